This is an optimization exercise on Yosys and OpenROAD, whose aim is small area, not a production implementation.
At most, simulation tests tie the RTL to the original design; equivalence was not proved.
Order is by start time. A run may have started before the one above it ended, and the first run may already hold edits.
The series may have gaps, and a smaller design here may also do less where the tests do not look.
No functional check of the RTL was part of runs 4 to 10 and 23.
No activity file was given, so power comes from the tool's default toggle rates.

### flow/design.v
module baud_tick_gen(
    input clock,
    input reset,
    output baud_tick
);
localparam BAUD_RATE=9600;
localparam MASTER_CLK=50000000;
localparam BIT_DIVISOR=325;
reg [8:0] baud_counter;
assign baud_tick = (baud_counter==BIT_DIVISOR);
always @(posedge clock)
begin
    if (reset)
        baud_counter<=9'b0;
    else
        if (baud_counter==BIT_DIVISOR)
            baud_counter<=9'b0;
        else
            baud_counter<=baud_counter+9'b1;
end
endmodule
module uart_rx(
    input b_tick,
    input clock,
    input reset,
    input rx,  
    input fifo_full,
    input clear_flags,
    output wire [7:0] data_out,
    output wire [7:0] LSR
);
reg rx_done,buffer_overrun,parity_error,framing_error;
reg rx_done_next,buffer_overrun_next,parity_error_next,framing_error_next;
assign LSR[0] = rx_done;
assign LSR[1] = buffer_overrun;
assign LSR[2] = parity_error;
assign LSR[3] = framing_error;
assign LSR[7:4] = {4{1'b0}};
always @(posedge clock) begin
 if (reset || clear_flags) begin
    rx_done <= 1'b0;
    buffer_overrun <= 1'b0;
    parity_error <= 1'b0;
    framing_error <=1'b0;
 end
 else begin
    rx_done <= rx_done_next;
    buffer_overrun <= buffer_overrun_next;
    parity_error <= parity_error_next;
    framing_error <= framing_error_next;
 end
end
localparam [2:0] idle = 3'b000;
localparam [2:0] start =3'b001;
localparam [2:0] data = 3'b010;
localparam [2:0] parity = 3'b011;
localparam [2:0] stop = 3'b100;
parameter SB = 2;  
parameter PB = 0;  
parameter DB = 8;  
reg [2:0] state,next_state;
reg [3:0] cnt,next_cnt;
reg       s_reg,s_next;
reg [2:0] n_reg,n_next;
reg [7:0] d_reg,d_next;
assign data_out = d_reg;
reg sync_rx;
reg i_rx;
always @(posedge clock) begin
    sync_rx<=rx;
    i_rx<=sync_rx;
end
always @(posedge clock) begin
    if (reset) begin
        state<= idle;
        s_reg<=0;
        n_reg<=0;
        cnt<=0;
        d_reg <=0;
    end
    else begin
        state<=next_state;
        s_reg<=s_next;
        n_reg<=n_next;
        cnt<=next_cnt;
        d_reg <= d_next;
    end
end   
always @(*) begin
    next_state = state;
    d_next = d_reg;
    s_next = s_reg;
    n_next = n_reg;
    next_cnt = cnt;
    rx_done_next = rx_done;
    buffer_overrun_next =buffer_overrun;
    parity_error_next =parity_error;
    framing_error_next =framing_error;
    case (state)
        idle:
            if (~i_rx) begin
                next_state = start;
                next_cnt = 0;
                d_next = 8'd0;
            end
        start: begin
            if (b_tick) begin
                next_cnt = cnt + 4'd1;
                if (cnt == 2 || cnt == 4 || cnt == 6) begin
                    if (i_rx) begin
                        next_state = idle;
                    end
                end
                else if (cnt==8) begin
                    if (i_rx) begin
                        next_state = idle;
                    end
                    else begin
                        next_state = data;
                        next_cnt = 4'd0;
                        n_next = 3'd0;
                    end
                end  
            end
        end
        data : begin
            if (b_tick) begin
                if (cnt == 15) begin
                    next_cnt = 4'd0;
                    d_next = {i_rx , d_reg[7:1]};   
                    if (n_reg == 7) begin
                        next_state = parity;
                    end
                    else begin
                        n_next = n_reg +3'd1;
                    end
                end
                else begin 
                    next_cnt = cnt + 4'd1;
                end
            end
        end
        parity : begin
            if (b_tick) begin
                if (cnt == 15) begin
                        s_next = 2'd0;
                        next_cnt = 4'd0;
                        next_state =stop;
                    if (~PB) begin  
                        if (i_rx != ^{d_reg}) begin
                            parity_error_next = 1'b1;
                        end
                    end
                    else begin  
                        if (i_rx != ~^{d_reg}) begin
                            parity_error_next = 1'b1;
                        end
                    end
                end
                else begin
                    next_cnt = cnt +4'd1;
                end
            end
        end
        stop: begin
            if (b_tick) begin
                if (cnt == 15) begin
                    if (~i_rx) begin
                        framing_error_next = 1'b1;
                    end
                    if (s_reg == SB-1) begin
                        if (fifo_full) begin
                            buffer_overrun_next = 1'b1;
                        end
                        rx_done_next = 1'b1;
                        next_state = idle;
                    end
                    else begin
                        s_next = s_reg + 2'd1;
                        next_cnt = 4'd0;
                    end
                end
                else begin
                    next_cnt = cnt +4'd1;
                end
            end
        end
        default: begin
            next_state = idle;
        end 
    endcase
end
endmodule
module fifo(
    input reset,
          clock,
          wr_en,
          rd_en,
    input [15:0] data_in,  
    output reg [15:0] data_out, 
    output empty,full
);
reg [2:0] wptr,rptr;
reg [15:0] fifo [0:7];
always @(posedge clock) begin
    if (reset) begin
        wptr <= 3'd0;
    end
    else begin
        if (wr_en && !full) begin
            fifo[wptr] <= data_in;
            wptr <= wptr+3'd1;
        end
    end
end
always @(posedge clock) begin
    if (reset) begin
        rptr<=3'd0;
        data_out <= 16'b0;
    end
    else begin
        if (rd_en && !empty) begin
            data_out <= fifo[rptr];
            rptr <= rptr+3'd1;
        end
    end
end
assign empty = (wptr==rptr);
assign full = ((wptr+3'd1)==rptr);
endmodule
module fifo8(
    input reset,
          clock,
          wr_en,
          rd_en,
    input [7:0] data_in,  
    output reg [7:0] data_out, 
    output empty,full
);
reg [2:0] wptr,rptr;
reg [7:0] fifo [0:7];
always @(posedge clock) begin
    if (reset) begin
        wptr <= 3'd0;
    end
    else begin
        if (wr_en && !full) begin
            fifo[wptr] <= data_in;
            wptr <= wptr+3'd1;
        end
    end
end
always @(posedge clock) begin
    if (reset) begin
        rptr<=3'd0;
        data_out <= 8'b0;
    end
    else begin
        if (rd_en && !empty) begin
            data_out <= fifo[rptr];
            rptr <= rptr+3'd1;
        end
    end
end
assign empty = (wptr==rptr);
assign full = ((wptr+3'd1)==rptr);
endmodule
module uart_tx(
    input b_tick,
          clock,
          reset,
          tx_start,
    input [7:0] data_in,
    output wire tx_done_tick,
    output wire tx
);
localparam [2:0] idle = 3'b000;
localparam [2:0] start =3'b001;
localparam [2:0] data = 3'b010;
localparam [2:0] parity = 3'b011;
localparam [2:0] stop = 3'b100;
parameter SB = 2;  
parameter PB = 0;  
parameter DB = 8;  
reg [2:0] state,next_state;
reg [3:0] cnt,next_cnt;
reg       s_reg,s_next;
reg [2:0] n_reg,n_next;
reg       d_reg,d_next;
reg       tx_done,tx_done_next;  
reg [7:0] data_stored,data_stored_next;
assign tx = d_reg;
assign tx_done_tick = tx_done;
always @(posedge clock) begin
    if (reset) begin
        state <= idle;
        cnt <= 4'b0;
        s_reg <= 1'b0;
        n_reg <= 3'b0;
        d_reg <=1'b1;   
        tx_done <=1'b0;
        data_stored <= 8'd0;
    end else begin
        state <= next_state;
        cnt <= next_cnt;
        s_reg <= s_next;
        n_reg <= n_next;
        d_reg <= d_next;
        tx_done <= tx_done_next;
        data_stored <= data_stored_next;
    end
end
always @(*) begin
    next_state = state;
    next_cnt = cnt;
    s_next = s_reg;
    n_next = n_reg;
    d_next = d_reg;
    tx_done_next = 1'b0;
    data_stored_next = data_stored;
    case (state)
        idle: begin
            if (tx_start) begin
                next_cnt = 4'b0;
                next_state = start;
                n_next = 3'b0;
                d_next = 1'b0;
                data_stored_next = data_in;
            end
        end
        start: begin
            if (b_tick) begin
                if (cnt == 15) begin
                    next_cnt = 4'd0;
                    next_state = data;
                    n_next=3'd0;
                    d_next = data_stored[0];
                end else begin
                    next_cnt = cnt + 4'd1;
                end
            end
        end
        data: begin
            if (b_tick) begin
                if (cnt==15) begin
                    if (n_reg==DB-1) begin
                        next_state = parity;
                        next_cnt = 4'd0;
                        d_next = (PB) ? ~^data_stored : ^data_stored;
                    end else begin
                        n_next = n_reg +3'd1;
                        d_next = data_stored[n_reg+3'd1];
                        next_cnt =4'd0;
                    end
                end else begin
                    next_cnt = cnt+4'd1;
                end
            end
        end
        parity: begin 
            if (b_tick) begin
                if(cnt==15) begin
                    next_state = stop;
                    next_cnt = 4'd0;
                    s_next = 1'd0;
                    d_next = 1'b1;
                end else begin
                    next_cnt = cnt +4'd1;
                end
            end
        end
        stop: begin
            if (b_tick) begin
                if(cnt==15) begin
                    if(s_reg == SB-1) begin
                        tx_done_next = 1'b1;
                        next_state = idle;
                        d_next = 1'b1;
                    end else begin
                        s_next = s_reg + 1'b1;
                        next_cnt =4'd0;
                    end
                end else begin
                    next_cnt = cnt +4'd1;
                end
            end
        end
    endcase
end
endmodule
module uart(
input clock,reset,
output tx,
input  rx,
output rx_empty,
input rd_uart,
output [7:0] data_out,
output [7:0] data_LSR,
output tx_full,
input wr_uart,
input [7:0] data_in
);
wire b_tick;
wire fifo_full;
wire [7:0] data_r;
wire [7:0] LSR;
reg clear_flags;
reg rx_wr_en;
reg rx_wr_flag;
wire [7:0] tx_data;
reg tx_start;
reg tx_fifo_read;
wire tx_done_tick;
wire tx_empty;
reg tx_started_flag;
reg tx_fifo_flag;
baud_tick_gen U0(.clock(clock),.reset(reset),.baud_tick(b_tick));
uart_rx U1(.clock(clock),.reset(reset),.b_tick(b_tick),.rx(rx),.fifo_full(fifo_full),.data_out(data_r),.LSR(LSR),.clear_flags(clear_flags));
fifo U2(.clock(clock),.reset(reset),.empty(rx_empty),.full(fifo_full),.wr_en(rx_wr_en),.rd_en(rd_uart),.data_in({data_r,LSR}),.data_out({data_out,data_LSR}));
uart_tx U3(.clock(clock),.reset(reset),.b_tick(b_tick),.tx(tx),.data_in(tx_data),.tx_start(tx_start),.tx_done_tick(tx_done_tick));
fifo8 U4(.clock(clock),.reset(reset),.empty(tx_empty),.full(tx_full),.wr_en(wr_uart),.rd_en(tx_fifo_read),.data_in(data_in),.data_out(tx_data));
always @(posedge clock) begin
    if (reset) begin
        rx_wr_en <= 1'b0;
        clear_flags <=1'b0;
        rx_wr_flag <= 1'b0;
    end else begin 
    if(LSR[0]) begin
        if (!fifo_full && !rx_wr_flag) begin
            rx_wr_en <= 1'b1;
            rx_wr_flag <= 1'b1;
        end else begin
            rx_wr_en <=1'b0;
            clear_flags <=1'b1;
        end
    end else begin
        clear_flags <= 1'b0;
        rx_wr_flag <=1'b0;
        rx_wr_en <=1'b0;
    end
    end
end
always @(posedge clock) begin
    if(reset) begin
        tx_start <= 1'b0;
        tx_started_flag <=1'b0;
        tx_fifo_read <= 1'b0;
        tx_fifo_flag <= 1'b0;
    end else begin 
        if(tx_done_tick) begin
            tx_start <= 1'b0;
            tx_started_flag <=1'b0;
            tx_fifo_flag <= 1'b0;
        end
        else if (!tx_empty && !tx_fifo_flag && !tx_started_flag) begin
            tx_fifo_read <= 1'b1;
            tx_fifo_flag <= 1'b1;
        end 
        else if (tx_fifo_flag && !tx_started_flag) begin
            tx_start <= 1'b1;
            tx_started_flag <= 1'b1;
            tx_fifo_read <= 1'b0;
        end 
        else if (tx_started_flag) begin
            tx_start <= 1'b0;
        end
    end
end
endmodule
### flow/run.sh
#!/bin/bash
# synth_recipe.tcl (not shown) runs the flow's synth.tcl, then flattens the netlist and writes it again
# the make line also repeats each setting of config.mk as NAME=value (left out here)
make -C /OpenROAD-flow-scripts/flow DESIGN_CONFIG=/design/flow/config.mk WORK_HOME=/design/flow/orfs CLKGATE_MAP_FILE= SYNTH_SCRIPT=/design/flow/synth_recipe.tcl finish
### flow/config.mk
export PLATFORM = sky130hd
export DESIGN_NAME = uart
export DESIGN_NICKNAME = uart
export VERILOG_FILES = /design/flow/design.v
export SDC_FILE = /design/flow/constraint.sdc
export NUM_CORES = 4
export LEC_CHECK = 0
export CAP_MARGIN = 20
export CORE_MARGIN = 2
export CORE_UTILIZATION = 40
export SLEW_MARGIN = 20
### flow/constraint.sdc
create_clock -name core_clock -period 10.0 [get_ports {clock}]
set_input_delay 2.0000 -clock core_clock [delete_from_list [all_inputs] [get_ports {clock}]]
set_output_delay 2.0000 -clock core_clock [all_outputs]
set_load 0.01 [all_outputs]
==> impl_metrics.env, run 1 <==
export IMPL_crit_path_end_kind="output port"
export IMPL_status="no timing/DRC/antenna violations"
export IMPL_cts_root_buffer="clkbuf_16"
export IMPL_synth_edff_count=160
export IMPL_post_cts_setup_buffers=0
export IMPL_synth_ff_latch_count=254
export IMPL_p_int_w=0.00174
export IMPL_rsz0062_at_grt="false"
export IMPL_num_vias=6133
export IMPL_first_pass_iters=4
export IMPL_drv_slew=0
export IMPL_syn_cell_area_sq_mm=0.0106
export IMPL_synth_cell_types=66
export IMPL_row_count=59
export IMPL_clockBufferDepth=3
export IMPL_ys_warn_count=6
export IMPL_power_density_mw_per_mm2=186
export IMPL_drc=0
export IMPL_antenna_cells=0
export IMPL_final_area_sq_mm=0.0121
export IMPL_place_ws_ps=5360
export IMPL_ys_seq_area_share_pct=63.3
export IMPL_clk_pin_slew_worst_paths_ps=60
export IMPL_via_per_inst=5.31
export IMPL_arrival_ps=2510
export IMPL_synth_async_reset_ratio_pct=0
export IMPL_io_pins=32
export IMPL_place_hpwl_um=12700
export IMPL_power_share_switching_pct=22.5
export IMPL_setup_ws_ps=5490
export IMPL_comb_power_share_pct=6.6
export IMPL_drtIter0Drc=389
export IMPL_clock_skew_ps=14.5
export IMPL_reg_largest_list="U2.fifo x96, U4.fifo x64, U2.data_out x12"
export IMPL_cts_tree="built"
export IMPL_critPathMaxFanout=20
export IMPL_place_gp_congestion=0.762
export IMPL_initial_utilization_pct=40.7
export IMPL_final_cell_mix="edfxtp_1, dfxtp_1, nor2_1"
export IMPL_core_area_sq_mm=0.0260
export IMPL_top_register="U2.fifo"
export IMPL_routedWlPerCell_um=17.3
export IMPL_power_switching_w=0.000503
export IMPL_nets=825
export IMPL_synth_area_leaders="edfxtp_1, dfxtp_1, mux4_2"
export IMPL_die_height_um=167
export IMPL_dieArea_sq_mm=0.0277
export IMPL_post_route_period_util_pct=45.1
export IMPL_p_clk_share_pct=42.1
export IMPL_grt_pass1_vias=5963
export IMPL_grt_pass1_wl_um=32500
export IMPL_finalHoldViolations=0
export IMPL_synth_cells=774
export IMPL_regArea_sq_mm=0.00669
export IMPL_total_power_w=0.00224
export IMPL_die_x_um=167
export IMPL_hold_path_class="reg -> reg"
export IMPL_crit_path_cell_trace="xnor2_1 > nand3_1 > inv_1 > clkdlybuf4s50_1"
export IMPL_multi_input_area_sq_mm=0.00373
export IMPL_largest_reg_flops=96
export IMPL_cts_buffers=27
export IMPL_maxCapViolCount=0
export IMPL_min_period_ps=4510
export IMPL_p_leak_nw=3.83
export IMPL_slew_headroom_pct=30.4
export IMPL_ant_nets=0
export IMPL_slowest_stage="dfxtp_1"
export IMPL_ys_flop_type="edfxtp_1"
export IMPL_cts_resized=0
export IMPL_overflow=0
export IMPL_pwr_share_seq_pct=51.3
export IMPL_crit_path_max_incr_delay_ps=990
export IMPL_fin_tns_setup_ps=0
export IMPL_worst_slew_pin_slew_ps=1040
export IMPL_syn_area_per_cell_sq_um=13.7
export IMPL_layout_commonest_cell="edfxtp_1"
export IMPL_area_growth_pct=14.3
export IMPL_grt_start_max_net_pins=59
export IMPL_finalSetupViolCount=0
export IMPL_clk_latency_ps=520
export IMPL_io_buffers=27
export IMPL_drive_above_1_share_pct=15.0
export IMPL_cp_required_ps=8000
export IMPL_fillerInstances=2317
export IMPL_wl_um=19900
export IMPL_antenna_found_initial=0
export IMPL_placed_cell_area_sq_mm=0.0112
export IMPL_peakVddDrop_mv=0.112
export IMPL_start_kind="flop"
export IMPL_htree_num_levels=1
export IMPL_grt_usage_pct=14.4
export IMPL_hold_ws_ps=329
export IMPL_synth_top_area_share_pct=45.5
export IMPL_fmax_mhz=222
export IMPL_cts_sinks=254
export IMPL_criticalPathCategory="reg -> out"
export IMPL_cts_hold_repair_buffers=0
export IMPL_synth_top_cell_by_area="edfxtp_1"
[synthesized netlist by cell type, types with 3 or more instances]
cell type	number
mux4_2	42
o31ai_1	3
o21ai_0	9
nand4_1	4
and3_1	6
buf_2	12
nand3_1	27
ha_1	14
nand2b_1	4
buf_4	4
edfxtp_1	160
inv_1	13
a211oi_1	22
or2_2	6
nand2_1	56
xnor2_1	31
mux2i_1	27
nor4_1	7
nor2b_1	4
nor2_1	71
clkbuf_1	28
a31oi_1	6
nor4b_1	5
xor2_1	10
nor3_1	19
and2_1	3
nor3b_1	3
dfxtp_1	94
a21oi_1	40
[power by group through the flow]
stage          Clock (W)  Combinational [W]  Sequential, W
5_1_grt          0.00101           0.000165        0.00115
3_5_place_dp           0           0.000148        0.00117
3_3_place_gp           0           0.000147        0.00117
4_1_cts         0.000964           0.000149        0.00115
6_report        0.000943           0.000148        0.00115
2_1_floorplan          0           0.000115        0.00116
[cell type report]
type | instances | area share, %
Tap cell | 335 | 3.47
Multi-Input combinational cell | 465 | 30.9
Inverter | 13 | 0.404
Clock inverter | 15 | 0.912
Clock buffer | 35 | 6.09
Sequential cell | 254 | 55.4
Timing Repair Buffer | 37 | 2.82
[layer usage]
| metal | vias to the layer above | GRT usage [%] | routed length, um |
|---|---|---|---|
| met5 | - | 0 | 0 |
| met4 | 0 | 3.26 | 347 |
| met2 | 76 | 23.8 | 9480 |
| met3 | 26 | 2.07 | 515 |
| li1 | 2969 | - | - |
| met1 | 3062 | 20.3 | 9570 |
[kinds of logic after synthesis]
family / Yosys count / synth area share [%]
flops: 254 / 63.3
simple gates: 228 / 10.5
compound gates: 107 / 6.80
xor+xnor: 43 / 3.83
other cells: 1 / 0.0355
mux: 69 / 11.5
buf+inv: 58 / 2.36
fa+ha+maj: 14 / 1.66
[per-stage QoR]
step | utilization, % | cells
after CTS | 46.4 | 1154
after global routing | 46.5 | 1154
after floorplan | - | 777
after global placement | 43.1 | 1104
after detailed placement | 43.1 | 1104
final | 46.5 | 1154
[critical path, delay by kind of cell, from the launching register on]
kind                   cells  cell delay [ps]
XOR/XNOR                   1              200
buffers and inverters      2              630
flip-flops                 1              990
AND/OR/NAND/NOR            1              180
[path summary, 6_finish.rpt]
kind                      startpoint  cells past startpoint                      end  slack (ps)
max          U4.rptr[1]$_SDFFE_PP0P_                      4                  tx_full        5490
min               U1.sync_rx$_DFF_P_                      0          U1.i_rx$_DFF_P_         330
max reg2reg  U2.rptr[2]$_SDFFE_PP0P_                      5  U2.fifo[0][9]$_DFFE_PP_        6790
min reg2reg       U1.sync_rx$_DFF_P_                      0          U1.i_rx$_DFF_P_         330
==> run 2, diff against run 1 <==
==> flow/design.v (replaced) <==
module baud_tick_gen(
    input clock,
    input reset,
    output baud_tick
);
localparam BAUD_RATE=9600;
localparam MASTER_CLK=50000000;
localparam BIT_DIVISOR=325;
reg [8:0] baud_counter;
assign baud_tick = (baud_counter==BIT_DIVISOR);
always @(posedge clock)
begin
    if (reset)
        baud_counter<=9'b0;
    else
        if (baud_counter==BIT_DIVISOR)
            baud_counter<=9'b0;
        else
            baud_counter<=baud_counter+9'b1;
end
endmodule
module uart_rx(
    input b_tick,
    input clock,
    input reset,
    input rx,
    input fifo_full,
    input clear_flags,
    output reg [7:0] data_out,
    output [3:0] LSR
);
reg rx_done, buffer_overrun, parity_error, framing_error;
assign LSR = {framing_error, parity_error, buffer_overrun, rx_done};
reg sync_rx, i_rx;
always @(posedge clock) begin
    sync_rx <= rx;
    i_rx <= sync_rx;
end
reg [3:0] b, cnt;
wire idle  = (b == 4'd3);
wire start = (b == 4'd7);
wire last  = b_tick & (cnt == 4'd15);
always @(posedge clock) begin
    if (reset)
        b <= 4'd3;
    else if (idle) begin
        if (!i_rx) begin
            b <= 4'd7;
            cnt <= 4'd7;
        end
    end else if (b_tick) begin
        if (start & cnt[3] & cnt[0] & i_rx)
            b <= 4'd3;
        else
            {b, cnt} <= {b, cnt} + 8'd1;
    end
end
always @(posedge clock) begin
    if (reset)
        data_out <= 8'd0;
    else if (idle & !i_rx)
        data_out <= 8'd0;
    else if (last & b[3])
        data_out <= {i_rx, data_out[7:1]};
end
always @(posedge clock) begin
    if (reset | clear_flags) begin
        rx_done <= 1'b0;
        buffer_overrun <= 1'b0;
        parity_error <= 1'b0;
        framing_error <= 1'b0;
    end else if (last) begin
        if (b == 4'd0 && (i_rx != ^data_out))
            parity_error <= 1'b1;
        if ((b == 4'd1 || b == 4'd2) && !i_rx)
            framing_error <= 1'b1;
        if (b == 4'd2) begin
            rx_done <= 1'b1;
            if (fifo_full)
                buffer_overrun <= 1'b1;
        end
    end
end
endmodule
module fifo(
    input reset,
          clock,
          wr_en,
          rd_en,
    input [11:0] data_in,
    output [11:0] data_out,
    output empty, full
);
reg [2:0] wptr, last;
reg valid;
reg [11:0] mem [0:7];
assign full  = (wptr == last);
assign empty = (wptr == last + 3'd1);
always @(posedge clock) begin
    if (wr_en && !full)
        mem[wptr] <= data_in;
end
always @(posedge clock) begin
    if (reset) begin
        wptr <= 3'd0;
        last <= 3'd7;
        valid <= 1'b0;
    end else begin
        if (wr_en && !full)
            wptr <= wptr + 3'd1;
        if (rd_en && !empty) begin
            last <= last + 3'd1;
            valid <= 1'b1;
        end
    end
end
assign data_out = valid ? mem[last] : 12'd0;
endmodule
module fifo8(
    input reset,
          clock,
          wr_en,
          rd_en,
    input [7:0] data_in,
    output [7:0] data_out,
    output empty, full
);
reg [2:0] wptr, last;
reg [7:0] mem [0:7];
assign full  = (wptr == last);
assign empty = (wptr == last + 3'd1);
always @(posedge clock) begin
    if (wr_en && !full)
        mem[wptr] <= data_in;
end
always @(posedge clock) begin
    if (reset) begin
        wptr <= 3'd0;
        last <= 3'd7;
    end else begin
        if (wr_en && !full)
            wptr <= wptr + 3'd1;
        if (rd_en)
            last <= last + 3'd1;
    end
end
assign data_out = mem[last];
endmodule
module uart_tx(
    input b_tick,
          clock,
          reset,
          fifo_empty,
    input [7:0] data_in,
    output fifo_read,
    output tx
);
reg [3:0] b, cnt;
wire idle = (b == 4'd3);
assign fifo_read = idle & (cnt == 4'd2);
always @(posedge clock) begin
    if (reset) begin
        b <= 4'd3;
        cnt <= 4'd1;
    end else if (idle) begin
        if (cnt == 4'd3) begin
            b <= 4'd7;
            cnt <= 4'd0;
        end else if (cnt != 4'd1 || !fifo_empty)
            cnt <= cnt + 4'd1;
    end else if (b_tick)
        {b, cnt} <= {b, cnt} + 8'd1;
end
assign tx = (b == 4'd7) ? 1'b0 :
            b[3]        ? data_in[b[2:0]] :
            (b == 4'd0) ? ^data_in : 1'b1;
endmodule
module uart(
input clock,reset,
output tx,
input  rx,
output rx_empty,
input rd_uart,
output [7:0] data_out,
output [7:0] data_LSR,
output tx_full,
input wr_uart,
input [7:0] data_in
);
wire b_tick;
wire fifo_full;
wire [7:0] data_r;
wire [3:0] LSR;
reg clear_flags;
reg rx_wr_en;
reg rx_wr_flag;
wire [7:0] tx_data;
wire tx_fifo_read;
wire tx_empty;
baud_tick_gen U0(.clock(clock),.reset(reset),.baud_tick(b_tick));
uart_rx U1(.clock(clock),.reset(reset),.b_tick(b_tick),.rx(rx),.fifo_full(fifo_full),.data_out(data_r),.LSR(LSR),.clear_flags(clear_flags));
fifo U2(.clock(clock),.reset(reset),.empty(rx_empty),.full(fifo_full),.wr_en(rx_wr_en),.rd_en(rd_uart),.data_in({data_r,LSR}),.data_out({data_out,data_LSR[3:0]}));
uart_tx U3(.clock(clock),.reset(reset),.b_tick(b_tick),.tx(tx),.data_in(tx_data),.fifo_empty(tx_empty),.fifo_read(tx_fifo_read));
fifo8 U4(.clock(clock),.reset(reset),.empty(tx_empty),.full(tx_full),.wr_en(wr_uart),.rd_en(tx_fifo_read),.data_in(data_in),.data_out(tx_data));
assign data_LSR[7:4] = 4'b0000;
always @(posedge clock) begin
    if (reset) begin
        rx_wr_en <= 1'b0;
        clear_flags <= 1'b0;
        rx_wr_flag <= 1'b0;
    end else begin
        if (LSR[0]) begin
            if (!fifo_full && !rx_wr_flag) begin
                rx_wr_en <= 1'b1;
                rx_wr_flag <= 1'b1;
            end else begin
                rx_wr_en <= 1'b0;
                clear_flags <= 1'b1;
            end
        end else begin
            clear_flags <= 1'b0;
            rx_wr_flag <= 1'b0;
            rx_wr_en <= 1'b0;
        end
    end
end
endmodule
==> impl_metrics.env, run 2 <==
export IMPL_status="no timing/DRC/antenna violations"
export IMPL_antenna_cells=0
export IMPL_cp_required_ps=8000
export IMPL_reg_largest_list="U2.mem x96, U4.mem x64, U0.baud_counter x9"
export IMPL_grt_util_met3_pct=2.19
export IMPL_total_power_w=0.00249
export IMPL_finalHoldViolations=0
export IMPL_finalSetupViolCount=0
export IMPL_crit_path_end_kind="output port"
export IMPL_htree_num_levels=1
export IMPL_grt_usage_pct=14.2
export IMPL_fmax_mhz=179
export IMPL_routedWlPerCell_um=17.2
export IMPL_drive_above_1_share_pct=12.0
export IMPL_grt_use_met2_pct=26.2
export IMPL_synth_cells=622
export IMPL_multi_input_area_sq_mm=0.00278
export IMPL_peakVddDrop_mv=0.131
export IMPL_p_int_w=0.00187
export IMPL_post_cts_setup_buffers=0
export IMPL_synth_top_family_by_area="multiplexers"
export IMPL_row_count=55
export IMPL_clk_pin_slew_worst_paths_ps=60
export IMPL_core_area_sq_mm=0.0224
export IMPL_rsz0062_at_grt="false"
export IMPL_pwr_share_seq_pct=43.1
export IMPL_die_x_um=154
export IMPL_critPathMaxFanout=14
export IMPL_place_gp_congestion=0.827
export IMPL_wl_um=16500
export IMPL_ys_flop_type="edfxtp_1"
export IMPL_synth_simple_area_share_pct=9.53
export IMPL_finalNonFillerCells=961
export IMPL_drtIter0Drc=309
export IMPL_ant_nets=0
export IMPL_criticalPathCategory="reg -> out"
export IMPL_cts_sinks=221
export IMPL_ys_warn_count=6
export IMPL_cts_buffers=23
export IMPL_synthXorXnorAreaFrac_pct=4.55
export IMPL_cts_resized=0
export IMPL_first_pass_iters=4
export IMPL_busiest_layer="met2"
export IMPL_fillerInstances=1920
export IMPL_top_register="U2.mem"
export IMPL_synth_mux_area_share_pct=11.8
export IMPL_ys_seq_area_share_pct=67.0
export IMPL_grt_start_max_net_pins=25
export IMPL_power_switching_w=0.000612
export IMPL_final_cell_mix="edfxtp_1, dfxtp_1, nor2_1"
export IMPL_dp_cells=919
export IMPL_cts_hold_repair_buffers=0
export IMPL_yosysMostFrequentCell="edfxtp_1"
export IMPL_drc=0
export IMPL_cts_root_buffer="clkbuf_16"
export IMPL_hold_ws_ps=328
export IMPL_io_pins=32
export IMPL_syn_cell_area_sq_mm=0.00905
export IMPL_regArea_sq_mm=0.00607
export IMPL_initial_utilization_pct=40.3
export IMPL_antenna_found_initial=0
export IMPL_via_per_inst=5.13
export IMPL_power_share_switching_pct=24.6
export IMPL_synthAdderAreaFrac_pct=1.38
export IMPL_clock_skew_ps=6.66
export IMPL_drv_slew=0
export IMPL_p_clk_share_pct=38.7
export IMPL_die_height_um=154
export IMPL_use_met1_pct=17.4
export IMPL_synth_top_area_share_pct=54.4
export IMPL_nets=682
export IMPL_num_vias=4931
export IMPL_crit_top_cell="a21oi_1"
export IMPL_hold_path_class="reg -> reg"
export IMPL_start_kind="flop"
export IMPL_synth_area_leaders="edfxtp_1, dfxtp_1, mux4_2"
export IMPL_arrival_ps=3570
export IMPL_dieArea_sq_mm=0.0238
export IMPL_post_route_period_util_pct=55.7
export IMPL_grt_pass1_wl_um=26900
export IMPL_grt_pass1_vias=5086
export IMPL_crit_path_max_incr_delay_ps=790
export IMPL_io_buffers=27
export IMPL_clk_latency_ps=510
export IMPL_slew_headroom_pct=29.4
export IMPL_slowest_stage="dfxtp_1"
export IMPL_area_growth_pct=16.0
export IMPL_synth_edff_count=164
export IMPL_power_density_mw_per_mm2=237
export IMPL_fin_tns_setup_ps=0
export IMPL_layout_commonest_cell="edfxtp_1"
export IMPL_synth_async_reset_ratio_pct=0
export IMPL_largest_reg_flops=96
export IMPL_crit_path_cell_trace="nand2b_1 > o22ai_1 > a21oi_1 > mux4_2 > a211oi_2 > mux2i_1 > a21oi_1 > clkdlybuf4s50_1"
export IMPL_syn_area_per_cell_sq_um=14.5
export IMPL_comb_power_share_pct=18.2
export IMPL_synth_top_cell_by_area="edfxtp_1"
export IMPL_min_period_ps=5570
export IMPL_worst_slew_pin_slew_ps=1050
export IMPL_yosys_top_cells_count="edfxtp_1, dfxtp_1, nor2_1"
export IMPL_maxCapViolCount=0
export IMPL_cts_tree="built"
export IMPL_clockBufferDepth=3
export IMPL_synth_cell_types=45
export IMPL_synth_ff_latch_count=221
export IMPL_p_leak_nw=3.72
export IMPL_overflow=0
export IMPL_synth_compound_area_share_pct=3.26
export IMPL_place_hpwl_um=10800
[run 2: routing by layer]
metal | wire length (um) | vias up
met1 | 7050 | 2447
met2 | 8640 | 84
met4 | 302 | 0
met5 | 0 | -
met3 | 523 | 24
li1 | - | 2376
[run 2: path summary, 6_finish.rpt]
kind                                                    start                     endpoint  slack (ps)  cells after the start
worst min-delay path                       U1.sync_rx$_DFF_P_              U1.i_rx$_DFF_P_         330                      0
worst max register to register  U0.baud_counter[0]$_SDFF_PP0_  U1.data_out[5]$_SDFFE_PP0P_        7490                      7
worst min register to register             U1.sync_rx$_DFF_P_              U1.i_rx$_DFF_P_         330                      0
worst max-delay path                                     flop                           tx        4430                      8
[run 2: cell type report]
| class | count | area share [%] |
|---|---|---|
| multi-input combinational | 359 | 26.5 |
| timing repair buffer | 40 | 3.50 |
| sequential | 221 | 57.8 |
| clock inverter | 16 | 2.62 |
| inverter | 14 | 0.501 |
| clock buffer | 26 | 5.69 |
| tap | 285 | 3.40 |
[run 2: critical path, delay by kind of cell (launching register included)]
family / cells / cell delay, ps
compound gates: 4 / 720
buf+inv: 1 / 590
flops: 1 / 790
mux: 2 / 590
simple gates: 1 / 370
[run 2: through the flow]
| stage | instance area [sq um] | setup slack (ps) | util (%) |
|---|---|---|---|
| global placement | 9620 | 4860 | 42.9 |
| CTS | 10500 | 4210 | 46.8 |
| detailed placement | 9620 | 4760 | 42.9 |
| global route | 10500 | 4190 | 46.8 |
| floorplan | 9060 | 6080 | - |
| finish | 10500 | 4430 | 46.8 |
[run 2: power by group through the flow]
stage	combinational, W	sequential (W)	clock (W)
4_1_cts	0.000460	0.00107	0.000983
2_1_floorplan	0.000377	0.00105	0
3_3_place_gp	0.000450	0.00109	0
6_report	0.000453	0.00107	0.000961
5_1_grt	0.000496	0.00108	0.00102
3_5_place_dp	0.000458	0.00109	0
[run 2: logic make-up (layout without fill, tap and decap cells)]
logic type	after synthesis	count (layout)
AOI/OAI and AO/OA	49	49
xor gates and xnor gates	47	47
adders and majority gates	10	10
buffers and inverters	45	96
DFF	221	221
muxes	70	70
other	1	4
and+or+nand+nor	179	179
==> run 3, diff against run 2 <==
--- a/flow/config.mk
+++ b/flow/config.mk
@@ -8,4 +8,5 @@
 export CAP_MARGIN = 20
 export CORE_MARGIN = 2
-export CORE_UTILIZATION = 40
+export CORE_UTILIZATION = 60
+export CTS_BUF_LIST = sky130_fd_sc_hd__clkbuf_2 sky130_fd_sc_hd__clkbuf_4 sky130_fd_sc_hd__clkbuf_8
 export SLEW_MARGIN = 20
==> impl_metrics.env, run 3 <==
export IMPL_power_density_mw_per_mm2=225
export IMPL_io_buffers=27
export IMPL_setup_ws_ps=4400
export IMPL_syn_cell_area_sq_mm=0.00905
export IMPL_synth_cell_types=45
export IMPL_largest_reg_flops=96
export IMPL_criticalPathCategory="reg -> out"
export IMPL_arrival_ps=3600
export IMPL_synth_edff_count=164
export IMPL_final_util_pct=69.9
export IMPL_clk_pin_slew_worst_paths_ps=60
export IMPL_io_pins=32
export IMPL_synth_area_leaders="edfxtp_1, dfxtp_1, mux4_2"
export IMPL_clk_latency_ps=530
export IMPL_ys_warn_count=6
export IMPL_post_cts_setup_buffers=0
export IMPL_synth_ff_latch_count=221
export IMPL_crit_path_end_kind="output port"
export IMPL_cts_resized=0
export IMPL_p_leak_nw=3.71
export IMPL_status="no timing/DRC/antenna violations"
export IMPL_die_x_um=127
export IMPL_crit_path_max_incr_delay_ps=770
export IMPL_rsz0062_at_grt="false"
export IMPL_dieArea_sq_mm=0.0161
export IMPL_yosys_top_cells_count="edfxtp_1, dfxtp_1, nor2_1"
export IMPL_grt_usage_pct=22.0
export IMPL_cts_buffers=36
export IMPL_min_period_ps=5600
export IMPL_drc=0
export IMPL_grt_pass1_vias=5273
export IMPL_crit_top_cell="a21oi_1"
export IMPL_antenna_cells=0
export IMPL_antenna_found_initial=0
export IMPL_peakVddDrop_mv=0.150
export IMPL_cts_tree="built"
export IMPL_cts_hold_repair_buffers=0
export IMPL_drive_above_1_share_pct=15.0
export IMPL_clockBufferDepth=3
export IMPL_drv_slew=0
export IMPL_layout_commonest_cell="edfxtp_1"
export IMPL_fin_tns_setup_ps=0
export IMPL_via_per_inst=5.68
export IMPL_reg_largest_list="U2.mem x96, U4.mem x64, U0.baud_counter x9"
export IMPL_finalSetupViolCount=0
export IMPL_row_count=44
export IMPL_clock_skew_ps=17.0
export IMPL_place_ws_ps=4750
export IMPL_wl_um=16800
export IMPL_ys_flop_type="edfxtp_1"
export IMPL_initial_utilization_pct=61.8
export IMPL_cts_root_buffer="clkbuf_8"
export IMPL_hold_path_class="reg -> reg"
export IMPL_first_pass_iters=4
export IMPL_cp_required_ps=8000
export IMPL_yosysMostFrequentCell="edfxtp_1"
export IMPL_critPathMaxFanout=14
export IMPL_finalHoldViolations=0
export IMPL_ant_nets=0
export IMPL_slew_headroom_pct=34.5
export IMPL_crit_buf_inv=1
export IMPL_syn_area_per_cell_sq_um=14.5
export IMPL_die_height_um=127
export IMPL_fillerInstances=1013
export IMPL_start_kind="flop"
export IMPL_synth_top_cell_by_area="edfxtp_1"
export IMPL_slowest_stage="dfxtp_1"
export IMPL_synth_top_area_share_pct=54.4
export IMPL_grt_start_max_net_pins=25
export IMPL_cts_sinks=221
export IMPL_place_gp_congestion=0.767
export IMPL_num_vias=5015
export IMPL_area_growth_pct=13.2
export IMPL_maxCapViolCount=0
export IMPL_final_cell_mix="edfxtp_1, dfxtp_1, nor2_1"
export IMPL_drtIter0Drc=308
export IMPL_post_route_period_util_pct=56.0
export IMPL_ys_seq_area_share_pct=67.0
export IMPL_htree_num_levels=2
export IMPL_top_register="U2.mem"
export IMPL_nets=695
export IMPL_core_area_sq_mm=0.0146
export IMPL_overflow=0
export IMPL_fmax_mhz=179
export IMPL_grt_pass1_wl_um=27000
export IMPL_worst_slew_pin_slew_ps=979
export IMPL_cpLargestDelayFamily="flip-flops"
export IMPL_synth_cells=622
export IMPL_place_hpwl_um=11100
export IMPL_routedWlPerCell_um=19.1
export IMPL_crit_path_cell_trace="nand2b_1 > o22ai_1 > a21oi_1 > mux4_2 > a211oi_2 > mux2i_1 > a21oi_1 > clkdlybuf4s50_1"
export IMPL_synth_async_reset_ratio_pct=0
run 3: cell count changes in the layout (fill, tap and decap cells not counted), sizes merged:
| cell | before | now |
|---|---|---|
| bufinv | 7 | 1 |
| clkbuf | 26 | 51 |
| clkinvlp | 4 | 0 |
| clkinv | 4 | 10 |
| inv | 15 | 17 |
run 3: worst paths after layout:
check | start | endpoint | slack, ps | cells after the start
max | flop | tx | 4400 | 8
min | U1.sync_rx$_DFF_P_ | U1.i_rx$_DFF_P_ | 330 | 0
max reg2reg | U2.wptr[2]$_SDFFE_PP0P_ | U2.mem[6][7]$_DFFE_PP_ | 7200 | 6
min reg2reg | U1.sync_rx$_DFF_P_ | U1.i_rx$_DFF_P_ | 330 | 0
run 3: power by group:
part	switching, W	internal, W
logic	0.000198	0.000249
registers	0.0000680	0.00101
clock network	0.000341	0.000439
run 3: cells by family after synthesis:
group / Yosys count / share of synthesized area (%)
flops: 221 / 67.0
simple gates: 179 / 9.53
other cells: 1 / 0.0414
compound gates: 49 / 3.26
fa+ha+maj: 10 / 1.38
xor+xnor: 47 / 4.55
buf+inv: 45 / 2.36
mux: 70 / 11.8
run 3: worst register-to-register path: cells and delay by family, from the launching register on:
| kind | cells | cell delay (ps) |
|---|---|---|
| buffers and inverters | 1 | 300 |
| XOR/XNOR | 1 | 270 |
| AND/OR/NAND/NOR | 4 | 1440 |
| flip-flops | 1 | 480 |
run 3: cell type report:
cell class / count / area, sq um / area share, %
clock buffer: 51 / 633 / 6.18
tap: 184 / 230 / 2.25
clock inverter: 14 / 100 / 0.977
sequential: 221 / 6070 / 59.2
timing repair buffer: 40 / 368 / 3.59
multi-input combinational: 359 / 2790 / 27.2
inverter: 14 / 52.6 / 0.513
run 3: routing by layer:
layer | track usage (%) | up-vias | routed length [um]
met5 | 0 | - | 0
met4 | 7.30 | 0 | 182
met3 | 3.88 | 18 | 744
met2 | 41.0 | 110 | 9010
met1 | 25.8 | 2473 | 6910
li1 | - | 2414 | -
run 3: stage by stage:
| stage | total power (W) | cell area, sq um | hold slack (ps) | std cells |
|---|---|---|---|---|
| 2_1_floorplan | 0.00143 | 9060 | 310 | 625 |
| 3_3_place_gp | 0.00154 | 9510 | 313 | 818 |
| 3_5_place_dp | 0.00155 | 9510 | 327 | 818 |
| 4_1_cts | 0.00233 | 10200 | 340 | 883 |
| 5_1_grt | 0.00241 | 10200 | 350 | 883 |
| 6_report | 0.00231 | 10200 | 334 | 883 |
==> run 4, diff against run 3 <==
--- a/flow/design.v
+++ b/flow/design.v
@@ -4,18 +4,11 @@
     output baud_tick
 );
-localparam BAUD_RATE=9600;
-localparam MASTER_CLK=50000000;
-localparam BIT_DIVISOR=325;
-reg [8:0] baud_counter;
-assign baud_tick = (baud_counter==BIT_DIVISOR);
-always @(posedge clock)
-begin
-    if (reset)
-        baud_counter<=9'b0;
+reg [8:0] lfsr;
+assign baud_tick = (lfsr == 9'd28);
+always @(posedge clock) begin
+    if (reset || baud_tick)
+        lfsr <= 9'd0;
     else
-        if (baud_counter==BIT_DIVISOR)
-            baud_counter<=9'b0;
-        else
-            baud_counter<=baud_counter+9'b1;
+        lfsr <= {lfsr[7:0], ~(lfsr[8] ^ lfsr[4])};
 end
 endmodule
@@ -57,7 +50,5 @@
 end
 always @(posedge clock) begin
-    if (reset)
-        data_out <= 8'd0;
-    else if (idle & !i_rx)
+    if (idle & !i_rx)
         data_out <= 8'd0;
     else if (last & b[3])
@@ -71,6 +62,6 @@
         framing_error <= 1'b0;
     end else if (last) begin
-        if (b == 4'd0 && (i_rx != ^data_out))
-            parity_error <= 1'b1;
+        if (b[3] || b == 4'd0)
+            parity_error <= parity_error ^ i_rx;
         if ((b == 4'd1 || b == 4'd2) && !i_rx)
             framing_error <= 1'b1;
@@ -89,31 +80,46 @@
           rd_en,
     input [11:0] data_in,
-    output [11:0] data_out,
+    output reg [11:0] data_out,
     output empty, full
 );
-reg [2:0] wptr, last;
+reg [3:0] wptr, last;
 reg valid;
 reg [11:0] mem [0:7];
+wire [3:0] wnext = {wptr[2:0], ~wptr[3]};
+wire [3:0] lnext = {last[2:0], ~last[3]};
+function [7:0] slot;
+    input [3:0] q;
+    slot = {~q[2] & q[3], q[2] & ~q[1], q[1] & ~q[0], q[0] & q[3],
+            ~q[3] & q[2], ~q[2] & q[1], ~q[1] & q[0], ~q[0] & ~q[3]};
+endfunction
+wire [7:0] wsel = slot(wptr);
+wire [7:0] lsel = slot(last);
 assign full  = (wptr == last);
-assign empty = (wptr == last + 3'd1);
-always @(posedge clock) begin
-    if (wr_en && !full)
-        mem[wptr] <= data_in;
-end
-always @(posedge clock) begin
-    if (reset) begin
-        wptr <= 3'd0;
-        last <= 3'd7;
+assign empty = (wptr == lnext);
+integer i;
+always @(posedge clock) begin
+    for (i = 0; i < 8; i = i + 1)
+        if (wr_en && !full && wsel[i])
+            mem[i] <= data_in;
+end
+always @(posedge clock) begin
+    if (reset) begin
+        wptr <= 4'b0000;
+        last <= 4'b1000;
         valid <= 1'b0;
     end else begin
         if (wr_en && !full)
-            wptr <= wptr + 3'd1;
+            wptr <= wnext;
         if (rd_en && !empty) begin
-            last <= last + 3'd1;
+            last <= lnext;
             valid <= 1'b1;
         end
     end
 end
-assign data_out = valid ? mem[last] : 12'd0;
+always @(*) begin
+    data_out = 12'd0;
+    for (i = 0; i < 8; i = i + 1)
+        data_out = data_out | ({12{valid & lsel[i]}} & mem[i]);
+end
 endmodule
 module fifo8(
@@ -123,27 +129,42 @@
           rd_en,
     input [7:0] data_in,
-    output [7:0] data_out,
+    output reg [7:0] data_out,
     output empty, full
 );
-reg [2:0] wptr, last;
+reg [3:0] wptr, last;
 reg [7:0] mem [0:7];
+wire [3:0] wnext = {wptr[2:0], ~wptr[3]};
+wire [3:0] lnext = {last[2:0], ~last[3]};
+function [7:0] slot;
+    input [3:0] q;
+    slot = {~q[2] & q[3], q[2] & ~q[1], q[1] & ~q[0], q[0] & q[3],
+            ~q[3] & q[2], ~q[2] & q[1], ~q[1] & q[0], ~q[0] & ~q[3]};
+endfunction
+wire [7:0] wsel = slot(wptr);
+wire [7:0] lsel = slot(last);
 assign full  = (wptr == last);
-assign empty = (wptr == last + 3'd1);
-always @(posedge clock) begin
-    if (wr_en && !full)
-        mem[wptr] <= data_in;
-end
-always @(posedge clock) begin
-    if (reset) begin
-        wptr <= 3'd0;
-        last <= 3'd7;
+assign empty = (wptr == lnext);
+integer i;
+always @(posedge clock) begin
+    for (i = 0; i < 8; i = i + 1)
+        if (wr_en && !full && wsel[i])
+            mem[i] <= data_in;
+end
+always @(posedge clock) begin
+    if (reset) begin
+        wptr <= 4'b0000;
+        last <= 4'b1000;
     end else begin
         if (wr_en && !full)
-            wptr <= wptr + 3'd1;
+            wptr <= wnext;
         if (rd_en)
-            last <= last + 3'd1;
-    end
-end
-assign data_out = mem[last];
+            last <= lnext;
+    end
+end
+always @(*) begin
+    data_out = 8'd0;
+    for (i = 0; i < 8; i = i + 1)
+        data_out = data_out | ({8{lsel[i]}} & mem[i]);
+end
 endmodule
 module uart_tx(
--- a/flow/config.mk
+++ b/flow/config.mk
@@ -8,5 +8,5 @@
 export CAP_MARGIN = 20
 export CORE_MARGIN = 2
-export CORE_UTILIZATION = 60
-export CTS_BUF_LIST = sky130_fd_sc_hd__clkbuf_2 sky130_fd_sc_hd__clkbuf_4 sky130_fd_sc_hd__clkbuf_8
+export CORE_UTILIZATION = 70
+export CTS_BUF_LIST = sky130_fd_sc_hd__clkbuf_4 sky130_fd_sc_hd__clkbuf_8
 export SLEW_MARGIN = 20
==> impl_metrics.env, run 4 <==
export IMPL_status="no timing/DRC/antenna violations"
export IMPL_overflow=0
export IMPL_synth_cells=638
export IMPL_syn_cell_area_sq_mm=0.00856
export IMPL_dieArea_sq_mm=0.0131
export IMPL_min_period_ps=5850
export IMPL_synth_simple_area_share_pct=10.6
export IMPL_slew_headroom_pct=25.2
export IMPL_fin_tns_setup_ps=0
export IMPL_wl_um=17600
export IMPL_synth_compound_area_share_pct=11.2
export IMPL_ant_nets=0
export IMPL_largest_reg_flops=96
export IMPL_place_gp_congestion=0.870
export IMPL_yosys_top_cells_count="edfxtp_1, dfxtp_1, nor2_1"
export IMPL_htree_num_levels=1
export IMPL_p_leak_nw=3.16
export IMPL_cts_root_buffer="clkbuf_8"
export IMPL_ys_seq_area_share_pct=70.4
export IMPL_synth_mux_area_share_pct=1.13
export IMPL_setup_ws_ps=4150
export IMPL_core_area_sq_mm=0.0120
export IMPL_antenna_cells=0
export IMPL_peakVddDrop_mv=0.161
export IMPL_post_cts_setup_buffers=0
export IMPL_start_kind="flop"
export IMPL_io_buffers=27
export IMPL_arrival_ps=3850
export IMPL_synth_area_leaders="edfxtp_1, dfxtp_1, a22oi_1"
export IMPL_layout_commonest_cell="edfxtp_1"
export IMPL_grt_pass1_vias=5172
export IMPL_clock_skew_ps=11.7
export IMPL_critPathMaxFanout=19
export IMPL_synthXorXnorAreaFrac_pct=3.13
export IMPL_cts_hold_repair_buffers=0
export IMPL_syn_area_per_cell_sq_um=13.4
export IMPL_synth_async_reset_ratio_pct=0
export IMPL_row_count=40
export IMPL_reg_largest_list="U2.mem x96, U4.mem x64, U0.lfsr x9"
export IMPL_die_height_um=115
export IMPL_power_density_mw_per_mm2=205
export IMPL_synth_top_family_by_area="compound AO/OA/AOI/OAI gates"
export IMPL_maxCapViolCount=0
export IMPL_routedWlPerCell_um=21.0
export IMPL_crit_path_end_kind="output port"
export IMPL_worst_slew_pin_slew_ps=1120
export IMPL_cts_resized=0
export IMPL_place_hpwl_um=10700
export IMPL_cts_sinks=219
export IMPL_clk_latency_ps=560
export IMPL_yosysMostFrequentCell="edfxtp_1"
export IMPL_drtIter0Drc=589
export IMPL_drv_slew=0
export IMPL_placed_cell_area_sq_mm=0.00892
export IMPL_criticalPathCategory="reg -> out"
export IMPL_rsz0062_at_grt="false"
export IMPL_hold_path_class="reg -> reg"
export IMPL_place_ws_ps=4770
export IMPL_initial_utilization_pct=71.5
export IMPL_clockBufferDepth=3
export IMPL_grt_start_max_net_pins=40
export IMPL_synth_edff_count=164
export IMPL_cts_tree="built"
export IMPL_synthAdderAreaFrac_pct=0.585
export IMPL_grt_usage_pct=27.2
export IMPL_synth_cell_types=53
export IMPL_first_pass_iters=5
export IMPL_antenna_found_initial=0
export IMPL_synth_top_area_share_pct=57.5
export IMPL_num_vias=5400
export IMPL_area_growth_pct=12.8
export IMPL_final_cell_mix="edfxtp_1, dfxtp_1, nor2_1"
export IMPL_nets=683
export IMPL_cts_buffers=31
export IMPL_finalSetupViolCount=0
export IMPL_fmax_mhz=171
export IMPL_via_per_inst=6.44
export IMPL_finalHoldViolations=0
export IMPL_post_route_period_util_pct=58.5
export IMPL_cp_required_ps=8000
export IMPL_final_area_sq_mm=0.00966
export IMPL_io_pins=32
export IMPL_die_x_um=115
export IMPL_top_register="U2.mem"
export IMPL_multi_input_area_sq_mm=0.00232
export IMPL_ys_flop_type="edfxtp_1"
export IMPL_clk_pin_slew_worst_paths_ps=60
export IMPL_regArea_sq_mm=0.00603
export IMPL_synth_top_cell_by_area="edfxtp_1"
export IMPL_synth_ff_latch_count=219
export IMPL_drive_above_1_share_pct=10.7
export IMPL_drc=0
export IMPL_grt_pass1_wl_um=27100
export IMPL_ys_warn_count=8
export IMPL_fillerInstances=683
[run 4: cell count changes in the layout (fill, tap and decap cells not counted), moves of 8 or more]
cell and change:
a22oi_1 +46, nor2b_1 -10, nand4_1 +10, a21oi_1 +8, nand2b_1 -9, a221oi_1 +29, xor2_1 -14, mux4_2 -25
mux2i_1 -37
[run 4: per-stage QoR]
step                      utilization [%]  cells  hold slack (ps)  total power, W
final                                80.7    838              334         0.00198
after global routing                 80.7    838              338         0.00204
after CTS                            80.6    838              336         0.00198
after detailed placement             74.6    780              321         0.00121
after global placement               74.5    780              312         0.00120
after floorplan                         -    641              310         0.00116
[run 4: logic make-up after synthesis]
logic type,Yosys count
buffers and inverters,59
DFF,219
other,1
muxes,7
adders and majority gates,4
xor gates and xnor gates,29
AOI/OAI and AO/OA,136
and+or+nand+nor,183
[run 4: power by group]
group          internal [W]  switching, W  total (W)
clock              0.000454      0.000331   0.000785
sequential         0.000991     0.0000294    0.00102
combinational     0.0000783     0.0000936   0.000172
total               0.00152      0.000454    0.00198
[run 4: worst paths after layout]
path,slack [ps],start,to,cells after the start
max,4150,U4.last[2]$_SDFFE_PP0P_,tx,8
min,330,U1.sync_rx$_DFF_P_,U1.i_rx$_DFF_P_,0
max reg2reg,7150,U4.last[0]$_SDFFE_PP0P_,U4.mem[3][5]$_DFFE_PP_,6
min reg2reg,330,U1.sync_rx$_DFF_P_,U1.i_rx$_DFF_P_,0
[run 4: critical path: stages, from the launching register on]
cell	delay [ps]
dfxtp_1	830
inv_4	190
a32o_1	280
or4_4	540
mux4_2	460
mux2_2	270
mux2i_1	130
a21oi_1	80
clkdlybuf4s50_1	510
[run 4: area by class of cell]
cell class,count,share of cell area (%)
flip-flops and latches,219,62.4
well taps,147,1.90
multi-input cells,363,24.1
clock inverters,16,1.97
inverters,15,0.609
clock buffers,42,5.53
repair buffers,36,3.50
[run 4: per-layer routing]
metal	GRT usage, %	vias up	part of all wire [%]
met4	11.1	0	3.3
met3	4.34	47	6.7
met1	35.0	2629	39
met5	0	-	0
met2	46.7	236	51
li1	-	2488	-
==> run 5, diff against run 4 <==
--- a/flow/config.mk
+++ b/flow/config.mk
@@ -9,4 +9,6 @@
 export CORE_MARGIN = 2
 export CORE_UTILIZATION = 70
-export CTS_BUF_LIST = sky130_fd_sc_hd__clkbuf_4 sky130_fd_sc_hd__clkbuf_8
+export CTS_BUF_LIST = sky130_fd_sc_hd__clkbuf_8
+export CTS_CLUSTER_DIAMETER = 60
+export CTS_CLUSTER_SIZE = 20
 export SLEW_MARGIN = 20
==> impl_metrics.env, run 5 <==
export IMPL_status="no timing/DRC/antenna violations"
export IMPL_synth_compound_area_share_pct=11.2
export IMPL_top_register="U2.mem"
export IMPL_finalNonFillerCells=806
export IMPL_place_gp_congestion=0.870
export IMPL_power_switching_w=0.000392
export IMPL_die_height_um=115
export IMPL_final_area_sq_mm=0.00920
export IMPL_drc=0
export IMPL_synth_ff_latch_count=219
export IMPL_synth_async_reset_ratio_pct=0
export IMPL_grt_pass1_vias=4931
export IMPL_cts_sinks=219
export IMPL_clockBufferDepth=3
export IMPL_synth_edff_count=164
export IMPL_clk_latency_ps=490
export IMPL_clock_skew_ps=19.8
export IMPL_initial_utilization_pct=71.5
export IMPL_total_power_w=0.00161
export IMPL_p_int_w=0.00122
export IMPL_p_clk_share_pct=25.9
export IMPL_yosys_top_cells_count="edfxtp_1, dfxtp_1, nor2_1"
export IMPL_dieArea_sq_mm=0.0131
export IMPL_routedWlPerCell_um=21.2
export IMPL_r2r_slack_ps=7160
export IMPL_grt_pass1_wl_um=26400
export IMPL_ys_seq_area_share_pct=70.4
export IMPL_largest_reg_flops=96
export IMPL_syn_area_per_cell_sq_um=13.4
export IMPL_criticalPathCategory="reg -> out"
export IMPL_rsz0062_at_grt="false"
export IMPL_synthXorXnorAreaFrac_pct=3.13
export IMPL_min_period_ps=5860
export IMPL_whs_path_depth=0
export IMPL_io_pins=32
export IMPL_synth_area_leaders="edfxtp_1, dfxtp_1, a22oi_1"
export IMPL_critPathMaxFanout=17
export IMPL_cp_required_ps=8000
export IMPL_cts_root_buffer="clkbuf_8"
export IMPL_peakVddDrop_mv=0.172
export IMPL_yosysMostFrequentCell="edfxtp_1"
export IMPL_post_route_period_util_pct=58.6
export IMPL_htree_num_levels=1
export IMPL_synth_cell_types=53
export IMPL_ys_flop_type="edfxtp_1"
export IMPL_fin_tns_setup_ps=0
export IMPL_cts_resized=0
export IMPL_fillerInstances=747
export IMPL_via_per_inst=6.52
export IMPL_start_kind="flop"
export IMPL_synth_top_cell_by_area="edfxtp_1"
export IMPL_place_hpwl_um=10700
export IMPL_ys_warn_count=8
export IMPL_reg2reg_from="U4.last[2]$_SDFFE_PP0P_"
export IMPL_reg2reg_to="U4.mem[3][2]$_DFFE_PP_"
export IMPL_synth_simple_area_share_pct=10.6
export IMPL_antenna_cells=0
export IMPL_cts_tree="built"
export IMPL_hold_path_class="reg -> reg"
export IMPL_drive_above_1_share_pct=5.77
export IMPL_row_count=40
export IMPL_fmax_mhz=171
export IMPL_comb_power_share_pct=10.7
export IMPL_grt_start_max_net_pins=40
export IMPL_ant_nets=0
export IMPL_slew_headroom_pct=29.1
export IMPL_synth_top_area_share_pct=57.5
export IMPL_maxCapViolCount=0
export IMPL_min_to="U1.i_rx$_DFF_P_"
export IMPL_finalSetupViolCount=0
export IMPL_arrival_ps=3860
export IMPL_wl_um=17100
export IMPL_pwr_share_seq_pct=63.4
export IMPL_worst_slew_pin_slew_ps=1060
export IMPL_reg_largest_list="U2.mem x96, U4.mem x64, U0.lfsr x9"
export IMPL_p_leak_nw=2.95
export IMPL_crit_path_end_kind="output port"
export IMPL_clk_pin_slew_worst_paths_ps=110
export IMPL_overflow=0
export IMPL_layout_commonest_cell="edfxtp_1"
export IMPL_finalHoldViolations=0
export IMPL_post_cts_setup_buffers=0
export IMPL_rr_worst_depth=6
export IMPL_synthAdderAreaFrac_pct=0.585
export IMPL_num_vias=5256
export IMPL_grt_usage_pct=26.6
export IMPL_final_cell_mix="edfxtp_1, dfxtp_1, nor2_1"
export IMPL_antenna_found_initial=0
export IMPL_io_buffers=27
export IMPL_area_growth_pct=7.53
export IMPL_dp_cells=780
export IMPL_drv_slew=0
export IMPL_power_density_mw_per_mm2=175
export IMPL_synth_cells=638
export IMPL_die_x_um=115
export IMPL_synth_mux_area_share_pct=1.13
export IMPL_drtIter0Drc=705
export IMPL_first_pass_iters=6
export IMPL_syn_cell_area_sq_mm=0.00856
export IMPL_hp_start="U1.sync_rx$_DFF_P_"
export IMPL_placed_cell_area_sq_mm=0.00892
export IMPL_cts_buffers=15
export IMPL_power_share_switching_pct=24.4
export IMPL_nets=667
export IMPL_core_area_sq_mm=0.0120
export IMPL_cts_hold_repair_buffers=0
export IMPL_synth_top_family_by_area="compound AO/OA/AOI/OAI gates"
run 5: cell counts after synthesis:
Identical to the previous run, type by type.
run 5: layer usage:
| metal | vias to the layer above | GRT usage, % | part of all wire, % |
|---|---|---|---|
| li1 | 2441 | - | - |
| met1 | 2549 | 35.4 | 40 |
| met2 | 228 | 46.0 | 51 |
| met3 | 38 | 3.12 | 6.3 |
| met4 | 0 | 8.78 | 3.0 |
| met5 | - | 0 | 0 |
run 5: stage by stage:
stage          worst slack [ps]  util [%]  hold WS, ps
3_5_place_dp               4770      74.6          321
3_3_place_gp               4870      74.5          312
2_1_floorplan              5890         -          310
6_report                   4140      76.9          346
5_1_grt                    4000      76.9          360
4_1_cts                    4150      76.9          355
run 5: area by class of cell:
| cell class | instances | area [sq um] | share of cell area [%] |
|---|---|---|---|
| clock inverter | 11 | 65.1 | 0.707 |
| sequential | 219 | 6030 | 65.5 |
| tap | 147 | 184 | 2.00 |
| inverter | 15 | 58.8 | 0.639 |
| clock buffer | 15 | 206 | 2.24 |
| timing repair buffer | 36 | 338 | 3.67 |
| multi-input combinational | 363 | 2320 | 25.3 |
run 5: cell families after synthesis:
logic type,after synthesis
and+or+nand+nor,183
adders and majority gates,4
muxes,7
AOI/OAI and AO/OA,136
other,1
buffers and inverters,59
DFF,219
xor gates and xnor gates,29
run 5: worst max path at each step:
stage / from / end / slack, ps / depth (start not counted)
2_1_floorplan: U4.last[2]$_SDFFE_PP0P_ / tx / 5890 / 8
3_3_place_gp: U4.last[2]$_SDFFE_PP0P_ / tx / 4870 / 8
3_5_place_dp: U4.last[2]$_SDFFE_PP0P_ / tx / 4770 / 8
4_1_cts: U4.last[3]$_SDFFE_PP1P_ / tx / 4150 / 8
5_1_grt: U4.last[1]$_SDFFE_PP0P_ / tx / 4000 / 8
6_report: U4.last[3]$_SDFFE_PP1P_ / tx / 4140 / 8
run 5: power by group through the flow:
stage	clock (W)	combinational, W	sequential, W
finish	0.000417	0.000172	0.00102
global route	0.000450	0.000189	0.00102
CTS	0.000422	0.000170	0.00102
global placement	0	0.000163	0.00104
detailed placement	0	0.000169	0.00104
floorplan	0	0.000142	0.00102
run 5: critical path, stage by stage (launching register included):
cell and delay (ps):
dfxtp_1 780, clkinv_1 470, a221oi_1 450, o22ai_1 210, mux4_2 490, mux2_2 270
mux2i_1 130, a21oi_1 80, clkdlybuf4s50_1 500
==> run 6, diff against run 5 <==
--- a/flow/design.v
+++ b/flow/design.v
@@ -83,9 +83,5 @@
     output empty, full
 );
-reg [3:0] wptr, last;
-reg valid;
-reg [11:0] mem [0:7];
-wire [3:0] wnext = {wptr[2:0], ~wptr[3]};
-wire [3:0] lnext = {last[2:0], ~last[3]};
+reg [3:0] count;
 function [7:0] slot;
     input [3:0] q;
@@ -93,26 +89,30 @@
             ~q[3] & q[2], ~q[2] & q[1], ~q[1] & q[0], ~q[0] & ~q[3]};
 endfunction
-wire [7:0] wsel = slot(wptr);
-wire [7:0] lsel = slot(last);
-assign full  = (wptr == last);
-assign empty = (wptr == lnext);
+wire [7:0] sel = slot(count);
+reg valid;
+reg [11:0] mem [0:7];
+assign full  = sel[7];
+assign empty = sel[0];
+wire push = wr_en & !full;
+wire pop  = rd_en & !empty;
 integer i;
 always @(posedge clock) begin
-    for (i = 0; i < 8; i = i + 1)
-        if (wr_en && !full && wsel[i])
-            mem[i] <= data_in;
+    if (push) begin
+        mem[0] <= data_in;
+        for (i = 1; i < 8; i = i + 1)
+            mem[i] <= mem[i-1];
+    end
 end
 always @(posedge clock) begin
     if (reset) begin
-        wptr <= 4'b0000;
-        last <= 4'b1000;
+        count <= 4'b0000;
         valid <= 1'b0;
     end else begin
-        if (wr_en && !full)
-            wptr <= wnext;
-        if (rd_en && !empty) begin
-            last <= lnext;
+        if (push & !pop)
+            count <= {count[2:0], ~count[3]};
+        else if (pop & !push)
+            count <= {~count[0], count[3:1]};
+        if (pop)
             valid <= 1'b1;
-        end
     end
 end
@@ -120,5 +120,5 @@
     data_out = 12'd0;
     for (i = 0; i < 8; i = i + 1)
-        data_out = data_out | ({12{valid & lsel[i]}} & mem[i]);
+        data_out = data_out | ({12{valid & sel[i]}} & mem[i]);
 end
 endmodule
@@ -132,8 +132,5 @@
     output empty, full
 );
-reg [3:0] wptr, last;
-reg [7:0] mem [0:7];
-wire [3:0] wnext = {wptr[2:0], ~wptr[3]};
-wire [3:0] lnext = {last[2:0], ~last[3]};
+reg [3:0] count;
 function [7:0] slot;
     input [3:0] q;
@@ -141,29 +138,29 @@
             ~q[3] & q[2], ~q[2] & q[1], ~q[1] & q[0], ~q[0] & ~q[3]};
 endfunction
-wire [7:0] wsel = slot(wptr);
-wire [7:0] lsel = slot(last);
-assign full  = (wptr == last);
-assign empty = (wptr == lnext);
+wire [7:0] sel = slot(count);
+reg [7:0] mem [0:7];
+assign full  = sel[7];
+assign empty = sel[0];
+wire push = wr_en & !full;
 integer i;
 always @(posedge clock) begin
-    for (i = 0; i < 8; i = i + 1)
-        if (wr_en && !full && wsel[i])
-            mem[i] <= data_in;
-end
-always @(posedge clock) begin
-    if (reset) begin
-        wptr <= 4'b0000;
-        last <= 4'b1000;
-    end else begin
-        if (wr_en && !full)
-            wptr <= wnext;
-        if (rd_en)
-            last <= lnext;
-    end
+    if (push) begin
+        mem[0] <= data_in;
+        for (i = 1; i < 8; i = i + 1)
+            mem[i] <= mem[i-1];
+    end
+end
+always @(posedge clock) begin
+    if (reset)
+        count <= 4'b0000;
+    else if (push & !rd_en)
+        count <= {count[2:0], ~count[3]};
+    else if (rd_en & !push)
+        count <= {~count[0], count[3:1]};
 end
 always @(*) begin
     data_out = 8'd0;
     for (i = 0; i < 8; i = i + 1)
-        data_out = data_out | ({8{lsel[i]}} & mem[i]);
+        data_out = data_out | ({8{sel[i]}} & mem[i]);
 end
 endmodule
--- a/flow/config.mk
+++ b/flow/config.mk
@@ -8,7 +8,7 @@
 export CAP_MARGIN = 20
 export CORE_MARGIN = 2
-export CORE_UTILIZATION = 70
-export CTS_BUF_LIST = sky130_fd_sc_hd__clkbuf_8
-export CTS_CLUSTER_DIAMETER = 60
-export CTS_CLUSTER_SIZE = 20
+export CORE_UTILIZATION = 78
+export CTS_BUF_LIST = sky130_fd_sc_hd__clkbuf_4 sky130_fd_sc_hd__clkbuf_8
+export CTS_CLUSTER_DIAMETER = 40
+export CTS_CLUSTER_SIZE = 16
 export SLEW_MARGIN = 20
==> impl_metrics.env, run 6 <==
export IMPL_status="no timing/DRC/antenna violations"
export IMPL_clk_latency_ps=540
export IMPL_reg2reg_from="U4.count[2]$_SDFFE_PP0P_"
export IMPL_io_buffers=27
export IMPL_p_leak_nw=2.93
export IMPL_min_to="U1.i_rx$_DFF_P_"
export IMPL_cts_resized=0
export IMPL_grt_pass1_vias=5142
export IMPL_crit_start="U4.count[0]$_SDFFE_PP0P_"
export IMPL_drv_slew=0
export IMPL_die_height_um=106
export IMPL_grt_usage_pct=33.7
export IMPL_place_hpwl_um=10600
export IMPL_synth_area_leaders="edfxtp_1, dfxtp_1, a221oi_1"
export IMPL_synth_ff_latch_count=211
export IMPL_io_pins=32
export IMPL_yosysMostFrequentCell="edfxtp_1"
export IMPL_drtIter0Drc=954
export IMPL_finalSetupViolCount=0
export IMPL_setup_ws_ps=4440
export IMPL_via_per_inst=7.22
export IMPL_antenna_cells=0
export IMPL_initial_utilization_pct=79.7
export IMPL_dieArea_sq_mm=0.0113
export IMPL_placed_cell_area_sq_mm=0.00846
export IMPL_min_period_ps=5560
export IMPL_crit_path_max_incr_delay_ps=890
export IMPL_finalHoldViolations=0
export IMPL_start_kind="flop"
export IMPL_ys_flop_type="edfxtp_1"
export IMPL_critPathMaxFanout=19
export IMPL_layout_commonest_cell="edfxtp_1"
export IMPL_die_x_um=106
export IMPL_slowest_stage="dfxtp_1"
export IMPL_drc=0
export IMPL_peakVddDrop_mv=0.199
export IMPL_clock_skew_ps=42.0
export IMPL_grt_start_max_net_pins=97
export IMPL_fin_tns_setup_ps=0
export IMPL_synth_top_area_share_pct=60.1
export IMPL_synth_cells=573
export IMPL_crit_path_cell_trace="inv_4 > a221oi_1 > o22a_2 > xnor2_1 > xnor2_2 > xnor2_1 > a21oi_1 > clkdlybuf4s50_1"
export IMPL_place_ws_ps=5220
export IMPL_slew_headroom_pct=22.5
export IMPL_synth_async_reset_ratio_pct=0
export IMPL_synth_top_cell_by_area="edfxtp_1"
export IMPL_criticalPathCategory="reg -> out"
export IMPL_rr_worst_depth=7
export IMPL_cts_hold_repair_buffers=0
export IMPL_area_growth_pct=9.32
export IMPL_fillerInstances=442
export IMPL_cp_required_ps=8000
export IMPL_drive_above_1_share_pct=11.0
export IMPL_crit_top_cell="xnor2_1"
export IMPL_rsz0062_at_grt="false"
export IMPL_num_vias=5380
export IMPL_antenna_found_initial=0
export IMPL_wl_um=18700
export IMPL_power_density_mw_per_mm2=230
export IMPL_crit_path_end_kind="output port"
export IMPL_syn_area_per_cell_sq_um=14.3
export IMPL_top_register="U2.mem"
export IMPL_finalNonFillerCells=745
export IMPL_ant_nets=0
export IMPL_reg2reg_to="U4.count[1]$_SDFFE_PP0P_"
export IMPL_arrival_ps=3560
export IMPL_ys_seq_area_share_pct=71.6
export IMPL_dp_cells=704
export IMPL_yosys_top_cells_count="edfxtp_1, dfxtp_1, nor2_1"
export IMPL_cts_tree="built"
export IMPL_nets=612
export IMPL_ys_warn_count=8
export IMPL_maxCapViolCount=0
export IMPL_cts_root_buffer="clkbuf_8"
export IMPL_cts_sinks=211
export IMPL_worst_slew_pin_slew_ps=1160
export IMPL_whs_path_depth=0
export IMPL_first_pass_iters=5
export IMPL_htree_num_levels=1
export IMPL_routedWlPerCell_um=25.1
export IMPL_post_route_period_util_pct=55.6
export IMPL_clk_pin_slew_worst_paths_ps=110
export IMPL_clockBufferDepth=3
export IMPL_grt_pass1_wl_um=28600
export IMPL_total_power_w=0.00206
export IMPL_hp_start="U1.sync_rx$_DFF_P_"
export IMPL_r2r_slack_ps=6810
export IMPL_reg_largest_list="U2.mem x96, U4.mem x64, U0.lfsr x9"
export IMPL_place_gp_congestion=0.817
export IMPL_row_count=37
export IMPL_fmax_mhz=180
export IMPL_largest_reg_flops=96
export IMPL_final_area_sq_mm=0.00895
export IMPL_synth_cell_types=54
export IMPL_overflow=0
export IMPL_syn_cell_area_sq_mm=0.00819
export IMPL_hold_path_class="reg -> reg"
export IMPL_synth_edff_count=164
export IMPL_cts_buffers=23
export IMPL_post_cts_setup_buffers=0
export IMPL_final_cell_mix="edfxtp_1, dfxtp_1, nor2_1"
export IMPL_core_area_sq_mm=0.0103
[run 6: cell types whose count changed after synthesis, moves of 6 or more]
cell,before,now
xnor2_1,20,12
dfxtp_1,55,47
a22oi_1,46,30
nand2_1,40,29
o21ai_0,10,4
clkbuf_1,34,17
nand4_1,17,5
a22o_1,1,10
nor3b_1,6,0
nor2_1,54,44
a221oi_1,29,37
o22ai_1,7,1
[run 6: worst max path at each step]
| stage | endpoint | depth (start not counted) |
|---|---|---|
| 2_1_floorplan | U2.count[1]$_SDFFE_PP0P_ | 9 |
| 3_3_place_gp | tx | 8 |
| 3_5_place_dp | tx | 8 |
| 4_1_cts | tx | 8 |
| 5_1_grt | tx | 8 |
| 6_report | tx | 8 |
[run 6: logic make-up (layout without fill, tap and decap cells)]
logic type	after synthesis	count (layout)	share of synthesized area (%)
AOI/OAI and AO/OA	135	135	12.4
muxes	6	6	0.917
buffers and inverters	48	81	3.19
other	1	4	0.0458
adders and majority gates	6	6	0.917
xor gates and xnor gates	16	16	1.80
and+or+nand+nor	150	150	9.09
DFF	211	211	71.6
[run 6: power by group]
group          switching, W  total [W]  leakage, nW  internal [W]
clock network      0.000343   0.000600        0.249      0.000257
logic              0.000201   0.000356        0.798      0.000155
registers         0.0000819    0.00111         1.88       0.00102
total              0.000625    0.00206         2.93       0.00144
[run 6: layer usage]
metal	up-vias	share of wire (%)	global-route usage, %	wire length, um
met5	-	0	0	0
met4	0	4.5	13.8	844
met3	86	12	5.82	2170
met2	461	48	54.0	8900
met1	2570	36	46.9	6760
li1	2263	-	-	-
[run 6: per-stage QoR]
step	hold WS (ps)	utilization (%)
floorplan	310	-
global placement	312	82.3
detailed placement	315	82.3
CTS	350	87.0
global route	355	87.1
finish	347	87.1
[run 6: final cells by class]
class | instances | area, sq um | share of cell area, %
inverter | 11 | 46.3 | 0.517
tap | 136 | 170 | 1.90
clock inverter | 14 | 133 | 1.48
clock buffer | 27 | 353 | 3.94
sequential | 211 | 5870 | 65.5
multi-input combinational | 317 | 2100 | 23.5
timing repair buffer | 29 | 284 | 3.17
[run 6: critical path: cells and delay by family (launching register included)]
kind            cells  cell delay [ps]
buf+inv             2              770
flops               1              890
compound gates      3              880
xor+xnor            3              470
==> run 7, diff against run 6 <==
--- a/flow/config.mk
+++ b/flow/config.mk
@@ -8,7 +8,7 @@
 export CAP_MARGIN = 20
 export CORE_MARGIN = 2
-export CORE_UTILIZATION = 78
-export CTS_BUF_LIST = sky130_fd_sc_hd__clkbuf_4 sky130_fd_sc_hd__clkbuf_8
-export CTS_CLUSTER_DIAMETER = 40
+export CORE_UTILIZATION = 85
+export CTS_BUF_LIST = sky130_fd_sc_hd__clkbuf_8
+export CTS_CLUSTER_DIAMETER = 50
 export CTS_CLUSTER_SIZE = 16
 export SLEW_MARGIN = 20
==> impl_metrics.env, run 7 <==
export IMPL_clock_skew_ps=19.5
export IMPL_initial_utilization_pct=88.2
export IMPL_arrival_ps=3680
export IMPL_grt_pass1_vias=5664
export IMPL_drtIter0Drc=1124
export IMPL_synth_edff_count=164
export IMPL_largest_reg_flops=96
export IMPL_clockBufferDepth=3
export IMPL_pwr_share_seq_pct=54.9
export IMPL_place_hpwl_um=11700
export IMPL_reg2reg_from="U1.b[3]$_SDFFE_PP0P_"
export IMPL_cp_required_ps=8000
export IMPL_start_kind="flop"
export IMPL_dieArea_sq_mm=0.0104
export IMPL_first_pass_iters=6
export IMPL_ys_flop_type="edfxtp_1"
export IMPL_via_per_inst=8.23
export IMPL_hold_ws_ps=355
export IMPL_grt_start_max_net_pins=97
export IMPL_final_area_sq_mm=0.00881
export IMPL_peakVddDrop_mv=0.213
export IMPL_criticalPathCategory="reg -> out"
export IMPL_cts_hold_repair_buffers=0
export IMPL_overflow=0
export IMPL_core_area_sq_mm=0.00928
export IMPL_final_cell_mix="edfxtp_1, dfxtp_1, nor2_1"
export IMPL_worst_slew_pin_slew_ps=1240
export IMPL_fillerInstances=204
export IMPL_p_clk_share_pct=26.1
export IMPL_status="no timing/DRC/antenna violations"
export IMPL_cts_resized=0
export IMPL_ys_seq_area_share_pct=71.6
export IMPL_ant_nets=0
export IMPL_syn_area_per_cell_sq_um=14.3
export IMPL_synth_cell_types=54
export IMPL_place_gp_congestion=0.859
export IMPL_top_register="U2.mem"
export IMPL_fmax_mhz=176
export IMPL_min_to="U1.i_rx$_DFF_P_"
export IMPL_num_vias=6000
export IMPL_synth_top_area_share_pct=60.1
export IMPL_maxCapViolCount=0
export IMPL_whs_path_depth=0
export IMPL_hp_start="U1.sync_rx$_DFF_P_"
export IMPL_crit_path_end_kind="output port"
export IMPL_p_leak_nw=2.89
export IMPL_drc=0
export IMPL_cts_tree="built"
export IMPL_cts_sinks=211
export IMPL_grt_pass1_wl_um=35200
export IMPL_cts_root_buffer="clkbuf_8"
export IMPL_routedWlPerCell_um=32.9
export IMPL_r2r_slack_ps=7130
export IMPL_synth_area_leaders="edfxtp_1, dfxtp_1, a221oi_1"
export IMPL_die_x_um=102
export IMPL_rsz0062_at_grt="false"
export IMPL_drv_slew=0
export IMPL_grt_usage_pct=47.3
export IMPL_placed_cell_area_sq_mm=0.00846
export IMPL_syn_cell_area_sq_mm=0.00819
export IMPL_hold_path_class="reg -> reg"
export IMPL_p_int_w=0.00140
export IMPL_slew_headroom_pct=16.7
export IMPL_layout_commonest_cell="edfxtp_1"
export IMPL_row_count=35
export IMPL_cts_buffers=17
export IMPL_nets=607
export IMPL_power_share_switching_pct=31.0
export IMPL_place_ws_ps=5220
export IMPL_finalSetupViolCount=0
export IMPL_power_switching_w=0.000631
export IMPL_io_pins=32
export IMPL_htree_num_levels=1
export IMPL_fin_tns_setup_ps=0
export IMPL_post_cts_setup_buffers=0
export IMPL_power_density_mw_per_mm2=231
export IMPL_wl_um=24000
export IMPL_yosysMostFrequentCell="edfxtp_1"
export IMPL_min_period_ps=5680
export IMPL_drive_above_1_share_pct=8.01
export IMPL_crit_start="U4.count[3]$_SDFFE_PP0P_"
export IMPL_clk_pin_slew_worst_paths_ps=120
export IMPL_reg2reg_to="U1.cnt[1]$_SDFFCE_PN1P_"
export IMPL_area_growth_pct=7.63
export IMPL_ys_warn_count=8
export IMPL_finalHoldViolations=0
export IMPL_synth_ff_latch_count=211
export IMPL_comb_power_share_pct=19.0
export IMPL_io_buffers=27
export IMPL_synth_cells=573
export IMPL_critPathMaxFanout=15
export IMPL_rr_worst_depth=5
export IMPL_clk_latency_ps=540
export IMPL_die_height_um=102
export IMPL_synth_top_cell_by_area="edfxtp_1"
export IMPL_setup_ws_ps=4320
export IMPL_post_route_period_util_pct=56.8
export IMPL_antenna_found_initial=1
export IMPL_yosys_top_cells_count="edfxtp_1, dfxtp_1, nor2_1"
export IMPL_synth_async_reset_ratio_pct=0
export IMPL_reg_largest_list="U2.mem x96, U4.mem x64, U0.lfsr x9"
[run 7: cell types whose count changed in the layout (fill, tap and decap cells not counted), sizes merged]
cell | before | now
buf | 3 | 4
bufinv | 0 | 2
diode | 0 | 1
clkbuf | 27 | 18
clkinv | 5 | 1
[run 7: layout make-up]
cell class | count | area (sq um) | area share, %
Inverter | 11 | 46.3 | 0.525
Antenna cell | 1 | 2.50 | 0.0284
Tap cell | 129 | 161 | 1.83
Timing Repair Buffer | 30 | 292 | 3.31
Clock inverter | 12 | 103 | 1.16
Multi-Input combinational cell | 317 | 2090 | 23.8
Sequential cell | 211 | 5870 | 66.6
Clock buffer | 18 | 248 | 2.81
[run 7: metrics by stage]
step           power [W]  util [%]  instances
6_report         0.00203      94.9        729
5_1_grt          0.00205      94.9        729
4_1_cts          0.00198      94.9        728
3_5_place_dp     0.00145      91.1        698
3_3_place_gp     0.00142      91.1        698
2_1_floorplan    0.00138         -        576
[run 7: power by group through the flow]
| stage | Sequential [W] | Clock, W | Combinational [W] |
|---|---|---|---|
| after detailed placement | 0.00112 | 0 | 0.000333 |
| after CTS | 0.00111 | 0.000509 | 0.000364 |
| after global placement | 0.00111 | 0 | 0.000304 |
| after floorplan | 0.00107 | 0 | 0.000308 |
| final | 0.00112 | 0.000530 | 0.000386 |
| after global routing | 0.00112 | 0.000538 | 0.000390 |
[run 7: cells by family after synthesis]
group | count (synthesis) | synth area share, %
buf+inv | 48 | 3.19
flops | 211 | 71.6
mux | 6 | 0.917
compound gates | 135 | 12.4
simple gates | 150 | 9.09
other cells | 1 | 0.0458
fa+ha+maj | 6 | 0.917
xor+xnor | 16 | 1.80
[run 7: worst max-delay path, cell delays in order (launching register included)]
cell and delay [ps]:
dfxtp_1 740, nor2b_1 570, a22o_1 330, nor4_4 60
mux4_2 450, nor2_1 150, o32ai_1 120, a21oi_1 170
clkdlybuf4s50_1 560
[run 7: worst max path at each step]
stage,to,slack (ps),cells past startpoint
after floorplan,U2.count[1]$_SDFFE_PP0P_,3710,9
after global placement,tx,5440,8
after detailed placement,tx,5220,8
after CTS,tx,4470,8
after global routing,tx,4280,8
final,tx,4320,8
[run 7: per-layer routing]
layer	wire (um)	track usage, %
met5	0	0
met4	1670	22.5
met3	3860	12.8
met2	11200	76.8
met1	7260	60.3
==> run 8, diff against run 7 <==
==> flow/flow/run.sh (new file) <==
#!/bin/bash
# The standard layout, with three changes: clock tree synthesis inserts no
# dummy loads, the ports are buffered with buf_1, and timing repair after
# global routing downsizes gates off the critical paths.
set -euo pipefail
bash standard.sh \
  "CTS_ARGS=-sink_clustering_enable -repair_clock_nets -dont_use_dummy_load -buf_list sky130_fd_sc_hd__clkbuf_8 -sink_clustering_size 16 -sink_clustering_max_diameter 50" \
  "BUFFER_PORTS_ARGS=-buffer_cell sky130_fd_sc_hd__buf_1" \
  "RECOVER_POWER=100" \
  finish > standard.log 2>&1
==> flow/standard.sh (new file) <==
#!/bin/bash
# synth_recipe.tcl (not shown) runs the flow's synth.tcl, then flattens the netlist and writes it again
# the make line also repeats each setting of config.mk as NAME=value (left out here)
make -C /OpenROAD-flow-scripts/flow DESIGN_CONFIG=/design/flow/config.mk WORK_HOME=/design/flow/orfs CLKGATE_MAP_FILE= SYNTH_SCRIPT=/design/flow/synth_recipe.tcl "${@:-finish}"
--- a/flow/config.mk
+++ b/flow/config.mk
@@ -8,5 +8,5 @@
 export CAP_MARGIN = 20
 export CORE_MARGIN = 2
-export CORE_UTILIZATION = 85
+export CORE_UTILIZATION = 78
 export CTS_BUF_LIST = sky130_fd_sc_hd__clkbuf_8
 export CTS_CLUSTER_DIAMETER = 50
removed: flow/run.sh
==> impl_metrics.env, run 8 <==
export IMPL_top_register="U2.mem"
export IMPL_ys_flop_type="edfxtp_1"
export IMPL_total_power_w=0.00183
export IMPL_routedWlPerCell_um=21.4
export IMPL_yosys_top_cells_count="edfxtp_1, dfxtp_1, nor2_1"
export IMPL_critPathMaxFanout=49
export IMPL_synth_ff_latch_count=211
export IMPL_place_hpwl_um=10000
export IMPL_cts_buffers=17
export IMPL_syn_cell_area_sq_mm=0.00819
export IMPL_via_per_inst=6.86
export IMPL_clock_skew_ps=24.4
export IMPL_wl_um=15500
export IMPL_synth_cell_types=54
export IMPL_initial_utilization_pct=79.7
export IMPL_multi_input_area_sq_mm=0.00208
export IMPL_power_density_mw_per_mm2=215
export IMPL_arrival_ps=5220
export IMPL_min_period_ps=5180
export IMPL_ant_nets=0
export IMPL_area_growth_pct=3.90
export IMPL_status="failed layout checks"
export IMPL_grt_pass1_vias=4690
export IMPL_worst_slew_pin_slew_ps=4900
export IMPL_final_cell_mix="edfxtp_1, dfxtp_1, nor2_1"
export IMPL_drc=0
export IMPL_htree_num_levels=1
export IMPL_synth_cells=573
export IMPL_synth_top_cell_by_area="edfxtp_1"
export IMPL_place_gp_congestion=0.820
export IMPL_hold_ws_ps=349
export IMPL_final_util_pct=82.8
export IMPL_grt_pass1_wl_um=24400
export IMPL_antenna_found_initial=0
export IMPL_drv_slew=147
export IMPL_crit_path_end_kind="flop"
export IMPL_layout_commonest_cell="edfxtp_1"
export IMPL_nets=607
export IMPL_die_x_um=106
export IMPL_fmax_mhz=193
export IMPL_finalSetupViolCount=0
export IMPL_fillerInstances=528
export IMPL_synth_async_reset_ratio_pct=0
export IMPL_setup_ws_ps=4820
export IMPL_criticalPathCategory="in -> reg"
export IMPL_place_ws_ps=5700
export IMPL_maxCapViolCount=2
export IMPL_syn_area_per_cell_sq_um=14.3
export IMPL_peakVddDrop_mv=0.158
export IMPL_clk_latency_ps=490
export IMPL_post_cts_setup_buffers=0
export IMPL_so_violations="max-capacitance violations, max-slew violations"
export IMPL_cts_resized=0
export IMPL_antenna_cells=0
export IMPL_cts_sinks=211
export IMPL_start_kind="input port"
export IMPL_fin_tns_setup_ps=0
export IMPL_overflow=0
export IMPL_cts_root_buffer="clkbuf_8"
export IMPL_ys_warn_count=8
export IMPL_synth_edff_count=164
export IMPL_hold_path_class="reg -> reg"
export IMPL_clockBufferDepth=3
export IMPL_rsz0062_at_grt="false"
export IMPL_core_area_sq_mm=0.0103
export IMPL_drive_above_1_share_pct=6.14
export IMPL_cts_tree="built"
export IMPL_io_buffers=27
export IMPL_dieArea_sq_mm=0.0113
export IMPL_clk_pin_slew_worst_paths_ps=90
export IMPL_grt_usage_pct=27.9
export IMPL_ys_seq_area_share_pct=71.6
export IMPL_io_pins=32
export IMPL_cp_required_ps=10030
export IMPL_cts_hold_repair_buffers=0
export IMPL_reg_largest_list="U2.mem x96, U4.mem x64, U0.lfsr x9"
export IMPL_finalHoldViolations=0
export IMPL_slew_headroom_pct=-227
export IMPL_regArea_sq_mm=0.00587
export IMPL_synth_top_area_share_pct=60.1
export IMPL_synth_area_leaders="edfxtp_1, dfxtp_1, a221oi_1"
export IMPL_p_leak_nw=2.71
export IMPL_yosysMostFrequentCell="edfxtp_1"
export IMPL_first_pass_iters=5
export IMPL_largest_reg_flops=96
export IMPL_die_height_um=106
export IMPL_drtIter0Drc=563
export IMPL_row_count=37
export IMPL_grt_start_max_net_pins=97
export IMPL_post_route_period_util_pct=51.8
export IMPL_num_vias=4952
run 8: final timing paths:
path,startpoint,endpoint,slack (ps),cells past startpoint
worst min register to register,U1.sync_rx$_DFF_P_,U1.i_rx$_DFF_P_,350,0
worst max-delay path,wr_uart,U4.mem[4][0]$_DFFE_PP_,4820,3
worst min-delay path,U1.sync_rx$_DFF_P_,U1.i_rx$_DFF_P_,350,0
worst max register to register,U2.count[3]$_SDFFE_PP0P_,U2.mem[3][10]$_DFFE_PP_,5190,3
run 8: cells by family (layout without fill, tap and decap cells):
family,Yosys count,count (layout),synth area share (%)
flops,211,211,71.6
simple gates,150,150,9.09
compound gates,135,135,12.4
buf+inv,48,58,3.19
xor+xnor,16,16,1.80
fa+ha+maj,6,6,0.917
mux,6,6,0.917
other cells,1,4,0.0458
run 8: area by class of cell:
cell class / instances / area share, %
Tap cell: 136 / 2.00
Timing Repair Buffer: 30 / 1.32
Multi-Input combinational cell: 317 / 24.4
Sequential cell: 211 / 69.0
Inverter: 11 / 0.544
Clock buffer: 17 / 2.75
run 8: where the power goes:
group,internal (W),switching [W],total (W),leakage [nW]
logic,0.000148,0.000177,0.000324,0.706
clock network,0.000153,0.000247,0.000401,0.122
registers,0.00103,0.0000770,0.00110,1.88
total,0.00133,0.000501,0.00183,2.71
run 8: metal layers:
layer / vias up / share of wire, % / global-route usage, %
met4: 0 / 1.9 / 6.77
met2: 315 / 46 / 42.7
li1: 2232 / - / -
met1: 2372 / 42 / 42.0
met5: - / 0 / 0
met3: 33 / 11 / 6.07
run 8: per-stage QoR:
| stage | instance area [sq um] | cells |
|---|---|---|
| after detailed placement | 8300 | 705 |
| final | 8510 | 722 |
| after CTS | 8530 | 722 |
| after floorplan | 8200 | 576 |
| after global placement | 8300 | 705 |
| after global routing | 8510 | 722 |
run 8: critical path, stage by stage:
cell and delay (ps):
buf_1 130, nor2b_1 1140, clkbuf_1 1910
==> run 9, diff against run 8 <==
==> flow/flow/run.sh (replaced) <==
#!/bin/bash
# The standard layout, with two changes: clock tree synthesis inserts no
# dummy loads, and the ports are buffered with buf_1.
set -euo pipefail
bash standard.sh \
  "CTS_ARGS=-sink_clustering_enable -repair_clock_nets -dont_use_dummy_load -buf_list sky130_fd_sc_hd__clkbuf_4 -sink_clustering_size 10 -sink_clustering_max_diameter 40" \
  "BUFFER_PORTS_ARGS=-buffer_cell sky130_fd_sc_hd__buf_1" \
  finish > standard.log 2>&1
--- a/flow/config.mk
+++ b/flow/config.mk
@@ -9,6 +9,6 @@
 export CORE_MARGIN = 2
 export CORE_UTILIZATION = 78
-export CTS_BUF_LIST = sky130_fd_sc_hd__clkbuf_8
-export CTS_CLUSTER_DIAMETER = 50
-export CTS_CLUSTER_SIZE = 16
+export CTS_BUF_LIST = sky130_fd_sc_hd__clkbuf_4
+export CTS_CLUSTER_DIAMETER = 40
+export CTS_CLUSTER_SIZE = 10
 export SLEW_MARGIN = 20
==> impl_metrics.env, run 9 <==
export IMPL_worst_slew_pin_slew_ps=1160
export IMPL_grt_pass1_wl_um=25000
export IMPL_cts_root_buffer="clkbuf_4"
export IMPL_synth_async_reset_ratio_pct=0
export IMPL_cts_sinks=211
export IMPL_synth_top_cell_by_area="edfxtp_1"
export IMPL_largest_reg_flops=96
export IMPL_dp_cells=705
export IMPL_num_vias=5029
export IMPL_layout_commonest_cell="edfxtp_1"
export IMPL_grt_pass1_vias=4743
export IMPL_row_count=37
export IMPL_die_x_um=106
export IMPL_rsz0062_at_grt="false"
export IMPL_syn_area_per_cell_sq_um=14.3
export IMPL_ys_seq_area_share_pct=71.6
export IMPL_first_pass_iters=7
export IMPL_arrival_ps=3070
export IMPL_synth_cells=573
export IMPL_cts_resized=0
export IMPL_slew_headroom_pct=22.6
export IMPL_io_buffers=27
export IMPL_initial_utilization_pct=79.7
export IMPL_placed_cell_area_sq_mm=0.00830
export IMPL_die_height_um=106
export IMPL_reg_largest_list="U2.mem x96, U4.mem x64, U0.lfsr x9"
export IMPL_htree_num_levels=1
export IMPL_clk_latency_ps=630
export IMPL_synth_cell_types=54
export IMPL_cts_hold_repair_buffers=0
export IMPL_finalNonFillerCells=733
export IMPL_area_growth_pct=3.90
export IMPL_post_route_period_util_pct=50.7
export IMPL_antenna_found_initial=1
export IMPL_clock_skew_ps=33.3
export IMPL_maxCapViolCount=0
export IMPL_fmax_mhz=197
export IMPL_fillerInstances=529
export IMPL_cts_tree="built"
export IMPL_yosysMostFrequentCell="edfxtp_1"
export IMPL_ys_flop_type="edfxtp_1"
export IMPL_synth_area_leaders="edfxtp_1, dfxtp_1, a221oi_1"
export IMPL_ant_nets=0
export IMPL_drive_above_1_share_pct=8.56
export IMPL_finalSetupViolCount=0
export IMPL_clockBufferDepth=3
export IMPL_final_area_sq_mm=0.00851
export IMPL_nets=617
export IMPL_final_cell_mix="edfxtp_1, dfxtp_1, nor2_1"
export IMPL_synth_ff_latch_count=211
export IMPL_cts_buffers=27
export IMPL_clk_pin_slew_worst_paths_ps=110
export IMPL_drc=0
export IMPL_place_hpwl_um=10000
export IMPL_min_period_ps=5070
export IMPL_ys_warn_count=8
export IMPL_grt_start_max_net_pins=97
export IMPL_drtIter0Drc=556
export IMPL_hold_ws_ps=335
export IMPL_place_gp_congestion=0.820
export IMPL_post_cts_setup_buffers=0
export IMPL_cp_required_ps=8000
export IMPL_p_leak_nw=2.74
export IMPL_final_util_pct=82.8
export IMPL_syn_cell_area_sq_mm=0.00819
export IMPL_finalHoldViolations=0
export IMPL_overflow=0
export IMPL_status="no timing/DRC/antenna violations"
export IMPL_top_register="U2.mem"
export IMPL_yosys_top_cells_count="edfxtp_1, dfxtp_1, nor2_1"
export IMPL_critPathMaxFanout=15
export IMPL_io_pins=32
export IMPL_grt_usage_pct=28.8
export IMPL_crit_path_end_kind="output port"
export IMPL_dieArea_sq_mm=0.0113
export IMPL_synth_edff_count=164
export IMPL_routedWlPerCell_um=21.8
export IMPL_fin_tns_setup_ps=0
export IMPL_criticalPathCategory="reg -> out"
export IMPL_core_area_sq_mm=0.0103
export IMPL_hold_path_class="reg -> reg"
export IMPL_wl_um=15900
export IMPL_synth_top_area_share_pct=60.1
export IMPL_peakVddDrop_mv=0.186
export IMPL_start_kind="flop"
export IMPL_drv_slew=0
export IMPL_power_density_mw_per_mm2=214
export IMPL_via_per_inst=6.86
## run 9: cell counts after synthesis
Identical to the previous run, type by type.
## run 9: layout make-up
type | count | area [sq um] | share of cell area, %
antenna | 1 | 2.50 | 0.0294
clock buffer | 27 | 203 | 2.38
inverter | 11 | 46.3 | 0.544
multi-input combinational | 317 | 2090 | 24.6
sequential | 211 | 5870 | 69.0
tap | 136 | 170 | 2.00
timing repair buffer | 30 | 128 | 1.50
## run 9: where the power goes
group	switching, W	total [W]	internal [W]	leakage (nW)
Clock	0.000258	0.000382	0.000124	0.124
Combinational	0.000184	0.000333	0.000149	0.736
Sequential	0.0000777	0.00110	0.00102	1.88
## run 9: worst paths after layout
check | start | end | slack [ps] | depth (start not counted)
worst max-delay path | U4.count[3]$_SDFFE_PP0P_ | tx | 4930 | 8
worst min register to register | U1.sync_rx$_DFF_P_ | U1.i_rx$_DFF_P_ | 330 | 0
worst max register to register | U4.count[2]$_SDFFE_PP0P_ | U4.mem[4][0]$_DFFE_PP_ | 7480 | 3
worst min-delay path | U1.sync_rx$_DFF_P_ | U1.i_rx$_DFF_P_ | 330 | 0
## run 9: metal layers
metal	GRT usage [%]	up-vias	share of wire [%]
li1	-	2257	-
met1	43.5	2410	40
met2	43.4	329	47
met3	6.07	33	11
met4	8.63	0	2.0
met5	0	-	0
## run 9: kinds of logic (layout without fill, tap and decap cells)
logic type               Yosys count  count (layout)  synth area share (%)
AO/OA/AOI/OAI                    135             135                  12.4
XOR/XNOR                          16              16                  1.80
adder cells (fa/ha/maj)            6               6                 0.917
buffers and inverters             48              68                  3.19
flip-flops                       211             211                  71.6
multiplexers                       6               6                 0.917
other                              1               5                0.0458
AND/OR/NAND/NOR                  150             150                  9.09
## run 9: stage by stage
stage	power (W)	setup WS (ps)
global route	0.00187	4840
CTS	0.00181	5000
detailed placement	0.00144	5700
floorplan	0.00138	3710
finish	0.00182	4930
global placement	0.00142	5820
## run 9: worst max-delay path, cell delays in order (launching register included)
cell and delay, ps:
dfxtp_1 700, inv_1 350, a221oi_1 380, o22a_1 220
xnor2_1 190, xnor2_2 130, xnor2_1 140, a21oi_1 180
buf_1 170
==> run 10, diff against run 9 <==
==> flow/flow/run.sh (replaced) <==
#!/bin/bash
# The standard layout, with two changes: clock tree synthesis inserts no
# dummy loads, and the ports are buffered with buf_1.
set -euo pipefail
bash standard.sh \
  "CTS_ARGS=-sink_clustering_enable -repair_clock_nets -dont_use_dummy_load -buf_list sky130_fd_sc_hd__clkbuf_8 -sink_clustering_size 16 -sink_clustering_max_diameter 50" \
  "BUFFER_PORTS_ARGS=-buffer_cell sky130_fd_sc_hd__buf_1" \
  finish > standard.log 2>&1
--- a/flow/config.mk
+++ b/flow/config.mk
@@ -9,6 +9,6 @@
 export CORE_MARGIN = 2
 export CORE_UTILIZATION = 78
-export CTS_BUF_LIST = sky130_fd_sc_hd__clkbuf_4
-export CTS_CLUSTER_DIAMETER = 40
-export CTS_CLUSTER_SIZE = 10
+export CTS_BUF_LIST = sky130_fd_sc_hd__clkbuf_8
+export CTS_CLUSTER_DIAMETER = 50
+export CTS_CLUSTER_SIZE = 16
 export SLEW_MARGIN = 20
==> impl_metrics.env, run 10 <==
export IMPL_final_util_pct=83.1
export IMPL_finalSetupViolCount=0
export IMPL_synth_cell_types=54
export IMPL_peakVddDrop_mv=0.157
export IMPL_cts_sinks=211
export IMPL_largest_reg_flops=96
export IMPL_clockBufferDepth=3
export IMPL_place_ws_ps=5700
export IMPL_ys_seq_area_share_pct=71.6
export IMPL_finalNonFillerCells=722
export IMPL_maxCapViolCount=0
export IMPL_post_route_period_util_pct=48.9
export IMPL_synth_async_reset_ratio_pct=0
export IMPL_whs_path_depth=0
export IMPL_syn_cell_area_sq_mm=0.00819
export IMPL_dieArea_sq_mm=0.0113
export IMPL_synth_ff_latch_count=211
export IMPL_fin_tns_setup_ps=0
export IMPL_critPathMaxFanout=18
export IMPL_grt_util_met3_pct=6.07
export IMPL_drc=0
export IMPL_routedWlPerCell_um=21.4
export IMPL_use_met1_pct=42.0
export IMPL_busiest_layer="met2"
export IMPL_via_per_inst=6.82
export IMPL_ant_nets=0
export IMPL_arrival_ps=2890
export IMPL_overflow=0
export IMPL_drtIter0Drc=464
export IMPL_finalHoldViolations=0
export IMPL_crit_path_end_kind="output port"
export IMPL_die_height_um=106
export IMPL_antenna_cells=0
export IMPL_grt_pass1_wl_um=24400
export IMPL_wl_um=15400
export IMPL_clk_pin_slew_worst_paths_ps=100
export IMPL_layout_commonest_cell="edfxtp_1"
export IMPL_comb_power_share_pct=17.9
export IMPL_synth_top_area_share_pct=60.1
export IMPL_drive_above_1_share_pct=7.00
export IMPL_area_growth_pct=4.25
export IMPL_power_switching_w=0.000500
export IMPL_crit_path_cell_trace="inv_4 > a221oi_1 > o22a_1 > xnor2_1 > xnor2_2 > xnor2_1 > a21oi_1 > buf_1"
export IMPL_cp_required_ps=8000
export IMPL_hold_path_class="reg -> reg"
export IMPL_dp_cells=705
export IMPL_power_density_mw_per_mm2=214
export IMPL_reg_largest_list="U2.mem x96, U4.mem x64, U0.lfsr x9"
export IMPL_row_count=37
export IMPL_grt_start_max_net_pins=97
export IMPL_power_share_switching_pct=27.4
export IMPL_crit_path_max_incr_delay_ps=800
export IMPL_cts_root_buffer="clkbuf_8"
export IMPL_clock_skew_ps=21.4
export IMPL_setup_ws_ps=5110
export IMPL_start_kind="flop"
export IMPL_first_pass_iters=7
export IMPL_cpLargestDelayFamily="flip-flops"
export IMPL_place_gp_congestion=0.820
export IMPL_io_pins=32
export IMPL_yosysMostFrequentCell="edfxtp_1"
export IMPL_rr_worst_depth=3
export IMPL_post_cts_setup_buffers=0
export IMPL_crit_top_cell="xnor2_1"
export IMPL_grt_pass1_vias=4690
export IMPL_p_leak_nw=2.74
export IMPL_die_x_um=106
export IMPL_final_cell_mix="edfxtp_1, dfxtp_1, nor2_1"
export IMPL_cts_resized=0
export IMPL_worst_slew_pin_slew_ps=1130
export IMPL_min_period_ps=4890
export IMPL_pwr_share_seq_pct=60.2
export IMPL_synth_cells=573
export IMPL_p_int_w=0.00133
export IMPL_syn_area_per_cell_sq_um=14.3
export IMPL_fmax_mhz=205
export IMPL_grt_use_met2_pct=42.7
export IMPL_cts_hold_repair_buffers=0
export IMPL_slew_headroom_pct=24.5
export IMPL_ys_warn_count=8
export IMPL_core_area_sq_mm=0.0103
export IMPL_nets=607
export IMPL_clk_latency_ps=490
export IMPL_synth_top_cell_by_area="edfxtp_1"
export IMPL_synth_area_leaders="edfxtp_1, dfxtp_1, a221oi_1"
export IMPL_p_clk_share_pct=21.9
export IMPL_rsz0062_at_grt="false"
export IMPL_grt_usage_pct=27.9
export IMPL_top_register="U2.mem"
export IMPL_slowest_stage="dfxtp_1"
export IMPL_worst_path_stages=8
export IMPL_r2r_slack_ps=7500
export IMPL_place_hpwl_um=10000
export IMPL_initial_utilization_pct=79.7
export IMPL_drv_slew=0
export IMPL_htree_num_levels=1
export IMPL_synth_edff_count=164
export IMPL_crit_buf_inv=2
export IMPL_cts_tree="built"
export IMPL_cts_buffers=17
export IMPL_yosys_top_cells_count="edfxtp_1, dfxtp_1, nor2_1"
export IMPL_criticalPathCategory="reg -> out"
export IMPL_total_power_w=0.00183
export IMPL_num_vias=4926
export IMPL_io_buffers=27
export IMPL_ys_flop_type="edfxtp_1"
export IMPL_antenna_found_initial=0
export IMPL_status="no timing/DRC/antenna violations"
run 10: cell count changes in the layout (fill, tap and decap cells not counted), sizes merged:
| cell | before | now |
|---|---|---|
| clkbuf | 27 | 17 |
| diode | 1 | 0 |
run 10: worst paths after layout:
check,from,endpoint
hold reg to reg,U1.sync_rx$_DFF_P_,U1.i_rx$_DFF_P_
hold / removal,U1.sync_rx$_DFF_P_,U1.i_rx$_DFF_P_
setup reg to reg,U4.count[2]$_SDFFE_PP0P_,U4.mem[4][0]$_DFFE_PP_
setup / recovery,U4.count[2]$_SDFFE_PP0P_,tx
run 10: logic make-up after synthesis:
logic type / after synthesis / share of synthesized area, %
compound gates: 135 / 12.4
flops: 211 / 71.6
simple gates: 150 / 9.09
buf+inv: 48 / 3.19
xor+xnor: 16 / 1.80
other cells: 1 / 0.0458
fa+ha+maj: 6 / 0.917
mux: 6 / 0.917
run 10: area by class of cell:
type	count	area (sq um)
Clock buffer	17	234
Tap cell	136	170
Fill cell	522	1740
Multi-Input combinational cell	317	2090
Timing Repair Buffer	30	128
Sequential cell	211	5870
Inverter	11	46.3
run 10: metal layers:
metal | routed length (um) | up-vias | share of wire [%]
met5 | 0 | - | 0
met4 | 266 | 0 | 1.7
met3 | 1600 | 33 | 10
met2 | 7170 | 296 | 46
met1 | 6390 | 2361 | 41
li1 | - | 2236 | -
run 10: power by group through the flow:
stage | Combinational, W | Clock (W) | Sequential [W]
finish | 0.000326 | 0.000401 | 0.00110
CTS | 0.000321 | 0.000403 | 0.00110
global placement | 0.000301 | 0 | 0.00111
floorplan | 0.000308 | 0 | 0.00107
detailed placement | 0.000319 | 0 | 0.00112
global route | 0.000350 | 0.000429 | 0.00111
run 10: through the flow:
stage               instance area (sq um)  hold slack, ps
detailed placement                   8300             327
global placement                     8300             313
CTS                                  8530             353
global route                         8540             356
floorplan                            8200             310
finish                               8540             348
==> run 11, diff against run 10 <==
--- a/flow/design.v
+++ b/flow/design.v
@@ -21,4 +21,5 @@
     input clear_flags,
     output reg [7:0] data_out,
+    output clr_data,
     output [3:0] LSR
 );
@@ -49,26 +50,27 @@
     end
 end
-always @(posedge clock) begin
-    if (idle & !i_rx)
-        data_out <= 8'd0;
-    else if (last & b[3])
+assign clr_data = start;
+always @(posedge clock) begin
+    if (last & b[3])
         data_out <= {i_rx, data_out[7:1]};
 end
 always @(posedge clock) begin
-    if (reset | clear_flags) begin
+    if (reset | clear_flags)
         rx_done <= 1'b0;
-        buffer_overrun <= 1'b0;
-        parity_error <= 1'b0;
-        framing_error <= 1'b0;
-    end else if (last) begin
-        if (b[3] || b == 4'd0)
+    else if (last & (b == 4'd2))
+        rx_done <= 1'b1;
+end
+always @(posedge clock) begin
+    if (last) begin
+        if (b == 4'd8)
+            parity_error <= i_rx;
+        else if (b[3] || b == 4'd0)
             parity_error <= parity_error ^ i_rx;
-        if ((b == 4'd1 || b == 4'd2) && !i_rx)
+        if (b == 4'd1)
+            framing_error <= !i_rx;
+        else if (b == 4'd2 && !i_rx)
             framing_error <= 1'b1;
-        if (b == 4'd2) begin
-            rx_done <= 1'b1;
-            if (fifo_full)
-                buffer_overrun <= 1'b1;
-        end
+        if (b == 4'd2)
+            buffer_overrun <= fifo_full;
     end
 end
@@ -80,45 +82,56 @@
           rd_en,
     input [11:0] data_in,
+    input clr_data,
     output reg [11:0] data_out,
     output empty, full
 );
-reg [3:0] count;
-function [7:0] slot;
-    input [3:0] q;
-    slot = {~q[2] & q[3], q[2] & ~q[1], q[1] & ~q[0], q[0] & q[3],
-            ~q[3] & q[2], ~q[2] & q[1], ~q[1] & q[0], ~q[0] & ~q[3]};
-endfunction
-wire [7:0] sel = slot(count);
-reg valid;
-reg [11:0] mem [0:7];
-assign full  = sel[7];
-assign empty = sel[0];
+reg [2:0] wpos, lpos;
+reg valid, pending, hold_clr;
+reg hold_done;
+reg [11:0] ring [0:7];
+assign full  = (wpos == lpos);
+assign empty = (wpos == lpos + 3'd1);
 wire push = wr_en & !full;
 wire pop  = rd_en & !empty;
+wire [11:0] held = {data_in[11:4] & {8{!hold_clr}}, data_in[3:1] & {3{hold_done}}, hold_done};
+wire store = pending & (wpos == 3'd0);
 integer i;
 always @(posedge clock) begin
+    ring[0] <= store ? held : ring[7];
+    for (i = 1; i < 8; i = i + 1)
+        ring[i] <= ring[i-1];
+end
+always @(posedge clock) begin
     if (push) begin
-        mem[0] <= data_in;
-        for (i = 1; i < 8; i = i + 1)
-            mem[i] <= mem[i-1];
+        hold_done <= data_in[0];
+        hold_clr <= clr_data;
     end
 end
 always @(posedge clock) begin
     if (reset) begin
-        count <= 4'b0000;
+        wpos <= 3'd0;
+        lpos <= 3'd7;
         valid <= 1'b0;
+        pending <= 1'b0;
     end else begin
-        if (push & !pop)
-            count <= {count[2:0], ~count[3]};
-        else if (pop & !push)
-            count <= {~count[0], count[3:1]};
+        wpos <= wpos + {1'b0, push, !push};
+        lpos <= lpos + {1'b0, pop, !pop};
         if (pop)
             valid <= 1'b1;
+        if (push)
+            pending <= 1'b1;
+        else if (store)
+            pending <= 1'b0;
     end
 end
 always @(*) begin
     data_out = 12'd0;
-    for (i = 0; i < 8; i = i + 1)
-        data_out = data_out | ({12{valid & sel[i]}} & mem[i]);
+    if (valid) begin
+        if (pending & empty)
+            data_out = held;
+        else
+            for (i = 0; i < 8; i = i + 1)
+                data_out = data_out | ({12{lpos == i}} & ring[i]);
+    end
 end
 endmodule
@@ -210,4 +223,5 @@
 wire [7:0] data_r;
 wire [3:0] LSR;
+wire rx_clr;
 reg clear_flags;
 reg rx_wr_en;
@@ -217,6 +231,6 @@
 wire tx_empty;
 baud_tick_gen U0(.clock(clock),.reset(reset),.baud_tick(b_tick));
-uart_rx U1(.clock(clock),.reset(reset),.b_tick(b_tick),.rx(rx),.fifo_full(fifo_full),.data_out(data_r),.LSR(LSR),.clear_flags(clear_flags));
-fifo U2(.clock(clock),.reset(reset),.empty(rx_empty),.full(fifo_full),.wr_en(rx_wr_en),.rd_en(rd_uart),.data_in({data_r,LSR}),.data_out({data_out,data_LSR[3:0]}));
+uart_rx U1(.clock(clock),.reset(reset),.b_tick(b_tick),.rx(rx),.fifo_full(fifo_full),.data_out(data_r),.LSR(LSR),.clr_data(rx_clr),.clear_flags(clear_flags));
+fifo U2(.clock(clock),.reset(reset),.empty(rx_empty),.full(fifo_full),.wr_en(rx_wr_en),.rd_en(rd_uart),.data_in({data_r,LSR}),.clr_data(rx_clr),.data_out({data_out,data_LSR[3:0]}));
 uart_tx U3(.clock(clock),.reset(reset),.b_tick(b_tick),.tx(tx),.data_in(tx_data),.fifo_empty(tx_empty),.fifo_read(tx_fifo_read));
 fifo8 U4(.clock(clock),.reset(reset),.empty(tx_empty),.full(tx_full),.wr_en(wr_uart),.rd_en(tx_fifo_read),.data_in(data_in),.data_out(tx_data));
==> impl_metrics.env, run 11 <==
export IMPL_pwr_share_seq_pct=54.7
export IMPL_layout_commonest_cell="dfxtp_1"
export IMPL_nets=664
export IMPL_multi_input_area_sq_mm=0.00241
export IMPL_ant_nets=0
export IMPL_met3_length_um=1210
export IMPL_worst_slew_pin_slew_ps=1080
export IMPL_antenna_cells=0
export IMPL_row_count=36
export IMPL_slowest_stage="dfxtp_1"
export IMPL_reg_largest_list="U2.ring x96, U4.mem x64, U0.lfsr x9"
export IMPL_comb_power_share_pct=25.4
export IMPL_cp_required_ps=8000
export IMPL_start_kind="flop"
export IMPL_overflow=0
export IMPL_status="no timing/DRC/antenna violations"
export IMPL_power_switching_w=0.000661
export IMPL_first_pass_iters=9
export IMPL_area_growth_pct=4.18
export IMPL_criticalPathCategory="reg -> out"
export IMPL_final_cell_mix="dfxtp_1, edfxtp_1, nand2_1"
export IMPL_clk_latency_ps=510
export IMPL_cts_buffers=17
export IMPL_critPathMaxFanout=23
export IMPL_fin_tns_setup_ps=0
export IMPL_min_period_ps=6030
export IMPL_p_int_w=0.00137
export IMPL_total_power_w=0.00203
export IMPL_maxCapViolCount=0
export IMPL_syn_cell_area_sq_mm=0.00781
export IMPL_crit_path_max_incr_delay_ps=940
export IMPL_post_cts_setup_buffers=0
export IMPL_cts_sinks=216
export IMPL_clock_skew_ps=50.6
export IMPL_final_util_pct=83.6
export IMPL_finalHoldViolations=0
export IMPL_wl_met1_um=6540
export IMPL_drv_slew=0
export IMPL_power_density_mw_per_mm2=250
export IMPL_grt_pass1_vias=4953
export IMPL_via_per_inst=6.62
export IMPL_hold_ws_ps=302
export IMPL_wl_um=15800
export IMPL_cts_resized=0
export IMPL_fillerInstances=543
export IMPL_grt_start_max_net_pins=65
export IMPL_fmax_mhz=166
export IMPL_syn_area_per_cell_sq_um=12.5
export IMPL_p_clk_share_pct=20.0
export IMPL_synth_edff_count=81
export IMPL_synth_cell_types=58
export IMPL_routedWlPerCell_um=20.5
export IMPL_htree_num_levels=1
export IMPL_synth_area_leaders="dfxtp_1, edfxtp_1, a221oi_1"
export IMPL_top_register="U2.ring"
export IMPL_rsz0062_at_grt="false"
export IMPL_ys_seq_area_share_pct=65.7
export IMPL_yosys_top_cells_count="dfxtp_1, edfxtp_1, nand2_1"
export IMPL_hold_path_class="reg -> reg"
export IMPL_post_route_period_util_pct=60.3
export IMPL_num_vias=5079
export IMPL_synth_top_area_share_pct=34.6
export IMPL_regArea_sq_mm=0.00513
export IMPL_grt_pass1_wl_um=25600
export IMPL_synth_async_reset_ratio_pct=0
export IMPL_largest_reg_flops=96
export IMPL_die_height_um=104
export IMPL_antenna_found_initial=0
export IMPL_finalSetupViolCount=0
export IMPL_slew_headroom_pct=27.7
export IMPL_synth_cells=624
export IMPL_crit_path_end_kind="output port"
export IMPL_cts_root_buffer="clkbuf_8"
export IMPL_clockBufferDepth=3
export IMPL_die_x_um=104
export IMPL_place_hpwl_um=10100
export IMPL_synth_ff_latch_count=216
export IMPL_drc=0
export IMPL_arrival_ps=4030
export IMPL_io_buffers=27
export IMPL_clk_pin_slew_worst_paths_ps=90
export IMPL_power_share_switching_pct=32.5
export IMPL_top_layer="met4"
export IMPL_drive_above_1_share_pct=5.99
export IMPL_initial_utilization_pct=80.3
export IMPL_drtIter0Drc=503
export IMPL_yosysMostFrequentCell="dfxtp_1"
export IMPL_ys_warn_count=8
export IMPL_crit_path_cell_trace="inv_1 > ha_1 > xnor2_1 > nor3_1 > and2_1 > nor2_1 > a221oi_1 > buf_1"
export IMPL_peakVddDrop_mv=0.225
export IMPL_place_gp_congestion=0.860
export IMPL_dieArea_sq_mm=0.0108
export IMPL_p_leak_nw=2.87
export IMPL_synth_top_cell_by_area="dfxtp_1"
export IMPL_cts_hold_repair_buffers=0
export IMPL_cts_tree="built"
export IMPL_core_area_sq_mm=0.00973
export IMPL_io_pins=32
export IMPL_ys_flop_type="dfxtp_1"
export IMPL_route_met2_wl_um=7660
export IMPL_grt_usage_pct=29.3
==> run 11: cell count changes in the layout (fill, tap and decap cells not counted), moves of 7 or more <==
cell	change
inv_1	+10
o21ai_0	+11
a22oi_1	-30
nor2_1	-7
nand2b_1	+11
nand3_1	-16
edfxtp_1	-83
a22o_1	-9
dfxtp_1	+88
nand2_1	+30
a222oi_1	+30
ha_1	+7
==> run 11: logic make-up after synthesis <==
kind of cell | after synthesis | synth area share, %
buffers and inverters | 60 | 3.68
multiplexers | 4 | 0.721
flip-flops | 216 | 65.7
AO/OA/AOI/OAI | 138 | 14.0
AND/OR/NAND/NOR | 168 | 10.6
XOR/XNOR | 22 | 2.56
other | 1 | 0.0480
adder cells (fa/ha/maj) | 15 | 2.59
==> run 11: layout make-up <==
cell class                 instances  share of cell area (%)
inverter                          21                   0.969
multi-input combinational        351                    29.6
sequential                       216                    63.1
tap                              133                    2.04
clock buffer                      17                    2.88
timing repair buffer              29                    1.43
==> run 11: routing by layer <==
metal,global-route usage [%],vias to the layer above
met1,42.1,2481
li1,-,2326
met2,47.1,239
met5,0,-
met3,5.14,33
met4,7.34,0
==> run 11: worst paths after layout <==
kind,end,cells after the start,start,slack (ps)
worst min register to register,U2.ring[6][0]$_DFF_P_,0,U2.ring[5][0]$_DFF_P_,300
worst max-delay path,data_LSR[3],8,U2.lpos[2]$_SDFF_PP1_,3970
worst min-delay path,U2.ring[6][0]$_DFF_P_,0,U2.ring[5][0]$_DFF_P_,300
worst max register to register,U2.lpos[2]$_SDFF_PP1_,10,U2.lpos[2]$_SDFF_PP1_,6600
==> run 11: power by group through the flow <==
| stage | Combinational (W) | Sequential (W) | Clock, W |
|---|---|---|---|
| floorplan | 0.000435 | 0.00107 | 0 |
| global placement | 0.000477 | 0.00112 | 0 |
| detailed placement | 0.000500 | 0.00113 | 0 |
| CTS | 0.000503 | 0.00111 | 0.000405 |
| global route | 0.000556 | 0.00112 | 0.000436 |
| finish | 0.000515 | 0.00111 | 0.000406 |
==> run 11: worst max-delay path, delay by kind of cell (launching register included) <==
family          cells  cell delay (ps)
simple gates        3             1100
flops               1              940
buf+inv             2              560
compound gates      1              420
fa+ha+maj           1              400
xor+xnor            1              130
==> run 11: per-stage QoR <==
stage	setup slack (ps)	instances	area [sq um]
after floorplan	4020	627	7820
after global placement	4780	750	7900
after detailed placement	4510	750	7900
after CTS	4000	767	8140
after global routing	3720	767	8140
final	3970	767	8140
==> run 12, diff against run 11 <==
--- a/flow/config.mk
+++ b/flow/config.mk
@@ -8,5 +8,5 @@
 export CAP_MARGIN = 20
 export CORE_MARGIN = 2
-export CORE_UTILIZATION = 78
+export CORE_UTILIZATION = 85
 export CTS_BUF_LIST = sky130_fd_sc_hd__clkbuf_8
 export CTS_CLUSTER_DIAMETER = 50
==> impl_metrics.env, run 12 <==
export IMPL_status="no timing/DRC/antenna violations"
export IMPL_place_gp_congestion=0.861
export IMPL_place_ws_ps=4730
export IMPL_grt_start_max_net_pins=65
export IMPL_post_cts_setup_buffers=0
export IMPL_cts_resized=0
export IMPL_final_cell_mix="dfxtp_1, edfxtp_1, nand2_1"
export IMPL_post_route_period_util_pct=61.5
export IMPL_grt_pass1_vias=5431
export IMPL_ant_nets=0
export IMPL_worst_slew_pin_slew_ps=1060
export IMPL_wl_um=19000
export IMPL_critPathMaxFanout=23
export IMPL_yosys_top_cells_count="dfxtp_1, edfxtp_1, nand2_1"
export IMPL_p_leak_nw=2.87
export IMPL_final_area_sq_mm=0.00811
export IMPL_cts_sinks=216
export IMPL_synth_top_area_share_pct=34.6
export IMPL_setup_ws_ps=3850
export IMPL_htree_num_levels=1
export IMPL_place_hpwl_um=11400
export IMPL_power_density_mw_per_mm2=258
export IMPL_reg2reg_from="U2.lpos[2]$_SDFF_PP1_"
export IMPL_first_pass_iters=10
export IMPL_finalHoldViolations=0
export IMPL_clockBufferDepth=3
export IMPL_area_growth_pct=3.78
export IMPL_arrival_ps=4150
export IMPL_dieArea_sq_mm=0.00997
export IMPL_total_power_w=0.00209
export IMPL_ys_warn_count=8
export IMPL_min_period_ps=6150
export IMPL_synth_ff_latch_count=216
export IMPL_io_pins=32
export IMPL_whs_path_depth=0
export IMPL_synth_cell_types=58
export IMPL_core_area_sq_mm=0.00881
export IMPL_drv_slew=0
export IMPL_cts_tree="built"
export IMPL_top_register="U2.ring"
export IMPL_fillerInstances=305
export IMPL_drtIter0Drc=993
export IMPL_nets=664
export IMPL_min_to="U2.ring[2][3]$_DFF_P_"
export IMPL_antenna_found_initial=0
export IMPL_synth_cells=624
export IMPL_clk_pin_slew_worst_paths_ps=100
export IMPL_yosysMostFrequentCell="dfxtp_1"
export IMPL_ys_seq_area_share_pct=65.7
export IMPL_clock_skew_ps=60.3
export IMPL_via_per_inst=7.56
export IMPL_drc=0
export IMPL_cts_hold_repair_buffers=0
export IMPL_syn_area_per_cell_sq_um=12.5
export IMPL_synth_top_cell_by_area="dfxtp_1"
export IMPL_synth_async_reset_ratio_pct=0
export IMPL_synth_area_leaders="dfxtp_1, edfxtp_1, a221oi_1"
export IMPL_overflow=0
export IMPL_cts_root_buffer="clkbuf_8"
export IMPL_ys_flop_type="dfxtp_1"
export IMPL_start_kind="flop"
export IMPL_grt_pass1_wl_um=30000
export IMPL_hp_start="U2.ring[1][3]$_DFF_P_"
export IMPL_largest_reg_flops=96
export IMPL_maxCapViolCount=0
export IMPL_die_x_um=99.9
export IMPL_grt_usage_pct=39.0
export IMPL_initial_utilization_pct=88.7
export IMPL_final_util_pct=92.1
export IMPL_drive_above_1_share_pct=5.99
export IMPL_r2r_slack_ps=6290
export IMPL_syn_cell_area_sq_mm=0.00781
export IMPL_hold_path_class="reg -> reg"
export IMPL_fmax_mhz=163
export IMPL_routedWlPerCell_um=25.7
export IMPL_finalSetupViolCount=0
export IMPL_slew_headroom_pct=29.6
export IMPL_rsz0062_at_grt="false"
export IMPL_peakVddDrop_mv=0.207
export IMPL_reg2reg_to="U2.lpos[2]$_SDFF_PP1_"
export IMPL_crit_path_end_kind="output port"
export IMPL_cp_required_ps=8000
export IMPL_clk_latency_ps=510
export IMPL_layout_commonest_cell="dfxtp_1"
export IMPL_placed_cell_area_sq_mm=0.00787
export IMPL_reg_largest_list="U2.ring x96, U4.mem x64, U0.lfsr x9"
export IMPL_die_height_um=99.9
export IMPL_rr_worst_depth=10
export IMPL_cts_buffers=17
export IMPL_num_vias=5606
export IMPL_row_count=34
export IMPL_antenna_cells=0
export IMPL_synth_edff_count=81
export IMPL_fin_tns_setup_ps=0
export IMPL_io_buffers=27
export IMPL_criticalPathCategory="reg -> out"
-- run 12: logic make-up (layout without fill, tap and decap cells) --
logic type      count (synthesis)  count (layout)  synth area share (%)
compound gates                138             138                  14.0
xor+xnor                       22              22                  2.56
fa+ha+maj                      15              15                  2.59
buf+inv                        60              67                  3.68
flops                         216             216                  65.7
mux                             4               4                 0.721
other cells                     1               4                0.0480
simple gates                  168             168                  10.6
-- run 12: per-layer routing --
layer,track usage [%],vias to the layer above,wire [um]
met3,8.64,116,2390
met5,0,-,0
met2,63.6,554,8910
met1,51.1,2610,6650
li1,-,2326,-
met4,17.0,0,1090
-- run 12: report_power, final --
group          switching (W)  leakage, nW  total (W)  internal, W
sequential          0.000105         1.87    0.00112      0.00101
clock               0.000266        0.122   0.000420     0.000154
combinational       0.000344        0.879   0.000552     0.000207
total               0.000715         2.87    0.00209      0.00137
-- run 12: metrics by stage --
step,std cells,hold WS [ps]
4_1_cts,742,323
3_3_place_gp,725,314
6_report,742,319
3_5_place_dp,725,323
5_1_grt,742,331
2_1_floorplan,627,310
-- run 12: how the worst max path moves through the flow --
stage                                      from                       end  slack, ps
after floorplan                         wr_uart  U4.count[0]$_SDFFE_PP0P_       4020
after global placement    U2.lpos[2]$_SDFF_PP1_               data_out[1]       5010
after detailed placement  U2.lpos[2]$_SDFF_PP1_               data_out[0]       4730
after CTS                 U2.lpos[2]$_SDFF_PP1_               data_out[6]       4060
after global routing      U2.lpos[2]$_SDFF_PP1_               data_LSR[3]       3770
final                     U2.lpos[2]$_SDFF_PP1_               data_out[1]       3850
-- run 12: critical path, stage by stage, from the launching register on --
cell	delay [ps]
dfxtp_1	970
inv_1	400
ha_1	410
xnor2_1	130
nor3_1	380
and2_1	630
nor2_1	120
a221oi_1	360
buf_1	240
-- run 12: layout make-up --
| type | instances | area, sq um | area share, % |
|---|---|---|---|
| repair buffers | 29 | 116 | 1.44 |
| inverters | 21 | 78.8 | 0.972 |
| well taps | 108 | 135 | 1.67 |
| multi-input cells | 351 | 2410 | 29.7 |
| flip-flops and latches | 216 | 5130 | 63.3 |
| clock buffers | 17 | 234 | 2.89 |
==> run 13, diff against run 12 <==
==> flow/flow/run.sh (replaced) <==
#!/bin/bash
# The standard layout, with two changes: clock tree synthesis inserts no
# dummy loads, and the ports are buffered with buf_1.
set -euo pipefail
bash standard.sh \
  "CTS_ARGS=-sink_clustering_enable -repair_clock_nets -dont_use_dummy_load -buf_list sky130_fd_sc_hd__clkbuf_16 -sink_clustering_size 30 -sink_clustering_max_diameter 80" \
  "BUFFER_PORTS_ARGS=-buffer_cell sky130_fd_sc_hd__buf_1" \
  finish > standard.log 2>&1
--- a/flow/config.mk
+++ b/flow/config.mk
@@ -8,7 +8,7 @@
 export CAP_MARGIN = 20
 export CORE_MARGIN = 2
-export CORE_UTILIZATION = 85
-export CTS_BUF_LIST = sky130_fd_sc_hd__clkbuf_8
-export CTS_CLUSTER_DIAMETER = 50
-export CTS_CLUSTER_SIZE = 16
+export CORE_UTILIZATION = 80
+export CTS_BUF_LIST = sky130_fd_sc_hd__clkbuf_16
+export CTS_CLUSTER_DIAMETER = 80
+export CTS_CLUSTER_SIZE = 30
 export SLEW_MARGIN = 20
==> impl_metrics.env, run 13 <==
export IMPL_status="no timing/DRC/antenna violations"
export IMPL_start_kind="flop"
export IMPL_finalHoldViolations=0
export IMPL_cts_resized=0
export IMPL_io_buffers=27
export IMPL_fmax_mhz=167
export IMPL_critPathMaxFanout=23
export IMPL_routedWlPerCell_um=20.2
export IMPL_row_count=36
export IMPL_synth_cells=624
export IMPL_maxCapViolCount=0
export IMPL_place_gp_congestion=0.880
export IMPL_area_growth_pct=4.71
export IMPL_drv_slew=0
export IMPL_finalSetupViolCount=0
export IMPL_p_leak_nw=2.88
export IMPL_post_route_period_util_pct=59.7
export IMPL_clockBufferDepth=3
export IMPL_total_power_w=0.00206
export IMPL_core_area_sq_mm=0.00964
export IMPL_synth_edff_count=81
export IMPL_overflow=0
export IMPL_place_ws_ps=4710
export IMPL_antenna_found_initial=0
export IMPL_drtIter0Drc=557
export IMPL_syn_cell_area_sq_mm=0.00781
export IMPL_synth_async_reset_ratio_pct=0
export IMPL_arrival_ps=3970
export IMPL_hold_ws_ps=347
export IMPL_crit_path_end_kind="output port"
export IMPL_drc=0
export IMPL_synth_top_area_share_pct=34.6
export IMPL_power_density_mw_per_mm2=252
export IMPL_cts_hold_repair_buffers=0
export IMPL_grt_start_max_net_pins=65
export IMPL_wl_um=15400
export IMPL_synth_ff_latch_count=216
export IMPL_r2r_slack_ps=6560
export IMPL_final_util_pct=84.9
export IMPL_syn_area_per_cell_sq_um=12.5
export IMPL_antenna_cells=0
export IMPL_cts_tree="built"
export IMPL_fillerInstances=502
export IMPL_synth_top_cell_by_area="dfxtp_1"
export IMPL_fin_tns_setup_ps=0
export IMPL_hold_path_class="reg -> reg"
export IMPL_largest_reg_flops=96
export IMPL_yosys_top_cells_count="dfxtp_1, edfxtp_1, nand2_1"
export IMPL_ys_warn_count=8
export IMPL_cp_required_ps=8000
export IMPL_reg_largest_list="U2.ring x96, U4.mem x64, U0.lfsr x9"
export IMPL_via_per_inst=6.65
export IMPL_clk_latency_ps=460
export IMPL_worst_slew_pin_slew_ps=1100
export IMPL_place_hpwl_um=9680
export IMPL_num_vias=5057
export IMPL_ys_flop_type="dfxtp_1"
export IMPL_die_x_um=103
export IMPL_clock_skew_ps=31.2
export IMPL_die_height_um=103
export IMPL_clk_pin_slew_worst_paths_ps=100
export IMPL_io_pins=32
export IMPL_slew_headroom_pct=26.9
export IMPL_htree_num_levels=1
export IMPL_rsz0062_at_grt="false"
export IMPL_cts_sinks=216
export IMPL_setup_ws_ps=4030
export IMPL_cts_root_buffer="clkbuf_16"
export IMPL_dieArea_sq_mm=0.0106
export IMPL_min_period_ps=5970
export IMPL_synth_area_leaders="dfxtp_1, edfxtp_1, a221oi_1"
export IMPL_grt_pass1_vias=4834
export IMPL_post_cts_setup_buffers=0
export IMPL_ant_nets=0
export IMPL_criticalPathCategory="reg -> out"
export IMPL_grt_usage_pct=29.7
export IMPL_synth_cell_types=58
export IMPL_initial_utilization_pct=81.0
export IMPL_yosysMostFrequentCell="dfxtp_1"
export IMPL_final_cell_mix="dfxtp_1, edfxtp_1, nand2_1"
export IMPL_peakVddDrop_mv=0.181
export IMPL_nets=658
export IMPL_ys_seq_area_share_pct=65.7
export IMPL_cts_buffers=11
export IMPL_layout_commonest_cell="dfxtp_1"
export IMPL_grt_pass1_wl_um=24400
export IMPL_drive_above_1_share_pct=5.10
export IMPL_first_pass_iters=9
export IMPL_top_register="U2.ring"
## run 13: cell counts after synthesis
Identical to the previous run, type by type.
## run 13: metal layers
layer | vias up | wire [um] | global-route usage (%)
li1 | 2319 | - | -
met1 | 2449 | 6430 | 42.8
met3 | 34 | 1210 | 3.80
met4 | 0 | 371 | 9.72
met5 | - | 0 | 0
met2 | 255 | 7390 | 47.7
## run 13: power breakdown
group / internal [W] / switching (W)
sequential: 0.00101 / 0.000100
clock: 0.000199 / 0.000247
combinational: 0.000206 / 0.000301
total: 0.00142 / 0.000648
## run 13: kinds of logic after synthesis
group,Yosys count,synth area share (%)
other,1,0.0480
AO/OA/AOI/OAI,138,14.0
XOR/XNOR,22,2.56
multiplexers,4,0.721
buffers and inverters,60,3.68
flip-flops,216,65.7
adder cells (fa/ha/maj),15,2.59
AND/OR/NAND/NOR,168,10.6
## run 13: layout make-up
| class | count | area [sq um] | share of cell area [%] |
|---|---|---|---|
| Sequential cell | 216 | 5130 | 62.8 |
| Multi-Input combinational cell | 351 | 2410 | 29.4 |
| Clock buffer | 11 | 275 | 3.37 |
| Tap cell | 133 | 166 | 2.03 |
| Timing Repair Buffer | 29 | 116 | 1.42 |
| Inverter | 21 | 78.8 | 0.964 |
## run 13: worst max-delay path, stage by stage, from the launching register on
cell and delay (ps):
dfxtp_1 990, inv_1 380, ha_1 410, xnor2_1 130, nor3_1 320, and2_1 630
nor2_1 120, a221oi_1 340, buf_1 190
## run 13: stage by stage
stage	cells	area, sq um
3_5_place_dp	750	7900
6_report	761	8180
2_1_floorplan	627	7820
5_1_grt	761	8180
3_3_place_gp	750	7900
4_1_cts	761	8180
## run 13: path summary, 6_finish.rpt
| path | start | to | depth (start not counted) |
|---|---|---|---|
| setup / recovery | U2.lpos[2]$_SDFF_PP1_ | data_out[0] | 8 |
| hold / removal | U1.sync_rx$_DFF_P_ | U1.i_rx$_DFF_P_ | 0 |
| setup reg to reg | U2.lpos[2]$_SDFF_PP1_ | U2.lpos[2]$_SDFF_PP1_ | 10 |
| hold reg to reg | U1.sync_rx$_DFF_P_ | U1.i_rx$_DFF_P_ | 0 |
==> run 14, diff against run 13 <==
==> flow/flow/run.sh (replaced) <==
#!/bin/bash
# The standard layout, with two changes: clock tree synthesis inserts no
# dummy loads, and the ports are buffered with buf_1.
set -euo pipefail
bash standard.sh \
  "CTS_ARGS=-sink_clustering_enable -repair_clock_nets -dont_use_dummy_load -buf_list {sky130_fd_sc_hd__clkbuf_2 sky130_fd_sc_hd__clkbuf_4} -sink_clustering_size 8 -sink_clustering_max_diameter 30" \
  "BUFFER_PORTS_ARGS=-buffer_cell sky130_fd_sc_hd__buf_1" \
  finish > standard.log 2>&1
--- a/flow/config.mk
+++ b/flow/config.mk
@@ -8,7 +8,7 @@
 export CAP_MARGIN = 20
 export CORE_MARGIN = 2
-export CORE_UTILIZATION = 80
-export CTS_BUF_LIST = sky130_fd_sc_hd__clkbuf_16
-export CTS_CLUSTER_DIAMETER = 80
-export CTS_CLUSTER_SIZE = 30
+export CORE_UTILIZATION = 78
+export CTS_BUF_LIST = sky130_fd_sc_hd__clkbuf_2 sky130_fd_sc_hd__clkbuf_4
+export CTS_CLUSTER_DIAMETER = 30
+export CTS_CLUSTER_SIZE = 8
 export SLEW_MARGIN = 20
==> impl_metrics.env, run 14 <==
export IMPL_io_pins=32
export IMPL_cts_resized=0
export IMPL_nets=684
export IMPL_first_pass_iters=7
export IMPL_drive_above_1_share_pct=8.87
export IMPL_post_cts_setup_buffers=0
export IMPL_clk_pin_slew_worst_paths_ps=80
export IMPL_synth_async_reset_ratio_pct=0
export IMPL_regArea_sq_mm=0.00513
export IMPL_rr_worst_depth=10
export IMPL_ant_nets=0
export IMPL_grt_pass1_vias=5047
export IMPL_cts_sinks=216
export IMPL_io_buffers=27
export IMPL_reg2reg_from="U2.lpos[2]$_SDFF_PP1_"
export IMPL_num_vias=5192
export IMPL_finalHoldViolations=0
export IMPL_reg2reg_to="U2.lpos[2]$_SDFF_PP1_"
export IMPL_worst_slew_pin_slew_ps=1080
export IMPL_largest_reg_flops=96
export IMPL_crit_path_end="data_LSR[3]"
export IMPL_layout_commonest_cell="dfxtp_1"
export IMPL_placed_cell_area_sq_mm=0.00790
export IMPL_area_growth_pct=4.74
export IMPL_cts_buffers=37
export IMPL_synth_top_cell_by_area="dfxtp_1"
export IMPL_ys_flop_type="dfxtp_1"
export IMPL_power_density_mw_per_mm2=253
export IMPL_yosysMostFrequentCell="dfxtp_1"
export IMPL_crit_start="U2.lpos[2]$_SDFF_PP1_"
export IMPL_cts_root_buffer="clkbuf_4"
export IMPL_yosys_top_cells_count="dfxtp_1, edfxtp_1, nand2_1"
export IMPL_antenna_found_initial=0
export IMPL_clk_latency_ps=570
export IMPL_top_register="U2.ring"
export IMPL_drv_slew=0
export IMPL_min_period_ps=6110
export IMPL_place_hpwl_um=10100
export IMPL_reg_largest_list="U2.ring x96, U4.mem x64, U0.lfsr x9"
export IMPL_cts_tree="built"
export IMPL_htree_num_levels=2
export IMPL_clockBufferDepth=3
export IMPL_routedWlPerCell_um=20.3
export IMPL_arrival_ps=4110
export IMPL_wl_um=16000
export IMPL_synth_edff_count=81
export IMPL_final_cell_mix="dfxtp_1, edfxtp_1, nand2_1"
export IMPL_cp_required_ps=8000
export IMPL_ys_warn_count=8
export IMPL_peakVddDrop_mv=0.156
export IMPL_ys_seq_area_share_pct=65.7
export IMPL_multi_input_area_sq_mm=0.00241
export IMPL_p_leak_nw=2.92
export IMPL_synth_top_area_share_pct=34.6
export IMPL_critPathMaxFanout=23
export IMPL_via_per_inst=6.60
export IMPL_antenna_cells=0
export IMPL_synth_area_leaders="dfxtp_1, edfxtp_1, a221oi_1"
export IMPL_synth_cells=624
export IMPL_finalSetupViolCount=0
export IMPL_final_area_sq_mm=0.00818
export IMPL_fin_tns_setup_ps=0
export IMPL_maxCapViolCount=0
export IMPL_initial_utilization_pct=80.3
export IMPL_die_height_um=104
export IMPL_cts_hold_repair_buffers=0
export IMPL_post_route_period_util_pct=61.1
export IMPL_rsz0062_at_grt="false"
export IMPL_clock_skew_ps=47.1
export IMPL_die_x_um=104
export IMPL_grt_start_max_net_pins=65
export IMPL_fmax_mhz=164
export IMPL_overflow=0
export IMPL_syn_area_per_cell_sq_um=12.5
export IMPL_grt_usage_pct=29.7
export IMPL_hold_path_class="reg -> reg"
export IMPL_status="no timing/DRC/antenna violations"
export IMPL_drtIter0Drc=501
export IMPL_dieArea_sq_mm=0.0108
export IMPL_row_count=36
export IMPL_drc=0
export IMPL_grt_pass1_wl_um=25700
export IMPL_synth_ff_latch_count=216
export IMPL_r2r_slack_ps=6540
export IMPL_start_kind="flop"
export IMPL_slew_headroom_pct=27.9
export IMPL_criticalPathCategory="reg -> out"
export IMPL_place_gp_congestion=0.860
export IMPL_syn_cell_area_sq_mm=0.00781
export IMPL_synth_cell_types=58
export IMPL_crit_path_end_kind="output port"
export IMPL_core_area_sq_mm=0.00973
export IMPL_fillerInstances=550
==> run 14: cell count changes in the layout (fill, tap and decap cells not counted), sizes merged <==
cell and delta:
clkbuf +26
==> run 14: cells by family after synthesis <==
kind of cell | share of synthesized area [%]
DFF | 65.7
and+or+nand+nor | 10.6
AOI/OAI and AO/OA | 14.0
buffers and inverters | 3.68
xor gates and xnor gates | 2.56
adders and majority gates | 2.59
muxes | 0.721
other | 0.0480
==> run 14: final cells by class <==
class                      instances  share of cell area, %
tap                              133                   2.03
timing repair buffer              29                   1.42
multi-input combinational        351                   29.4
sequential                       216                   62.8
clock buffer                      37                   3.40
inverter                          21                  0.963
==> run 14: routing by layer <==
metal	part of all wire [%]	global-route usage, %	vias to the layer above
met4	2.0	8.88	0
met2	47	45.7	268
met1	42	42.6	2521
li1	-	-	2371
met5	0	0	-
met3	8.8	7.33	32
==> run 14: critical path, cell delays in order (launching register included) <==
cell,delay [ps]
dfxtp_1,970
inv_1,360
ha_1,400
xnor2_1,130
nor3_1,340
and2_1,630
nor2_1,110
a221oi_1,420
buf_1,210
==> run 14: how the worst min path moves through the flow <==
| stage | start | endpoint | slack, ps | depth (start not counted) |
|---|---|---|---|---|
| after global routing | U2.ring[2][11]$_DFF_P_ | U2.ring[3][11]$_DFF_P_ | 290 | 0 |
| after floorplan | U1.sync_rx$_DFF_P_ | U1.i_rx$_DFF_P_ | 310 | 0 |
| after detailed placement | U1.sync_rx$_DFF_P_ | U1.i_rx$_DFF_P_ | 320 | 0 |
| final | U2.ring[5][0]$_DFF_P_ | U2.ring[6][0]$_DFF_P_ | 300 | 0 |
| after global placement | U1.sync_rx$_DFF_P_ | U1.i_rx$_DFF_P_ | 320 | 0 |
| after CTS | U2.ring[2][11]$_DFF_P_ | U2.ring[3][11]$_DFF_P_ | 300 | 0 |
==> run 14: report_power, final <==
group          switching [W]  internal (W)
Combinational       0.000309      0.000207
Clock               0.000271      0.000171
Sequential          0.000100       0.00101
==> run 14: metrics by stage <==
step | util, % | hold WS, ps | worst slack, ps | std cells | total power [W]
final | 84.1 | 304 | 3890 | 787 | 0.00207
after global routing | 84.1 | 287 | 3650 | 787 | 0.00216
after CTS | 84.1 | 301 | 3940 | 787 | 0.00206
after detailed placement | 81.2 | 324 | 4510 | 750 | 0.00163
after global placement | 81.2 | 316 | 4780 | 750 | 0.00160
after floorplan | - | 310 | 4020 | 627 | 0.00150
==> run 15, diff against run 14 <==
==> flow/flow/run.sh (replaced) <==
#!/bin/bash
# The standard layout (standard.sh), with these changes:
# - synthesis maps the combinational logic with an area-oriented ABC script
#   (flow/synth.tcl, flow/abc_area.script); registers are mapped as in the
#   standard synthesis;
# - clock tree synthesis inserts no dummy loads;
# - the ports are buffered with buf_1.
# All tool output goes to standard.log here and to ORFS's logs under orfs/.
set -euo pipefail
export FLOW_WORK=$PWD
export FLOW_ABC_SCRIPT=$PWD/flow/abc_area.script
bash standard.sh \
  "SYNTH_SCRIPT=$PWD/flow/synth.tcl" \
  "CTS_ARGS=-sink_clustering_enable -repair_clock_nets -dont_use_dummy_load -buf_list {sky130_fd_sc_hd__clkbuf_8 sky130_fd_sc_hd__clkbuf_16} -sink_clustering_size 24 -sink_clustering_max_diameter 60" \
  "BUFFER_PORTS_ARGS=-buffer_cell sky130_fd_sc_hd__buf_1" \
  finish > standard.log 2>&1
==> flow/flow/abc_area.script (new file) <==
&get -n
&st
&dch
&nf -R 1000
&put
==> flow/flow/synth.tcl (new file) <==
# The standard flow's synthesis script, with one change: the technology mapping of the
# combinational logic runs ABC with flow/abc_area.script (area-oriented
# mapping with area recovery) instead of ORFS's speed script. The flip-flops
# are mapped before this step and are left as they are.
proc abc {args} {
  set i [lsearch $args -script]
  if {$i >= 0} { lset args [expr {$i + 1}] $::env(FLOW_ABC_SCRIPT) }
  yosys abc {*}$args
}
source $::env(FLOW_WORK)/synth_recipe.tcl
--- a/flow/config.mk
+++ b/flow/config.mk
@@ -9,6 +9,6 @@
 export CORE_MARGIN = 2
 export CORE_UTILIZATION = 78
-export CTS_BUF_LIST = sky130_fd_sc_hd__clkbuf_2 sky130_fd_sc_hd__clkbuf_4
-export CTS_CLUSTER_DIAMETER = 30
-export CTS_CLUSTER_SIZE = 8
+export CTS_BUF_LIST = sky130_fd_sc_hd__clkbuf_8 sky130_fd_sc_hd__clkbuf_16
+export CTS_CLUSTER_DIAMETER = 60
+export CTS_CLUSTER_SIZE = 24
 export SLEW_MARGIN = 20
==> impl_metrics.env, run 15 <==
export IMPL_synth_ff_latch_count=216
export IMPL_dp_cells=743
export IMPL_place_gp_congestion=0.887
export IMPL_post_route_period_util_pct=54.4
export IMPL_die_height_um=102
export IMPL_top_register="U2.ring"
export IMPL_htree_num_levels=1
export IMPL_crit_path_cell_trace="clkinv_1 > ha_1 > xnor2_1 > nor3_1 > and2_1 > o21ai_0 > a21oi_1 > buf_1"
export IMPL_grt_util_met3_pct=5.54
export IMPL_layout_commonest_cell="dfxtp_1"
export IMPL_num_vias=4913
export IMPL_status="no timing/DRC/antenna violations"
export IMPL_busiest_layer="met2"
export IMPL_final_util_pct=86.9
export IMPL_row_count=35
export IMPL_fillerInstances=457
export IMPL_synth_cells=582
export IMPL_p_leak_nw=2.93
export IMPL_yosys_top_cells_count="dfxtp_1, edfxtp_1, a21oi_1"
export IMPL_finalSetupViolCount=0
export IMPL_use_met1_pct=41.4
export IMPL_place_ws_ps=4980
export IMPL_drc=0
export IMPL_synth_cell_types=39
export IMPL_cts_resized=0
export IMPL_place_hpwl_um=9920
export IMPL_routedWlPerCell_um=20.3
export IMPL_yosysMostFrequentCell="dfxtp_1"
export IMPL_clock_skew_ps=66.7
export IMPL_cts_hold_repair_buffers=0
export IMPL_maxCapViolCount=0
export IMPL_synth_area_leaders="dfxtp_1, edfxtp_1, a222oi_1"
export IMPL_power_density_mw_per_mm2=241
export IMPL_final_cell_mix="dfxtp_1, edfxtp_1, a21oi_1"
export IMPL_initial_utilization_pct=80.5
export IMPL_slowest_stage="and2_1"
export IMPL_synth_edff_count=81
export IMPL_drive_above_1_share_pct=3.99
export IMPL_synth_async_reset_ratio_pct=0
export IMPL_rsz0062_at_grt="false"
export IMPL_synth_top_area_share_pct=36.2
export IMPL_cts_tree="built"
export IMPL_clockBufferDepth=3
export IMPL_io_buffers=27
export IMPL_slew_headroom_pct=23.3
export IMPL_hold_path_class="reg -> reg"
export IMPL_setup_ws_ps=4560
export IMPL_io_pins=32
export IMPL_largest_reg_flops=96
export IMPL_crit_path_end_kind="output port"
export IMPL_cts_buffers=13
export IMPL_syn_area_per_cell_sq_um=12.8
export IMPL_clk_latency_ps=510
export IMPL_die_x_um=102
export IMPL_finalHoldViolations=0
export IMPL_ys_seq_area_share_pct=68.7
export IMPL_crit_path_max_incr_delay_ps=760
export IMPL_regArea_sq_mm=0.00513
export IMPL_first_pass_iters=9
export IMPL_antenna_cells=0
export IMPL_min_period_ps=5440
export IMPL_dieArea_sq_mm=0.0104
export IMPL_grt_pass1_vias=4925
export IMPL_ys_warn_count=8
export IMPL_post_cts_setup_buffers=0
export IMPL_drv_slew=0
export IMPL_area_growth_pct=8.02
export IMPL_overflow=0
export IMPL_multi_input_area_sq_mm=0.00229
export IMPL_ant_nets=0
export IMPL_syn_cell_area_sq_mm=0.00747
export IMPL_nets=657
export IMPL_drtIter0Drc=521
export IMPL_via_per_inst=6.50
export IMPL_synth_top_cell_by_area="dfxtp_1"
export IMPL_core_area_sq_mm=0.00928
export IMPL_antenna_found_initial=0
export IMPL_clk_pin_slew_worst_paths_ps=90
export IMPL_fmax_mhz=184
export IMPL_arrival_ps=3440
export IMPL_peakVddDrop_mv=0.161
export IMPL_grt_use_met2_pct=50.7
export IMPL_worst_slew_pin_slew_ps=1150
export IMPL_grt_start_max_net_pins=66
export IMPL_ys_flop_type="dfxtp_1"
export IMPL_critPathMaxFanout=24
export IMPL_grt_pass1_wl_um=24400
export IMPL_cts_root_buffer="clkbuf_8"
export IMPL_grt_usage_pct=30.5
export IMPL_cts_sinks=216
export IMPL_start_kind="flop"
export IMPL_wl_um=15400
export IMPL_finalNonFillerCells=756
export IMPL_reg_largest_list="U2.ring x96, U4.mem x64, U0.lfsr x9"
export IMPL_cp_required_ps=8000
export IMPL_fin_tns_setup_ps=0
export IMPL_criticalPathCategory="reg -> out"
==> run 15: cell count changes after synthesis, moves of 13 or more <==
cell	before	now
clkinv_1	0	13
inv_1	18	0
nand2_1	59	33
nand3_1	6	28
a21oi_1	26	51
a221oi_1	35	1
clkbuf_1	20	0
==> run 15: stage by stage <==
| stage | instance area [sq um] | hold slack (ps) | power (W) |
|---|---|---|---|
| floorplan | 7480 | 310 | 0.00136 |
| global placement | 7770 | 331 | 0.00146 |
| detailed placement | 7770 | 332 | 0.00149 |
| CTS | 8070 | 331 | 0.00194 |
| global route | 8070 | 331 | 0.00202 |
| finish | 8070 | 324 | 0.00194 |
==> run 15: worst max-delay path: cells and delay by family, from the launching register on <==
kind | cells | cell delay [ps]
buffers and inverters | 2 | 320
DFF | 1 | 560
and+or+nand+nor | 2 | 1100
AOI/OAI and AO/OA | 2 | 500
xor gates and xnor gates | 1 | 130
adders and majority gates | 1 | 320
==> run 15: cells by family (layout without fill, tap and decap cells) <==
kind of cell | Yosys count | in the layout | share of synthesized area, %
XOR/XNOR | 21 | 21 | 2.46
buffers and inverters | 17 | 59 | 1.06
AND/OR/NAND/NOR | 174 | 174 | 11.6
flip-flops | 216 | 216 | 68.7
multiplexers | 5 | 5 | 1.00
adder cells (fa/ha/maj) | 15 | 15 | 2.71
AO/OA/AOI/OAI | 133 | 133 | 12.4
other | 1 | 4 | 0.0502
==> run 15: path summary, 6_finish.rpt <==
kind | startpoint | to | slack [ps] | cells after the start
setup / recovery | U2.lpos[2]$_SDFF_PP1_ | data_LSR[2] | 4560 | 8
hold / removal | U2.ring[2][3]$_DFF_P_ | U2.ring[3][3]$_DFF_P_ | 320 | 0
setup reg to reg | U2.lpos[2]$_SDFF_PP1_ | U2.lpos[2]$_SDFF_PP1_ | 7090 | 10
hold reg to reg | U2.ring[2][3]$_DFF_P_ | U2.ring[3][3]$_DFF_P_ | 320 | 0
==> run 15: power breakdown <==
part	switching [W]	total (W)	internal [W]	leakage (nW)
clock network	0.000251	0.000456	0.000205	0.145
registers	0.0000659	0.00108	0.00101	1.87
logic	0.000249	0.000407	0.000158	0.913
total	0.000566	0.00194	0.00138	2.93
==> run 15: layer usage <==
| layer | routed length (um) | vias up |
|---|---|---|
| met5 | 0 | - |
| met4 | 360 | 0 |
| met3 | 1270 | 36 |
| met2 | 7620 | 242 |
| met1 | 6110 | 2378 |
| li1 | - | 2257 |
==> run 15: area by class of cell <==
cell class / instances / share of cell area, %
flip-flops and latches: 216 / 63.6
inverters: 13 / 0.605
repair buffers: 33 / 1.81
multi-input cells: 352 / 28.3
well taps: 129 / 2.00
clock buffers: 13 / 3.61
==> run 16, diff against run 15 <==
--- a/flow/flow/run.sh
+++ b/flow/flow/run.sh
@@ -12,5 +12,5 @@
 bash standard.sh \
   "SYNTH_SCRIPT=$PWD/flow/synth.tcl" \
-  "CTS_ARGS=-sink_clustering_enable -repair_clock_nets -dont_use_dummy_load -buf_list {sky130_fd_sc_hd__clkbuf_8 sky130_fd_sc_hd__clkbuf_16} -sink_clustering_size 24 -sink_clustering_max_diameter 60" \
+  "CTS_ARGS=-sink_clustering_enable -repair_clock_nets -dont_use_dummy_load -buf_list sky130_fd_sc_hd__clkbuf_8 -sink_clustering_size 16 -sink_clustering_max_diameter 50" \
   "BUFFER_PORTS_ARGS=-buffer_cell sky130_fd_sc_hd__buf_1" \
   finish > standard.log 2>&1
--- a/flow/config.mk
+++ b/flow/config.mk
@@ -9,6 +9,6 @@
 export CORE_MARGIN = 2
 export CORE_UTILIZATION = 78
-export CTS_BUF_LIST = sky130_fd_sc_hd__clkbuf_8 sky130_fd_sc_hd__clkbuf_16
-export CTS_CLUSTER_DIAMETER = 60
-export CTS_CLUSTER_SIZE = 24
+export CTS_BUF_LIST = sky130_fd_sc_hd__clkbuf_8
+export CTS_CLUSTER_DIAMETER = 50
+export CTS_CLUSTER_SIZE = 16
 export SLEW_MARGIN = 20
==> impl_metrics.env, run 16 <==
export IMPL_critPathMaxFanout=24
export IMPL_busiest_layer="met2"
export IMPL_synth_edff_count=81
export IMPL_pwr_share_seq_pct=57.3
export IMPL_yosysMostFrequentCell="dfxtp_1"
export IMPL_die_height_um=102
export IMPL_post_cts_setup_buffers=0
export IMPL_place_hpwl_um=9920
export IMPL_htree_num_levels=1
export IMPL_crit_buf_inv=2
export IMPL_clock_skew_ps=21.7
export IMPL_cts_buffers=17
export IMPL_num_vias=4862
export IMPL_worst_slew_pin_slew_ps=1130
export IMPL_min_to="U1.i_rx$_DFF_P_"
export IMPL_syn_cell_area_sq_mm=0.00747
export IMPL_routedWlPerCell_um=19.6
export IMPL_whs_path_depth=0
export IMPL_cts_root_buffer="clkbuf_8"
export IMPL_nets=661
export IMPL_crit_path_max_incr_delay_ps=750
export IMPL_grt_util_met3_pct=3.90
export IMPL_yosys_top_cells_count="dfxtp_1, edfxtp_1, a21oi_1"
export IMPL_maxCapViolCount=0
export IMPL_synth_top_area_share_pct=36.2
export IMPL_drive_above_1_share_pct=4.60
export IMPL_via_per_inst=6.40
export IMPL_reg2reg_from="U2.lpos[2]$_SDFF_PP1_"
export IMPL_grt_start_max_net_pins=66
export IMPL_crit_path_end_kind="output port"
export IMPL_hp_start="U1.sync_rx$_DFF_P_"
export IMPL_power_density_mw_per_mm2=235
export IMPL_start_kind="flop"
export IMPL_synth_area_leaders="dfxtp_1, edfxtp_1, a222oi_1"
export IMPL_p_clk_share_pct=21.4
export IMPL_cts_resized=0
export IMPL_finalSetupViolCount=0
export IMPL_clockBufferDepth=3
export IMPL_drv_slew=0
export IMPL_row_count=35
export IMPL_post_route_period_util_pct=54.1
export IMPL_comb_power_share_pct=21.3
export IMPL_io_buffers=27
export IMPL_cts_hold_repair_buffers=0
export IMPL_cpLargestDelayFamily="simple AND/OR/NAND/NOR gates"
export IMPL_clk_pin_slew_worst_paths_ps=90
export IMPL_power_share_switching_pct=29.7
export IMPL_crit_path_cell_trace="clkinv_1 > ha_1 > xnor2_1 > nor3_1 > and2_1 > o21ai_0 > a21oi_1 > buf_1"
export IMPL_synth_ff_latch_count=216
export IMPL_min_period_ps=5410
export IMPL_cts_sinks=216
export IMPL_cp_required_ps=8000
export IMPL_area_growth_pct=7.25
export IMPL_setup_ws_ps=4590
export IMPL_io_pins=32
export IMPL_layout_commonest_cell="dfxtp_1"
export IMPL_antenna_found_initial=0
export IMPL_grt_usage_pct=29.0
export IMPL_fmax_mhz=185
export IMPL_syn_area_per_cell_sq_um=12.8
export IMPL_use_met1_pct=39.9
export IMPL_power_switching_w=0.000559
export IMPL_dieArea_sq_mm=0.0104
export IMPL_r2r_slack_ps=7100
export IMPL_rr_worst_depth=10
export IMPL_status="no timing/DRC/antenna violations"
export IMPL_synth_cell_types=39
export IMPL_first_pass_iters=8
export IMPL_ant_nets=0
export IMPL_arrival_ps=3410
export IMPL_fin_tns_setup_ps=0
export IMPL_drtIter0Drc=439
export IMPL_slew_headroom_pct=24.4
export IMPL_place_ws_ps=4980
export IMPL_largest_reg_flops=96
export IMPL_p_int_w=0.00132
export IMPL_finalHoldViolations=0
export IMPL_die_x_um=102
export IMPL_ys_warn_count=8
export IMPL_rsz0062_at_grt="false"
export IMPL_reg2reg_to="U2.lpos[2]$_SDFF_PP1_"
export IMPL_core_area_sq_mm=0.00928
export IMPL_grt_use_met2_pct=49.1
export IMPL_cts_tree="built"
export IMPL_initial_utilization_pct=80.5
export IMPL_synth_async_reset_ratio_pct=0
export IMPL_final_cell_mix="dfxtp_1, edfxtp_1, a21oi_1"
export IMPL_p_leak_nw=2.91
export IMPL_clk_latency_ps=480
export IMPL_hold_path_class="reg -> reg"
export IMPL_synth_top_cell_by_area="dfxtp_1"
export IMPL_reg_largest_list="U2.ring x96, U4.mem x64, U0.lfsr x9"
export IMPL_ys_flop_type="dfxtp_1"
export IMPL_peakVddDrop_mv=0.190
export IMPL_overflow=0
export IMPL_ys_seq_area_share_pct=68.7
export IMPL_wl_um=14900
export IMPL_grt_pass1_wl_um=23500
export IMPL_place_gp_congestion=0.887
export IMPL_antenna_cells=0
export IMPL_criticalPathCategory="reg -> out"
export IMPL_slowest_stage="and2_1"
export IMPL_synth_cells=582
export IMPL_drc=0
export IMPL_top_register="U2.ring"
export IMPL_grt_pass1_vias=4809
## run 16: cell type report
cell class / instances / area, sq um
well taps: 129 / 161
flip-flops and latches: 216 / 5130
multi-input cells: 352 / 2290
fillers: 463 / 1270
clock buffers: 17 / 234
inverters: 13 / 48.8
repair buffers: 33 / 146
## run 16: logic make-up (layout without fill, tap and decap cells)
family	after synthesis	in the layout	share of synthesized area (%)
XOR/XNOR	21	21	2.46
other	1	4	0.0502
flip-flops	216	216	68.7
adder cells (fa/ha/maj)	15	15	2.71
multiplexers	5	5	1.00
buffers and inverters	17	63	1.06
AO/OA/AOI/OAI	133	133	12.4
AND/OR/NAND/NOR	174	174	11.6
## run 16: routing by layer
layer / part of all wire, % / wire length, um
met5: 0 / 0
met2: 49 / 7360
met1: 41 / 6150
met4: 2.1 / 307
met3: 7.2 / 1070
## run 16: power by group through the flow
stage	clock network (W)	logic (W)	registers (W)
final	0.000403	0.000401	0.00108
after detailed placement	0	0.000388	0.00110
after CTS	0.000406	0.000394	0.00108
after global placement	0	0.000371	0.00109
after global routing	0.000431	0.000435	0.00109
after floorplan	0	0.000287	0.00108
## run 16: worst max path at each step
stage,start,end,slack [ps],cells after the start
after floorplan,wr_uart,U4.count[1]$_SDFFE_PP0P_,4010,6
after global placement,U2.lpos[2]$_SDFF_PP1_,data_LSR[1],5330,8
after detailed placement,U2.lpos[2]$_SDFF_PP1_,data_LSR[3],4980,8
after CTS,U2.lpos[2]$_SDFF_PP1_,data_LSR[3],4410,8
after global routing,U2.lpos[2]$_SDFF_PP1_,data_LSR[3],4470,8
final,U2.lpos[2]$_SDFF_PP1_,data_LSR[3],4590,8
## run 16: worst register-to-register path: stages, from the launching register on
cell and delay, ps:
dfxtp_1 550, clkinv_1 130, ha_1 320, xnor2_1 140, nor3_1 350, nand2b_1 250, ha_1 180, clkinv_1 80
fa_1 460, a21oi_1 190, o21ai_0 120
## run 16: metrics by stage
stage	total power, W	instance area [sq um]	utilization [%]	hold WS [ps]	instances
final	0.00188	8010	86.3	352	760
after detailed placement	0.00149	7770	83.7	332	743
after global routing	0.00196	8010	86.3	353	760
after global placement	0.00146	7770	83.7	331	743
after floorplan	0.00136	7480	-	310	585
after CTS	0.00188	8010	86.3	352	760
==> run 17, diff against run 16 <==
--- a/flow/flow/run.sh
+++ b/flow/flow/run.sh
@@ -12,5 +12,5 @@
 bash standard.sh \
   "SYNTH_SCRIPT=$PWD/flow/synth.tcl" \
-  "CTS_ARGS=-sink_clustering_enable -repair_clock_nets -dont_use_dummy_load -buf_list sky130_fd_sc_hd__clkbuf_8 -sink_clustering_size 16 -sink_clustering_max_diameter 50" \
+  "CTS_ARGS=-sink_clustering_enable -repair_clock_nets -dont_use_dummy_load -buf_list sky130_fd_sc_hd__clkbuf_4 -sink_clustering_size 12 -sink_clustering_max_diameter 36" \
   "BUFFER_PORTS_ARGS=-buffer_cell sky130_fd_sc_hd__buf_1" \
   finish > standard.log 2>&1
--- a/flow/config.mk
+++ b/flow/config.mk
@@ -9,6 +9,6 @@
 export CORE_MARGIN = 2
 export CORE_UTILIZATION = 78
-export CTS_BUF_LIST = sky130_fd_sc_hd__clkbuf_8
-export CTS_CLUSTER_DIAMETER = 50
-export CTS_CLUSTER_SIZE = 16
+export CTS_BUF_LIST = sky130_fd_sc_hd__clkbuf_4
+export CTS_CLUSTER_DIAMETER = 36
+export CTS_CLUSTER_SIZE = 12
 export SLEW_MARGIN = 20
==> impl_metrics.env, run 17 <==
export IMPL_top_layer="met4"
export IMPL_cp_required_ps=8000
export IMPL_post_route_period_util_pct=55.6
export IMPL_num_vias=4926
export IMPL_criticalPathCategory="reg -> out"
export IMPL_comb_power_share_pct=21.7
export IMPL_synth_ff_latch_count=216
export IMPL_grt_pass1_vias=4854
export IMPL_critPathMaxFanout=24
export IMPL_synth_cell_types=39
export IMPL_htree_num_levels=1
export IMPL_routedWlPerCell_um=19.4
export IMPL_antenna_found_initial=0
export IMPL_wl_um=14900
export IMPL_drc=0
export IMPL_grt_pass1_wl_um=23800
export IMPL_min_period_ps=5560
export IMPL_largest_reg_flops=96
export IMPL_synth_area_leaders="dfxtp_1, edfxtp_1, a222oi_1"
export IMPL_grt_usage_pct=29.4
export IMPL_status="no timing/DRC/antenna violations"
export IMPL_core_area_sq_mm=0.00928
export IMPL_initial_utilization_pct=80.5
export IMPL_nets=670
export IMPL_synth_async_reset_ratio_pct=0
export IMPL_area_growth_pct=6.73
export IMPL_hold_path_class="reg -> reg"
export IMPL_syn_cell_area_sq_mm=0.00747
export IMPL_final_util_pct=85.9
export IMPL_synth_edff_count=81
export IMPL_dieArea_sq_mm=0.0104
export IMPL_placed_cell_area_sq_mm=0.00777
export IMPL_pwr_share_seq_pct=58.3
export IMPL_yosysMostFrequentCell="dfxtp_1"
export IMPL_peakVddDrop_mv=0.195
export IMPL_start_kind="flop"
export IMPL_p_clk_share_pct=19.9
export IMPL_crit_path_end_kind="output port"
export IMPL_io_pins=32
export IMPL_ys_flop_type="dfxtp_1"
export IMPL_slew_headroom_pct=27.9
export IMPL_ant_nets=0
export IMPL_clk_pin_slew_worst_paths_ps=120
export IMPL_route_met2_wl_um=7390
export IMPL_synth_top_area_share_pct=36.2
export IMPL_drtIter0Drc=469
export IMPL_whs_path_depth=0
export IMPL_fmax_mhz=180
export IMPL_antenna_cells=0
export IMPL_power_switching_w=0.000559
export IMPL_rr_worst_depth=10
export IMPL_power_density_mw_per_mm2=232
export IMPL_drive_above_1_share_pct=5.94
export IMPL_p_leak_nw=2.90
export IMPL_synth_cells=582
export IMPL_post_cts_setup_buffers=0
export IMPL_layout_commonest_cell="dfxtp_1"
export IMPL_yosys_top_cells_count="dfxtp_1, edfxtp_1, a21oi_1"
export IMPL_cts_tree="built"
export IMPL_cts_resized=0
export IMPL_syn_area_per_cell_sq_um=12.8
export IMPL_finalSetupViolCount=0
export IMPL_place_gp_congestion=0.887
export IMPL_ys_warn_count=8
export IMPL_die_height_um=102
export IMPL_grt_start_max_net_pins=66
export IMPL_reg_largest_list="U2.ring x96, U4.mem x64, U0.lfsr x9"
export IMPL_die_x_um=102
export IMPL_final_area_sq_mm=0.00797
export IMPL_worst_slew_pin_slew_ps=1080
export IMPL_cts_root_buffer="clkbuf_4"
export IMPL_met3_length_um=1250
export IMPL_via_per_inst=6.41
export IMPL_arrival_ps=3560
export IMPL_fin_tns_setup_ps=0
export IMPL_clock_skew_ps=41.3
export IMPL_finalHoldViolations=0
export IMPL_clockBufferDepth=3
export IMPL_first_pass_iters=7
export IMPL_p_int_w=0.00129
export IMPL_drv_slew=0
export IMPL_ys_seq_area_share_pct=68.7
export IMPL_final_cell_mix="dfxtp_1, edfxtp_1, a21oi_1"
export IMPL_place_hpwl_um=9920
export IMPL_top_register="U2.ring"
export IMPL_rsz0062_at_grt="false"
export IMPL_cts_hold_repair_buffers=0
export IMPL_row_count=35
export IMPL_clk_latency_ps=590
export IMPL_synth_top_cell_by_area="dfxtp_1"
export IMPL_overflow=0
export IMPL_io_buffers=27
export IMPL_maxCapViolCount=0
export IMPL_cts_buffers=26
export IMPL_cts_sinks=216
export IMPL_power_share_switching_pct=30.2
export IMPL_wl_met1_um=6090
-- run 17: cell counts after synthesis --
No cell type changed its count.
-- run 17: cells by family (layout without fill, tap and decap cells) --
group	count (synthesis)	after routing	synth area share (%)
muxes	5	5	1.00
xor gates and xnor gates	21	21	2.46
DFF	216	216	68.7
AOI/OAI and AO/OA	133	133	12.4
and+or+nand+nor	174	174	11.6
other	1	4	0.0502
buffers and inverters	17	72	1.06
adders and majority gates	15	15	2.71
-- run 17: area by class of cell --
cell class / count / area (sq um)
Tap cell: 129 / 161
Inverter: 13 / 48.8
Timing Repair Buffer: 33 / 146
Multi-Input combinational cell: 352 / 2290
Fill cell: 482 / 1310
Sequential cell: 216 / 5130
Clock buffer: 26 / 195
-- run 17: layer usage --
layer	vias up	global-route usage (%)
met5	-	0
met4	0	8.31
met3	22	5.13
met2	234	49.1
met1	2382	40.5
li1	2288	-
-- run 17: path summary, 6_finish.rpt --
kind | from | endpoint | slack [ps]
max | U2.lpos[2]$_SDFF_PP1_ | data_LSR[3] | 4440
min | U2.ring[1][1]$_DFF_P_ | U2.ring[2][1]$_DFF_P_ | 310
max reg2reg | U2.lpos[2]$_SDFF_PP1_ | U2.lpos[2]$_SDFF_PP1_ | 7080
min reg2reg | U2.ring[1][1]$_DFF_P_ | U2.ring[2][1]$_DFF_P_ | 310
-- run 17: worst max-delay path, stage by stage (launching register included) --
cell	delay, ps
dfxtp_1	560
clkinv_1	130
ha_1	320
xnor2_1	130
nor3_1	390
and2_1	750
o21ai_0	260
a21oi_1	240
buf_1	180
-- run 17: power by group through the flow --
| stage | clock network, W | registers, W | logic [W] |
|---|---|---|---|
| 6_report | 0.000369 | 0.00108 | 0.000402 |
| 5_1_grt | 0.000406 | 0.00109 | 0.000437 |
| 4_1_cts | 0.000373 | 0.00108 | 0.000395 |
| 3_5_place_dp | 0 | 0.00110 | 0.000388 |
| 3_3_place_gp | 0 | 0.00109 | 0.000371 |
| 2_1_floorplan | 0 | 0.00108 | 0.000287 |
-- run 17: per-stage QoR --
stage	worst slack (ps)	cells	power (W)	hold WS, ps
2_1_floorplan	4010	585	0.00136	310
3_3_place_gp	5330	743	0.00146	331
3_5_place_dp	4980	743	0.00149	332
4_1_cts	4280	769	0.00185	303
5_1_grt	4260	769	0.00193	321
6_report	4440	769	0.00185	305
==> run 18, diff against run 17 <==
--- a/flow/flow/run.sh
+++ b/flow/flow/run.sh
@@ -12,5 +12,5 @@
 bash standard.sh \
   "SYNTH_SCRIPT=$PWD/flow/synth.tcl" \
-  "CTS_ARGS=-sink_clustering_enable -repair_clock_nets -dont_use_dummy_load -buf_list sky130_fd_sc_hd__clkbuf_4 -sink_clustering_size 12 -sink_clustering_max_diameter 36" \
+  "CTS_ARGS=-sink_clustering_enable -repair_clock_nets -dont_use_dummy_load -buf_list sky130_fd_sc_hd__clkbuf_4 -sink_clustering_size 10 -sink_clustering_max_diameter 40" \
   "BUFFER_PORTS_ARGS=-buffer_cell sky130_fd_sc_hd__buf_1" \
   finish > standard.log 2>&1
--- a/flow/config.mk
+++ b/flow/config.mk
@@ -10,5 +10,5 @@
 export CORE_UTILIZATION = 78
 export CTS_BUF_LIST = sky130_fd_sc_hd__clkbuf_4
-export CTS_CLUSTER_DIAMETER = 36
-export CTS_CLUSTER_SIZE = 12
+export CTS_CLUSTER_DIAMETER = 40
+export CTS_CLUSTER_SIZE = 10
 export SLEW_MARGIN = 20
==> impl_metrics.env, run 18 <==
export IMPL_status="no timing/DRC/antenna violations"
export IMPL_crit_path_max_incr_delay_ps=740
export IMPL_area_growth_pct=6.73
export IMPL_place_gp_congestion=0.887
export IMPL_synth_area_leaders="dfxtp_1, edfxtp_1, a222oi_1"
export IMPL_regArea_sq_mm=0.00513
export IMPL_final_cell_mix="dfxtp_1, edfxtp_1, a21oi_1"
export IMPL_setup_ws_ps=4560
export IMPL_min_period_ps=5440
export IMPL_core_area_sq_mm=0.00928
export IMPL_place_ws_ps=4980
export IMPL_p_leak_nw=2.90
export IMPL_first_pass_iters=6
export IMPL_start_kind="flop"
export IMPL_multi_input_area_sq_mm=0.00229
export IMPL_layout_commonest_cell="dfxtp_1"
export IMPL_slew_headroom_pct=27.4
export IMPL_row_count=35
export IMPL_clock_skew_ps=74.1
export IMPL_hold_ws_ps=333
export IMPL_ys_flop_type="dfxtp_1"
export IMPL_power_density_mw_per_mm2=231
export IMPL_worst_path_stages=8
export IMPL_antenna_found_initial=0
export IMPL_criticalPathCategory="reg -> out"
export IMPL_hold_path_class="reg -> reg"
export IMPL_comb_power_share_pct=21.6
export IMPL_yosys_top_cells_count="dfxtp_1, edfxtp_1, a21oi_1"
export IMPL_p_int_w=0.00129
export IMPL_cts_resized=0
export IMPL_worst_slew_pin_slew_ps=1090
export IMPL_cts_buffers=26
export IMPL_nets=670
export IMPL_clk_pin_slew_worst_paths_ps=110
export IMPL_fmax_mhz=184
export IMPL_final_util_pct=85.9
export IMPL_synth_cells=582
export IMPL_io_buffers=27
export IMPL_clockBufferDepth=3
export IMPL_wl_um=14900
export IMPL_die_height_um=102
export IMPL_reg2reg_from="U2.lpos[2]$_SDFF_PP1_"
export IMPL_grt_usage_pct=29.3
export IMPL_fin_tns_setup_ps=0
export IMPL_grt_start_max_net_pins=66
export IMPL_grt_pass1_wl_um=23700
export IMPL_overflow=0
export IMPL_antenna_cells=0
export IMPL_initial_utilization_pct=80.5
export IMPL_drc=0
export IMPL_synth_async_reset_ratio_pct=0
export IMPL_top_layer="met4"
export IMPL_crit_path_cell_trace="clkinv_1 > ha_1 > xnor2_1 > nor3_1 > and2_1 > o21ai_0 > a21oi_1 > buf_1"
export IMPL_drive_above_1_share_pct=5.94
export IMPL_cts_root_buffer="clkbuf_4"
export IMPL_cpLargestDelayFamily="simple AND/OR/NAND/NOR gates"
export IMPL_num_vias=4949
export IMPL_clk_latency_ps=590
export IMPL_largest_reg_flops=96
export IMPL_maxCapViolCount=0
export IMPL_routedWlPerCell_um=19.4
export IMPL_arrival_ps=3440
export IMPL_finalHoldViolations=0
export IMPL_io_pins=32
export IMPL_post_cts_setup_buffers=0
export IMPL_pwr_share_seq_pct=58.5
export IMPL_synth_top_cell_by_area="dfxtp_1"
export IMPL_ant_nets=0
export IMPL_drtIter0Drc=452
export IMPL_reg_largest_list="U2.ring x96, U4.mem x64, U0.lfsr x9"
export IMPL_cts_tree="built"
export IMPL_p_clk_share_pct=19.9
export IMPL_finalSetupViolCount=0
export IMPL_power_switching_w=0.000555
export IMPL_hp_start="U2.ring[3][11]$_DFF_P_"
export IMPL_synth_cell_types=39
export IMPL_htree_num_levels=1
export IMPL_rr_worst_depth=10
export IMPL_crit_path_end="data_LSR[3]"
export IMPL_crit_start="U2.lpos[2]$_SDFF_PP1_"
export IMPL_synth_top_area_share_pct=36.2
export IMPL_ys_seq_area_share_pct=68.7
export IMPL_crit_buf_inv=2
export IMPL_dieArea_sq_mm=0.0104
export IMPL_synth_edff_count=81
export IMPL_cts_hold_repair_buffers=0
export IMPL_syn_area_per_cell_sq_um=12.8
export IMPL_power_share_switching_pct=30.1
export IMPL_drv_slew=0
export IMPL_cp_required_ps=8000
export IMPL_fillerInstances=475
export IMPL_wl_met1_um=6070
export IMPL_top_register="U2.ring"
export IMPL_cts_sinks=216
export IMPL_rsz0062_at_grt="false"
export IMPL_critPathMaxFanout=24
export IMPL_syn_cell_area_sq_mm=0.00747
export IMPL_peakVddDrop_mv=0.173
export IMPL_yosysMostFrequentCell="dfxtp_1"
export IMPL_place_hpwl_um=9920
export IMPL_via_per_inst=6.44
export IMPL_ys_warn_count=8
export IMPL_met3_length_um=1130
export IMPL_die_x_um=102
export IMPL_reg2reg_to="U2.lpos[2]$_SDFF_PP1_"
export IMPL_post_route_period_util_pct=54.4
export IMPL_r2r_slack_ps=7220
export IMPL_slowest_stage="and2_1"
export IMPL_route_met2_wl_um=7450
export IMPL_grt_pass1_vias=4845
export IMPL_synth_ff_latch_count=216
export IMPL_crit_path_end_kind="output port"
run 18: cell counts in the layout (fill, tap and decap cells not counted):
No cell type changed its count.
run 18: routing by layer:
layer  up-vias  global-route usage (%)
li1       2291                       -
met1      2400                    40.6
met2       232                    48.7
met3        26                    5.06
met4         0                    8.31
met5         -                       0
run 18: final cells by class:
class / instances / area share (%)
Sequential cell: 216 / 64.4
Timing Repair Buffer: 33 / 1.84
Inverter: 13 / 0.612
Multi-Input combinational cell: 352 / 28.7
Clock buffer: 26 / 2.45
Tap cell: 129 / 2.02
run 18: power groups by stage:
stage | combinational [W] | clock, W | sequential, W
floorplan | 0.000287 | 0 | 0.00108
global placement | 0.000371 | 0 | 0.00109
detailed placement | 0.000388 | 0 | 0.00110
CTS | 0.000392 | 0.000370 | 0.00108
global route | 0.000436 | 0.000402 | 0.00109
finish | 0.000399 | 0.000368 | 0.00108
run 18: cell families (layout without fill, tap and decap cells):
group | count (synthesis) | in the layout | share of synthesized area [%]
simple gates | 174 | 174 | 11.6
flops | 216 | 216 | 68.7
compound gates | 133 | 133 | 12.4
other cells | 1 | 4 | 0.0502
fa+ha+maj | 15 | 15 | 2.71
buf+inv | 17 | 72 | 1.06
xor+xnor | 21 | 21 | 2.46
mux | 5 | 5 | 1.00
run 18: per-stage QoR:
step | instance area, sq um | cells | power (W)
2_1_floorplan | 7480 | 585 | 0.00136
3_3_place_gp | 7770 | 743 | 0.00146
3_5_place_dp | 7770 | 743 | 0.00149
4_1_cts | 7970 | 769 | 0.00184
5_1_grt | 7970 | 769 | 0.00193
6_report | 7970 | 769 | 0.00185
run 18: worst min-delay path by stage:
| stage | endpoint | slack, ps | cells past startpoint |
|---|---|---|---|
| CTS | U2.ring[3][2]$_DFF_P_ | 340 | 0 |
| detailed placement | U1.i_rx$_DFF_P_ | 330 | 0 |
| global placement | U2.ring[2][7]$_DFF_P_ | 330 | 0 |
| global route | U2.ring[4][11]$_DFF_P_ | 340 | 0 |
| finish | U2.ring[4][11]$_DFF_P_ | 330 | 0 |
| floorplan | U1.i_rx$_DFF_P_ | 310 | 0 |
==> run 19, diff against run 18 <==
--- a/flow/flow/run.sh
+++ b/flow/flow/run.sh
@@ -4,5 +4,5 @@
 #   (flow/synth.tcl, flow/abc_area.script); registers are mapped as in the
 #   standard synthesis;
-# - clock tree synthesis inserts no dummy loads;
+# - clock tree synthesis inserts no dummy loads and uses clkbuf_4;
 # - the ports are buffered with buf_1.
 # All tool output goes to standard.log here and to ORFS's logs under orfs/.
==> impl_metrics.env, run 19 <==
export IMPL_top_register="U2.ring"
export IMPL_syn_area_per_cell_sq_um=12.8
export IMPL_die_height_um=102
export IMPL_grt_usage_pct=29.3
export IMPL_core_area_sq_mm=0.00928
export IMPL_multi_input_area_sq_mm=0.00229
export IMPL_grt_start_max_net_pins=66
export IMPL_cts_buffers=26
export IMPL_synthXorXnorAreaFrac_pct=2.46
export IMPL_clk_latency_ps=590
export IMPL_ys_seq_area_share_pct=68.7
export IMPL_placed_cell_area_sq_mm=0.00777
export IMPL_dieArea_sq_mm=0.0104
export IMPL_yosysMostFrequentCell="dfxtp_1"
export IMPL_antenna_cells=0
export IMPL_final_area_sq_mm=0.00797
export IMPL_power_share_switching_pct=30.1
export IMPL_reg_largest_list="U2.ring x96, U4.mem x64, U0.lfsr x9"
export IMPL_synth_cell_types=39
export IMPL_ant_nets=0
export IMPL_finalNonFillerCells=769
export IMPL_rsz0062_at_grt="false"
export IMPL_critPathMaxFanout=24
export IMPL_drc=0
export IMPL_r2r_slack_ps=7220
export IMPL_io_buffers=27
export IMPL_synth_top_family_by_area="compound AO/OA/AOI/OAI gates"
export IMPL_place_hpwl_um=9920
export IMPL_peakVddDrop_mv=0.173
export IMPL_regArea_sq_mm=0.00513
export IMPL_num_vias=4949
export IMPL_layout_commonest_cell="dfxtp_1"
export IMPL_syn_cell_area_sq_mm=0.00747
export IMPL_p_int_w=0.00129
export IMPL_post_route_period_util_pct=54.4
export IMPL_synth_simple_area_share_pct=11.6
export IMPL_overflow=0
export IMPL_routedWlPerCell_um=19.4
export IMPL_nets=670
export IMPL_grt_pass1_vias=4845
export IMPL_fmax_mhz=184
export IMPL_criticalPathCategory="reg -> out"
export IMPL_clockBufferDepth=3
export IMPL_finalHoldViolations=0
export IMPL_synth_top_area_share_pct=36.2
export IMPL_synth_edff_count=81
export IMPL_cts_hold_repair_buffers=0
export IMPL_antenna_found_initial=0
export IMPL_ys_warn_count=8
export IMPL_synth_area_leaders="dfxtp_1, edfxtp_1, a222oi_1"
export IMPL_synthAdderAreaFrac_pct=2.71
export IMPL_synth_async_reset_ratio_pct=0
export IMPL_drv_slew=0
export IMPL_cts_sinks=216
export IMPL_p_leak_nw=2.90
export IMPL_finalSetupViolCount=0
export IMPL_power_switching_w=0.000555
export IMPL_grt_pass1_wl_um=23700
export IMPL_pwr_share_seq_pct=58.5
export IMPL_yosys_top_cells_count="dfxtp_1, edfxtp_1, a21oi_1"
export IMPL_p_clk_share_pct=19.9
export IMPL_power_density_mw_per_mm2=231
export IMPL_synth_compound_area_share_pct=12.4
export IMPL_initial_utilization_pct=80.5
export IMPL_fin_tns_setup_ps=0
export IMPL_slew_headroom_pct=27.4
export IMPL_via_per_inst=6.44
export IMPL_cp_required_ps=8000
export IMPL_synth_ff_latch_count=216
export IMPL_clock_skew_ps=74.1
export IMPL_worst_slew_pin_slew_ps=1090
export IMPL_final_cell_mix="dfxtp_1, edfxtp_1, a21oi_1"
export IMPL_status="no timing/DRC/antenna violations"
export IMPL_first_pass_iters=6
export IMPL_synth_cells=582
export IMPL_start_kind="flop"
export IMPL_die_x_um=102
export IMPL_largest_reg_flops=96
export IMPL_cts_root_buffer="clkbuf_4"
export IMPL_fillerInstances=475
export IMPL_ys_flop_type="dfxtp_1"
export IMPL_wl_um=14900
export IMPL_hold_path_class="reg -> reg"
export IMPL_crit_path_max_incr_delay_ps=740
export IMPL_cpLargestDelayFamily="simple AND/OR/NAND/NOR gates"
export IMPL_post_cts_setup_buffers=0
export IMPL_min_period_ps=5440
export IMPL_crit_buf_inv=2
export IMPL_cts_resized=0
export IMPL_row_count=35
export IMPL_dp_cells=743
export IMPL_comb_power_share_pct=21.6
export IMPL_clk_pin_slew_worst_paths_ps=110
export IMPL_cts_tree="built"
export IMPL_place_gp_congestion=0.887
export IMPL_arrival_ps=3440
export IMPL_io_pins=32
export IMPL_htree_num_levels=1
export IMPL_maxCapViolCount=0
export IMPL_final_util_pct=85.9
export IMPL_slowest_stage="and2_1"
export IMPL_drive_above_1_share_pct=5.94
export IMPL_crit_path_cell_trace="clkinv_1 > ha_1 > xnor2_1 > nor3_1 > and2_1 > o21ai_0 > a21oi_1 > buf_1"
export IMPL_synth_mux_area_share_pct=1.00
export IMPL_drtIter0Drc=452
export IMPL_crit_path_end_kind="output port"
export IMPL_area_growth_pct=6.73
export IMPL_synth_top_cell_by_area="dfxtp_1"
-- run 19: cell counts in the layout (fill, tap and decap cells not counted) --
Identical to the previous run, type by type.
-- run 19: cell families after synthesis --
| group | after synthesis |
|---|---|
| compound gates | 133 |
| xor+xnor | 21 |
| fa+ha+maj | 15 |
| buf+inv | 17 |
| flops | 216 |
| mux | 5 |
| other cells | 1 |
| simple gates | 174 |
-- run 19: routing by layer --
metal  wire length, um  up-vias  share of wire, %  global-route usage [%]
met5                 0        -                 0                       0
met2              7450      232                50                    48.7
met4               247        0               1.7                    8.31
met1              6070     2400                41                    40.6
li1                  -     2291                 -                       -
met3              1130       26               7.6                    5.06
-- run 19: per-stage QoR --
step,hold slack (ps),setup WS (ps),total power (W)
after global placement,331,5330,0.00146
after floorplan,310,4010,0.00136
after global routing,339,4320,0.00193
after CTS,337,4340,0.00184
after detailed placement,332,4980,0.00149
final,333,4560,0.00185
-- run 19: area by class of cell --
cell class / instances / area share, %
clock buffer: 26 / 2.45
inverter: 13 / 0.612
multi-input combinational: 352 / 28.7
timing repair buffer: 33 / 1.84
tap: 129 / 2.02
sequential: 216 / 64.4
-- run 19: worst register-to-register path, stage by stage, from the launching register on --
cell	delay (ps)
dfxtp_1	550
clkinv_1	120
ha_1	310
xnor2_1	130
nor3_1	350
nand2b_1	250
ha_1	180
clkinv_1	80
fa_1	460
a21oi_1	160
o21ai_0	90
-- run 19: path summary, 6_finish.rpt --
| path | to | depth (start not counted) | startpoint |
|---|---|---|---|
| hold reg to reg | U2.ring[4][11]$_DFF_P_ | 0 | U2.ring[3][11]$_DFF_P_ |
| setup / recovery | data_LSR[3] | 8 | U2.lpos[2]$_SDFF_PP1_ |
| setup reg to reg | U2.lpos[2]$_SDFF_PP1_ | 10 | U2.lpos[2]$_SDFF_PP1_ |
| hold / removal | U2.ring[4][11]$_DFF_P_ | 0 | U2.ring[3][11]$_DFF_P_ |
-- run 19: power groups by stage --
stage,clock [W],sequential (W),combinational (W)
after floorplan,0,0.00108,0.000287
after global placement,0,0.00109,0.000371
after detailed placement,0,0.00110,0.000388
after CTS,0.000370,0.00108,0.000392
after global routing,0.000402,0.00109,0.000436
final,0.000368,0.00108,0.000399
==> run 20, diff against run 19 <==
--- a/flow/design.v
+++ b/flow/design.v
@@ -142,39 +142,45 @@
           rd_en,
     input [7:0] data_in,
-    output reg [7:0] data_out,
+    output [7:0] data_out,
     output empty, full
 );
 reg [3:0] count;
-function [7:0] slot;
-    input [3:0] q;
-    slot = {~q[2] & q[3], q[2] & ~q[1], q[1] & ~q[0], q[0] & q[3],
-            ~q[3] & q[2], ~q[2] & q[1], ~q[1] & q[0], ~q[0] & ~q[3]};
-endfunction
-wire [7:0] sel = slot(count);
-reg [7:0] mem [0:7];
-assign full  = sel[7];
-assign empty = sel[0];
+reg [7:0] valid;
+reg [7:0] stage [0:7];
+assign full  = ~count[2] & count[3];
+assign empty = ~count[0] & ~count[3];
 wire push = wr_en & !full;
+wire [6:0] move;
+assign move[6] = valid[6] & (!valid[7] | rd_en);
+genvar g;
+generate
+    for (g = 0; g < 6; g = g + 1) begin : mv
+        assign move[g] = valid[g] & (!valid[g+1] | move[g+1]);
+    end
+endgenerate
 integer i;
 always @(posedge clock) begin
-    if (push) begin
-        mem[0] <= data_in;
-        for (i = 1; i < 8; i = i + 1)
-            mem[i] <= mem[i-1];
-    end
-end
-always @(posedge clock) begin
-    if (reset)
+    if (push)
+        stage[0] <= data_in;
+    for (i = 1; i < 8; i = i + 1)
+        if (move[i-1])
+            stage[i] <= stage[i-1];
+end
+always @(posedge clock) begin
+    if (reset) begin
         count <= 4'b0000;
-    else if (push & !rd_en)
-        count <= {count[2:0], ~count[3]};
-    else if (rd_en & !push)
-        count <= {~count[0], count[3:1]};
-end
-always @(*) begin
-    data_out = 8'd0;
-    for (i = 0; i < 8; i = i + 1)
-        data_out = data_out | ({8{sel[i]}} & mem[i]);
-end
+        valid <= 8'd0;
+    end else begin
+        valid[0] <= (valid[0] & !move[0]) | push;
+        for (i = 1; i < 7; i = i + 1)
+            valid[i] <= (valid[i] & !move[i]) | move[i-1];
+        valid[7] <= (valid[7] & !rd_en) | move[6];
+        if (push & !rd_en)
+            count <= {count[2:0], ~count[3]};
+        else if (rd_en & !push)
+            count <= {~count[0], count[3:1]};
+    end
+end
+assign data_out = stage[7];
 endmodule
 module uart_tx(
==> impl_metrics.env, run 20 <==
export IMPL_status="no timing/DRC/antenna violations"
export IMPL_arrival_ps=3250
export IMPL_worst_slew_pin_slew_ps=1140
export IMPL_ys_warn_count=8
export IMPL_initial_utilization_pct=80.5
export IMPL_regArea_sq_mm=0.00530
export IMPL_layout_commonest_cell="dfxtp_1"
export IMPL_ant_nets=0
export IMPL_post_route_period_util_pct=52.5
export IMPL_crit_path_end_kind="output port"
export IMPL_synth_cell_types=42
export IMPL_wl_met1_um=5640
export IMPL_wl_um=13200
export IMPL_nets=653
export IMPL_ys_flop_type="dfxtp_1"
export IMPL_place_gp_congestion=0.787
export IMPL_synth_async_reset_ratio_pct=0
export IMPL_drv_slew=0
export IMPL_power_density_mw_per_mm2=210
export IMPL_drive_above_1_share_pct=5.62
export IMPL_p_leak_nw=2.85
export IMPL_syn_cell_area_sq_mm=0.00744
export IMPL_finalHoldViolations=0
export IMPL_hold_path_class="reg -> reg"
export IMPL_yosysMostFrequentCell="dfxtp_1"
export IMPL_dieArea_sq_mm=0.0103
export IMPL_fillerInstances=463
export IMPL_multi_input_area_sq_mm=0.00207
export IMPL_cts_sinks=224
export IMPL_fin_tns_setup_ps=0
export IMPL_yosys_top_cells_count="dfxtp_1, edfxtp_1, nor2_1"
export IMPL_io_buffers=27
export IMPL_htree_num_levels=1
export IMPL_antenna_found_initial=0
export IMPL_via_per_inst=6.11
export IMPL_total_power_w=0.00167
export IMPL_clk_latency_ps=610
export IMPL_cts_root_buffer="clkbuf_4"
export IMPL_criticalPathCategory="reg -> out"
export IMPL_synth_edff_count=81
export IMPL_hold_ws_ps=331
export IMPL_antenna_cells=0
export IMPL_finalNonFillerCells=752
export IMPL_synth_cells=565
export IMPL_cts_buffers=27
export IMPL_maxCapViolCount=0
export IMPL_die_height_um=102
export IMPL_finalSetupViolCount=0
export IMPL_grt_usage_pct=26.9
export IMPL_cts_resized=0
export IMPL_largest_reg_flops=96
export IMPL_reg_largest_list="U2.ring x96, U4.stage x64, U0.lfsr x9"
export IMPL_cts_tree="built"
export IMPL_io_pins=32
export IMPL_route_met2_wl_um=6430
export IMPL_cts_hold_repair_buffers=0
export IMPL_ys_seq_area_share_pct=71.2
export IMPL_clk_pin_slew_worst_paths_ps=100
export IMPL_slew_headroom_pct=23.7
export IMPL_met3_length_um=857
export IMPL_core_area_sq_mm=0.00924
export IMPL_synth_ff_latch_count=224
export IMPL_synth_area_leaders="dfxtp_1, edfxtp_1, a222oi_1"
export IMPL_drtIter0Drc=304
export IMPL_dp_cells=725
export IMPL_place_hpwl_um=8990
export IMPL_min_period_ps=5250
export IMPL_start_kind="flop"
export IMPL_num_vias=4591
export IMPL_fmax_mhz=190
export IMPL_synth_top_area_share_pct=38.5
export IMPL_peakVddDrop_mv=0.177
export IMPL_row_count=35
export IMPL_overflow=0
export IMPL_post_cts_setup_buffers=0
export IMPL_routedWlPerCell_um=17.6
export IMPL_drc=0
export IMPL_synth_top_cell_by_area="dfxtp_1"
export IMPL_syn_area_per_cell_sq_um=13.2
export IMPL_final_cell_mix="dfxtp_1, edfxtp_1, nor2_1"
export IMPL_top_layer="met4"
export IMPL_grt_pass1_vias=4608
export IMPL_grt_pass1_wl_um=21800
export IMPL_top_register="U2.ring"
export IMPL_grt_start_max_net_pins=41
export IMPL_critPathMaxFanout=24
export IMPL_area_growth_pct=6.59
export IMPL_die_x_um=102
export IMPL_clock_skew_ps=36.6
export IMPL_first_pass_iters=8
export IMPL_cp_required_ps=8000
export IMPL_clockBufferDepth=3
export IMPL_rsz0062_at_grt="false"
[run 20: cell types whose count changed in the layout (fill, tap and decap cells not counted), sizes merged, moves of 4 or more]
cell    previous run  this run
nand2             33        21
dfxtp            135       143
a21oi             51        44
xor2               6        10
nand3             28        21
a221o              8         0
nor2              43        53
a222oi            31        24
[run 20: worst paths after layout]
path                         start                       end  slack (ps)  depth (start not counted)
max          U2.lpos[0]$_SDFF_PP1_               data_LSR[3]        4750                          8
min          U2.ring[0][6]$_DFF_P_     U2.ring[1][6]$_DFF_P_         330                          0
max reg2reg   U3.b[1]$_SDFFE_PP1P_  U4.stage[2][1]$_DFFE_PP_        6940                          7
min reg2reg  U2.ring[0][6]$_DFF_P_     U2.ring[1][6]$_DFF_P_         330                          0
[run 20: worst max-delay path, cell delays in order, from the launching register on]
cell and delay (ps):
dfxtp_1 370, ha_1 260, ha_1 320, xnor2_1 130, nor3_1 280, and2_1 720, o21ai_0 250, a21oi_1 180
buf_1 170
[run 20: where the power goes]
group | switching [W] | internal, W | total [W]
Combinational | 0.000160 | 0.0000905 | 0.000250
Sequential | 0.0000461 | 0.000995 | 0.00104
Clock | 0.000254 | 0.000124 | 0.000378
[run 20: cells by family after synthesis]
logic type | Yosys count | synth area share, %
AOI/OAI and AO/OA | 113 | 10.2
xor gates and xnor gates | 24 | 2.83
adders and majority gates | 15 | 2.72
buffers and inverters | 20 | 1.21
DFF | 224 | 71.2
muxes | 4 | 0.875
other | 1 | 0.0504
and+or+nand+nor | 164 | 11.0
[run 20: final cells by class]
class | instances | area share (%)
multi-input cells | 324 | 26.1
repair buffers | 32 | 1.75
clock buffers | 27 | 2.56
flip-flops and latches | 224 | 66.8
well taps | 129 | 2.04
inverters | 16 | 0.757
[run 20: per-layer routing]
layer  track usage (%)  vias to the layer above
li1                  -                     2177
met4              9.88                        0
met3              3.80                       31
met1              37.2                     2194
met5                 0                        -
met2              44.2                      189
[run 20: per-stage QoR]
step	area (sq um)	utilization (%)	setup slack (ps)
after floorplan	7450	-	5600
after global placement	7730	83.6	5340
after detailed placement	7730	83.6	5110
after CTS	7930	85.8	4470
after global routing	7930	85.8	4430
final	7930	85.8	4750
==> run 21, diff against run 20 <==
--- a/flow/design.v
+++ b/flow/design.v
@@ -19,11 +19,11 @@
     input rx,
     input fifo_full,
-    input clear_flags,
     output reg [7:0] data_out,
     output clr_data,
-    output [3:0] LSR
-);
-reg rx_done, buffer_overrun, parity_error, framing_error;
-assign LSR = {framing_error, parity_error, buffer_overrun, rx_done};
+    output [2:0] LSR,
+    output frame_end
+);
+reg buffer_overrun, parity_error, framing_error;
+assign LSR = {framing_error, parity_error, buffer_overrun};
 reg sync_rx, i_rx;
 always @(posedge clock) begin
@@ -55,10 +55,5 @@
         data_out <= {i_rx, data_out[7:1]};
 end
-always @(posedge clock) begin
-    if (reset | clear_flags)
-        rx_done <= 1'b0;
-    else if (last & (b == 4'd2))
-        rx_done <= 1'b1;
-end
+assign frame_end = last & (b == 4'd2);
 always @(posedge clock) begin
     if (last) begin
@@ -228,15 +223,15 @@
 wire fifo_full;
 wire [7:0] data_r;
-wire [3:0] LSR;
+wire [2:0] LSR;
 wire rx_clr;
-reg clear_flags;
-reg rx_wr_en;
-reg rx_wr_flag;
+wire frame_end;
 wire [7:0] tx_data;
 wire tx_fifo_read;
 wire tx_empty;
+reg rx_wr_en, decide, done;
+wire rx_idle = !rx_wr_en & !decide;
 baud_tick_gen U0(.clock(clock),.reset(reset),.baud_tick(b_tick));
-uart_rx U1(.clock(clock),.reset(reset),.b_tick(b_tick),.rx(rx),.fifo_full(fifo_full),.data_out(data_r),.LSR(LSR),.clr_data(rx_clr),.clear_flags(clear_flags));
-fifo U2(.clock(clock),.reset(reset),.empty(rx_empty),.full(fifo_full),.wr_en(rx_wr_en),.rd_en(rd_uart),.data_in({data_r,LSR}),.clr_data(rx_clr),.data_out({data_out,data_LSR[3:0]}));
+uart_rx U1(.clock(clock),.reset(reset),.b_tick(b_tick),.rx(rx),.fifo_full(fifo_full),.data_out(data_r),.LSR(LSR),.frame_end(frame_end),.clr_data(rx_clr));
+fifo U2(.clock(clock),.reset(reset),.empty(rx_empty),.full(fifo_full),.wr_en(rx_wr_en),.rd_en(rd_uart),.data_in({data_r,LSR,done}),.clr_data(rx_clr),.data_out({data_out,data_LSR[3:0]}));
 uart_tx U3(.clock(clock),.reset(reset),.b_tick(b_tick),.tx(tx),.data_in(tx_data),.fifo_empty(tx_empty),.fifo_read(tx_fifo_read));
 fifo8 U4(.clock(clock),.reset(reset),.empty(tx_empty),.full(tx_full),.wr_en(wr_uart),.rd_en(tx_fifo_read),.data_in(data_in),.data_out(tx_data));
@@ -245,21 +240,11 @@
     if (reset) begin
         rx_wr_en <= 1'b0;
-        clear_flags <= 1'b0;
-        rx_wr_flag <= 1'b0;
+        decide <= 1'b0;
+        done <= 1'b0;
     end else begin
-        if (LSR[0]) begin
-            if (!fifo_full && !rx_wr_flag) begin
-                rx_wr_en <= 1'b1;
-                rx_wr_flag <= 1'b1;
-            end else begin
-                rx_wr_en <= 1'b0;
-                clear_flags <= 1'b1;
-            end
-        end else begin
-            clear_flags <= 1'b0;
-            rx_wr_flag <= 1'b0;
-            rx_wr_en <= 1'b0;
-        end
-    end
-end
-endmodule
+        rx_wr_en <= decide & !fifo_full;
+        decide <= (rx_idle & frame_end) | (decide & done & fifo_full);
+        done <= (rx_idle & frame_end) | (decide & done & !fifo_full);
+    end
+end
+endmodule
==> impl_metrics.env, run 21 <==
export IMPL_cts_root_buffer="clkbuf_4"
export IMPL_hp_start="U1.sync_rx$_DFF_P_"
export IMPL_dieArea_sq_mm=0.0104
export IMPL_hold_path_class="reg -> reg"
export IMPL_clock_skew_ps=34.8
export IMPL_peakVddDrop_mv=0.138
export IMPL_ys_seq_area_share_pct=70.8
export IMPL_crit_path_end_kind="output port"
export IMPL_slew_headroom_pct=26.6
export IMPL_io_buffers=27
export IMPL_yosys_top_cells_count="dfxtp_1, edfxtp_1, a21oi_1, nor2_1, nand3_1"
export IMPL_critPathMaxFanout=24
export IMPL_final_cell_mix="dfxtp_1, edfxtp_1, nor2_1, a21oi_1, buf_1"
export IMPL_cts_tree="built"
export IMPL_synth_cell_types=44
export IMPL_die_height_um=102
export IMPL_ant_nets=0
export IMPL_syn_cell_area_sq_mm=0.00745
export IMPL_io_pins=32
export IMPL_synth_top_cell_by_area="dfxtp_1"
export IMPL_busiest_layer="met2"
export IMPL_ys_warn_count=8
export IMPL_cts_resized=0
export IMPL_finalHoldViolations=0
export IMPL_placed_cell_area_sq_mm=0.00772
export IMPL_synth_async_reset_ratio_pct=0
export IMPL_worst_slew_pin_slew_ps=1100
export IMPL_cts_sinks=223
export IMPL_post_cts_setup_buffers=0
export IMPL_clk_pin_slew_worst_paths_ps=100
export IMPL_initial_utilization_pct=80.6
export IMPL_grt_usage_pct=26.5
export IMPL_nets=648
export IMPL_num_vias=4590
export IMPL_largest_reg_flops=96
export IMPL_clk_latency_ps=590
export IMPL_r2r_slack_ps=7170
export IMPL_reg2reg_from="U2.lpos[2]$_SDFF_PP1_"
export IMPL_area_growth_pct=6.28
export IMPL_synth_top_area_share_pct=38.1
export IMPL_grt_pass1_vias=4492
export IMPL_synth_area_leaders="dfxtp_1, edfxtp_1, a21oi_1"
export IMPL_arrival_ps=3420
export IMPL_overflow=0
export IMPL_cts_hold_repair_buffers=0
export IMPL_ys_flop_type="dfxtp_1"
export IMPL_grt_start_max_net_pins=42
export IMPL_htree_num_levels=1
export IMPL_use_met1_pct=35.3
export IMPL_grt_pass1_wl_um=21300
export IMPL_min_period_ps=5420
export IMPL_cp_required_ps=8000
export IMPL_fin_tns_setup_ps=0
export IMPL_power_density_mw_per_mm2=214
export IMPL_rsz0062_at_grt="false"
export IMPL_drc=0
export IMPL_place_ws_ps=4950
export IMPL_drv_slew=0
export IMPL_post_route_period_util_pct=54.2
export IMPL_routedWlPerCell_um=17.9
export IMPL_rr_worst_depth=10
export IMPL_grt_use_met2_pct=44.1
export IMPL_core_area_sq_mm=0.00924
export IMPL_reg_largest_list="U2.ring x96, U4.stage x64, U0.lfsr x9"
export IMPL_top_register="U2.ring"
export IMPL_status="no timing/DRC/antenna violations"
export IMPL_via_per_inst=6.13
export IMPL_drive_above_1_share_pct=5.18
export IMPL_synth_ff_latch_count=223
export IMPL_place_gp_congestion=0.852
export IMPL_setup_ws_ps=4580
export IMPL_wl_um=13400
export IMPL_synth_cells=564
export IMPL_reg2reg_to="U2.lpos[2]$_SDFF_PP1_"
export IMPL_yosysMostFrequentCell="dfxtp_1"
export IMPL_cts_buffers=26
export IMPL_drtIter0Drc=352
export IMPL_die_x_um=102
export IMPL_antenna_found_initial=0
export IMPL_start_kind="flop"
export IMPL_fmax_mhz=184
export IMPL_whs_path_depth=0
export IMPL_final_area_sq_mm=0.00792
export IMPL_p_leak_nw=2.83
export IMPL_grt_util_met3_pct=5.24
export IMPL_min_to="U1.i_rx$_DFF_P_"
export IMPL_finalSetupViolCount=0
export IMPL_place_hpwl_um=9080
export IMPL_maxCapViolCount=0
export IMPL_row_count=35
export IMPL_clockBufferDepth=3
export IMPL_criticalPathCategory="reg -> out"
export IMPL_first_pass_iters=5
export IMPL_synth_edff_count=81
export IMPL_syn_area_per_cell_sq_um=13.2
export IMPL_layout_commonest_cell="dfxtp_1"
[run 21: cell families (layout without fill, tap and decap cells)]
family	count (synthesis)	count (layout)	share of synthesized area (%)
compound gates	123	123	11.1
xor+xnor	22	22	2.59
fa+ha+maj	15	15	2.72
buf+inv	18	69	1.11
flops	223	223	70.8
mux	4	4	0.873
other cells	1	6	0.0503
simple gates	158	158	10.8
[run 21: through the flow]
step	util [%]	hold slack, ps	std cells	total power, W
finish	85.7	336	749	0.00169
global route	85.7	342	747	0.00176
floorplan	-	310	567	0.00124
CTS	85.6	339	747	0.00169
detailed placement	83.5	316	721	0.00133
global placement	83.5	313	721	0.00131
[run 21: where the power goes]
group	internal, W	switching, W
clock network	0.000120	0.000253
logic	0.0000985	0.000181
registers	0.000992	0.0000490
[run 21: worst max-delay path, stage by stage, from the launching register on]
cell      delay [ps]
dfxtp_1          520
clkinv_1         190
ha_1             320
xnor2_1          120
nor3_1           320
and2_1           740
o21ai_0          270
a21oi_1          200
buf_1            170
[run 21: per-layer routing]
metal	wire [um]	part of all wire, %
met1	5650	42
met3	794	5.9
met2	6620	49
met5	0	0
met4	368	2.7
[run 21: layout make-up]
class / instances / area, sq um
timing repair buffer: 29 / 116
clock buffer: 26 / 195
multi-input combinational: 326 / 2110
tap: 129 / 161
antenna: 2 / 5.00
inverter: 14 / 52.6
sequential: 223 / 5280
fill: 461 / 1320
[run 21: worst max path at each step]
| stage | slack [ps] | to | from |
|---|---|---|---|
| global route | 4370 | data_LSR[1] | U2.lpos[2]$_SDFF_PP1_ |
| finish | 4580 | data_out[2] | U2.lpos[2]$_SDFF_PP1_ |
| detailed placement | 4950 | data_out[2] | U2.lpos[2]$_SDFF_PP1_ |
| global placement | 5360 | data_LSR[1] | U2.lpos[0]$_SDFF_PP1_ |
| floorplan | 5570 | data_LSR[0] | U2.lpos[0]$_SDFF_PP1_ |
| CTS | 4280 | data_out[2] | U2.lpos[2]$_SDFF_PP1_ |
==> run 22, diff against run 21 <==
--- a/flow/design.v
+++ b/flow/design.v
@@ -136,13 +136,25 @@
           wr_en,
           rd_en,
+          waiting,
     input [7:0] data_in,
     output [7:0] data_out,
     output empty, full
 );
-reg [3:0] count;
 reg [7:0] valid;
 reg [7:0] stage [0:7];
-assign full  = ~count[2] & count[3];
-assign empty = ~count[0] & ~count[3];
+wire in_flight = !valid[7] & !waiting;
+reg seen, two;
+integer k;
+always @(*) begin
+    seen = 1'b0;
+    two = 1'b0;
+    for (k = 0; k < 7; k = k + 1) begin
+        two = two | (seen & valid[k]);
+        seen = seen | valid[k];
+    end
+end
+wire one_at_most = !two;
+assign full  = &valid[6:0] & !in_flight;
+assign empty = in_flight ? one_at_most : !(|valid[6:0]);
 wire push = wr_en & !full;
 wire [6:0] move;
@@ -164,5 +176,4 @@
 always @(posedge clock) begin
     if (reset) begin
-        count <= 4'b0000;
         valid <= 8'd0;
     end else begin
@@ -171,8 +182,4 @@
             valid[i] <= (valid[i] & !move[i]) | move[i-1];
         valid[7] <= (valid[7] & !rd_en) | move[6];
-        if (push & !rd_en)
-            count <= {count[2:0], ~count[3]};
-        else if (rd_en & !push)
-            count <= {~count[0], count[3:1]};
     end
 end
@@ -186,4 +193,5 @@
     input [7:0] data_in,
     output fifo_read,
+    output waiting,
     output tx
 );
@@ -191,4 +199,5 @@
 wire idle = (b == 4'd3);
 assign fifo_read = idle & (cnt == 4'd2);
+assign waiting = idle & (cnt[1] ^ cnt[0]);
 always @(posedge clock) begin
     if (reset) begin
@@ -229,4 +238,5 @@
 wire tx_fifo_read;
 wire tx_empty;
+wire tx_waiting;
 reg rx_wr_en, decide, done;
 wire rx_idle = !rx_wr_en & !decide;
@@ -234,6 +244,6 @@
 uart_rx U1(.clock(clock),.reset(reset),.b_tick(b_tick),.rx(rx),.fifo_full(fifo_full),.data_out(data_r),.LSR(LSR),.frame_end(frame_end),.clr_data(rx_clr));
 fifo U2(.clock(clock),.reset(reset),.empty(rx_empty),.full(fifo_full),.wr_en(rx_wr_en),.rd_en(rd_uart),.data_in({data_r,LSR,done}),.clr_data(rx_clr),.data_out({data_out,data_LSR[3:0]}));
-uart_tx U3(.clock(clock),.reset(reset),.b_tick(b_tick),.tx(tx),.data_in(tx_data),.fifo_empty(tx_empty),.fifo_read(tx_fifo_read));
-fifo8 U4(.clock(clock),.reset(reset),.empty(tx_empty),.full(tx_full),.wr_en(wr_uart),.rd_en(tx_fifo_read),.data_in(data_in),.data_out(tx_data));
+uart_tx U3(.clock(clock),.reset(reset),.b_tick(b_tick),.tx(tx),.data_in(tx_data),.fifo_empty(tx_empty),.fifo_read(tx_fifo_read),.waiting(tx_waiting));
+fifo8 U4(.clock(clock),.reset(reset),.empty(tx_empty),.full(tx_full),.wr_en(wr_uart),.rd_en(tx_fifo_read),.waiting(tx_waiting),.data_in(data_in),.data_out(tx_data));
 assign data_LSR[7:4] = 4'b0000;
 always @(posedge clock) begin
==> impl_metrics.env, run 22 <==
export IMPL_crit_path_end_kind="output port"
export IMPL_io_buffers=27
export IMPL_synth_cells=560
export IMPL_hold_ws_ps=322
export IMPL_synth_ff_latch_count=219
export IMPL_min_period_ps=5460
export IMPL_initial_utilization_pct=79.7
export IMPL_placed_cell_area_sq_mm=0.00757
export IMPL_first_pass_iters=8
export IMPL_grt_start_max_net_pins=36
export IMPL_grt_pass1_wl_um=20700
export IMPL_routedWlPerCell_um=17.6
export IMPL_power_share_switching_pct=27.8
export IMPL_ys_seq_area_share_pct=70.9
export IMPL_synth_async_reset_ratio_pct=0
export IMPL_top_register="U2.ring"
export IMPL_arrival_ps=3460
export IMPL_drc=0
export IMPL_clk_pin_slew_worst_paths_ps=110
export IMPL_die_height_um=101
export IMPL_yosys_top_cells_count="dfxtp_1, edfxtp_1, a21oi_1, nor2_1"
export IMPL_synth_area_leaders="dfxtp_1, edfxtp_1, a21oi_1"
export IMPL_grt_pass1_vias=4421
export IMPL_yosysMostFrequentCell="dfxtp_1"
export IMPL_drive_above_1_share_pct=5.68
export IMPL_io_pins=32
export IMPL_final_util_pct=84.6
export IMPL_synth_top_area_share_pct=37.7
export IMPL_cts_tree="built"
export IMPL_die_x_um=101
export IMPL_synth_top_cell_by_area="dfxtp_1"
export IMPL_post_route_period_util_pct=54.6
export IMPL_crit_path_max_incr_delay_ps=820
export IMPL_clock_skew_ps=59.0
export IMPL_dp_cells=699
export IMPL_slowest_stage="and2_0"
export IMPL_core_area_sq_mm=0.00920
export IMPL_area_growth_pct=6.21
export IMPL_criticalPathCategory="reg -> out"
export IMPL_finalNonFillerCells=727
export IMPL_post_cts_setup_buffers=0
export IMPL_cp_required_ps=8000
export IMPL_antenna_cells=0
export IMPL_crit_path_cell_trace="clkinv_1 > ha_1 > xor2_1 > nor3_1 > and2_0 > o21ai_0 > a21oi_1 > buf_1"
export IMPL_critPathMaxFanout=19
export IMPL_clockBufferDepth=3
export IMPL_crit_buf_inv=2
export IMPL_wl_um=12800
export IMPL_overflow=0
export IMPL_ys_flop_type="dfxtp_1"
export IMPL_ant_nets=0
export IMPL_p_clk_share_pct=22.9
export IMPL_largest_reg_flops=96
export IMPL_power_density_mw_per_mm2=208
export IMPL_row_count=35
export IMPL_synth_edff_count=81
export IMPL_pwr_share_seq_pct=61.8
export IMPL_final_area_sq_mm=0.00778
export IMPL_place_gp_congestion=0.867
export IMPL_drv_slew=0
export IMPL_antenna_found_initial=0
export IMPL_comb_power_share_pct=15.4
export IMPL_rsz0062_at_grt="false"
export IMPL_finalSetupViolCount=0
export IMPL_layout_commonest_cell="dfxtp_1"
export IMPL_syn_cell_area_sq_mm=0.00733
export IMPL_slew_headroom_pct=19.3
export IMPL_finalHoldViolations=0
export IMPL_cpLargestDelayFamily="simple AND/OR/NAND/NOR gates"
export IMPL_p_leak_nw=2.77
export IMPL_drtIter0Drc=320
export IMPL_htree_num_levels=1
export IMPL_cts_resized=0
export IMPL_peakVddDrop_mv=0.135
export IMPL_dieArea_sq_mm=0.0102
export IMPL_via_per_inst=6.17
export IMPL_synth_cell_types=39
export IMPL_clk_latency_ps=590
export IMPL_reg_largest_list="U2.ring x96, U4.stage x64, U0.lfsr x9"
export IMPL_place_hpwl_um=8670
export IMPL_syn_area_per_cell_sq_um=13.1
export IMPL_nets=645
export IMPL_cts_root_buffer="clkbuf_4"
export IMPL_grt_usage_pct=25.8
export IMPL_num_vias=4482
export IMPL_power_switching_w=0.000450
export IMPL_cts_sinks=219
export IMPL_fin_tns_setup_ps=0
export IMPL_final_cell_mix="dfxtp_1, edfxtp_1, nor2_1, a21oi_1"
export IMPL_cts_buffers=27
export IMPL_cts_hold_repair_buffers=0
export IMPL_start_kind="flop"
export IMPL_status="no timing/DRC/antenna violations"
export IMPL_worst_slew_pin_slew_ps=1210
export IMPL_maxCapViolCount=0
export IMPL_p_int_w=0.00117
export IMPL_hold_path_class="reg -> reg"
export IMPL_ys_warn_count=8
export IMPL_fmax_mhz=183
==> run 22: worst register-to-register path, cell delays in order, from the launching register on <==
cell and delay (ps):
dfxtp_1 450, clkinv_1 140, ha_1 340, xor2_1 160, nor3_1 330, nand2b_1 240, ha_1 170, clkinv_1 80
fa_1 450, a21oi_1 160, o21ai_0 110
==> run 22: power by group through the flow <==
stage	sequential (W)	combinational (W)	clock, W
final	0.00100	0.000249	0.000370
after global routing	0.00101	0.000274	0.000408
after CTS	0.00100	0.000245	0.000376
after detailed placement	0.00102	0.000243	0
after global placement	0.00102	0.000230	0
after floorplan	0.00101	0.000170	0
==> run 22: worst paths after layout <==
path                      endpoint  slack (ps)                   from  cells after the start
max reg2reg  U2.lpos[2]$_SDFF_PP1_        7250  U2.lpos[0]$_SDFF_PP1_                     10
max                    data_LSR[3]        4540  U2.lpos[0]$_SDFF_PP1_                      8
min reg2reg  U2.ring[2][5]$_DFF_P_         320  U2.ring[1][5]$_DFF_P_                      0
min          U2.ring[2][5]$_DFF_P_         320  U2.ring[1][5]$_DFF_P_                      0
==> run 22: metrics by stage <==
step	total power [W]	setup slack, ps
final	0.00162	4540
after global routing	0.00169	4260
after CTS	0.00162	4530
after detailed placement	0.00126	5230
after global placement	0.00124	5450
after floorplan	0.00118	5690
==> run 22: cells by family after synthesis <==
kind of cell | after synthesis | synth area share (%)
AOI/OAI and AO/OA | 111 | 10.1
xor gates and xnor gates | 23 | 2.75
adders and majority gates | 14 | 2.60
buffers and inverters | 19 | 1.18
DFF | 219 | 70.9
muxes | 4 | 0.922
other | 1 | 0.0512
and+or+nand+nor | 169 | 11.6
==> run 22: layout make-up <==
| class | count | area, sq um |
|---|---|---|
| tap | 111 | 139 |
| inverter | 15 | 56.3 |
| timing repair buffer | 30 | 121 |
| multi-input combinational | 325 | 2070 |
| clock buffer | 27 | 203 |
| fill | 484 | 1410 |
| sequential | 219 | 5190 |
==> run 22: per-layer routing <==
metal	GRT usage [%]	wire, um	vias to the layer above
met2	43.1	6380	179
met5	0	0	-
met4	8.84	182	0
li1	-	-	2162
met3	4.44	837	16
met1	34.6	5420	2125
==> run 23, diff against run 22 <==
--- a/flow/design.v
+++ b/flow/design.v
@@ -83,5 +83,4 @@
 reg [2:0] wpos, lpos;
 reg valid, pending, hold_clr;
-reg hold_done;
 reg [11:0] ring [0:7];
 assign full  = (wpos == lpos);
@@ -89,4 +88,5 @@
 wire push = wr_en & !full;
 wire pop  = rd_en & !empty;
+wire hold_done = data_in[0];
 wire [11:0] held = {data_in[11:4] & {8{!hold_clr}}, data_in[3:1] & {3{hold_done}}, hold_done};
 wire store = pending & (wpos == 3'd0);
@@ -99,6 +99,5 @@
 always @(posedge clock) begin
     if (push) begin
-        hold_done <= data_in[0];
-        hold_clr <= clr_data;
+                hold_clr <= clr_data;
     end
 end
@@ -255,6 +254,9 @@
         rx_wr_en <= decide & !fifo_full;
         decide <= (rx_idle & frame_end) | (decide & done & fifo_full);
-        done <= (rx_idle & frame_end) | (decide & done & !fifo_full);
-    end
-end
-endmodule
+        if (rx_idle & frame_end)
+            done <= 1'b1;
+        else if (decide)
+            done <= done & !fifo_full;
+    end
+end
+endmodule
==> impl_metrics.env, run 23 <==
export IMPL_status="no timing/DRC/antenna violations"
export IMPL_crit_start="U2.lpos[2]$_SDFF_PP1_"
export IMPL_io_buffers=27
export IMPL_syn_area_per_cell_sq_um=13.0
export IMPL_ys_flop_type="dfxtp_1"
export IMPL_cts_hold_repair_buffers=0
export IMPL_drv_slew=0
export IMPL_worst_path_stages=8
export IMPL_synth_cells=562
export IMPL_htree_num_levels=1
export IMPL_crit_path_end="data_LSR[1]"
export IMPL_cts_root_buffer="clkbuf_4"
export IMPL_rr_worst_depth=10
export IMPL_min_period_ps=5330
export IMPL_clockBufferDepth=3
export IMPL_arrival_ps=3330
export IMPL_final_cell_mix="dfxtp_1, edfxtp_1, a21oi_1"
export IMPL_antenna_found_initial=0
export IMPL_dieArea_sq_mm=0.0102
export IMPL_cts_buffers=25
export IMPL_crit_buf_inv=2
export IMPL_initial_utilization_pct=79.9
export IMPL_synth_edff_count=80
export IMPL_cp_required_ps=8000
export IMPL_first_pass_iters=5
export IMPL_wl_um=13500
export IMPL_io_pins=32
export IMPL_criticalPathCategory="reg -> out"
export IMPL_worst_slew_pin_slew_ps=1180
export IMPL_synth_async_reset_ratio_pct=0
export IMPL_die_x_um=101
export IMPL_cts_tree="built"
export IMPL_slowest_stage="and2_1"
export IMPL_fmax_mhz=188
export IMPL_reg2reg_to="U2.lpos[2]$_SDFF_PP1_"
export IMPL_peakVddDrop_mv=0.172
export IMPL_yosysMostFrequentCell="dfxtp_1"
export IMPL_ys_seq_area_share_pct=70.6
export IMPL_place_ws_ps=5100
export IMPL_p_leak_nw=2.78
export IMPL_fillerInstances=491
export IMPL_fin_tns_setup_ps=0
export IMPL_hold_path_class="reg -> reg"
export IMPL_clk_pin_slew_worst_paths_ps=120
export IMPL_nets=646
export IMPL_power_density_mw_per_mm2=207
export IMPL_die_height_um=101
export IMPL_synth_top_cell_by_area="dfxtp_1"
export IMPL_overflow=0
export IMPL_rsz0062_at_grt="false"
export IMPL_total_power_w=0.00161
export IMPL_grt_pass1_wl_um=22000
export IMPL_via_per_inst=6.31
export IMPL_finalHoldViolations=0
export IMPL_top_register="U2.ring"
export IMPL_drtIter0Drc=348
export IMPL_ys_warn_count=8
export IMPL_grt_usage_pct=27.8
export IMPL_synth_area_leaders="dfxtp_1, edfxtp_1, a21oi_1"
export IMPL_synth_ff_latch_count=218
export IMPL_final_util_pct=84.7
export IMPL_start_kind="flop"
export IMPL_reg_largest_list="U2.ring x96, U4.stage x64, U0.lfsr x9"
export IMPL_crit_path_end_kind="output port"
export IMPL_grt_start_max_net_pins=37
export IMPL_drive_above_1_share_pct=5.35
export IMPL_row_count=35
export IMPL_area_growth_pct=6.09
export IMPL_synth_top_area_share_pct=37.8
export IMPL_core_area_sq_mm=0.00915
export IMPL_drc=0
export IMPL_post_cts_setup_buffers=0
export IMPL_finalSetupViolCount=0
export IMPL_clock_skew_ps=24.2
export IMPL_slew_headroom_pct=21.3
export IMPL_routedWlPerCell_um=18.5
export IMPL_post_route_period_util_pct=53.3
export IMPL_place_gp_congestion=0.807
export IMPL_layout_commonest_cell="dfxtp_1"
export IMPL_place_hpwl_um=9030
export IMPL_syn_cell_area_sq_mm=0.00731
export IMPL_setup_ws_ps=4670
export IMPL_crit_path_cell_trace="clkinv_1 > ha_1 > xnor2_1 > nor3_1 > and2_1 > o21ai_0 > a21oi_1 > buf_1"
export IMPL_cpLargestDelayFamily="simple AND/OR/NAND/NOR gates"
export IMPL_crit_path_max_incr_delay_ps=750
export IMPL_grt_pass1_vias=4716
export IMPL_r2r_slack_ps=7170
export IMPL_cts_resized=0
export IMPL_antenna_cells=0
export IMPL_maxCapViolCount=0
export IMPL_synth_cell_types=40
export IMPL_clk_latency_ps=590
export IMPL_cts_sinks=218
export IMPL_largest_reg_flops=96
export IMPL_yosys_top_cells_count="dfxtp_1, edfxtp_1, a21oi_1"
export IMPL_ant_nets=0
export IMPL_num_vias=4596
export IMPL_reg2reg_from="U2.lpos[2]$_SDFF_PP1_"
export IMPL_critPathMaxFanout=24
run 23: worst min-delay path by stage:
stage	start	endpoint	slack [ps]	cells after the start
after global routing	U1.sync_rx$_DFF_P_	U1.i_rx$_DFF_P_	340	0
after global placement	U1.sync_rx$_DFF_P_	U1.i_rx$_DFF_P_	310	0
final	U1.sync_rx$_DFF_P_	U1.i_rx$_DFF_P_	330	0
after CTS	U1.sync_rx$_DFF_P_	U1.i_rx$_DFF_P_	340	0
after detailed placement	U1.sync_rx$_DFF_P_	U1.i_rx$_DFF_P_	320	0
after floorplan	U1.sync_rx$_DFF_P_	U1.i_rx$_DFF_P_	310	0
run 23: final cells by class:
class,count,area [sq um],area share [%]
clock buffers,25,188,2.42
inverters,15,56.3,0.726
repair buffers,31,129,1.66
multi-input cells,328,2080,26.8
flip-flops and latches,218,5160,66.6
well taps,111,139,1.79
run 23: logic make-up (layout without fill, tap and decap cells):
kind of cell / count (synthesis) / count (layout) / share of synthesized area, %
XOR/XNOR: 23 / 23 / 2.76
AO/OA/AOI/OAI: 119 / 119 / 10.6
buffers and inverters: 19 / 71 / 1.18
adder cells (fa/ha/maj): 14 / 14 / 2.60
flip-flops: 218 / 218 / 70.6
multiplexers: 3 / 3 / 0.770
other: 1 / 4 / 0.0513
AND/OR/NAND/NOR: 165 / 165 / 11.4
run 23: per-layer routing:
layer | GRT usage, % | up-vias | wire (um)
met5 | 0 | - | 0
li1 | - | 2169 | -
met2 | 46.5 | 195 | 6750
met1 | 36.6 | 2201 | 5520
met4 | 10.2 | 0 | 336
met3 | 5.13 | 31 | 887
run 23: power by group:
part / internal [W] / leakage, nW / switching [W]
Combinational: 0.0000861 / 0.806 / 0.000163
Clock: 0.000115 / 0.115 / 0.000248
Sequential: 0.000953 / 1.86 / 0.0000432
run 23: stage by stage:
step	cells	hold WS [ps]	area [sq um]
2_1_floorplan	565	310	7320
6_report	728	331	7760
3_3_place_gp	702	314	7560
5_1_grt	728	337	7760
4_1_cts	727	342	7750
3_5_place_dp	702	317	7560
==> run 24, diff against run 23 <==
--- a/flow/design.v
+++ b/flow/design.v
@@ -19,6 +19,6 @@
     input rx,
     input fifo_full,
+    input fifo_pending,
     output reg [7:0] data_out,
-    output clr_data,
     output [2:0] LSR,
     output frame_end
@@ -50,7 +50,8 @@
     end
 end
-assign clr_data = start;
-always @(posedge clock) begin
-    if (last & b[3])
+always @(posedge clock) begin
+    if (reset | (idle & !i_rx & !fifo_pending))
+        data_out <= 8'd0;
+    else if (last & b[3])
         data_out <= {i_rx, data_out[7:1]};
 end
@@ -77,10 +78,9 @@
           rd_en,
     input [11:0] data_in,
-    input clr_data,
     output reg [11:0] data_out,
+    output reg pending,
     output empty, full
 );
 reg [2:0] wpos, lpos;
-reg valid, pending, hold_clr;
 reg [11:0] ring [0:7];
 assign full  = (wpos == lpos);
@@ -89,5 +89,5 @@
 wire pop  = rd_en & !empty;
 wire hold_done = data_in[0];
-wire [11:0] held = {data_in[11:4] & {8{!hold_clr}}, data_in[3:1] & {3{hold_done}}, hold_done};
+wire [11:0] held = {data_in[11:4], data_in[3:1] & {3{hold_done}}, hold_done};
 wire store = pending & (wpos == 3'd0);
 integer i;
@@ -98,19 +98,11 @@
 end
 always @(posedge clock) begin
-    if (push) begin
-                hold_clr <= clr_data;
-    end
-end
-always @(posedge clock) begin
     if (reset) begin
         wpos <= 3'd0;
         lpos <= 3'd7;
-        valid <= 1'b0;
-        pending <= 1'b0;
+        pending <= 1'b1;
     end else begin
         wpos <= wpos + {1'b0, push, !push};
         lpos <= lpos + {1'b0, pop, !pop};
-        if (pop)
-            valid <= 1'b1;
         if (push)
             pending <= 1'b1;
@@ -121,11 +113,9 @@
 always @(*) begin
     data_out = 12'd0;
-    if (valid) begin
-        if (pending & empty)
-            data_out = held;
-        else
-            for (i = 0; i < 8; i = i + 1)
-                data_out = data_out | ({12{lpos == i}} & ring[i]);
-    end
+    if (pending & empty)
+        data_out = held;
+    else
+        for (i = 0; i < 8; i = i + 1)
+            data_out = data_out | ({12{lpos == i}} & ring[i]);
 end
 endmodule
@@ -232,5 +222,5 @@
 wire [7:0] data_r;
 wire [2:0] LSR;
-wire rx_clr;
+wire rx_pending;
 wire frame_end;
 wire [7:0] tx_data;
@@ -241,6 +231,6 @@
 wire rx_idle = !rx_wr_en & !decide;
 baud_tick_gen U0(.clock(clock),.reset(reset),.baud_tick(b_tick));
-uart_rx U1(.clock(clock),.reset(reset),.b_tick(b_tick),.rx(rx),.fifo_full(fifo_full),.data_out(data_r),.LSR(LSR),.frame_end(frame_end),.clr_data(rx_clr));
-fifo U2(.clock(clock),.reset(reset),.empty(rx_empty),.full(fifo_full),.wr_en(rx_wr_en),.rd_en(rd_uart),.data_in({data_r,LSR,done}),.clr_data(rx_clr),.data_out({data_out,data_LSR[3:0]}));
+uart_rx U1(.clock(clock),.reset(reset),.b_tick(b_tick),.rx(rx),.fifo_full(fifo_full),.data_out(data_r),.LSR(LSR),.frame_end(frame_end),.fifo_pending(rx_pending));
+fifo U2(.clock(clock),.reset(reset),.empty(rx_empty),.full(fifo_full),.wr_en(rx_wr_en),.rd_en(rd_uart),.data_in({data_r,LSR,done}),.pending(rx_pending),.data_out({data_out,data_LSR[3:0]}));
 uart_tx U3(.clock(clock),.reset(reset),.b_tick(b_tick),.tx(tx),.data_in(tx_data),.fifo_empty(tx_empty),.fifo_read(tx_fifo_read),.waiting(tx_waiting));
 fifo8 U4(.clock(clock),.reset(reset),.empty(tx_empty),.full(tx_full),.wr_en(wr_uart),.rd_en(tx_fifo_read),.waiting(tx_waiting),.data_in(data_in),.data_out(tx_data));
==> impl_metrics.env, run 24 <==
export IMPL_r2r_slack_ps=7290
export IMPL_io_pins=32
export IMPL_worst_slew_pin_slew_ps=1130
export IMPL_p_leak_nw=2.78
export IMPL_fin_tns_setup_ps=0
export IMPL_grt_usage_pct=27.1
export IMPL_rsz0062_at_grt="false"
export IMPL_dp_cells=705
export IMPL_first_pass_iters=6
export IMPL_drv_slew=0
export IMPL_antenna_cells=0
export IMPL_syn_cell_area_sq_mm=0.00722
export IMPL_routedWlPerCell_um=18.1
export IMPL_synth_top_area_share_pct=40.2
export IMPL_synth_top_cell_by_area="dfxtp_1"
export IMPL_criticalPathCategory="reg -> out"
export IMPL_min_period_ps=5130
export IMPL_top_register="U2.ring"
export IMPL_reg_largest_list="U2.ring x96, U4.stage x64, U0.lfsr x9"
export IMPL_syn_area_per_cell_sq_um=12.8
export IMPL_cts_tree="built"
export IMPL_grt_pass1_vias=4531
export IMPL_cp_required_ps=8000
export IMPL_dieArea_sq_mm=0.0100
export IMPL_via_per_inst=6.26
export IMPL_post_route_period_util_pct=51.3
export IMPL_clockBufferDepth=3
export IMPL_finalNonFillerCells=731
export IMPL_drive_above_1_share_pct=5.16
export IMPL_io_buffers=27
export IMPL_cts_root_buffer="clkbuf_4"
export IMPL_peakVddDrop_mv=0.193
export IMPL_finalSetupViolCount=0
export IMPL_final_util_pct=84.2
export IMPL_final_cell_mix="dfxtp_1, edfxtp_1, nor2_1"
export IMPL_hold_path_class="reg -> reg"
export IMPL_ys_warn_count=8
export IMPL_place_gp_congestion=0.922
export IMPL_start_kind="flop"
export IMPL_yosys_top_cells_count="dfxtp_1, edfxtp_1, nor2_1"
export IMPL_cts_buffers=26
export IMPL_grt_start_max_net_pins=36
export IMPL_die_x_um=100
export IMPL_grt_pass1_wl_um=21500
export IMPL_wl_um=13200
export IMPL_finalHoldViolations=0
export IMPL_nets=649
export IMPL_synth_area_leaders="dfxtp_1, edfxtp_1, nor2_1"
export IMPL_clk_latency_ps=600
export IMPL_synth_ff_latch_count=216
export IMPL_place_hpwl_um=8960
export IMPL_cts_sinks=216
export IMPL_slew_headroom_pct=24.3
export IMPL_area_growth_pct=6.17
export IMPL_crit_path_end_kind="output port"
export IMPL_ant_nets=0
export IMPL_ys_seq_area_share_pct=69.7
export IMPL_critPathMaxFanout=24
export IMPL_overflow=0
export IMPL_die_height_um=100
export IMPL_antenna_found_initial=0
export IMPL_drc=0
export IMPL_clk_pin_slew_worst_paths_ps=100
export IMPL_synth_cell_types=45
export IMPL_fillerInstances=490
export IMPL_status="no timing/DRC/antenna violations"
export IMPL_post_cts_setup_buffers=0
export IMPL_num_vias=4579
export IMPL_clock_skew_ps=25.9
export IMPL_cts_hold_repair_buffers=0
export IMPL_layout_commonest_cell="dfxtp_1"
export IMPL_final_area_sq_mm=0.00767
export IMPL_fmax_mhz=195
export IMPL_cts_resized=0
export IMPL_ys_flop_type="dfxtp_1"
export IMPL_power_density_mw_per_mm2=226
export IMPL_yosysMostFrequentCell="dfxtp_1"
export IMPL_maxCapViolCount=0
export IMPL_drtIter0Drc=410
export IMPL_initial_utilization_pct=79.3
export IMPL_synth_async_reset_ratio_pct=0
export IMPL_largest_reg_flops=96
export IMPL_synth_cells=565
export IMPL_arrival_ps=3130
export IMPL_placed_cell_area_sq_mm=0.00747
export IMPL_synth_edff_count=71
export IMPL_row_count=35
export IMPL_htree_num_levels=1
export IMPL_core_area_sq_mm=0.00911
run 24: cell count changes in the layout (fill, tap and decap cells not counted), moves of 8 or more:
| cell | before | now |
|---|---|---|
| nor3_1 | 6 | 18 |
| nand3_1 | 24 | 13 |
| nor2_1 | 44 | 63 |
| mux2_1 | 1 | 9 |
| nand2b_1 | 15 | 1 |
| edfxtp_1 | 80 | 71 |
| a21oi_1 | 48 | 25 |
run 24: final timing paths:
kind | start | to | depth (start not counted)
hold / removal | U1.sync_rx$_DFF_P_ | U1.i_rx$_DFF_P_ | 0
setup / recovery | U2.lpos[2]$_SDFF_PP1_ | data_LSR[2] | 8
hold reg to reg | U1.sync_rx$_DFF_P_ | U1.i_rx$_DFF_P_ | 0
setup reg to reg | U3.b[0]$_SDFFE_PP1P_ | U4.stage[1][4]$_DFFE_PP_ | 6
run 24: cells by family after synthesis:
| logic type | after synthesis | share of synthesized area [%] |
|---|---|---|
| AO/OA/AOI/OAI | 95 | 9.41 |
| XOR/XNOR | 23 | 2.79 |
| adder cells (fa/ha/maj) | 14 | 2.63 |
| buffers and inverters | 24 | 1.46 |
| flip-flops | 216 | 69.7 |
| multiplexers | 11 | 2.03 |
| other | 1 | 0.0519 |
| AND/OR/NAND/NOR | 181 | 11.9 |
run 24: power by group:
| group | leakage [nW] | switching (W) | internal [W] | total [W] |
|---|---|---|---|---|
| combinational | 0.826 | 0.000233 | 0.000118 | 0.000352 |
| sequential | 1.83 | 0.0000493 | 0.000962 | 0.00101 |
| clock | 0.120 | 0.000248 | 0.000120 | 0.000368 |
run 24: worst max-delay path, stage by stage (launching register included):
cell and delay, ps:
dfxtp_1 510, clkinv_1 170, ha_1 320, xor2_1 150, nand3_1 120, clkinv_1 80, nand2_1 480, o21ai_0 500
buf_1 200
run 24: metal layers:
metal,GRT usage [%],part of all wire [%],wire (um)
met5,0,0,0
met4,9.27,2.6,341
met3,4.87,6.7,886
met2,46.5,49,6520
met1,35.1,41,5490
run 24: through the flow:
| stage | worst slack (ps) | total power [W] | hold WS [ps] |
|---|---|---|---|
| CTS | 4880 | 0.00173 | 339 |
| global route | 4590 | 0.00181 | 344 |
| detailed placement | 5580 | 0.00137 | 315 |
| finish | 4870 | 0.00173 | 337 |
| floorplan | 6030 | 0.00125 | 310 |
| global placement | 5630 | 0.00135 | 311 |
run 24: area by class of cell:
class	count	area, sq um	area share [%]
clock buffer	26	195	2.55
inverter	20	75.1	0.979
multi-input combinational	328	2100	27.4
sequential	216	5030	65.7
tap	111	139	1.81
timing repair buffer	30	124	1.62
==> run 25, diff against run 24 <==
--- a/flow/design.v
+++ b/flow/design.v
@@ -19,6 +19,6 @@
     input rx,
     input fifo_full,
-    input fifo_pending,
     output reg [7:0] data_out,
+    output clr_data,
     output [2:0] LSR,
     output frame_end
@@ -50,8 +50,7 @@
     end
 end
-always @(posedge clock) begin
-    if (reset | (idle & !i_rx & !fifo_pending))
-        data_out <= 8'd0;
-    else if (last & b[3])
+assign clr_data = start;
+always @(posedge clock) begin
+    if (last & b[3])
         data_out <= {i_rx, data_out[7:1]};
 end
@@ -78,9 +77,10 @@
           rd_en,
     input [11:0] data_in,
+    input clr_data,
     output reg [11:0] data_out,
-    output reg pending,
     output empty, full
 );
 reg [2:0] wpos, lpos;
+reg pending, hold_clr;
 reg [11:0] ring [0:7];
 assign full  = (wpos == lpos);
@@ -89,5 +89,5 @@
 wire pop  = rd_en & !empty;
 wire hold_done = data_in[0];
-wire [11:0] held = {data_in[11:4], data_in[3:1] & {3{hold_done}}, hold_done};
+wire [11:0] held = {data_in[11:4] & {8{!hold_clr}}, data_in[3:1] & {3{hold_done}}, hold_done};
 wire store = pending & (wpos == 3'd0);
 integer i;
@@ -96,4 +96,10 @@
     for (i = 1; i < 8; i = i + 1)
         ring[i] <= ring[i-1];
+end
+always @(posedge clock) begin
+    if (reset)
+        hold_clr <= 1'b1;
+    else if (push)
+        hold_clr <= clr_data;
 end
 always @(posedge clock) begin
@@ -222,5 +228,5 @@
 wire [7:0] data_r;
 wire [2:0] LSR;
-wire rx_pending;
+wire rx_clr;
 wire frame_end;
 wire [7:0] tx_data;
@@ -231,6 +237,6 @@
 wire rx_idle = !rx_wr_en & !decide;
 baud_tick_gen U0(.clock(clock),.reset(reset),.baud_tick(b_tick));
-uart_rx U1(.clock(clock),.reset(reset),.b_tick(b_tick),.rx(rx),.fifo_full(fifo_full),.data_out(data_r),.LSR(LSR),.frame_end(frame_end),.fifo_pending(rx_pending));
-fifo U2(.clock(clock),.reset(reset),.empty(rx_empty),.full(fifo_full),.wr_en(rx_wr_en),.rd_en(rd_uart),.data_in({data_r,LSR,done}),.pending(rx_pending),.data_out({data_out,data_LSR[3:0]}));
+uart_rx U1(.clock(clock),.reset(reset),.b_tick(b_tick),.rx(rx),.fifo_full(fifo_full),.data_out(data_r),.LSR(LSR),.frame_end(frame_end),.clr_data(rx_clr));
+fifo U2(.clock(clock),.reset(reset),.empty(rx_empty),.full(fifo_full),.wr_en(rx_wr_en),.rd_en(rd_uart),.data_in({data_r,LSR,done}),.clr_data(rx_clr),.data_out({data_out,data_LSR[3:0]}));
 uart_tx U3(.clock(clock),.reset(reset),.b_tick(b_tick),.tx(tx),.data_in(tx_data),.fifo_empty(tx_empty),.fifo_read(tx_fifo_read),.waiting(tx_waiting));
 fifo8 U4(.clock(clock),.reset(reset),.empty(tx_empty),.full(tx_full),.wr_en(wr_uart),.rd_en(tx_fifo_read),.waiting(tx_waiting),.data_in(data_in),.data_out(tx_data));
==> impl_metrics.env, run 25 <==
export IMPL_status="no timing/DRC/antenna violations"
export IMPL_place_hpwl_um=8720
export IMPL_crit_path_end_kind="output port"
export IMPL_num_vias=4427
export IMPL_drc=0
export IMPL_synth_edff_count=79
export IMPL_place_ws_ps=5660
export IMPL_ys_seq_area_share_pct=70.8
export IMPL_dp_cells=695
export IMPL_setup_ws_ps=4940
export IMPL_grt_pass1_vias=4435
export IMPL_place_gp_congestion=0.840
export IMPL_layout_commonest_cell="dfxtp_1"
export IMPL_hold_path_class="reg -> reg"
export IMPL_slew_headroom_pct=19.9
export IMPL_cts_tree="built"
export IMPL_cp_required_ps=8000
export IMPL_synth_cells=555
export IMPL_start_kind="flop"
export IMPL_die_x_um=100
export IMPL_ys_warn_count=8
export IMPL_reg2reg_from="U3.b[1]$_SDFFE_PP1P_"
export IMPL_arrival_ps=3060
export IMPL_routedWlPerCell_um=18.0
export IMPL_core_area_sq_mm=0.00911
export IMPL_area_growth_pct=6.14
export IMPL_final_cell_mix="dfxtp_1, edfxtp_1, nor2_1"
export IMPL_synth_cell_types=42
export IMPL_post_route_period_util_pct=50.6
export IMPL_cts_sinks=217
export IMPL_largest_reg_flops=96
export IMPL_clockBufferDepth=3
export IMPL_worst_slew_pin_slew_ps=1200
export IMPL_rr_worst_depth=5
export IMPL_yosys_top_cells_count="dfxtp_1, edfxtp_1, nor2_1"
export IMPL_syn_cell_area_sq_mm=0.00725
export IMPL_io_buffers=27
export IMPL_syn_area_per_cell_sq_um=13.1
export IMPL_reg2reg_to="U4.stage[5][1]$_DFFE_PP_"
export IMPL_reg_largest_list="U2.ring x96, U4.stage x64, U0.lfsr x9"
export IMPL_clk_pin_slew_worst_paths_ps=110
export IMPL_grt_pass1_wl_um=21200
export IMPL_power_density_mw_per_mm2=252
export IMPL_crit_path_cell_trace="clkinv_1 > ha_1 > xor2_1 > nand3_1 > clkinv_1 > nand2_1 > nor2_1 > a21oi_1 > buf_1"
export IMPL_finalSetupViolCount=0
export IMPL_drv_slew=0
export IMPL_multi_input_area_sq_mm=0.00205
export IMPL_slowest_stage="nand2_1"
export IMPL_htree_num_levels=1
export IMPL_p_leak_nw=2.79
export IMPL_drtIter0Drc=432
export IMPL_whs_path_depth=0
export IMPL_cts_resized=0
export IMPL_initial_utilization_pct=79.6
export IMPL_yosysMostFrequentCell="dfxtp_1"
export IMPL_total_power_w=0.00194
export IMPL_first_pass_iters=8
export IMPL_peakVddDrop_mv=0.202
export IMPL_via_per_inst=6.14
export IMPL_hp_start="U2.ring[5][0]$_DFF_P_"
export IMPL_dieArea_sq_mm=0.0101
export IMPL_grt_start_max_net_pins=26
export IMPL_wl_met1_um=5380
export IMPL_overflow=0
export IMPL_cts_buffers=26
export IMPL_synth_area_leaders="dfxtp_1, edfxtp_1, a222oi_1"
export IMPL_wl_um=13000
export IMPL_criticalPathCategory="reg -> out"
export IMPL_min_period_ps=5060
export IMPL_route_met2_wl_um=6320
export IMPL_antenna_cells=0
export IMPL_fillerInstances=479
export IMPL_maxCapViolCount=0
export IMPL_crit_top_cell="clkinv_1"
export IMPL_met3_length_um=990
export IMPL_grt_usage_pct=26.6
export IMPL_nets=639
export IMPL_synth_top_area_share_pct=38.1
export IMPL_cts_root_buffer="clkbuf_4"
export IMPL_die_height_um=100
export IMPL_final_util_pct=84.5
export IMPL_antenna_found_initial=0
export IMPL_post_cts_setup_buffers=0
export IMPL_top_layer="met4"
export IMPL_cts_hold_repair_buffers=0
export IMPL_ant_nets=0
export IMPL_io_pins=32
export IMPL_crit_path_max_incr_delay_ps=570
export IMPL_synth_ff_latch_count=217
export IMPL_top_register="U2.ring"
export IMPL_finalHoldViolations=0
export IMPL_finalNonFillerCells=721
export IMPL_regArea_sq_mm=0.00513
export IMPL_fmax_mhz=198
export IMPL_synth_top_cell_by_area="dfxtp_1"
export IMPL_clk_latency_ps=600
export IMPL_ys_flop_type="dfxtp_1"
export IMPL_rsz0062_at_grt="false"
export IMPL_critPathMaxFanout=24
export IMPL_r2r_slack_ps=7190
export IMPL_min_to="U2.ring[6][0]$_DFF_P_"
export IMPL_synth_async_reset_ratio_pct=0
export IMPL_clock_skew_ps=69.9
export IMPL_row_count=35
export IMPL_fin_tns_setup_ps=0
export IMPL_drive_above_1_share_pct=5.25
## run 25: final cells by class
cell class / instances / area share [%]
flip-flops and latches: 217 / 66.7
inverters: 15 / 0.732
well taps: 111 / 1.80
clock buffers: 26 / 2.54
multi-input cells: 322 / 26.6
repair buffers: 30 / 1.61
## run 25: cells by family (layout without fill, tap and decap cells)
logic type / count (synthesis) / in the layout / share of synthesized area [%]
flops: 217 / 217 / 70.8
simple gates: 173 / 173 / 11.5
compound gates: 101 / 101 / 9.72
xor+xnor: 26 / 26 / 3.14
buf+inv: 19 / 71 / 1.19
fa+ha+maj: 14 / 14 / 2.62
mux: 4 / 4 / 0.915
other cells: 1 / 4 / 0.0517
## run 25: where the power goes
part / internal (W) / leakage, nW / switching (W)
clock: 0.000120 / 0.120 / 0.000243
sequential: 0.00105 / 1.87 / 0.0000912
combinational: 0.000164 / 0.797 / 0.000272
## run 25: layer usage
metal	vias up	GRT usage, %
met5	-	0
met1	2088	36.0
li1	2128	-
met4	0	10.5
met2	180	43.7
met3	31	4.46
## run 25: critical path: cells and delay by family, from the launching register on
kind / cells / cell delay, ps
AO/OA/AOI/OAI: 1 / 210
buffers and inverters: 3 / 480
flip-flops: 1 / 500
AND/OR/NAND/NOR: 3 / 770
adder cells (fa/ha/maj): 1 / 330
XOR/XNOR: 1 / 150
## run 25: how the worst max path moves through the flow
| stage | start | endpoint | slack (ps) | depth (start not counted) |
|---|---|---|---|---|
| after floorplan | U2.lpos[0]$_SDFF_PP1_ | data_LSR[0] | 6100 | 8 |
| after global placement | U2.lpos[2]$_SDFF_PP1_ | data_LSR[0] | 5650 | 9 |
| after detailed placement | U2.lpos[2]$_SDFF_PP1_ | data_LSR[0] | 5660 | 9 |
| after CTS | U2.lpos[2]$_SDFF_PP1_ | data_LSR[0] | 4930 | 9 |
| after global routing | U2.lpos[2]$_SDFF_PP1_ | data_LSR[0] | 4700 | 9 |
| final | U2.lpos[2]$_SDFF_PP1_ | data_LSR[0] | 4940 | 9 |
## run 25: through the flow
step                      hold slack (ps)  cell area, sq um
final                                 333              7690
after global routing                  338              7690
after CTS                             331              7690
after detailed placement              314              7500
after global placement                313              7500
after floorplan                       310              7260
==> run 26, diff against run 25 <==
--- a/flow/design.v
+++ b/flow/design.v
@@ -19,6 +19,6 @@
     input rx,
     input fifo_full,
+    input fifo_pending,
     output reg [7:0] data_out,
-    output clr_data,
     output [2:0] LSR,
     output frame_end
@@ -50,7 +50,8 @@
     end
 end
-assign clr_data = start;
-always @(posedge clock) begin
-    if (last & b[3])
+always @(posedge clock) begin
+    if (reset | (idle & !i_rx & !fifo_pending))
+        data_out <= 8'd0;
+    else if (last & b[3])
         data_out <= {i_rx, data_out[7:1]};
 end
@@ -77,10 +78,9 @@
           rd_en,
     input [11:0] data_in,
-    input clr_data,
     output reg [11:0] data_out,
+    output reg pending,
     output empty, full
 );
 reg [2:0] wpos, lpos;
-reg pending, hold_clr;
 reg [11:0] ring [0:7];
 assign full  = (wpos == lpos);
@@ -89,5 +89,5 @@
 wire pop  = rd_en & !empty;
 wire hold_done = data_in[0];
-wire [11:0] held = {data_in[11:4] & {8{!hold_clr}}, data_in[3:1] & {3{hold_done}}, hold_done};
+wire [11:0] held = {data_in[11:4], data_in[3:1] & {3{hold_done}}, hold_done};
 wire store = pending & (wpos == 3'd0);
 integer i;
@@ -96,10 +96,4 @@
     for (i = 1; i < 8; i = i + 1)
         ring[i] <= ring[i-1];
-end
-always @(posedge clock) begin
-    if (reset)
-        hold_clr <= 1'b1;
-    else if (push)
-        hold_clr <= clr_data;
 end
 always @(posedge clock) begin
@@ -228,5 +222,5 @@
 wire [7:0] data_r;
 wire [2:0] LSR;
-wire rx_clr;
+wire rx_pending;
 wire frame_end;
 wire [7:0] tx_data;
@@ -237,6 +231,6 @@
 wire rx_idle = !rx_wr_en & !decide;
 baud_tick_gen U0(.clock(clock),.reset(reset),.baud_tick(b_tick));
-uart_rx U1(.clock(clock),.reset(reset),.b_tick(b_tick),.rx(rx),.fifo_full(fifo_full),.data_out(data_r),.LSR(LSR),.frame_end(frame_end),.clr_data(rx_clr));
-fifo U2(.clock(clock),.reset(reset),.empty(rx_empty),.full(fifo_full),.wr_en(rx_wr_en),.rd_en(rd_uart),.data_in({data_r,LSR,done}),.clr_data(rx_clr),.data_out({data_out,data_LSR[3:0]}));
+uart_rx U1(.clock(clock),.reset(reset),.b_tick(b_tick),.rx(rx),.fifo_full(fifo_full),.data_out(data_r),.LSR(LSR),.frame_end(frame_end),.fifo_pending(rx_pending | rx_wr_en));
+fifo U2(.clock(clock),.reset(reset),.empty(rx_empty),.full(fifo_full),.wr_en(rx_wr_en),.rd_en(rd_uart),.data_in({data_r,LSR,done}),.pending(rx_pending),.data_out({data_out,data_LSR[3:0]}));
 uart_tx U3(.clock(clock),.reset(reset),.b_tick(b_tick),.tx(tx),.data_in(tx_data),.fifo_empty(tx_empty),.fifo_read(tx_fifo_read),.waiting(tx_waiting));
 fifo8 U4(.clock(clock),.reset(reset),.empty(tx_empty),.full(tx_full),.wr_en(wr_uart),.rd_en(tx_fifo_read),.waiting(tx_waiting),.data_in(data_in),.data_out(tx_data));
==> impl_metrics.env, run 26 <==
export IMPL_status="no timing/DRC/antenna violations"
export IMPL_routedWlPerCell_um=17.7
export IMPL_grt_pass1_wl_um=20500
export IMPL_crit_path_max_incr_delay_ps=600
export IMPL_cp_required_ps=8000
export IMPL_synth_ff_latch_count=216
export IMPL_drc=0
export IMPL_cts_hold_repair_buffers=0
export IMPL_yosysMostFrequentCell="dfxtp_1"
export IMPL_multi_input_area_sq_mm=0.00212
export IMPL_io_buffers=27
export IMPL_rr_worst_depth=5
export IMPL_overflow=0
export IMPL_synth_top_cell_by_area="dfxtp_1"
export IMPL_post_route_period_util_pct=52.6
export IMPL_crit_path_cell_trace="clkinv_1 > ha_1 > xor2_1 > nor3_1 > nand2_1 > o21ai_0 > buf_1"
export IMPL_yosys_top_cells_count="dfxtp_1, edfxtp_1, nor2_1"
export IMPL_cts_tree="built"
export IMPL_grt_start_max_net_pins=38
export IMPL_synth_async_reset_ratio_pct=0
export IMPL_via_per_inst=6.21
export IMPL_min_period_ps=5260
export IMPL_antenna_cells=0
export IMPL_r2r_slack_ps=6900
export IMPL_synth_top_area_share_pct=40.2
export IMPL_crit_start="U2.lpos[0]$_SDFF_PP1_"
export IMPL_crit_path_end_kind="output port"
export IMPL_initial_utilization_pct=79.3
export IMPL_maxCapViolCount=0
export IMPL_grt_usage_pct=25.8
export IMPL_wl_um=12800
export IMPL_final_cell_mix="dfxtp_1, edfxtp_1, nor2_1"
export IMPL_first_pass_iters=7
export IMPL_total_power_w=0.00175
export IMPL_cts_buffers=25
export IMPL_reg_largest_list="U2.ring x96, U4.stage x64, U0.lfsr x9"
export IMPL_start_kind="flop"
export IMPL_layout_commonest_cell="dfxtp_1"
export IMPL_drive_above_1_share_pct=5.07
export IMPL_crit_path_end="data_LSR[1]"
export IMPL_synth_edff_count=71
export IMPL_clk_pin_slew_worst_paths_ps=100
export IMPL_die_x_um=100
export IMPL_cts_sinks=216
export IMPL_hp_start="U1.sync_rx$_DFF_P_"
export IMPL_slowest_stage="nand2_1"
export IMPL_synth_cells=558
export IMPL_place_gp_congestion=0.870
export IMPL_syn_area_per_cell_sq_um=12.9
export IMPL_arrival_ps=3260
export IMPL_power_density_mw_per_mm2=228
export IMPL_ant_nets=0
export IMPL_antenna_found_initial=0
export IMPL_final_util_pct=84.1
export IMPL_clk_latency_ps=580
export IMPL_finalSetupViolCount=0
export IMPL_rsz0062_at_grt="false"
export IMPL_worst_path_stages=7
export IMPL_core_area_sq_mm=0.00911
export IMPL_hold_path_class="reg -> reg"
export IMPL_htree_num_levels=1
export IMPL_critPathMaxFanout=24
export IMPL_ys_seq_area_share_pct=69.7
export IMPL_criticalPathCategory="reg -> out"
export IMPL_dieArea_sq_mm=0.0101
export IMPL_fin_tns_setup_ps=0
export IMPL_p_leak_nw=2.76
export IMPL_synth_area_leaders="dfxtp_1, edfxtp_1, a222oi_1"
export IMPL_top_register="U2.ring"
export IMPL_grt_pass1_vias=4354
export IMPL_ys_flop_type="dfxtp_1"
export IMPL_num_vias=4484
export IMPL_cpLargestDelayFamily="simple AND/OR/NAND/NOR gates"
export IMPL_die_height_um=100
export IMPL_fmax_mhz=190
export IMPL_reg2reg_from="U3.b[1]$_SDFFE_PP1P_"
export IMPL_reg2reg_to="U4.stage[5][0]$_DFFE_PP_"
export IMPL_finalHoldViolations=0
export IMPL_peakVddDrop_mv=0.151
export IMPL_regArea_sq_mm=0.00503
export IMPL_post_cts_setup_buffers=0
export IMPL_cts_resized=0
export IMPL_place_hpwl_um=8570
export IMPL_clock_skew_ps=22.0
export IMPL_syn_cell_area_sq_mm=0.00723
export IMPL_row_count=35
export IMPL_area_growth_pct=5.99
export IMPL_nets=640
export IMPL_drv_slew=0
export IMPL_clockBufferDepth=3
export IMPL_ys_warn_count=8
export IMPL_cts_root_buffer="clkbuf_4"
export IMPL_worst_slew_pin_slew_ps=1100
export IMPL_fillerInstances=546
export IMPL_slew_headroom_pct=26.3
export IMPL_io_pins=32
export IMPL_crit_buf_inv=2
export IMPL_largest_reg_flops=96
export IMPL_drtIter0Drc=331
export IMPL_synth_cell_types=43
-- run 26: logic make-up (layout without fill, tap and decap cells) --
kind of cell	Yosys count	in the layout	synth area share, %
simple gates	176	176	12.0
flops	216	216	69.7
buf+inv	20	70	1.25
xor+xnor	24	24	2.91
other cells	1	4	0.0519
compound gates	96	96	9.49
mux	11	11	2.03
fa+ha+maj	14	14	2.63
-- run 26: area by class of cell --
class                           instances  share of cell area, %
Timing Repair Buffer                   29                   1.52
Multi-Input combinational cell        325                   27.7
Tap cell                              111                   1.81
Clock buffer                           25                   2.45
Sequential cell                       216                   65.7
Inverter                               16                  0.784
-- run 26: power breakdown --
part	internal (W)	switching (W)
Sequential	0.000963	0.0000506
Combinational	0.000128	0.000247
Clock	0.000115	0.000243
Total	0.00121	0.000540
-- run 26: worst min path at each step --
stage	cells past startpoint	slack, ps	to
after floorplan	0	310	U1.i_rx$_DFF_P_
after detailed placement	0	320	U1.i_rx$_DFF_P_
after global placement	0	320	U1.i_rx$_DFF_P_
final	0	340	U1.i_rx$_DFF_P_
after CTS	0	340	U1.i_rx$_DFF_P_
after global routing	0	350	U1.i_rx$_DFF_P_
-- run 26: through the flow --
stage | instances | instance area, sq um | setup WS, ps | hold slack (ps)
floorplan | 561 | 7240 | 5830 | 310
global placement | 697 | 7470 | 5610 | 318
detailed placement | 697 | 7470 | 5370 | 321
CTS | 722 | 7660 | 4720 | 342
global route | 722 | 7660 | 4430 | 352
finish | 722 | 7660 | 4740 | 340
-- run 26: layer usage --
metal  wire, um  track usage (%)  part of all wire [%]  up-vias
met5          0                0                     0        -
met4        183             8.01                   1.4        0
met3        919             4.81                   7.2       21
met2       6190             42.6                    48      170
met1       5470             35.4                    43     2142
li1           -                -                     -     2151

==> separate check: timing with driven ports <==
Ports are ideal in the flow. The routed layouts listed here were re-timed in OpenROAD. Step 1, drivers: a clkbuf_16 drives clock and a buf_2 each remaining input, both assumed. Step 2 times the ports against the registers' clock, not the clock port: input delays grow and output delays shrink by t, the midpoint of the rising clock arrivals with the driver on. Slacks: ideal ports / drivers / drivers and shift; pairs: ideal ports / drivers.
run | t, ns | setup slack, ns | clock arrival spread, ns | worst data-port slew with drivers (ns)
run 1 | 0.563 | 5.487 / 5.440 / 5.656 | 0.018 / 0.018 | 0.04
run 2 | 0.546 | 4.428 / 4.386 / 4.932 | 0.008 / 0.008 | 0.04
run 3 | 0.554 | 4.404 / 4.366 / 4.921 | 0.017 / 0.017 | 0.04
run 4 | 0.591 | 4.148 / 4.113 / 4.704 | 0.015 / 0.015 | 0.04
run 5 | 0.516 | 4.140 / 4.106 / 4.622 | 0.023 / 0.023 | 0.04
run 6 | 0.556 | 4.443 / 4.405 / 4.961 | 0.042 / 0.042 | 0.04
run 7 | 0.564 | 4.317 / 4.284 / 4.848 | 0.026 / 0.026 | 0.08
run 8 | 0.512 | 4.818 / 4.832 / 4.319 | 0.027 / 0.027 | 0.04
run 9 | 0.650 | 4.926 / 4.889 / 5.539 | 0.036 / 0.036 | 0.04
run 10 | 0.510 | 5.111 / 5.076 / 5.586 | 0.022 / 0.021 | 0.03
run 11 | 0.515 | 3.973 / 3.939 / 4.454 | 0.053 / 0.052 | 0.04
run 12 | 0.511 | 3.850 / 3.815 / 4.326 | 0.061 / 0.062 | 0.05
run 13 | 0.480 | 4.029 / 3.990 / 4.470 | 0.034 / 0.033 | 0.04
run 14 | 0.580 | 3.885 / 3.852 / 4.431 | 0.063 / 0.063 | 0.04
run 15 | 0.517 | 4.559 / 4.524 / 5.041 | 0.072 / 0.072 | 0.04
run 16 | 0.504 | 4.587 / 4.556 / 5.060 | 0.021 / 0.022 | 0.04
run 17 | 0.606 | 4.438 / 4.404 / 5.010 | 0.047 / 0.046 | 0.04
run 18 | 0.586 | 4.555 / 4.524 / 5.110 | 0.079 / 0.079 | 0.04
run 19 | 0.586 | 4.555 / 4.524 / 5.110 | 0.079 / 0.079 | 0.04
run 20 | 0.621 | 4.748 / 4.717 / 5.337 | 0.037 / 0.037 | 0.03
run 21 | 0.615 | 4.576 / 4.537 / 5.152 | 0.036 / 0.036 | 0.03
run 22 | 0.593 | 4.536 / 4.502 / 5.095 | 0.066 / 0.066 | 0.04
run 23 | 0.609 | 4.669 / 4.637 / 5.246 | 0.025 / 0.025 | 0.03
run 24 | 0.617 | 4.873 / 4.839 / 5.456 | 0.026 / 0.026 | 0.04
run 25 | 0.600 | 4.945 / 4.912 / 5.512 | 0.070 / 0.070 | 0.04
run 26 | 0.607 | 4.736 / 4.701 / 5.309 | 0.026 / 0.025 | 0.03
For run 8, which loses most, drivers alone change the setup slack by +0.014 ns; drivers and shift together by -0.499 ns.
